Context: an optimization exercise on an open-source flow, tuned for small area. The choices shown serve that exercise and are no tape-out recipe.
RTL that was checked went through simulation tests only; none was proved equivalent to the original.
Order is by start time. A run may have started before the one above it ended, and the first run may already hold edits.
Not every run is shown, and edits may drop behaviour that the tests do not exercise.
The RTL of runs 2, 5 and 9 was laid out without a check of its function.
No activity file was given, so power comes from the tool's default toggle rates. The clock port is modelled as an ideal driver; clocking choices that lean on that would not hold on a real chip.

[design.v]
`timescale 1ns / 1ps
module FD (output reg Q, input C, input D);
  always @(posedge C) Q <= D;
endmodule
module FDR (output reg Q, input C, input D, input R);
  always @(posedge C) Q <= R ? 1'b0 : D;
endmodule
module FDRE (output reg Q, input C, input CE, input D, input R);
  always @(posedge C)
    if (R) Q <= 1'b0;
    else if (CE) Q <= D;
endmodule
module FDS (output reg Q, input C, input D, input S);
  always @(posedge C) Q <= S ? 1'b1 : D;
endmodule
module LUT6 #(parameter [63:0] INIT = 64'h0)
  (output O, input I0, input I1, input I2, input I3, input I4, input I5);
  assign O = INIT[{I5, I4, I3, I2, I1, I0}];
endmodule
module LUT6_2 #(parameter [63:0] INIT = 64'h0)
  (output O6, output O5, input I0, input I1, input I2, input I3, input I4, input I5);
  assign O6 = INIT[{I5, I4, I3, I2, I1, I0}];
  assign O5 = INIT[{1'b0, I4, I3, I2, I1, I0}];
endmodule
module MUXCY (output O, input CI, input DI, input S);
  assign O = S ? CI : DI;
endmodule
module XORCY (output O, input CI, input LI);
  assign O = CI ^ LI;
endmodule
module RAM32M #(parameter [63:0] INIT_A = 64'h0, parameter [63:0] INIT_B = 64'h0,
                parameter [63:0] INIT_C = 64'h0, parameter [63:0] INIT_D = 64'h0)
  (output [1:0] DOA, output [1:0] DOB, output [1:0] DOC, output [1:0] DOD,
   input [4:0] ADDRA, input [4:0] ADDRB, input [4:0] ADDRC, input [4:0] ADDRD,
   input [1:0] DIA, input [1:0] DIB, input [1:0] DIC, input [1:0] DID,
   input WCLK, input WE);
  reg [1:0] ma [0:31];
  reg [1:0] mb [0:31];
  reg [1:0] mc [0:31];
  reg [1:0] md [0:31];
  always @(posedge WCLK)
    if (WE) begin
      ma[ADDRD] <= DIA;
      mb[ADDRD] <= DIB;
      mc[ADDRD] <= DIC;
      md[ADDRD] <= DID;
    end
  assign DOA = ma[ADDRA];
  assign DOB = mb[ADDRB];
  assign DOC = mc[ADDRC];
  assign DOD = md[ADDRD];
endmodule
module RAM64M #(parameter [63:0] INIT_A = 64'h0, parameter [63:0] INIT_B = 64'h0,
                parameter [63:0] INIT_C = 64'h0, parameter [63:0] INIT_D = 64'h0)
  (output DOA, output DOB, output DOC, output DOD,
   input [5:0] ADDRA, input [5:0] ADDRB, input [5:0] ADDRC, input [5:0] ADDRD,
   input DIA, input DIB, input DIC, input DID,
   input WCLK, input WE);
  reg ma [0:63];
  reg mb [0:63];
  reg mc [0:63];
  reg md [0:63];
  always @(posedge WCLK)
    if (WE) begin
      ma[ADDRD] <= DIA;
      mb[ADDRD] <= DIB;
      mc[ADDRD] <= DIC;
      md[ADDRD] <= DID;
    end
  assign DOA = ma[ADDRA];
  assign DOB = mb[ADDRB];
  assign DOC = mc[ADDRC];
  assign DOD = md[ADDRD];
endmodule
module RAM128X1S #(parameter [127:0] INIT = 128'h0)
  (output O, input A0, input A1, input A2, input A3, input A4, input A5, input A6,
   input D, input WCLK, input WE);
  reg m [0:127];
  wire [6:0] a = {A6, A5, A4, A3, A2, A1, A0};
  always @(posedge WCLK) if (WE) m[a] <= D;
  assign O = m[a];
endmodule
module RAM256X1S #(parameter [255:0] INIT = 256'h0)
  (output O, input [7:0] A, input D, input WCLK, input WE);
  reg m [0:255];
  always @(posedge WCLK) if (WE) m[A] <= D;
  assign O = m[A];
endmodule
`timescale 1ps/1ps
module kcpsm6 (address, instruction, bram_enable, in_port, out_port, port_id, write_strobe, k_write_strobe, read_strobe, interrupt, interrupt_ack, sleep, reset, clk) ;
parameter [7:0] 	hwbuild = 8'h00 ;
parameter [11:0] 	interrupt_vector = 12'h3FF ;
parameter integer scratch_pad_memory_size = 64 ;   
output [11:0]	address ;
input	 [17:0]    	instruction ;
output		bram_enable ;
input	 [7:0]	in_port ;
output [7:0]	out_port ;
output [7:0]	port_id ;
output		write_strobe ;
output		k_write_strobe ;
output		read_strobe ;
input			interrupt ;
output		interrupt_ack ;
input			sleep ;
input			reset ;
input			clk ;
wire	[2:1]		t_state_value ;
wire	[2:1]		t_state ;
wire 			run_value ;
wire              run ;
wire  		internal_reset_value ;
wire 			internal_reset ;
wire 			sync_sleep ;
wire 			int_enable_type ;
wire 			interrupt_enable_value ;
wire			interrupt_enable ;
wire			sync_interrupt ;
wire 			active_interrupt_value ;
wire 			active_interrupt ;
wire	[2:0]		arith_logical_sel ;
wire			arith_carry_in ;
wire			arith_carry_value ;
wire			arith_carry ;
wire 	[7:0]		half_arith_logical ;
wire 	[7:0]		logical_carry_mask ;
wire 	[7:0]		carry_arith_logical ;
wire 	[7:0]		arith_logical_value ;
wire 	[7:0]		arith_logical_result ;
wire 	[7:0]		shift_rotate_value ;
wire 	[7:0]		shift_rotate_result ;
wire			shift_in_bit ;
wire 	[7:0]		alu_result ;
wire 	[1:0]		alu_mux_sel_value ;
wire 	[1:0]		alu_mux_sel ;
wire			strobe_type ;
wire 			write_strobe_value ;
wire 			k_write_strobe_value ;
wire			read_strobe_value ;
wire			flag_enable_type ;
wire			flag_enable_value ;
wire			flag_enable ; 
wire			lower_parity ;
wire			lower_parity_sel ;
wire			carry_lower_parity ;
wire 			upper_parity ;
wire			parity ;
wire			shift_carry_value ;
wire			shift_carry ;
wire			carry_flag_value ;
wire			carry_flag ;
wire 			use_zero_flag_value ;
wire			use_zero_flag ;
wire 			drive_carry_in_zero ;
wire          	carry_in_zero ;
wire             	lower_zero ;
wire         	lower_zero_sel ;
wire       		carry_lower_zero ;
wire           	middle_zero ;
wire        	middle_zero_sel ;
wire      		carry_middle_zero ;
wire         	upper_zero_sel ;
wire        	zero_flag_value ;
wire              zero_flag ;
wire       		spm_enable_value ;
wire             	spm_enable ;
wire 	[7:0]		spm_ram_data ;
wire 	[7:0]		spm_data  ;
wire           	regbank_type ;
wire             	bank_value ;
wire              bank ;
wire          	loadstar_type ;
wire         	sx_addr4_value ;
wire   		register_enable_type ;
wire  		register_enable_value ;
wire        	register_enable ;
wire 	[4:0]		sx_addr ;
wire 	[4:0]		sy_addr ;
wire 	[7:0]		sx ;
wire 	[7:0]		sy ;
wire 	[7:0]		sy_or_kk ;
wire       		pc_move_is_valid ;
wire              move_type ;
wire           	returni_type ;
wire 	[2:0]		pc_mode ;
wire 	[11:0]	register_vector ;
wire 	[11:0]	half_pc ;
wire 	[10:0]	carry_pc ;
wire 	[11:0]	pc_value ;
wire 	[11:0]	pc ;
wire 	[11:0]	pc_vector ;
wire             	push_stack ;
wire              pop_stack ;
wire 	[11:0]	stack_memory ;
wire 	[11:0]	return_vector ;
wire       		stack_carry_flag ;
wire      		shadow_carry_flag ;
wire        	stack_zero_flag ;
wire      		shadow_zero_value ;
wire       		shadow_zero_flag ;
wire             	stack_bank ;
wire            	shadow_bank ;
wire              stack_bit ;
wire            	special_bit ;
wire 	[4:0]		half_pointer_value ;
wire 	[4:0]		feed_pointer_value ;
wire 	[4:0]		stack_pointer_carry ;
wire 	[4:0]		stack_pointer_value ;
wire 	[4:0]		stack_pointer ;
LUT6_2 #(
	.INIT	(64'hFFFFF55500000EEE))
reset_lut( 
	.I0 	(run),
	.I1 	(internal_reset),
	.I2 	(stack_pointer_carry[4]),
	.I3 	(t_state[2]),
	.I4 	(reset),
	.I5 	(1'b1),
	.O5 	(run_value),
	.O6 	(internal_reset_value));
FD run_flop (  
	.D 	(run_value),
	.Q 	(run),
	.C 	(clk));
FD internal_reset_flop(
	.D	(internal_reset_value),
	.Q	(internal_reset),
	.C	(clk));
FD sync_sleep_flop(
	.D 	(sleep),
	.Q 	(sync_sleep),
	.C 	(clk));
LUT6_2 #(
	.INIT    (64'h0083000B00C4004C))
t_state_lut( 
	.I0     (t_state[1]),
	.I1     (t_state[2]),
	.I2     (sync_sleep),
	.I3     (internal_reset),
	.I4     (special_bit),
	.I5     (1'b1),
	.O5     (t_state_value[1]),
	.O6     (t_state_value[2]));
FD t_state1_flop (  
	.D      (t_state_value[1]),
	.Q      (t_state[1]),
	.C      (clk));
FD t_state2_flop (  
	.D      (t_state_value[2]),
	.Q      (t_state[2]),
	.C      (clk));
LUT6_2 #(
	.INIT	(64'h0010000000000800))
int_enable_type_lut( 
	.I0     (instruction[13]),
	.I1     (instruction[14]),
	.I2     (instruction[15]),
	.I3     (instruction[16]),
	.I4     (instruction[17]),
	.I5     (1'b1),
	.O5     (loadstar_type),
	.O6     (int_enable_type)) ;
LUT6 #(
	.INIT    (64'h000000000000CAAA))
interrupt_enable_lut( 
	.I0     (interrupt_enable),
	.I1     (instruction[0]),
	.I2     (int_enable_type),
	.I3     (t_state[1]),
	.I4     (active_interrupt),
	.I5     (internal_reset),
	.O      (interrupt_enable_value));                     
FD interrupt_enable_flop (  
	.D      (interrupt_enable_value),
	.Q      (interrupt_enable),
	.C      (clk));
FD sync_interrupt_flop (  
	.D      (interrupt),
	.Q      (sync_interrupt),
	.C      (clk));
LUT6_2 # (
	.INIT    (64'hCC33FF0080808080))
active_interrupt_lut( 
	.I0     (interrupt_enable),
	.I1     (t_state[2]),
	.I2     (sync_interrupt),
	.I3     (bank),
	.I4     (loadstar_type),
	.I5     (1'b1),
	.O5     (active_interrupt_value), 
	.O6     (sx_addr4_value));
FD active_interrupt_flop (  
	.D      (active_interrupt_value),
	.Q      (active_interrupt),
	.C      (clk));
FD interrupt_ack_flop (  
	.D      (active_interrupt),
	.Q      (interrupt_ack),
	.C      (clk));
LUT6 #(
	.INIT    (64'h5A3CFFFF00000000))
pc_move_is_valid_lut( 
	.I0     (carry_flag),
	.I1     (zero_flag),
	.I2     (instruction[14]),
	.I3     (instruction[15]),
	.I4     (instruction[16]),
	.I5     (instruction[17]),
	.O      (pc_move_is_valid)) ;
LUT6_2 # (
	.INIT    (64'h7777027700000200))
move_type_lut( 
	.I0     (instruction[12]),
	.I1     (instruction[13]),
	.I2     (instruction[14]),
	.I3     (instruction[15]),
	.I4     (instruction[16]),
	.I5     (1'b1),
	.O5     (returni_type),
	.O6     (move_type)) ;
LUT6_2 # (
	.INIT    (64'h0000F000000023FF))
pc_mode1_lut( 
	.I0     (instruction[12]),
	.I1     (returni_type),
	.I2     (move_type),
	.I3     (pc_move_is_valid),
	.I4     (active_interrupt),
	.I5     (1'b1),
	.O5     (pc_mode[0]),
	.O6     (pc_mode[1])) ;
LUT6 # (
	.INIT    (64'hFFFFFFFF00040000))
pc_mode2_lut( 
	.I0     (instruction[12]),
	.I1     (instruction[14]),
	.I2     (instruction[15]),
	.I3     (instruction[16]),
	.I4     (instruction[17]),
	.I5     (active_interrupt),
	.O      (pc_mode[2])) ;
LUT6_2 # (
	.INIT    (64'hFFFF100000002000))
push_pop_lut( 
	.I0     (instruction[12]),
	.I1     (instruction[13]),
	.I2     (move_type),
	.I3     (pc_move_is_valid),
	.I4     (active_interrupt),
	.I5     (1'b1),
	.O5     (pop_stack),
	.O6     (push_stack)) ;
LUT6_2 #(
	.INIT    (64'h03CA000004200000))
alu_decode0_lut( 
	.I0     (instruction[13]),
	.I1     (instruction[14]),
	.I2     (instruction[15]),
	.I3     (instruction[16]),
	.I4     (1'b1),
	.I5     (1'b1),
	.O5     (alu_mux_sel_value[0]),
	.O6     (arith_logical_sel[0])) ;
FD alu_mux_sel0_flop(  
	.D      (alu_mux_sel_value[0]),
	.Q      (alu_mux_sel[0]),
	.C      (clk)) ;
LUT6_2 #(
	.INIT    (64'h7708000000000F00))
alu_decode1_lut( 
	.I0     (carry_flag),
	.I1     (instruction[13]),
	.I2     (instruction[14]),
	.I3     (instruction[15]),
	.I4     (instruction[16]),
	.I5     (1'b1),
	.O5     (alu_mux_sel_value[1]),
	.O6     (arith_carry_in)) ;                     
FD alu_mux_sel1_flop (  
	.D      (alu_mux_sel_value[1]),
	.Q      (alu_mux_sel[1]),
	.C      (clk)) ;
LUT6_2 # (
	.INIT    (64'hD000000002000000))
alu_decode2_lut( 
	.I0     (instruction[14]),
	.I1     (instruction[15]),
	.I2     (instruction[16]),
	.I3     (1'b1),
	.I4     (1'b1),
	.I5     (1'b1),
	.O5     (arith_logical_sel[1]),
	.O6     (arith_logical_sel[2])) ;
LUT6_2 # (
	.INIT    (64'h00013F3F0010F7CE))
register_enable_type_lut( 
	.I0     (instruction[13]),
	.I1     (instruction[14]),
	.I2     (instruction[15]),
	.I3     (instruction[16]),
	.I4     (instruction[17]),
	.I5     (1'b1),
	.O5     (flag_enable_type),
	.O6     (register_enable_type)) ;
LUT6_2 # (
	.INIT    (64'hC0CC0000A0AA0000))
register_enable_lut( 
	.I0     (flag_enable_type),
	.I1     (register_enable_type),
	.I2     (instruction[12]),
	.I3     (instruction[17]),
	.I4     (t_state[1]),
	.I5     (1'b1),
	.O5     (flag_enable_value),
	.O6     (register_enable_value)) ;
FDR flag_enable_flop (  
	.D      (flag_enable_value),
	.Q      (flag_enable),
	.R      (active_interrupt),
	.C      (clk)) ;
FDR register_enable_flop (  
	.D      (register_enable_value),
	.Q      (register_enable),
	.R      (active_interrupt),
	.C      (clk)) ;
LUT6_2 # (
	.INIT    (64'h8000000020000000))
spm_enable_lut( 
	.I0     (instruction[13]),
	.I1     (instruction[14]),
	.I2     (instruction[17]),
	.I3     (strobe_type),
	.I4     (t_state[1]),
	.I5     (1'b1),
	.O5     (k_write_strobe_value),
	.O6     (spm_enable_value)) ;
FDR k_write_strobe_flop (  
	.D      (k_write_strobe_value),
	.Q      (k_write_strobe),
	.R      (active_interrupt),
	.C      (clk)) ;
FDR spm_enable_flop (  
	.D      (spm_enable_value),
	.Q      (spm_enable),
	.R      (active_interrupt),
	.C      (clk)) ;
LUT6_2 # (
	.INIT    (64'h4000000001000000))
read_strobe_lut( 
	.I0     (instruction[13]),
	.I1     (instruction[14]),
	.I2     (instruction[17]),
	.I3     (strobe_type),
	.I4     (t_state[1]),
	.I5     (1'b1),
	.O5     (read_strobe_value),
	.O6     (write_strobe_value)) ;
FDR write_strobe_flop (  
	.D      (write_strobe_value),
	.Q      (write_strobe),
	.R      (active_interrupt),
	.C      (clk)) ;
FDR read_strobe_flop (  
	.D      (read_strobe_value),
	.Q      (read_strobe),
	.R      (active_interrupt),
	.C      (clk)) ;
LUT6 # (
	.INIT    (64'h0080020000000000))
regbank_type_lut( 
	.I0     (instruction[12]),
	.I1     (instruction[13]),
	.I2     (instruction[14]),
	.I3     (instruction[15]),
	.I4     (instruction[16]),
	.I5     (instruction[17]),
	.O      (regbank_type)) ;
LUT6 # (
	.INIT    (64'hACACFF00FF00FF00))
bank_lut( 
	.I0     (instruction[0]),
	.I1     (shadow_bank),
	.I2     (instruction[16]),
	.I3     (bank),
	.I4     (regbank_type),
	.I5     (t_state[1]),
	.O      (bank_value)) ;                     
FDR bank_flop (  
	.D      (bank_value),
	.Q      (bank),
	.R      (internal_reset),
	.C      (clk)) ;
FD sx_addr4_flop (  
	.D      (sx_addr4_value),
	.Q      (sx_addr[4]),
	.C      (clk)) ;
assign sx_addr[3:0] = instruction[11:8] ;
assign sy_addr = {bank, instruction[7:4]} ;
XORCY arith_carry_xorcy ( 
	.LI 	(1'b0),
	.CI 	(carry_arith_logical[7]),
	.O      (arith_carry_value)) ;
FD arith_carry_flop (  
	.D      (arith_carry_value),
	.Q      (arith_carry),
	.C      (clk)) ;
LUT6_2 # (
	.INIT    (64'h0000000087780000))
lower_parity_lut( 
	.I0     (instruction[13]),
	.I1     (carry_flag),
	.I2     (arith_logical_result[0]),
	.I3     (arith_logical_result[1]),
	.I4     (1'b1),
	.I5     (1'b1),
	.O5     (lower_parity),
	.O6     (lower_parity_sel)) ;  
MUXCY parity_muxcy ( 
	.DI	(lower_parity),
	.CI	(1'b0),                     
	.S	(lower_parity_sel),
	.O      (carry_lower_parity)) ;
LUT6 #(
	.INIT    (64'h6996966996696996))
upper_parity_lut( 
	.I0     (arith_logical_result[2]),
	.I1     (arith_logical_result[3]),
	.I2     (arith_logical_result[4]),
	.I3     (arith_logical_result[5]),
	.I4     (arith_logical_result[6]),
	.I5     (arith_logical_result[7]),
	.O      (upper_parity)) ;                     
XORCY parity_xorcy( 
	.LI	(upper_parity),
        .CI	(carry_lower_parity),
	.O      (parity)) ;
LUT6 #(
	.INIT    (64'hFFFFAACCF0F0F0F0))
shift_carry_lut( 
	.I0     (sx[0]),
	.I1     (sx[7]),
	.I2     (shadow_carry_flag),
	.I3     (instruction[3]),
	.I4     (instruction[7]),
	.I5     (instruction[16]),
	.O      (shift_carry_value)) ;                     
FD shift_carry_flop(  
	.D      (shift_carry_value),
	.Q      (shift_carry),
	.C      (clk)) ;
LUT6_2 #(
	.INIT    (64'h3333AACCF0AA0000))
carry_flag_lut( 
	.I0     (shift_carry),
	.I1     (arith_carry),
	.I2     (parity),
	.I3     (instruction[14]),
	.I4     (instruction[15]),
	.I5     (instruction[16]),
	.O5     (drive_carry_in_zero),
	.O6     (carry_flag_value)) ;  
FDRE carry_flag_flop(  
	.D      (carry_flag_value),
	.Q      (carry_flag),
       	.CE     (flag_enable),
	.R      (internal_reset),
	.C      (clk)) ;
MUXCY init_zero_muxcy( 
	.DI	(drive_carry_in_zero),
	.CI	(1'b0),
	.S	(carry_flag_value),
	.O      (carry_in_zero)) ;
LUT6_2 # (
	.INIT    (64'hA280000000F000F0))
use_zero_flag_lut( 
	.I0     (instruction[13]),
	.I1     (instruction[14]),
	.I2     (instruction[15]),
	.I3     (instruction[16]),
	.I4     (1'b1),
	.I5     (1'b1),
	.O5     (strobe_type),
	.O6     (use_zero_flag_value)) ;                     
FD use_zero_flag_flop(  
	.D      (use_zero_flag_value),
	.Q      (use_zero_flag),
	.C      (clk)) ;
LUT6_2 #(
	.INIT    (64'h0000000000000001))
lower_zero_lut( 
	.I0     (alu_result[0]),
	.I1     (alu_result[1]),
	.I2     (alu_result[2]),
	.I3     (alu_result[3]),
	.I4     (alu_result[4]),
	.I5     (1'b1),
	.O5     (lower_zero),
	.O6     (lower_zero_sel)) ;                     
MUXCY lower_zero_muxcy( 
	.DI	(lower_zero),
	.CI	(carry_in_zero),
	.S	(lower_zero_sel),
	.O      (carry_lower_zero)) ;
LUT6_2 # (
	.INIT    (64'h0000000D00000000))
middle_zero_lut( 
	.I0     (use_zero_flag),
	.I1     (zero_flag),
	.I2     (alu_result[5]),
	.I3     (alu_result[6]),
	.I4     (alu_result[7]),
	.I5     (1'b1),
	.O5     (middle_zero),
	.O6     (middle_zero_sel)) ;                     
MUXCY middle_zero_muxcy( 
	.DI	(middle_zero),
	.CI	(carry_lower_zero),                     
	.S 	(middle_zero_sel),
  	.O      (carry_middle_zero)) ;
LUT6 #(
	.INIT    (64'hFBFF000000000000))
upper_zero_lut( 
	.I0     (instruction[14]),
	.I1     (instruction[15]),
	.I2     (instruction[16]),
	.I3     (1'b1),
	.I4     (1'b1),
	.I5     (1'b1),
	.O      (upper_zero_sel)) ;                     
MUXCY upper_zero_muxcy( 
	.DI	(shadow_zero_flag),
	.CI	(carry_middle_zero),                    
	.S	(upper_zero_sel),
	.O      (zero_flag_value)) ;
FDRE zero_flag_flop(  
	.D      (zero_flag_value),
	.Q      (zero_flag),
	.CE     (flag_enable),
	.R      (internal_reset),
	.C      (clk)) ;
assign register_vector = {sx[3:0], sy} ;
genvar i ;
generate
for (i = 0 ; i <= 11 ; i = i+1)
begin : address_loop
parameter [7:0] id4 = 8'h30 + i/4 ;
parameter [7:0] id8 = 8'h30 + i/8 ;
parameter [7:0] ip4d8 = 8'h30 + (i+4)/8 ;	  
FD return_vector_flop(  
	.D      (stack_memory[i]),
	.Q      (return_vector[i]),
	.C      (clk));
if (i % 2 == 0) begin: output_data
LUT6_2 #(
	.INIT   (64'hFF00F0F0CCCCAAAA))
pc_vector_mux_lut( 
	.I0     (instruction[i]),
	.I1     (return_vector[i]),
	.I2     (instruction[i+1]),
	.I3     (return_vector[i+1]),
	.I4     (instruction[12]),
	.I5     (1'b1),
	.O5     (pc_vector[i]),
	.O6     (pc_vector[i+1]));
end  
FDRE pc_flop(  
	.D      (pc_value[i]),
	.Q      (pc[i]),
	.R      (internal_reset),
	.CE     (t_state[1]),
	.C      (clk));
if (i == 0) begin: lsb_pc
if (interrupt_vector[i] == 1'b0) begin: low_int_vector
LUT6 #(
	.INIT    (64'h00AA000033CC0F00))
pc_lut( 
	.I0     (register_vector[i]),
	.I1     (pc_vector[i]),
	.I2     (pc[i]),
	.I3     (pc_mode[0]),
	.I4     (pc_mode[1]),
	.I5     (pc_mode[2]), 
	.O      (half_pc[i]));
end  
if (interrupt_vector[i] == 1'b1) begin: high_int_vector
LUT6 #(
	.INIT    (64'h00AA00FF33CC0F00))
pc_lut( 
	.I0     (register_vector[i]),
	.I1     (pc_vector[i]),
	.I2     (pc[i]),
	.I3     (pc_mode[0]),
	.I4     (pc_mode[1]),
	.I5     (pc_mode[2]), 
	.O      (half_pc[i]));
end  
XORCY pc_xorcy( 
	.LI	(half_pc[i]),
	.CI	(1'b0),
	.O      (pc_value[i]));
MUXCY pc_muxcy( 
	.DI 	(pc_mode[0]),
	.CI 	(1'b0),
	.S	(half_pc[i]),
        .O      (carry_pc[i]));
end  
if (i > 0) begin : upper_pc
if (interrupt_vector[i] == 1'b0) begin: low_int_vector
LUT6 #(
	.INIT    (64'h00AA0000CCCCF000))
pc_lut( 
	.I0     (register_vector[i]),
	.I1     (pc_vector[i]),
	.I2     (pc[i]),
	.I3     (pc_mode[0]),
	.I4     (pc_mode[1]),
	.I5     (pc_mode[2]), 
	.O      (half_pc[i]));
end  
if (interrupt_vector[i] == 1'b1) begin: high_int_vector
LUT6 #(
	.INIT    (64'h00AA00FFCCCCF000))
pc_lut( 
	.I0     (register_vector[i]),
	.I1     (pc_vector[i]),
	.I2     (pc[i]),
	.I3     (pc_mode[0]),
	.I4     (pc_mode[1]),
	.I5     (pc_mode[2]), 
	.O      (half_pc[i]));
end  
XORCY pc_xorcy( 
	.LI	(half_pc[i]),
	.CI	(carry_pc[i-1]),
	.O      (pc_value[i]));
if (i < 11) begin: mid_pc
MUXCY pc_muxcy( 
	.DI 	(1'b0),
	.CI 	(carry_pc[i-1]),
	.S 	(half_pc[i]),
	.O     	(carry_pc[i]));
end  
end  
end  
endgenerate
FD shadow_carry_flag_flop(  
	.D      (stack_carry_flag),
	.Q      (shadow_carry_flag),
	.C      (clk)) ;
FD stack_zero_flop(  
	.D      (stack_zero_flag),
	.Q      (shadow_zero_value),
	.C      (clk)) ;
FD shadow_zero_flag_flop(  
	.D      (shadow_zero_value),
	.Q      (shadow_zero_flag),
	.C      (clk)) ;
FD shadow_bank_flop(  
	.D      (stack_bank),
	.Q      (shadow_bank),
	.C      (clk)) ;
FD stack_bit_flop(  
	.D      (stack_bit),
	.Q      (special_bit),
	.C      (clk)) ;
RAM32M #(
	.INIT_A	(64'h0000000000000000), 
	.INIT_B	(64'h0000000000000000), 
	.INIT_C (64'h0000000000000000), 
	.INIT_D (64'h0000000000000000)) 
stack_ram_low ( 
	.DOA	({stack_zero_flag, stack_carry_flag}), 
	.DOB	({stack_bit, stack_bank}),
	.DOC    (stack_memory[1:0]), 
	.DOD    (stack_memory[3:2]),
	.ADDRA	(stack_pointer[4:0]), 
	.ADDRB	(stack_pointer[4:0]), 
	.ADDRC  (stack_pointer[4:0]), 
	.ADDRD  (stack_pointer[4:0]),
	.DIA	({zero_flag, carry_flag}), 
	.DIB	({run, bank}),
	.DIC    (pc[1:0]),
	.DID    (pc[3:2]),
	.WE 	(t_state[1]), 
	.WCLK	(clk));
RAM32M #(
	.INIT_A	(64'h0000000000000000), 
	.INIT_B	(64'h0000000000000000), 
	.INIT_C	(64'h0000000000000000), 
	.INIT_D	(64'h0000000000000000)) 
stack_ram_high(    
	.DOA	(stack_memory[5:4]), 
	.DOB	(stack_memory[7:6]),
	.DOC   	(stack_memory[9:8]),
	.DOD   	(stack_memory[11:10]),
	.ADDRA 	(stack_pointer[4:0]), 
	.ADDRB 	(stack_pointer[4:0]), 
	.ADDRC  (stack_pointer[4:0]), 
	.ADDRD  (stack_pointer[4:0]),
	.DIA    (pc[5:4]),
	.DIB    (pc[7:6]),
	.DIC    (pc[9:8]),
	.DID    (pc[11:10]),
	.WE 	(t_state[1]),  
	.WCLK 	(clk));
generate
for (i = 0 ; i <= 4 ; i = i+1)
begin : stack_loop
parameter [7:0]	id4 = 8'h30 + i/4 ;
if (i == 0) begin: lsb_stack
FDR pointer_flop(  
	.D      (stack_pointer_value[i]),
	.Q      (stack_pointer[i]),
	.R      (internal_reset),
	.C      (clk)) ;
LUT6_2 #(
	.INIT    (64'h001529AAAAAAAAAA))
stack_pointer_lut( 
	.I0     (stack_pointer[i]),
	.I1     (pop_stack),
	.I2     (push_stack),
	.I3     (t_state[1]),
	.I4     (t_state[2]),
	.I5     (1'b1), 
	.O5     (feed_pointer_value[i]),
	.O6     (half_pointer_value[i]));
XORCY stack_xorcy( 
	.LI 	(half_pointer_value[i]),
	.CI 	(1'b0),
	.O      (stack_pointer_value[i]));
MUXCY stack_muxcy( 
	.DI	(feed_pointer_value[i]),
	.CI	(1'b0),
	.S 	(half_pointer_value[i]),
	.O      (stack_pointer_carry[i]));
end  
if (i > 0) begin: upper_stack
FDR pointer_flop(  
	.D      (stack_pointer_value[i]),
	.Q      (stack_pointer[i]),
	.R      (internal_reset),
	.C      (clk)) ;
LUT6_2 #(
	.INIT    (64'h002A252AAAAAAAAA))
stack_pointer_lut( 
	.I0     (stack_pointer[i]),
	.I1     (pop_stack),
	.I2     (push_stack),
	.I3     (t_state[1]),
	.I4     (t_state[2]),
	.I5     (1'b1), 
	.O5     (feed_pointer_value[i]),
	.O6     (half_pointer_value[i]));
XORCY stack_xorcy( 
	.LI 	(half_pointer_value[i]),
	.CI 	(stack_pointer_carry[i-1]),
	.O      (stack_pointer_value[i]));
MUXCY stack_muxcy( 
	.DI 	(feed_pointer_value[i]),
	.CI 	(stack_pointer_carry[i-1]),
	.S 	(half_pointer_value[i]),
	.O      (stack_pointer_carry[i]));
end  
end  
endgenerate
generate
for (i = 0 ; i <= 7 ; i = i+1)
begin : data_path_loop
parameter [7:0]	id1 = 8'h30 + i ;
parameter [7:0]	id2 = 8'h30 + i/2 ;
parameter [7:0]	id4 = 8'h30 + i/4 ;
if (i % 2 == 0) begin: output_data
LUT6_2 #(
	.INIT    (64'hFF00F0F0CCCCAAAA))
sy_kk_mux_lut( 
	.I0     (sy[i]),
	.I1     (instruction[i]),
	.I2     (sy[i+1]),
	.I3     (instruction[i+1]),
	.I4     (instruction[12]),
	.I5     (1'b1),
	.O5     (sy_or_kk[i]),
	.O6     (sy_or_kk[i+1]));
end  
if (i % 2 == 0) begin: second_operand
LUT6_2 #(
	.INIT    (64'hFF00F0F0CCCCAAAA))
out_port_lut( 
	.I0     (sx[i]),
	.I1     (instruction[i+4]),
	.I2     (sx[i+1]),
	.I3     (instruction[i+5]),
	.I4     (instruction[13]),
	.I5     (1'b1),
	.O5     (out_port[i]),
	.O6     (out_port[i+1]));
end  
LUT6_2 #(
	.INIT    (64'h69696E8ACCCC0000))
arith_logical_lut( 
	.I0     (sy_or_kk[i]),
	.I1     (sx[i]),
	.I2     (arith_logical_sel[0]),
	.I3     (arith_logical_sel[1]),
	.I4     (arith_logical_sel[2]),
	.I5     (1'b1),
	.O5     (logical_carry_mask[i]),
	.O6     (half_arith_logical[i]));
FD arith_logical_flop( 
	.D      (arith_logical_value[i]),
	.Q      (arith_logical_result[i]),
	.C      (clk)) ;
if (i == 0) begin: lsb_arith_logical
MUXCY arith_logical_muxcy( 
	.DI 	(logical_carry_mask[i]),
	.CI 	(arith_carry_in),
	.S 	(half_arith_logical[i]),
	.O      (carry_arith_logical[i]));
XORCY arith_logical_xorcy( 
	.LI 	(half_arith_logical[i]),
	.CI 	(arith_carry_in),
	.O      (arith_logical_value[i]));
end  
if (i > 0) begin: upper_arith_logical
MUXCY arith_logical_muxcy( 
	.DI 	(logical_carry_mask[i]),
	.CI 	(carry_arith_logical[i-1]),
	.S 	(half_arith_logical[i]),
	.O      (carry_arith_logical[i]));
XORCY arith_logical_xorcy( 
	.LI 	(half_arith_logical[i]),
	.CI 	(carry_arith_logical[i-1]),
	.O      (arith_logical_value[i]));
end  
if (hwbuild[i] == 1'b0) begin: low_hwbuild 
FDR shift_rotate_flop( 
	.D      (shift_rotate_value[i]),
	.Q      (shift_rotate_result[i]),
	.R      (instruction[7]),
	.C      (clk)) ;
end  
if (hwbuild[i] == 1'b1) begin: high_hwbuild 
FDS shift_rotate_flop( 
	.D      (shift_rotate_value[i]),
	.Q      (shift_rotate_result[i]),
	.S 	(instruction[7]),
	.C      (clk)) ;
end  
if (i == 0) begin: lsb_shift_rotate
LUT6 #(
	.INIT    (64'hBFBC8F8CB3B08380))
shift_bit_lut( 
	.I0     (instruction[0]),
	.I1     (instruction[1]),
	.I2     (instruction[2]),
	.I3     (carry_flag),
	.I4     (sx[0]),
	.I5     (sx[7]),
	.O      (shift_in_bit));
LUT6_2 #(
	.INIT    (64'hFF00F0F0CCCCAAAA))
shift_rotate_lut( 
	.I0     (shift_in_bit),
	.I1     (sx[i+1]),
	.I2     (sx[i]),
	.I3     (sx[i+2]),
	.I4     (instruction[3]),
	.I5     (1'b1),
	.O5     (shift_rotate_value[i]),
	.O6     (shift_rotate_value[i+1]));
end  
if (i == 2 || i == 4) begin: mid_shift_rotate
LUT6_2 #(
	.INIT    (64'hFF00F0F0CCCCAAAA))
shift_rotate_lut( 
	.I0     (sx[i-1]),
	.I1     (sx[i+1]),
	.I2     (sx[i]),
	.I3     (sx[i+2]),
	.I4     (instruction[3]),
	.I5     (1'b1),
	.O5     (shift_rotate_value[i]),
	.O6     (shift_rotate_value[i+1]));
end  
if (i == 6) begin: msb_shift_rotate
LUT6_2 #(
	.INIT    (64'hFF00F0F0CCCCAAAA))
shift_rotate_lut( 
	.I0     (sx[i-1]),
	.I1     (sx[i+1]),
	.I2     (sx[i]),
	.I3     (shift_in_bit),
	.I4     (instruction[3]),
	.I5     (1'b1),
	.O5     (shift_rotate_value[i]),
	.O6     (shift_rotate_value[i+1]));
end  
LUT6 #(
	.INIT    (64'hFF00F0F0CCCCAAAA))
alu_mux_lut( 
	.I0     (arith_logical_result[i]),
	.I1     (shift_rotate_result[i]),
	.I2     (in_port[i]),
	.I3     (spm_data[i]),
	.I4     (alu_mux_sel[0]),
	.I5     (alu_mux_sel[1]),
	.O      (alu_result[i]));
if (scratch_pad_memory_size == 64) begin : small_spm
FD spm_flop( 
	.D      (spm_ram_data[i]),
	.Q      (spm_data[i]),
	.C      (clk)) ;
if (i == 0 || i == 4) begin: small_spm_ram
RAM64M #( 
	.INIT_A	(64'h0000000000000000),
	.INIT_B	(64'h0000000000000000),
	.INIT_C	(64'h0000000000000000),
	.INIT_D	(64'h0000000000000000)) 
spm_ram(   
	.DOA 	(spm_ram_data[i]),
	.DOB 	(spm_ram_data[i+1]),
	.DOC    (spm_ram_data[i+2]),
	.DOD    (spm_ram_data[i+3]),
	.ADDRA 	(sy_or_kk[5:0]),
	.ADDRB 	(sy_or_kk[5:0]),
	.ADDRC  (sy_or_kk[5:0]),
	.ADDRD  (sy_or_kk[5:0]),
	.DIA 	(sx[i]),
	.DIB 	(sx[i+1]),
	.DIC    (sx[i+2]),
	.DID    (sx[i+3]),
	.WE 	(spm_enable),
	.WCLK 	(clk));
end  
end  
if (scratch_pad_memory_size == 128) begin : medium_spm
RAM128X1S  #(
	.INIT	(128'h00000000000000000000000000000000))
spm_ram(       
	.D      (sx[i]),
	.WE 	(spm_enable),
	.WCLK 	(clk),
	.A0 	(sy_or_kk[0]),
	.A1 	(sy_or_kk[1]),
	.A2 	(sy_or_kk[2]),
	.A3 	(sy_or_kk[3]),
	.A4 	(sy_or_kk[4]),
	.A5 	(sy_or_kk[5]),
	.A6 	(sy_or_kk[6]),
	.O      (spm_ram_data[i]));
FD spm_flop( 
	.D      (spm_ram_data[i]),
	.Q      (spm_data[i]),
	.C      (clk)) ;
end  
if (scratch_pad_memory_size == 256) begin : large_spm
RAM256X1S #(
	.INIT	(256'h0000000000000000000000000000000000000000000000000000000000000000))
spm_ram (       
	.D      (sx[i]),
	.WE 	(spm_enable),
	.WCLK 	(clk),
	.A 	(sy_or_kk),
	.O      (spm_ram_data[i]));
FD spm_flop( 
	.D      (spm_ram_data[i]),
	.Q      (spm_data[i]),
	.C      (clk)) ;
end  
end  
endgenerate
RAM32M #(
	.INIT_A	(64'h0000000000000000), 
	.INIT_B	(64'h0000000000000000), 
	.INIT_C (64'h0000000000000000), 
	.INIT_D (64'h0000000000000000)) 
lower_reg_banks(    
	.DOA 	(sy[1:0]), 
	.DOB 	(sx[1:0]),
	.DOC    (sy[3:2]),
	.DOD    (sx[3:2]),
	.ADDRA 	(sy_addr), 
	.ADDRB 	(sx_addr), 
	.ADDRC  (sy_addr), 
	.ADDRD  (sx_addr), 
	.DIA 	(alu_result[1:0]),
	.DIB 	(alu_result[1:0]),
	.DIC    (alu_result[3:2]),
	.DID    (alu_result[3:2]),
	.WE 	(register_enable), 
	.WCLK	(clk));
RAM32M #(
	.INIT_A	(64'h0000000000000000), 
	.INIT_B	(64'h0000000000000000), 
	.INIT_C (64'h0000000000000000),  
	.INIT_D (64'h0000000000000000)) 
upper_reg_banks(    
	.DOA 	(sy[5:4]), 
	.DOB 	(sx[5:4]),
	.DOC    (sy[7:6]),
	.DOD    (sx[7:6]),
	.ADDRA 	(sy_addr),
	.ADDRB 	(sx_addr),
	.ADDRC  (sy_addr), 
	.ADDRD  (sx_addr), 
	.DIA 	(alu_result[5:4]),
	.DIB 	(alu_result[5:4]),
	.DIC    (alu_result[7:6]),
	.DID    (alu_result[7:6]),
	.WE 	(register_enable), 
	.WCLK	(clk));
assign address = pc;
assign bram_enable = t_state[2];
assign port_id = sy_or_kk;
endmodule
[run.sh]
#!/bin/bash
# synth_recipe.tcl (not shown) runs the flow's synth.tcl, then flattens the netlist and writes it again
# the make line also repeats each setting of config.mk as NAME=value (left out here)
make -C /OpenROAD-flow-scripts/flow DESIGN_CONFIG=/design/flow/config.mk WORK_HOME=/design/flow/orfs CLKGATE_MAP_FILE= SYNTH_SCRIPT=/design/flow/synth_recipe.tcl finish
[config.mk]
export PLATFORM = sky130hd
export DESIGN_NAME = kcpsm6
export DESIGN_NICKNAME = kcpsm6
export VERILOG_FILES = /design/flow/design.v
export SDC_FILE = /design/flow/constraint.sdc
export NUM_CORES = 4
export LEC_CHECK = 0
export CAP_MARGIN = 20
export CORE_MARGIN = 2
export CORE_UTILIZATION = 40
export PLACE_DENSITY = 0.6
export SLEW_MARGIN = 20
[constraint.sdc]
create_clock -name core_clock -period 9.0 [get_ports {clk}]
set_input_delay 1.8000 -clock core_clock [delete_from_list [all_inputs] [get_ports {clk}]]
set_output_delay 1.8000 -clock core_clock [all_outputs]
set_load 0.01 [all_outputs]
==> run summary, run 1 <==
Tightest Hold Check Type=reg2reg; GRT Residual Overflow=0; die footprint=143000 sq um; Crit path required time=7.20 ns; Initial Util=40.2%; DRT Pass-1 Iters=6; Clk Latency, worst-skew pair=0.78 ns; Layout fillers=12000; Hold Fails Final Rpt=0; Post-synth EDFFs=1280; initial antenna violation count=8; Total GRT Usage=21.8%; PD cells=221 nW/um^2; number of core rows=137; area growth from synthesis to layout=12.9%; hold path start=stack_zero_flop.Q; Final Power=14000 uW; CP Launch Type=input port; Mapped Nets=3266; largest net degree at the start of global routing=71; DRC errors left=0; H-tree depth=4; footprint of the multi-input gates=14700 sq um; ratio of cells with drive above 1 in the final layout=18.8%; number of vias per cell=6.00; Netlist cell types=79; Top FF cell, synth=edfxtp_1; Mapped Area=55900 sq um; Max IR drop VDD=0.178 mV; Resize count post-CTS=0; RR Startpoint=lower_reg_banks.mb[19][1]; met2 Resource Use GR=33.1%; worst slew pin tran=1.23 ns; IO Pins=63; Synth Register Bits=1362; max-cap violation count=0; post-route ant nets=0; min Tclk post-route=7.78 ns; Mean Syn Cell Area=17.4 sq um; DR iter-0 viols=3826; total CTS buffers=142; Max Clk Rate=128 MHz; Leakage=0.0206 uW; wirelength, routed=156000 microns; Layout Nets=3337; commonest non-fill, non-tap cell in the layout=edfxtp_1; clock-pin transition on the worst setup and hold timing paths=0.06 ns; CTS sink cnt=1362; Seq/Total Area, Yosys=71.6%; Slew Limit Fails=0; routability cong.=0.918; buffer count from post-CTS setup fixing=0; Worst EP arrival=5.98 ns; crit path max fanout=16; run status=timing/DRC/antenna clean; Layout Skew=0.0403 ns; I/O Buffers=62; post-detail-place hpwl=97200 microns; CP Class=in2out; CP Capture Type=output pin; pre-CTS setup slack=1.16 ns; worst setup margin=1.22 ns; Chip Height=378 microns; commonest non-fill, non-tap cells in the layout=1280 x edfxtp_1, 249 x mux4_2, 228 x a22oi_1; Max clock buf depth=3; Die Width=378 microns; busiest grt layer=met2; grt met3 use=4.78%; setup TNS=0 ns; Root Driver=clkbuf_16; vias=31600; ys async rst share=0%; first-pass GRT wire length=225000 microns; Core ar.=139000 sq um; final period utilization=86.5%; RSZ-0062 raised after global routing=false; WL/cell=29.7 microns; slew margin rel.=17.1%; final setup fails=0; Worst setup startpoint=instruction[6]; Hold Buf Count CTS=0; FF/Latch Area=40100 sq um; number of global-route vias before repair=30500; met1 Use GR=31.7%; CTS tree=done; yosys warns=5; Syn Inst Count=3206
==> synth_stat cells, types with 39 or more instances <==
cell type	number	share of area, %
o21ai_0	42	0.38
a22oi_1	228	3.1
buf_4	39	0.52
mux4_2	249	10
a21oi_1	70	0.63
clkbuf_1	106	0.71
mux2i_1	153	2.7
dfxtp_1	82	2.9
edfxtp_1	1280	69
nor2_1	233	1.6
buf_2	47	0.42
nand2_1	123	0.83
nand4_1	56	0.63
==> per-stage QoR <==
stage	utilization (%)	area, sq um	hold WS [ns]	cells
detailed placement	42.1	58600	0.326	5009
global route	45.4	63200	0.355	5269
global placement	42.1	58600	0.314	5009
floorplan	-	55900	0.310	3206
finish	45.4	63200	0.340	5270
CTS	45.4	63200	0.341	5269
==> critical path, cell delays in order <==
cell,delay (ns)
clkdlybuf4s50_1,0.80
and2_1,0.54
a22oi_1,0.29
a21oi_1,0.11
nor4_1,1.04
mux2_2,0.57
clkdlybuf4s50_1,0.81
==> per-layer routing <==
| metal | wire length (microns) | part of all wire, % |
|---|---|---|
| met1 | 66400 | 42 |
| met2 | 71600 | 46 |
| met3 | 14400 | 9.2 |
| met4 | 3930 | 2.5 |
| met5 | 53 | 0.034 |
==> logic make-up after synthesis <==
logic type	count (synthesis)	share of synthesized area [%]
xor+xnor	25	0.391
compound gates	533	6.89
buf+inv	262	2.38
fa+ha+maj	30	0.671
simple gates	569	4.80
mux	425	13.2
flops	1362	71.6
==> final cells by class <==
type	count	share of cell area [%]
Antenna cell	1	0.00396
Clock buffer	178	5.95
Clock inverter	82	1.30
Inverter	24	0.151
Multi-Input combinational cell	1582	23.2
Sequential cell	1362	63.4
Tap cell	1876	3.72
Timing Repair Buffer	165	2.20
==> state kept, by name (all words and copies together), names as in the netlist, 6 cells and up <==
| name | cells |
|---|---|
| data_path_loop.small_spm.small_spm_ram.spm_ram.ma | 128 |
| data_path_loop.small_spm.small_spm_ram.spm_ram.mb | 128 |
| data_path_loop.small_spm.small_spm_ram.spm_ram.mc | 128 |
| data_path_loop.small_spm.small_spm_ram.spm_ram.md | 128 |
| stack_ram_high.ma | 64 |
| stack_ram_high.mb | 64 |
| stack_ram_high.mc | 64 |
| stack_ram_high.md | 64 |
| stack_ram_low.ma | 64 |
| stack_ram_low.mb | 64 |
| stack_ram_low.mc | 64 |
| stack_ram_low.md | 64 |
| upper_reg_banks.ma | 64 |
| lower_reg_banks.mc | 58 |
| lower_reg_banks.mb | 46 |
| upper_reg_banks.md | 44 |
| upper_reg_banks.mc | 20 |
| lower_reg_banks.ma | 18 |
| address_loop.pc_flop.Q | 12 |
| address_loop.return_vector_flop.Q | 12 |
| data_path_loop.arith_logical_flop.Q | 8 |
| data_path_loop.low_hwbuild.shift_rotate_flop.Q | 8 |
| data_path_loop.small_spm.spm_flop.Q | 8 |
| lower_reg_banks.md | 6 |
==> power breakdown <==
| part | internal, uW | switching (uW) | total (uW) |
|---|---|---|---|
| registers | 7080 | 33.6 | 7120 |
| clock network | 3260 | 2500 | 5760 |
| logic | 326 | 774 | 1100 |
| total | 10700 | 3310 | 14000 |
==> worst paths after layout <==
check | end | slack [ns] | cells after the start
worst max-delay path | port_id[1] | 1.22 | 7
worst min-delay path | shadow_zero_flag_flop.Q | 0.34 | 0
worst max register to register | data_path_loop[7].small_spm.spm_flop.Q | 3.88 | 12
worst min register to register | shadow_zero_flag_flop.Q | 0.34 | 0
==> run 2: changes to the inputs <==
--- a/design.v
+++ b/design.v
@@ -86,6 +86,30 @@
   always @(posedge WCLK) if (WE) m[A] <= D;
   assign O = m[A];
 endmodule
+module ohram #(parameter W = 8, parameter AW = 5, parameter NR = 1)
+  (input clk, input we, input [AW-1:0] wa, input [W-1:0] wd,
+   input [NR*AW-1:0] ra, output [NR*W-1:0] rd);
+  localparam N = 1 << AW;
+  wire [N*W-1:0] q;
+  genvar i, p;
+  generate
+    for (i = 0; i < N; i = i + 1) begin : word
+      reg [W-1:0] r;
+      always @(posedge clk) if (we && wa == i) r <= wd;
+      assign q[i*W +: W] = r;
+    end
+    for (p = 0; p < NR; p = p + 1) begin : port
+      wire [AW-1:0] a = ra[p*AW +: AW];
+      reg [W-1:0] o;
+      integer k;
+      always @* begin
+        o = {W{1'b0}};
+        for (k = 0; k < N; k = k + 1) o = o | ({W{a == k}} & q[k*W +: W]);
+      end
+      assign rd[p*W +: W] = o;
+    end
+  endgenerate
+endmodule
 `timescale 1ps/1ps
 module kcpsm6 (address, instruction, bram_enable, in_port, out_port, port_id, write_strobe, k_write_strobe, read_strobe, interrupt, interrupt_ack, sleep, reset, clk) ;
 parameter [7:0] 	hwbuild = 8'h00 ;
@@ -763,46 +787,11 @@
 	.D      (stack_bit),
 	.Q      (special_bit),
 	.C      (clk)) ;
-RAM32M #(
-	.INIT_A	(64'h0000000000000000), 
-	.INIT_B	(64'h0000000000000000), 
-	.INIT_C (64'h0000000000000000), 
-	.INIT_D (64'h0000000000000000)) 
-stack_ram_low ( 
-	.DOA	({stack_zero_flag, stack_carry_flag}), 
-	.DOB	({stack_bit, stack_bank}),
-	.DOC    (stack_memory[1:0]), 
-	.DOD    (stack_memory[3:2]),
-	.ADDRA	(stack_pointer[4:0]), 
-	.ADDRB	(stack_pointer[4:0]), 
-	.ADDRC  (stack_pointer[4:0]), 
-	.ADDRD  (stack_pointer[4:0]),
-	.DIA	({zero_flag, carry_flag}), 
-	.DIB	({run, bank}),
-	.DIC    (pc[1:0]),
-	.DID    (pc[3:2]),
-	.WE 	(t_state[1]), 
-	.WCLK	(clk));
-RAM32M #(
-	.INIT_A	(64'h0000000000000000), 
-	.INIT_B	(64'h0000000000000000), 
-	.INIT_C	(64'h0000000000000000), 
-	.INIT_D	(64'h0000000000000000)) 
-stack_ram_high(    
-	.DOA	(stack_memory[5:4]), 
-	.DOB	(stack_memory[7:6]),
-	.DOC   	(stack_memory[9:8]),
-	.DOD   	(stack_memory[11:10]),
-	.ADDRA 	(stack_pointer[4:0]), 
-	.ADDRB 	(stack_pointer[4:0]), 
-	.ADDRC  (stack_pointer[4:0]), 
-	.ADDRD  (stack_pointer[4:0]),
-	.DIA    (pc[5:4]),
-	.DIB    (pc[7:6]),
-	.DIC    (pc[9:8]),
-	.DID    (pc[11:10]),
-	.WE 	(t_state[1]),  
-	.WCLK 	(clk));
+ohram #(.W(16), .AW(5), .NR(1)) stack_ram (
+	.clk(clk), .we(t_state[1]), .wa(stack_pointer[4:0]),
+	.wd({zero_flag, carry_flag, run, bank, pc}),
+	.ra(stack_pointer[4:0]),
+	.rd({stack_zero_flag, stack_carry_flag, stack_bit, stack_bank, stack_memory}));
 generate
 for (i = 0 ; i <= 4 ; i = i+1)
 begin : stack_loop
@@ -1010,28 +999,6 @@
 	.D      (spm_ram_data[i]),
 	.Q      (spm_data[i]),
 	.C      (clk)) ;
-if (i == 0 || i == 4) begin: small_spm_ram
-RAM64M #( 
-	.INIT_A	(64'h0000000000000000),
-	.INIT_B	(64'h0000000000000000),
-	.INIT_C	(64'h0000000000000000),
-	.INIT_D	(64'h0000000000000000)) 
-spm_ram(   
-	.DOA 	(spm_ram_data[i]),
-	.DOB 	(spm_ram_data[i+1]),
-	.DOC    (spm_ram_data[i+2]),
-	.DOD    (spm_ram_data[i+3]),
-	.ADDRA 	(sy_or_kk[5:0]),
-	.ADDRB 	(sy_or_kk[5:0]),
-	.ADDRC  (sy_or_kk[5:0]),
-	.ADDRD  (sy_or_kk[5:0]),
-	.DIA 	(sx[i]),
-	.DIB 	(sx[i+1]),
-	.DIC    (sx[i+2]),
-	.DID    (sx[i+3]),
-	.WE 	(spm_enable),
-	.WCLK 	(clk));
-end  
 end  
 if (scratch_pad_memory_size == 128) begin : medium_spm
 RAM128X1S  #(
@@ -1069,46 +1036,12 @@
 end  
 end  
 endgenerate
-RAM32M #(
-	.INIT_A	(64'h0000000000000000), 
-	.INIT_B	(64'h0000000000000000), 
-	.INIT_C (64'h0000000000000000), 
-	.INIT_D (64'h0000000000000000)) 
-lower_reg_banks(    
-	.DOA 	(sy[1:0]), 
-	.DOB 	(sx[1:0]),
-	.DOC    (sy[3:2]),
-	.DOD    (sx[3:2]),
-	.ADDRA 	(sy_addr), 
-	.ADDRB 	(sx_addr), 
-	.ADDRC  (sy_addr), 
-	.ADDRD  (sx_addr), 
-	.DIA 	(alu_result[1:0]),
-	.DIB 	(alu_result[1:0]),
-	.DIC    (alu_result[3:2]),
-	.DID    (alu_result[3:2]),
-	.WE 	(register_enable), 
-	.WCLK	(clk));
-RAM32M #(
-	.INIT_A	(64'h0000000000000000), 
-	.INIT_B	(64'h0000000000000000), 
-	.INIT_C (64'h0000000000000000),  
-	.INIT_D (64'h0000000000000000)) 
-upper_reg_banks(    
-	.DOA 	(sy[5:4]), 
-	.DOB 	(sx[5:4]),
-	.DOC    (sy[7:6]),
-	.DOD    (sx[7:6]),
-	.ADDRA 	(sy_addr),
-	.ADDRB 	(sx_addr),
-	.ADDRC  (sy_addr), 
-	.ADDRD  (sx_addr), 
-	.DIA 	(alu_result[5:4]),
-	.DIB 	(alu_result[5:4]),
-	.DIC    (alu_result[7:6]),
-	.DID    (alu_result[7:6]),
-	.WE 	(register_enable), 
-	.WCLK	(clk));
+ohram #(.W(8), .AW(6), .NR(1)) spm_ram (
+	.clk(clk), .we(spm_enable), .wa(sy_or_kk[5:0]), .wd(sx),
+	.ra(sy_or_kk[5:0]), .rd(spm_ram_data));
+ohram #(.W(8), .AW(5), .NR(2)) reg_banks (
+	.clk(clk), .we(register_enable), .wa(sx_addr), .wd(alu_result),
+	.ra({sy_addr, sx_addr}), .rd({sy, sx}));
 assign address = pc;
 assign bram_enable = t_state[2];
 assign port_id = sy_or_kk;
--- a/config.mk
+++ b/config.mk
@@ -5,8 +5,10 @@
 export SDC_FILE = /design/flow/constraint.sdc
 export NUM_CORES = 4
 export LEC_CHECK = 0
+export ABC_AREA = 1
 export CAP_MARGIN = 20
 export CORE_MARGIN = 2
 export CORE_UTILIZATION = 40
+export CTS_BUF_LIST = sky130_fd_sc_hd__clkbuf_4
 export PLACE_DENSITY = 0.6
 export SLEW_MARGIN = 20
==> run 2 against run 1 <==
Still clean. Sequential share of layout area down 0.26 points. Critical path type unchanged. Largest cell class unchanged. Hold slack better by 0.032 ns. Largest power group unchanged. Flip-flop and latch count unchanged. Wire length up 39%. Utilization up 0.86 points. Cell count up 33%. Synthesized cell count up 40%. Clock power down 8.2%. Sequential power about the same. Via count up 28%.
==> run summary, run 2 <==
FF/Latch Area=40100 sq um (about the same); Sw Share=25.2% (+1.5 points); CP Cell Sequence=clkdlybuf4s50_1 -> nor2_2 -> nand3_1 -> inv_1 -> nand2_1 -> nand4_1 -> a211oi_1 -> nand4_1 -> or2_1 -> o21ai_2 -> inv_1 -> clkdlybuf4s50_1; largest registers=spm_ram.word.r: 512 flops, stack_ram.word.r: 512 flops, reg_banks.word.r: 256 flops; Slew Limit Fails=0 (unchanged); footprint of the multi-input gates=13500 sq um (-7.7%); CP Capture Type=output pin; number of vias per cell=5.78 (-3.6%); Comb pwr share=7.7% (-0.2 points); Max IR drop VDD=0.134 mV (-25%); Seq/Total Area, Yosys=72.7% (+1.1 points); Chip Height=375 microns (-0.73%); Simple-Gate Fraction of Synth Area=16.7% (+12 points); DRC errors left=0 (unchanged); vias=40600 (+28%); WL/cell=30.9 microns (+4.2%); Int Pwr=10100 uW (-5.5%); Seq pwr share=53.0% (+2.1 points); CP Class=in2out; CTS sink cnt=1362 (unchanged); adder-cell share of the synthesized area=0.636% (-0.035 points); setup TNS=0 ns (unchanged); Synth area leaders=edfxtp_1 70%, nand2_1 8.3%, dfxtp_1 3.0%; Post-DP Area=59000 sq um (+0.76%); I/O Buffers=62 (unchanged); Psw=3390 uW (+2.6%); number of global-route vias before repair=38500 (+26%); ys async rst share=0% (unchanged); clock-pin transition on the worst setup and hold timing paths=0.07 ns (about the same); Layout Nets=5044 (+51%); Hold Buf Count CTS=0 (unchanged); Clk Latency, worst-skew pair=1.37 ns (+0.59 ns); Hold Fails Final Rpt=0 (unchanged); Leakage=0.0222 uW (+7.3%); initial antenna violation count=21 (+13); post-synthesis mux area share=0% (-13 points); Finished Layout Cells=7024 (+33%); Post-synth EDFFs=1280 (unchanged); Mean Syn Cell Area=12.3 sq um (-30%); Max Clk Rate=125 MHz (-2.5%); min Tclk post-route=7.98 ns (+0.199 ns); crit path buf inv count=4 (+2); R2R cell count=22 (+10); PD cells=212 nW/um^2 (-4.0%); worst stage delay on the critical path=0.83 ns (-0.21 ns); total CTS buffers=369 (+160%); routability cong.=1.05 (+14%); Mapped Nets=4556 (+39%); crit path max fanout=15 (-1); yosys warns=6 (+1); hold path depth=0 (unchanged); Tightest Hold Check Type=reg2reg; wirelength, routed=217000 microns (+39%); Top FF cell, synth=edfxtp_1; Initial Util=40.2% (about the same); ratio of cells with drive above 1 in the final layout=18.0% (-0.73 points); final setup fails=0 (unchanged); max-cap violation count=0 (unchanged); H-tree depth=5 (+1); post-route ant nets=0 (unchanged); Total GRT Usage=30.4% (+8.6 points); cell depth of the worst setup path=12 (+5); die footprint=141000 sq um (-1.5%); hold_ws=0.372 ns (+0.0319 ns); Root Driver=clkbuf_4; largest family of logic cells by synthesized area=simple AND/OR/NAND/NOR gates; number of core rows=136 (-0.73%); final period utilization=88.7% (+2.2 points); top-area cell type share of the netlist area=69.7% (+1.0 points); Mapped Area=55100 sq um (-1.5%); Worst EP arrival=6.18 ns (+0.20 ns); CTS tree=done; Placed Cells=6409 (+28%); Synth top cells by count=1280 x edfxtp_1, 1218 x nand2_1, 356 x nor2_1, 264 x inv_1, 215 x nand4_1; cell with the most instances after synthesis=edfxtp_1; Layout fillers=12700 (+6.5%); RSZ-0062 raised after global routing=false; Clk network pwr share=39.3% (-1.9 points); Max clock buf depth=4 (+1); DR iter-0 viols=5888 (+54%); GRT Residual Overflow=0 (unchanged); area growth from synthesis to layout=15.1%; slew margin rel.=23.0% (+5.9 points); commonest non-fill, non-tap cell in the layout=edfxtp_1; Core ar.=137000 sq um (-1.5%); commonest non-fill, non-tap cells in the layout=1280 x edfxtp_1, 1212 x nand2_1, 553 x clkbuf_4; largest net degree at the start of global routing=71 (unchanged); buffer count from post-CTS setup fixing=0 (unchanged); Die Width=375 microns (-0.73%); DRT Pass-1 Iters=6 (unchanged); run status=timing/DRC/antenna clean; IO Pins=63 (unchanged); Crit path required time=7.20 ns (about the same); first-pass GRT wire length=298000 microns (+32%); CP Launch Type=input port; Yosys top cell by area=edfxtp_1; Resize count post-CTS=0 (unchanged); Layout Skew=0.155 ns (+0.114 ns); xor and xnor area share after synthesis=0.302% (-0.089 points); Synth Register Bits=1362 (unchanged); Netlist cell types=53 (-33%); worst slew pin tran=1.15 ns (-0.0836 ns); Crit path max-delay family=buffers and inverters; Syn Inst Count=4498 (+40%); Synth Area in Compound Gates=6.43% (-0.46 points); post-detail-place hpwl=152000 microns (+57%); design area=63400 sq um (+0.41%); CP max stage cell=clkdlybuf4s50_1
## run 2: power groups by stage
stage          clock network, uW  registers (uW)  logic [uW]
2_1_floorplan                  0            7260         474
3_3_place_gp                   0            7280        1020
6_report                    5290            7150        1030
3_5_place_dp                   0            7280        1020
4_1_cts                     5370            7150        1020
5_1_grt                     5720            7140        1080
## run 2: layout make-up
cell class / instances / area share, %
Inverter: 303 / 1.79
Antenna cell: 10 / 0.0394
Multi-Input combinational cell: 2699 / 21.3
Clock inverter: 52 / 0.323
Sequential cell: 1362 / 63.2
Timing Repair Buffer: 251 / 3.23
Tap cell: 1794 / 3.54
Clock buffer: 553 / 6.54
## run 2: per-stage QoR
stage	total power (uW)	utilization [%]	setup slack, ns
after floorplan	7740	-	2.96
after global placement	8300	43.0	1.24
after detailed placement	8300	43.0	1.24
after CTS	13500	46.2	1.29
after global routing	13900	46.2	1.06
final	13500	46.3	1.02
## run 2: worst reg2reg max path: cells and delay by family, from the launching register on
kind / cells / cell delay [ns]
AO/OA/AOI/OAI: 4 / 0.98
adder cells (fa/ha/maj): 1 / 0.29
buffers and inverters: 4 / 1.60
flip-flops: 1 / 0.84
AND/OR/NAND/NOR: 13 / 2.26
## run 2: final timing paths
path | slack, ns | startpoint | endpoint
hold / removal | 0.37 | stack_zero_flop.Q | shadow_zero_flag_flop.Q
setup / recovery | 1.02 | instruction[7] | port_id[5]
hold reg to reg | 0.37 | stack_zero_flop.Q | shadow_zero_flag_flop.Q
setup reg to reg | 3.00 | sx_addr4_flop.Q | data_path_loop[7].arith_logical_flop.Q
## run 2: logic make-up after synthesis
| kind of cell | after synthesis |
|---|---|
| adder cells (fa/ha/maj) | 28 |
| AND/OR/NAND/NOR | 2141 |
| flip-flops | 1362 |
| AO/OA/AOI/OAI | 511 |
| XOR/XNOR | 19 |
| buffers and inverters | 437 |
## run 2: per-layer routing
layer  GRT usage (%)  vias up  wire, microns
li1                -    17500              -
met1            45.2    20200          94500
met2            43.2     2604          91800
met3            7.95      370          24100
met4            10.2       10           6790
met5               0        -             68
==> run 3: changes to the inputs <==
==> design.v (replaced) <==
`timescale 1ns / 1ps
module aoi222 (input a0, input b0, input a1, input b1, input a2, input b2, output y);
  assign y = ~((a0 & b0) | (a1 & b1) | (a2 & b2));
endmodule
module aoi22 (input a0, input b0, input a1, input b1, output y);
  assign y = ~((a0 & b0) | (a1 & b1));
endmodule
module rdmux #(parameter N = 32) (input [N-1:0] s, input [N-1:0] d, output y);
  localparam G = N / 3, R = N % 3, P = G + (R != 0);
  wire [P-1:0] p;
  genvar i;
  generate
    for (i = 0; i < G; i = i + 1) begin : g
      aoi222 u (s[3*i], d[3*i], s[3*i+1], d[3*i+1], s[3*i+2], d[3*i+2], p[i]);
    end
    if (R == 2) begin : r2
      aoi22 u (s[3*G], d[3*G], s[3*G+1], d[3*G+1], p[G]);
    end
    if (R == 1) begin : r1
      assign p[G] = ~(s[3*G] & d[3*G]);
    end
  endgenerate
  assign y = ~&p;
endmodule
module nor2g (input a, input b, output y);
  assign y = ~(a | b);
endmodule
module dec #(parameter AW = 5, parameter W = 1)
  (input [AW-1:0] a, input we, output [(1<<AW)-1:0] y, output [(1<<AW)-1:0] w);
  localparam NB = 1 << (AW - 2);
  wire [3:0] pa_n, paw_n;
  wire [NB-1:0] pb_n;
  genvar i;
  generate
    for (i = 0; i < 4; i = i + 1) begin : pa
      assign pa_n[i] = ~(a[1:0] == i);
      assign paw_n[i] = ~(we & (a[1:0] == i));
    end
    for (i = 0; i < NB; i = i + 1) begin : pb
      assign pb_n[i] = ~(a[AW-1:2] == i);
    end
    for (i = 0; i < (1<<AW); i = i + 1) begin : d
      nor2g ur (.a(pa_n[i%4]), .b(pb_n[i/4]), .y(y[i]));
      if (W) begin : wr
        nor2g uw (.a(paw_n[i%4]), .b(pb_n[i/4]), .y(w[i]));
      end else begin : nwr
        assign w[i] = 1'b0;
      end
    end
  endgenerate
endmodule
`timescale 1ps/1ps
module kcpsm6 (address, instruction, bram_enable, in_port, out_port, port_id, write_strobe, k_write_strobe, read_strobe, interrupt, interrupt_ack, sleep, reset, clk) ;
parameter [7:0] 	hwbuild = 8'h00 ;
parameter [11:0] 	interrupt_vector = 12'h3FF ;
parameter integer scratch_pad_memory_size = 64 ;   
output [11:0]	address ;
input	 [17:0]    	instruction ;
output		bram_enable ;
input	 [7:0]	in_port ;
output [7:0]	out_port ;
output [7:0]	port_id ;
output		write_strobe ;
output		k_write_strobe ;
output		read_strobe ;
input			interrupt ;
output		interrupt_ack ;
input			sleep ;
input			reset ;
input			clk ;
function lut_bit(input [63:0] init, input [5:0] idx);
  lut_bit = init[idx];
endfunction
wire	[2:1]		t_state_value ;
wire	[2:1]		t_state ;
wire 			run_value ;
wire              run ;
wire  		internal_reset_value ;
wire 			internal_reset ;
wire 			sync_sleep ;
wire 			int_enable_type ;
wire 			interrupt_enable_value ;
wire			interrupt_enable ;
wire			sync_interrupt ;
wire 			active_interrupt_value ;
wire 			active_interrupt ;
wire	[2:0]		arith_logical_sel ;
wire			arith_carry_in ;
wire			arith_carry_value ;
wire			arith_carry ;
wire 	[7:0]		half_arith_logical ;
wire 	[7:0]		logical_carry_mask ;
wire 	[7:0]		carry_arith_logical ;
wire 	[7:0]		arith_logical_value ;
wire 	[7:0]		arith_logical_result ;
wire 	[7:0]		shift_rotate_value ;
wire 	[7:0]		shift_rotate_result ;
wire			shift_in_bit ;
wire 	[7:0]		alu_result ;
wire 	[1:0]		alu_mux_sel_value ;
wire 	[1:0]		alu_mux_sel ;
wire			strobe_type ;
wire 			write_strobe_value ;
wire 			k_write_strobe_value ;
wire			read_strobe_value ;
wire			flag_enable_type ;
wire			flag_enable_value ;
wire			flag_enable ; 
wire			lower_parity ;
wire			lower_parity_sel ;
wire			carry_lower_parity ;
wire 			upper_parity ;
wire			parity ;
wire			shift_carry_value ;
wire			shift_carry ;
wire			carry_flag_value ;
wire			carry_flag ;
wire 			use_zero_flag_value ;
wire			use_zero_flag ;
wire 			drive_carry_in_zero ;
wire          	carry_in_zero ;
wire             	lower_zero ;
wire         	lower_zero_sel ;
wire       		carry_lower_zero ;
wire           	middle_zero ;
wire        	middle_zero_sel ;
wire      		carry_middle_zero ;
wire         	upper_zero_sel ;
wire        	zero_flag_value ;
wire              zero_flag ;
wire       		spm_enable_value ;
wire             	spm_enable ;
wire 	[7:0]		spm_ram_data ;
wire 	[7:0]		spm_data  ;
wire           	regbank_type ;
wire             	bank_value ;
wire              bank ;
wire          	loadstar_type ;
wire         	sx_addr4_value ;
wire   		register_enable_type ;
wire  		register_enable_value ;
wire        	register_enable ;
wire 	[4:0]		sx_addr ;
wire 	[4:0]		sy_addr ;
wire 	[7:0]		sx ;
wire 	[7:0]		sy ;
wire 	[7:0]		sy_or_kk ;
wire       		pc_move_is_valid ;
wire              move_type ;
wire           	returni_type ;
wire 	[2:0]		pc_mode ;
wire 	[11:0]	register_vector ;
wire 	[11:0]	half_pc ;
wire 	[10:0]	carry_pc ;
wire 	[11:0]	pc_value ;
wire 	[11:0]	pc ;
wire 	[11:0]	pc_vector ;
wire             	push_stack ;
wire              pop_stack ;
wire 	[11:0]	stack_memory ;
wire 	[11:0]	return_vector ;
wire       		stack_carry_flag ;
wire      		shadow_carry_flag ;
wire        	stack_zero_flag ;
wire      		shadow_zero_value ;
wire       		shadow_zero_flag ;
wire             	stack_bank ;
wire            	shadow_bank ;
wire              stack_bit ;
wire            	special_bit ;
wire 	[4:0]		half_pointer_value ;
wire 	[4:0]		feed_pointer_value ;
wire 	[4:0]		stack_pointer_carry ;
wire 	[4:0]		stack_pointer_value ;
wire 	[4:0]		stack_pointer ;
assign internal_reset_value = lut_bit(64'hFFFFF55500000EEE, {1'b1, reset, t_state[2], stack_pointer_carry[4], internal_reset, run});
assign run_value = lut_bit(64'hFFFFF55500000EEE, {1'b0, reset, t_state[2], stack_pointer_carry[4], internal_reset, run});
reg run_flop_q;
always @(posedge clk) run_flop_q <= run_value;
assign run = run_flop_q;
reg internal_reset_flop_q;
always @(posedge clk) internal_reset_flop_q <= internal_reset_value;
assign internal_reset = internal_reset_flop_q;
reg sync_sleep_flop_q;
always @(posedge clk) sync_sleep_flop_q <= sleep;
assign sync_sleep = sync_sleep_flop_q;
assign t_state_value[2] = lut_bit(64'h0083000B00C4004C, {1'b1, special_bit, internal_reset, sync_sleep, t_state[2], t_state[1]});
assign t_state_value[1] = lut_bit(64'h0083000B00C4004C, {1'b0, special_bit, internal_reset, sync_sleep, t_state[2], t_state[1]});
reg t_state1_flop_q;
always @(posedge clk) t_state1_flop_q <= t_state_value[1];
assign t_state[1] = t_state1_flop_q;
reg t_state2_flop_q;
always @(posedge clk) t_state2_flop_q <= t_state_value[2];
assign t_state[2] = t_state2_flop_q;
assign int_enable_type = lut_bit(64'h0010000000000800, {1'b1, instruction[17], instruction[16], instruction[15], instruction[14], instruction[13]});
assign loadstar_type = lut_bit(64'h0010000000000800, {1'b0, instruction[17], instruction[16], instruction[15], instruction[14], instruction[13]});
assign interrupt_enable_value = lut_bit(64'h000000000000CAAA, {internal_reset, active_interrupt, t_state[1], int_enable_type, instruction[0], interrupt_enable});                     
reg interrupt_enable_flop_q;
always @(posedge clk) interrupt_enable_flop_q <= interrupt_enable_value;
assign interrupt_enable = interrupt_enable_flop_q;
reg sync_interrupt_flop_q;
always @(posedge clk) sync_interrupt_flop_q <= interrupt;
assign sync_interrupt = sync_interrupt_flop_q;
assign sx_addr4_value = lut_bit(64'hCC33FF0080808080, {1'b1, loadstar_type, bank, sync_interrupt, t_state[2], interrupt_enable});
assign active_interrupt_value = lut_bit(64'hCC33FF0080808080, {1'b0, loadstar_type, bank, sync_interrupt, t_state[2], interrupt_enable});
reg active_interrupt_flop_q;
always @(posedge clk) active_interrupt_flop_q <= active_interrupt_value;
assign active_interrupt = active_interrupt_flop_q;
reg interrupt_ack_flop_q;
always @(posedge clk) interrupt_ack_flop_q <= active_interrupt;
assign interrupt_ack = interrupt_ack_flop_q;
assign pc_move_is_valid = lut_bit(64'h5A3CFFFF00000000, {instruction[17], instruction[16], instruction[15], instruction[14], zero_flag, carry_flag});
assign move_type = lut_bit(64'h7777027700000200, {1'b1, instruction[16], instruction[15], instruction[14], instruction[13], instruction[12]});
assign returni_type = lut_bit(64'h7777027700000200, {1'b0, instruction[16], instruction[15], instruction[14], instruction[13], instruction[12]});
assign pc_mode[1] = lut_bit(64'h0000F000000023FF, {1'b1, active_interrupt, pc_move_is_valid, move_type, returni_type, instruction[12]});
assign pc_mode[0] = lut_bit(64'h0000F000000023FF, {1'b0, active_interrupt, pc_move_is_valid, move_type, returni_type, instruction[12]});
assign pc_mode[2] = lut_bit(64'hFFFFFFFF00040000, {active_interrupt, instruction[17], instruction[16], instruction[15], instruction[14], instruction[12]});
assign push_stack = lut_bit(64'hFFFF100000002000, {1'b1, active_interrupt, pc_move_is_valid, move_type, instruction[13], instruction[12]});
assign pop_stack = lut_bit(64'hFFFF100000002000, {1'b0, active_interrupt, pc_move_is_valid, move_type, instruction[13], instruction[12]});
assign arith_logical_sel[0] = lut_bit(64'h03CA000004200000, {1'b1, 1'b1, instruction[16], instruction[15], instruction[14], instruction[13]});
assign alu_mux_sel_value[0] = lut_bit(64'h03CA000004200000, {1'b0, 1'b1, instruction[16], instruction[15], instruction[14], instruction[13]});
reg alu_mux_sel0_flop_q;
always @(posedge clk) alu_mux_sel0_flop_q <= alu_mux_sel_value[0];
assign alu_mux_sel[0] = alu_mux_sel0_flop_q;
assign arith_carry_in = lut_bit(64'h7708000000000F00, {1'b1, instruction[16], instruction[15], instruction[14], instruction[13], carry_flag});
assign alu_mux_sel_value[1] = lut_bit(64'h7708000000000F00, {1'b0, instruction[16], instruction[15], instruction[14], instruction[13], carry_flag});                     
reg alu_mux_sel1_flop_q;
always @(posedge clk) alu_mux_sel1_flop_q <= alu_mux_sel_value[1];
assign alu_mux_sel[1] = alu_mux_sel1_flop_q;
assign arith_logical_sel[2] = lut_bit(64'hD000000002000000, {1'b1, 1'b1, 1'b1, instruction[16], instruction[15], instruction[14]});
assign arith_logical_sel[1] = lut_bit(64'hD000000002000000, {1'b0, 1'b1, 1'b1, instruction[16], instruction[15], instruction[14]});
assign register_enable_type = lut_bit(64'h00013F3F0010F7CE, {1'b1, instruction[17], instruction[16], instruction[15], instruction[14], instruction[13]});
assign flag_enable_type = lut_bit(64'h00013F3F0010F7CE, {1'b0, instruction[17], instruction[16], instruction[15], instruction[14], instruction[13]});
assign register_enable_value = lut_bit(64'hC0CC0000A0AA0000, {1'b1, t_state[1], instruction[17], instruction[12], register_enable_type, flag_enable_type});
assign flag_enable_value = lut_bit(64'hC0CC0000A0AA0000, {1'b0, t_state[1], instruction[17], instruction[12], register_enable_type, flag_enable_type});
reg flag_enable_flop_q;
always @(posedge clk) flag_enable_flop_q <= (active_interrupt) ? 1'b0 : (flag_enable_value);
assign flag_enable = flag_enable_flop_q;
reg register_enable_flop_q;
always @(posedge clk) register_enable_flop_q <= (active_interrupt) ? 1'b0 : (register_enable_value);
assign register_enable = register_enable_flop_q;
assign spm_enable_value = lut_bit(64'h8000000020000000, {1'b1, t_state[1], strobe_type, instruction[17], instruction[14], instruction[13]});
assign k_write_strobe_value = lut_bit(64'h8000000020000000, {1'b0, t_state[1], strobe_type, instruction[17], instruction[14], instruction[13]});
reg k_write_strobe_flop_q;
always @(posedge clk) k_write_strobe_flop_q <= (active_interrupt) ? 1'b0 : (k_write_strobe_value);
assign k_write_strobe = k_write_strobe_flop_q;
reg spm_enable_flop_q;
always @(posedge clk) spm_enable_flop_q <= (active_interrupt) ? 1'b0 : (spm_enable_value);
assign spm_enable = spm_enable_flop_q;
assign write_strobe_value = lut_bit(64'h4000000001000000, {1'b1, t_state[1], strobe_type, instruction[17], instruction[14], instruction[13]});
assign read_strobe_value = lut_bit(64'h4000000001000000, {1'b0, t_state[1], strobe_type, instruction[17], instruction[14], instruction[13]});
reg write_strobe_flop_q;
always @(posedge clk) write_strobe_flop_q <= (active_interrupt) ? 1'b0 : (write_strobe_value);
assign write_strobe = write_strobe_flop_q;
reg read_strobe_flop_q;
always @(posedge clk) read_strobe_flop_q <= (active_interrupt) ? 1'b0 : (read_strobe_value);
assign read_strobe = read_strobe_flop_q;
assign regbank_type = lut_bit(64'h0080020000000000, {instruction[17], instruction[16], instruction[15], instruction[14], instruction[13], instruction[12]});
assign bank_value = lut_bit(64'hACACFF00FF00FF00, {t_state[1], regbank_type, bank, instruction[16], shadow_bank, instruction[0]});                     
reg bank_flop_q;
always @(posedge clk) bank_flop_q <= (internal_reset) ? 1'b0 : (bank_value);
assign bank = bank_flop_q;
reg sx_addr4_flop_q;
always @(posedge clk) sx_addr4_flop_q <= sx_addr4_value;
assign sx_addr[4] = sx_addr4_flop_q;
assign sx_addr[3:0] = instruction[11:8] ;
assign sy_addr = {bank, instruction[7:4]} ;
assign arith_carry_value = (carry_arith_logical[7]) ^ (1'b0);
reg arith_carry_flop_q;
always @(posedge clk) arith_carry_flop_q <= arith_carry_value;
assign arith_carry = arith_carry_flop_q;
assign lower_parity_sel = lut_bit(64'h0000000087780000, {1'b1, 1'b1, arith_logical_result[1], arith_logical_result[0], carry_flag, instruction[13]});
assign lower_parity = lut_bit(64'h0000000087780000, {1'b0, 1'b1, arith_logical_result[1], arith_logical_result[0], carry_flag, instruction[13]});  
assign carry_lower_parity = (lower_parity_sel) ? (1'b0) : (lower_parity);
assign upper_parity = lut_bit(64'h6996966996696996, {arith_logical_result[7], arith_logical_result[6], arith_logical_result[5], arith_logical_result[4], arith_logical_result[3], arith_logical_result[2]});                     
assign parity = (carry_lower_parity) ^ (upper_parity);
assign shift_carry_value = lut_bit(64'hFFFFAACCF0F0F0F0, {instruction[16], instruction[7], instruction[3], shadow_carry_flag, sx[7], sx[0]});                     
reg shift_carry_flop_q;
always @(posedge clk) shift_carry_flop_q <= shift_carry_value;
assign shift_carry = shift_carry_flop_q;
assign carry_flag_value = lut_bit(64'h3333AACCF0AA0000, {instruction[16], instruction[15], instruction[14], parity, arith_carry, shift_carry});
assign drive_carry_in_zero = lut_bit(64'h3333AACCF0AA0000, {1'b0, instruction[15], instruction[14], parity, arith_carry, shift_carry});  
reg carry_flag_flop_q;
always @(posedge clk) carry_flag_flop_q <= (internal_reset) ? 1'b0 : (flag_enable) ? (carry_flag_value) : carry_flag_flop_q;
assign carry_flag = carry_flag_flop_q;
assign carry_in_zero = (carry_flag_value) ? (1'b0) : (drive_carry_in_zero);
assign use_zero_flag_value = lut_bit(64'hA280000000F000F0, {1'b1, 1'b1, instruction[16], instruction[15], instruction[14], instruction[13]});
assign strobe_type = lut_bit(64'hA280000000F000F0, {1'b0, 1'b1, instruction[16], instruction[15], instruction[14], instruction[13]});                     
reg use_zero_flag_flop_q;
always @(posedge clk) use_zero_flag_flop_q <= use_zero_flag_value;
assign use_zero_flag = use_zero_flag_flop_q;
assign lower_zero_sel = lut_bit(64'h0000000000000001, {1'b1, alu_result[4], alu_result[3], alu_result[2], alu_result[1], alu_result[0]});
assign lower_zero = lut_bit(64'h0000000000000001, {1'b0, alu_result[4], alu_result[3], alu_result[2], alu_result[1], alu_result[0]});                     
assign carry_lower_zero = (lower_zero_sel) ? (carry_in_zero) : (lower_zero);
assign middle_zero_sel = lut_bit(64'h0000000D00000000, {1'b1, alu_result[7], alu_result[6], alu_result[5], zero_flag, use_zero_flag});
assign middle_zero = lut_bit(64'h0000000D00000000, {1'b0, alu_result[7], alu_result[6], alu_result[5], zero_flag, use_zero_flag});                     
assign carry_middle_zero = (middle_zero_sel) ? (carry_lower_zero) : (middle_zero);
assign upper_zero_sel = lut_bit(64'hFBFF000000000000, {1'b1, 1'b1, 1'b1, instruction[16], instruction[15], instruction[14]});                     
assign zero_flag_value = (upper_zero_sel) ? (carry_middle_zero) : (shadow_zero_flag);
reg zero_flag_flop_q;
always @(posedge clk) zero_flag_flop_q <= (internal_reset) ? 1'b0 : (flag_enable) ? (zero_flag_value) : zero_flag_flop_q;
assign zero_flag = zero_flag_flop_q;
assign register_vector = {sx[3:0], sy} ;
genvar i ;
genvar j ;
generate
for (i = 0 ; i <= 11 ; i = i+1)
begin : address_loop
parameter [7:0] id4 = 8'h30 + i/4 ;
parameter [7:0] id8 = 8'h30 + i/8 ;
parameter [7:0] ip4d8 = 8'h30 + (i+4)/8 ;	  
reg return_vector_flop_q;
always @(posedge clk) return_vector_flop_q <= stack_memory[i];
assign return_vector[i] = return_vector_flop_q;
if (i % 2 == 0) begin: output_data
assign pc_vector[i+1] = lut_bit(64'hFF00F0F0CCCCAAAA, {1'b1, instruction[12], return_vector[i+1], instruction[i+1], return_vector[i], instruction[i]});
assign pc_vector[i] = lut_bit(64'hFF00F0F0CCCCAAAA, {1'b0, instruction[12], return_vector[i+1], instruction[i+1], return_vector[i], instruction[i]});
end 
reg pc_flop_q;
always @(posedge clk) pc_flop_q <= (internal_reset) ? 1'b0 : (t_state[1]) ? (pc_value[i]) : pc_flop_q;
assign pc[i] = pc_flop_q;
if (i == 0) begin: lsb_pc
if (interrupt_vector[i] == 1'b0) begin: low_int_vector
assign half_pc[i] = lut_bit(64'h00AA000033CC0F00, {pc_mode[2], pc_mode[1], pc_mode[0], pc[i], pc_vector[i], register_vector[i]});
end 
if (interrupt_vector[i] == 1'b1) begin: high_int_vector
assign half_pc[i] = lut_bit(64'h00AA00FF33CC0F00, {pc_mode[2], pc_mode[1], pc_mode[0], pc[i], pc_vector[i], register_vector[i]});
end 
assign pc_value[i] = (1'b0) ^ (half_pc[i]);
assign carry_pc[i] = (half_pc[i]) ? (1'b0) : (pc_mode[0]);
end 
if (i > 0) begin : upper_pc
if (interrupt_vector[i] == 1'b0) begin: low_int_vector
assign half_pc[i] = lut_bit(64'h00AA0000CCCCF000, {pc_mode[2], pc_mode[1], pc_mode[0], pc[i], pc_vector[i], register_vector[i]});
end 
if (interrupt_vector[i] == 1'b1) begin: high_int_vector
assign half_pc[i] = lut_bit(64'h00AA00FFCCCCF000, {pc_mode[2], pc_mode[1], pc_mode[0], pc[i], pc_vector[i], register_vector[i]});
end 
assign pc_value[i] = (carry_pc[i-1]) ^ (half_pc[i]);
if (i < 11) begin: mid_pc
assign carry_pc[i] = (half_pc[i]) ? (carry_pc[i-1]) : (1'b0);
end 
end 
end 
endgenerate
reg shadow_carry_flag_flop_q;
always @(posedge clk) shadow_carry_flag_flop_q <= stack_carry_flag;
assign shadow_carry_flag = shadow_carry_flag_flop_q;
reg stack_zero_flop_q;
always @(posedge clk) stack_zero_flop_q <= stack_zero_flag;
assign shadow_zero_value = stack_zero_flop_q;
reg shadow_zero_flag_flop_q;
always @(posedge clk) shadow_zero_flag_flop_q <= shadow_zero_value;
assign shadow_zero_flag = shadow_zero_flag_flop_q;
reg shadow_bank_flop_q;
always @(posedge clk) shadow_bank_flop_q <= stack_bank;
assign shadow_bank = shadow_bank_flop_q;
reg stack_bit_flop_q;
always @(posedge clk) stack_bit_flop_q <= stack_bit;
assign special_bit = stack_bit_flop_q;
wire [31:0] sp_sel ;
wire [15:0] stack_wd = {zero_flag, carry_flag, run, bank, pc} ;
wire [15:0] stack_rd ;
wire [31:0] sp_wr ;
dec #(.AW(5), .W(1)) sp_dec (.a(stack_pointer[4:0]), .we(t_state[1]), .y(sp_sel), .w(sp_wr)) ;
reg [15:0] stack_mem [0:31] ;
generate
for (i = 0 ; i < 32 ; i = i+1) begin : stack_word
  always @(posedge clk) if (sp_wr[i]) stack_mem[i] <= stack_wd ;
end
for (j = 0 ; j < 16 ; j = j+1) begin : stack_bit_rd
  wire [31:0] col ;
  for (i = 0 ; i < 32 ; i = i+1) begin : c
    assign col[i] = stack_mem[i][j] ;
  end
  rdmux #(.N(32)) u (.s(sp_sel), .d(col), .y(stack_rd[j])) ;
end
endgenerate
assign {stack_zero_flag, stack_carry_flag, stack_bit, stack_bank, stack_memory} = stack_rd ;
generate
for (i = 0 ; i <= 4 ; i = i+1)
begin : stack_loop
parameter [7:0]	id4 = 8'h30 + i/4 ;
if (i == 0) begin: lsb_stack
reg pointer_flop_q;
always @(posedge clk) pointer_flop_q <= (internal_reset) ? 1'b0 : (stack_pointer_value[i]);
assign stack_pointer[i] = pointer_flop_q;
assign half_pointer_value[i] = lut_bit(64'h001529AAAAAAAAAA, {1'b1, t_state[2], t_state[1], push_stack, pop_stack, stack_pointer[i]});
assign feed_pointer_value[i] = lut_bit(64'h001529AAAAAAAAAA, {1'b0, t_state[2], t_state[1], push_stack, pop_stack, stack_pointer[i]});
assign stack_pointer_value[i] = (1'b0) ^ (half_pointer_value[i]);
assign stack_pointer_carry[i] = (half_pointer_value[i]) ? (1'b0) : (feed_pointer_value[i]);
end 
if (i > 0) begin: upper_stack
reg pointer_flop_q;
always @(posedge clk) pointer_flop_q <= (internal_reset) ? 1'b0 : (stack_pointer_value[i]);
assign stack_pointer[i] = pointer_flop_q;
assign half_pointer_value[i] = lut_bit(64'h002A252AAAAAAAAA, {1'b1, t_state[2], t_state[1], push_stack, pop_stack, stack_pointer[i]});
assign feed_pointer_value[i] = lut_bit(64'h002A252AAAAAAAAA, {1'b0, t_state[2], t_state[1], push_stack, pop_stack, stack_pointer[i]});
assign stack_pointer_value[i] = (stack_pointer_carry[i-1]) ^ (half_pointer_value[i]);
assign stack_pointer_carry[i] = (half_pointer_value[i]) ? (stack_pointer_carry[i-1]) : (feed_pointer_value[i]);
end 
end 
endgenerate
generate
for (i = 0 ; i <= 7 ; i = i+1)
begin : data_path_loop
parameter [7:0]	id1 = 8'h30 + i ;
parameter [7:0]	id2 = 8'h30 + i/2 ;
parameter [7:0]	id4 = 8'h30 + i/4 ;
if (i % 2 == 0) begin: output_data
assign sy_or_kk[i+1] = lut_bit(64'hFF00F0F0CCCCAAAA, {1'b1, instruction[12], instruction[i+1], sy[i+1], instruction[i], sy[i]});
assign sy_or_kk[i] = lut_bit(64'hFF00F0F0CCCCAAAA, {1'b0, instruction[12], instruction[i+1], sy[i+1], instruction[i], sy[i]});
end 
if (i % 2 == 0) begin: second_operand
assign out_port[i+1] = lut_bit(64'hFF00F0F0CCCCAAAA, {1'b1, instruction[13], instruction[i+5], sx[i+1], instruction[i+4], sx[i]});
assign out_port[i] = lut_bit(64'hFF00F0F0CCCCAAAA, {1'b0, instruction[13], instruction[i+5], sx[i+1], instruction[i+4], sx[i]});
end 
assign half_arith_logical[i] = lut_bit(64'h69696E8ACCCC0000, {1'b1, arith_logical_sel[2], arith_logical_sel[1], arith_logical_sel[0], sx[i], sy_or_kk[i]});
assign logical_carry_mask[i] = lut_bit(64'h69696E8ACCCC0000, {1'b0, arith_logical_sel[2], arith_logical_sel[1], arith_logical_sel[0], sx[i], sy_or_kk[i]});
reg arith_logical_flop_q;
always @(posedge clk) arith_logical_flop_q <= arith_logical_value[i];
assign arith_logical_result[i] = arith_logical_flop_q;
if (i == 0) begin: lsb_arith_logical
assign carry_arith_logical[i] = (half_arith_logical[i]) ? (arith_carry_in) : (logical_carry_mask[i]);
assign arith_logical_value[i] = (arith_carry_in) ^ (half_arith_logical[i]);
end 
if (i > 0) begin: upper_arith_logical
assign carry_arith_logical[i] = (half_arith_logical[i]) ? (carry_arith_logical[i-1]) : (logical_carry_mask[i]);
assign arith_logical_value[i] = (carry_arith_logical[i-1]) ^ (half_arith_logical[i]);
end 
if (hwbuild[i] == 1'b0) begin: low_hwbuild 
reg shift_rotate_flop_q;
always @(posedge clk) shift_rotate_flop_q <= (instruction[7]) ? 1'b0 : (shift_rotate_value[i]);
assign shift_rotate_result[i] = shift_rotate_flop_q;
end 
if (hwbuild[i] == 1'b1) begin: high_hwbuild 
reg shift_rotate_flop_q;
always @(posedge clk) shift_rotate_flop_q <= (instruction[7]) ? 1'b1 : (shift_rotate_value[i]);
assign shift_rotate_result[i] = shift_rotate_flop_q;
end 
if (i == 0) begin: lsb_shift_rotate
assign shift_in_bit = lut_bit(64'hBFBC8F8CB3B08380, {sx[7], sx[0], carry_flag, instruction[2], instruction[1], instruction[0]});
assign shift_rotate_value[i+1] = lut_bit(64'hFF00F0F0CCCCAAAA, {1'b1, instruction[3], sx[i+2], sx[i], sx[i+1], shift_in_bit});
assign shift_rotate_value[i] = lut_bit(64'hFF00F0F0CCCCAAAA, {1'b0, instruction[3], sx[i+2], sx[i], sx[i+1], shift_in_bit});
end 
if (i == 2 || i == 4) begin: mid_shift_rotate
assign shift_rotate_value[i+1] = lut_bit(64'hFF00F0F0CCCCAAAA, {1'b1, instruction[3], sx[i+2], sx[i], sx[i+1], sx[i-1]});
assign shift_rotate_value[i] = lut_bit(64'hFF00F0F0CCCCAAAA, {1'b0, instruction[3], sx[i+2], sx[i], sx[i+1], sx[i-1]});
end 
if (i == 6) begin: msb_shift_rotate
assign shift_rotate_value[i+1] = lut_bit(64'hFF00F0F0CCCCAAAA, {1'b1, instruction[3], shift_in_bit, sx[i], sx[i+1], sx[i-1]});
assign shift_rotate_value[i] = lut_bit(64'hFF00F0F0CCCCAAAA, {1'b0, instruction[3], shift_in_bit, sx[i], sx[i+1], sx[i-1]});
end 
assign alu_result[i] = lut_bit(64'hFF00F0F0CCCCAAAA, {alu_mux_sel[1], alu_mux_sel[0], spm_data[i], in_port[i], shift_rotate_result[i], arith_logical_result[i]});
if (scratch_pad_memory_size == 64) begin : small_spm
reg spm_flop_q;
always @(posedge clk) spm_flop_q <= spm_ram_data[i];
assign spm_data[i] = spm_flop_q;
end 
if (scratch_pad_memory_size == 128) begin : medium_spm
RAM128X1S  #(
	.INIT	(128'h00000000000000000000000000000000))
spm_ram(       
	.D      (sx[i]),
	.WE 	(spm_enable),
	.WCLK 	(clk),
	.A0 	(sy_or_kk[0]),
	.A1 	(sy_or_kk[1]),
	.A2 	(sy_or_kk[2]),
	.A3 	(sy_or_kk[3]),
	.A4 	(sy_or_kk[4]),
	.A5 	(sy_or_kk[5]),
	.A6 	(sy_or_kk[6]),
	.O      (spm_ram_data[i]));
reg spm_flop_q;
always @(posedge clk) spm_flop_q <= spm_ram_data[i];
assign spm_data[i] = spm_flop_q;
end 
if (scratch_pad_memory_size == 256) begin : large_spm
RAM256X1S #(
	.INIT	(256'h0000000000000000000000000000000000000000000000000000000000000000))
spm_ram (       
	.D      (sx[i]),
	.WE 	(spm_enable),
	.WCLK 	(clk),
	.A 	(sy_or_kk),
	.O      (spm_ram_data[i]));
reg spm_flop_q;
always @(posedge clk) spm_flop_q <= spm_ram_data[i];
assign spm_data[i] = spm_flop_q;
end 
end 
endgenerate
wire [63:0] spm_sel ;
wire [63:0] spm_wr ;
dec #(.AW(6), .W(1)) spm_dec (.a(sy_or_kk[5:0]), .we(spm_enable), .y(spm_sel), .w(spm_wr)) ;
reg [7:0] spm_mem [0:63] ;
generate
for (i = 0 ; i < 64 ; i = i+1) begin : spm_word
  always @(posedge clk) if (spm_wr[i]) spm_mem[i] <= sx ;
end
for (j = 0 ; j < 8 ; j = j+1) begin : spm_bit_rd
  wire [63:0] col ;
  for (i = 0 ; i < 64 ; i = i+1) begin : c
    assign col[i] = spm_mem[i][j] ;
  end
  rdmux #(.N(64)) u (.s(spm_sel), .d(col), .y(spm_ram_data[j])) ;
end
endgenerate
wire [31:0] sx_sel ;
wire [31:0] sy_sel ;
wire [31:0] sx_wr ;
dec #(.AW(5), .W(1)) sx_dec (.a(sx_addr), .we(register_enable), .y(sx_sel), .w(sx_wr)) ;
wire [31:0] sy_unused ;
dec #(.AW(5), .W(0)) sy_dec (.a(sy_addr), .we(1'b0), .y(sy_sel), .w(sy_unused)) ;
reg [7:0] reg_mem [0:31] ;
generate
for (i = 0 ; i < 32 ; i = i+1) begin : reg_word
  always @(posedge clk) if (sx_wr[i]) reg_mem[i] <= alu_result ;
end
for (j = 0 ; j < 8 ; j = j+1) begin : reg_bit_rd
  wire [31:0] col ;
  for (i = 0 ; i < 32 ; i = i+1) begin : c
    assign col[i] = reg_mem[i][j] ;
  end
  rdmux #(.N(32)) ux (.s(sx_sel), .d(col), .y(sx[j])) ;
  rdmux #(.N(32)) uy (.s(sy_sel), .d(col), .y(sy[j])) ;
end
endgenerate
assign address = pc;
assign bram_enable = t_state[2];
assign port_id = sy_or_kk;
endmodule
==> config.mk (replaced) <==
export PLATFORM = sky130hd
export DESIGN_NAME = kcpsm6
export DESIGN_NICKNAME = kcpsm6
export VERILOG_FILES = /design/flow/design.v
export SDC_FILE = /design/flow/constraint.sdc
export NUM_CORES = 4
export LEC_CHECK = 0
export CAP_MARGIN = 20
export CORE_MARGIN = 2
export CORE_UTILIZATION = 60
export CTS_BUF_LIST = sky130_fd_sc_hd__clkbuf_8
export CTS_CLUSTER_DIAMETER = 60
export CTS_CLUSTER_SIZE = 20
export PLACE_DENSITY = 0.75
export SLEW_MARGIN = 20
export SYNTH_HIERARCHICAL = 1
export SYNTH_MINIMUM_KEEP_SIZE = 0
==> run 3 against run 2 <==
Critical path depth is 3 lower. Combinational power shrank 16%. Global-route usage rose by 1.5 points. Sequential power about the same. Setup slack worse by 0.17 ns. Largest power group unchanged. Fmax decreased by 2.0%. Non-clock buffer count fell by 110. Final area decreased by 11%. Total power fell by 17%. Wire length fell by 34%. Hold slack improved by 0.031 ns.
==> run summary, run 3 <==
run status=timing/DRC/antenna clean; met1 Use GR=45.6% (+0.47 points); CP Capture Type=output pin; Syn Inst Count=2971 (-34%); GRT Residual Overflow=0 (unchanged); Layout Nets=3199 (-37%); CTS sink cnt=1362 (unchanged); Max IR drop VDD=0.199 mV (+49%); Initial Util=60.7% (+21 points); DRC errors left=0 (unchanged); Total GRT Usage=31.9% (+1.5 points); commonest non-fill, non-tap cell in the layout=edfxtp_1; ratio of cells with drive above 1 in the final layout=10.9% (-7.2 points); final setup fails=0 (unchanged); IO Pins=63 (unchanged); post-route ant nets=0 (unchanged); Layout fillers=5808 (-54%); Hold Buf Count CTS=0 (unchanged); number of core rows=107 (-21%); cell mode on critical path=clkdlybuf4s50_1; Chip Height=298 microns (-21%); Die Width=298 microns (-21%); Max Clk Rate=123 MHz (-2.0%); CP Class=in2out; CP Cell Sequence=clkdlybuf4s50_1 -> or3b_1 -> nor2_1 -> a222oi_1 -> nand4_1 -> or3_1 -> mux2i_1 -> inv_1 -> clkdlybuf4s50_1; design area=56200 sq um (-11%); final period utilization=90.6% (+1.8 points); WL/cell=33.1 microns (+6.9%); worst stage delay on the critical path=1.02 ns (+0.19 ns); Mean Syn Cell Area=17.5 sq um (+42%); DRT Pass-1 Iters=14 (+8); Tightest Hold Check Type=reg2reg; I/O Buffers=62 (unchanged); Slew Limit Fails=0 (unchanged); worst slew pin tran=1.15 ns (+0.000944 ns); crit path max fanout=20 (+5); area growth from synthesis to layout=8.35%; grt met3 use=6.53% (-1.4 points); buffer count from post-CTS setup fixing=0 (unchanged); slew margin rel.=23.1% (+0.11 points); die footprint=88800 sq um (-37%); largest registers=spm_mem: 512 flops, stack_mem: 512 flops, reg_mem: 256 flops; clock-pin transition on the worst setup and hold timing paths=0.12 ns (+0.05 ns); PD cells=200 nW/um^2 (-6.1%); Root Driver=clkbuf_8; CTS tree=done; CP Launch Type=input port; busiest grt layer=met2; Core ar.=85400 sq um (-38%); largest net degree at the start of global routing=70 (-1.4%); Worst EP arrival=6.35 ns (+0.17 ns); Leakage=0.0168 uW (-24%); post-detail-place hpwl=93500 microns (-39%); max-cap violation count=0 (unchanged); total CTS buffers=96 (-74%); Mapped Area=51900 sq um (-5.9%); number of global-route vias before repair=30800 (-20%); DR iter-0 viols=7121 (+21%); wirelength, routed=144000 microns (-34%); Mapped Nets=3030 (-33%); vias=32400 (-20%); Max clock buf depth=3 (-1); Crit path max-delay family=buffers and inverters; Crit path required time=7.20 ns (about the same); Layout Skew=0.0445 ns (-0.110 ns); crit path buf inv count=3 (-1); met2 Resource Use GR=49.4% (+6.2 points); reg2reg setup slack=3.24 ns (+0.24 ns); Clk Latency, worst-skew pair=0.80 ns (-0.57 ns); initial antenna violation count=5 (-76%); min Tclk post-route=8.15 ns (+0.166 ns); CP max stage cell=clkdlybuf4s50_1; Post-DP Area=54100 sq um (-8.3%); commonest non-fill, non-tap cells in the layout=1280 x edfxtp_1, 488 x a222oi_1, 321 x nor2_1; RSZ-0062 raised after global routing=false; first-pass GRT wire length=208000 microns (-30%); routability cong.=0.985 (-5.8%); H-tree depth=3 (-2); Hold Fails Final Rpt=0 (unchanged); number of vias per cell=7.45 (+29%); Resize count post-CTS=0 (unchanged); yosys warns=10 (+4); setup TNS=0 ns (unchanged)
[run 3: cell type report]
| type | count | area, sq um | share of cell area, % |
|---|---|---|---|
| antenna | 4 | 10.0 | 0.0178 |
| clock buffer | 101 | 1390 | 2.47 |
| clock inverter | 64 | 584 | 1.04 |
| inverter | 25 | 93.8 | 0.167 |
| multi-input combinational | 1514 | 11400 | 20.2 |
| sequential | 1362 | 40100 | 71.3 |
| tap | 1144 | 1430 | 2.55 |
| timing repair buffer | 141 | 1230 | 2.18 |
[run 3: per-layer routing]
metal / vias to the layer above / part of all wire (%)
li1: 13400 / -
met3: 329 / 12
met1: 16200 / 38
met2: 2508 / 46
met4: 2 / 4.2
met5: - / 0.0069
[run 3: final timing paths]
check	start	end	depth (start not counted)
max reg2reg	bank_flop_q	data_path_loop[0].small_spm.spm_flop_q	13
min	stack_zero_flop_q	shadow_zero_flag_flop_q	0
max	instruction[7]	port_id[2]	9
min reg2reg	stack_zero_flop_q	shadow_zero_flag_flop_q	0
[run 3: report_power, final]
part | internal (uW) | total [uW] | switching, uW
Sequential | 7080 | 7120 | 36.2
Combinational | 224 | 863 | 639
Clock | 1160 | 3230 | 2060
[run 3: stage by stage]
stage               total power [uW]  setup WS, ns  utilization (%)  cells  hold slack, ns
detailed placement              8120          1.00             63.4   4184           0.385
global route                   11500         0.841             65.8   4352           0.387
finish                         11200         0.850             65.8   4355           0.403
CTS                            11200         0.986             65.7   4349           0.402
floorplan                       7700          2.84                -   2971           0.310
global placement                8090         0.974             63.4   4184           0.376
==> run 4: changes to the inputs <==
--- a/config.mk
+++ b/config.mk
@@ -8,9 +8,9 @@
 export CAP_MARGIN = 20
 export CORE_MARGIN = 2
 export CORE_UTILIZATION = 60
-export CTS_BUF_LIST = sky130_fd_sc_hd__clkbuf_8
-export CTS_CLUSTER_DIAMETER = 60
-export CTS_CLUSTER_SIZE = 20
+export CTS_BUF_LIST = sky130_fd_sc_hd__clkbuf_16
+export CTS_CLUSTER_DIAMETER = 80
+export CTS_CLUSTER_SIZE = 30
 export PLACE_DENSITY = 0.75
 export SLEW_MARGIN = 20
 export SYNTH_HIERARCHICAL = 1
==> run 4 against run 3 <==
Sequential power hardly changed. Setup slack better by 0.0032 ns. Count of clock-buffer cells in the layout is 44 lower. Hold slack better by 0.014 ns. Synthesized cell count stayed put. Register-to-register slack hardly changed. Global-route usage is 0.18 points lower. Via count is 0.72% lower. Clock skew is 0.010 ns lower. Combinational power hardly changed. Wire length hardly changed.
==> run summary, run 4 <==
wirelength, routed=144000 microns (about the same); I/O Buffers=62 (unchanged); post-route ant nets=0 (unchanged); RSZ-0062 raised after global routing=false; DR iter-0 viols=7169 (+0.67%); CP Class=in2out; initial antenna violation count=2 (-3); largest registers=spm_mem: 512 flops, stack_mem: 512 flops, reg_mem: 256 flops; Psw=2550 uW (-6.8%); Initial Util=60.7% (unchanged); Layout Nets=3156 (-1.3%); Worst EP arrival=6.35 ns (about the same); commonest non-fill, non-tap cell in the layout=edfxtp_1; number of global-route vias before repair=30300 (-1.5%); H-tree depth=2 (-1); Chip Height=298 microns (unchanged); die footprint=88800 sq um (unchanged); CTS tree=done; Layout Skew=0.0341 ns (-0.0104 ns); final period utilization=90.5% (about the same); Mean Syn Cell Area=17.5 sq um (unchanged); Hold Buf Count CTS=0 (unchanged); ratio of cells with drive above 1 in the final layout=8.68% (-2.2 points); buffer count from post-CTS setup fixing=0 (unchanged); Max IR drop VDD=0.251 mV (+26%); PD cells=198 nW/um^2 (-0.65%); worst stage delay on the critical path=0.99 ns (-0.03 ns); GRT Residual Overflow=0 (unchanged); CP max stage cell=clkdlybuf4s50_1; Sw Share=23.0% (-1.4 points); yosys warns=10 (unchanged); Mapped Area=51900 sq um (unchanged); total CTS buffers=55 (-43%); worst slew pin tran=1.17 ns (+0.0252 ns); min Tclk post-route=8.15 ns (-0.00318 ns); CTS sink cnt=1362 (unchanged); Die Width=298 microns (unchanged); Clk Latency, worst-skew pair=0.69 ns (-0.11 ns); final setup fails=0 (unchanged); Comb pwr share=7.8% (about the same); CP Cell Sequence=clkdlybuf4s50_1 -> or3b_1 -> nor2_1 -> a222oi_1 -> nand4_1 -> or3_1 -> mux2i_1 -> inv_1 -> clkdlybuf4s50_1; cell mode on critical path=clkdlybuf4s50_1; max-cap violation count=0 (unchanged); RR Startpoint=bank_flop_q; post-detail-place hpwl=93500 microns (unchanged); Worst setup startpoint=instruction[7]; met1 Use GR=45.8% (+0.16 points); WL/cell=33.5 microns (+1.4%); crit path max fanout=20 (unchanged); CP Launch Type=input port; busiest grt layer=met2; DRT Pass-1 Iters=14 (unchanged); met2 Resource Use GR=49.6% (+0.18 points); largest net degree at the start of global routing=70 (unchanged); Root Driver=clkbuf_16; Post-DP Area=54100 sq um (unchanged); Layout fillers=5828 (+0.34%); Core ar.=85400 sq um (unchanged); IO Pins=63 (unchanged); design area=55900 sq um (-0.42%); Clk network pwr share=28.0% (-0.8 points); Leakage=0.0167 uW (-0.54%); Syn Inst Count=2971 (unchanged); Hold Fails Final Rpt=0 (unchanged); hold path start=stack_zero_flop_q; number of core rows=107 (unchanged); clock-pin transition on the worst setup and hold timing paths=0.12 ns (about the same); commonest non-fill, non-tap cells in the layout=1280 x edfxtp_1, 488 x a222oi_1, 320 x nor2_1; setup TNS=0 ns (unchanged); first-pass GRT wire length=208000 microns (-0.35%); Max clock buf depth=3 (unchanged); Total GRT Usage=31.8% (-0.18 points); Max Clk Rate=123 MHz (about the same); area growth from synthesis to layout=7.89%; Mapped Nets=3030 (unchanged); Slew Limit Fails=0 (unchanged); number of vias per cell=7.51 (+0.79%); Crit path required time=7.20 ns (about the same); vias=32200 (-0.72%); Resize count post-CTS=0 (unchanged); Tightest Hold Check Type=reg2reg; CP Capture Type=output pin; run status=timing/DRC/antenna clean; Int Pwr=8540 uW (+0.77%); routability cong.=0.985 (unchanged); slew margin rel.=21.4% (-1.7 points); Seq pwr share=64.2% (+0.7 points); grt met3 use=5.65% (-0.88 points); DRC errors left=0 (unchanged)
[run 4: changes by cell type in the layout (fill, tap and decap cells not counted), sizes merged]
cell	change
clkbuf	-44
clkinvlp	-4
buf	-2
clkinv	-16
diode	-2
inv	+3
[run 4: per-layer routing]
| layer | wire, microns | up-vias | part of all wire (%) |
|---|---|---|---|
| met2 | 66800 | 2507 | 46 |
| met5 | 0 | - | 0 |
| met3 | 17500 | 324 | 12 |
| met1 | 53800 | 16100 | 37 |
| li1 | - | 13300 | - |
| met4 | 5800 | 0 | 4.0 |
[run 4: path summary, 6_finish.rpt]
| kind | end | slack, ns | cells past startpoint |
|---|---|---|---|
| setup / recovery | port_id[2] | 0.85 | 9 |
| hold reg to reg | shadow_zero_flag_flop_q | 0.42 | 0 |
| hold / removal | shadow_zero_flag_flop_q | 0.42 | 0 |
| setup reg to reg | data_path_loop[0].small_spm.spm_flop_q | 3.25 | 13 |
[run 4: power by group through the flow]
stage | Clock (uW) | Combinational, uW | Sequential (uW)
floorplan | 0 | 456 | 7240
global placement | 0 | 829 | 7260
detailed placement | 0 | 851 | 7270
CTS | 3130 | 848 | 7120
global route | 3340 | 906 | 7120
finish | 3110 | 862 | 7120
[run 4: worst max-delay path: cells and delay by family]
family                 cells  cell delay [ns]
buffers and inverters      3             2.18
and+or+nand+nor            4             1.84
AOI/OAI and AO/OA          1             0.31
muxes                      1             0.17
[run 4: stage by stage]
stage	setup slack, ns	util (%)	hold slack [ns]	power, uW	cells
floorplan	2.84	-	0.310	7700	2971
global placement	0.974	63.4	0.376	8090	4184
detailed placement	1.00	63.4	0.385	8120	4184
CTS	0.986	65.4	0.404	11100	4288
global route	0.858	65.5	0.399	11400	4288
finish	0.854	65.5	0.417	11100	4290
[run 4: area by class of cell]
type                       instances  area, sq um  area share (%)
sequential                      1362        40100            71.6
clock inverter                    47          328           0.586
multi-input combinational       1514        11400            20.3
tap                             1144         1430            2.56
antenna                            2         5.00         0.00895
inverter                          25         93.8           0.168
timing repair buffer             139         1210            2.16
clock buffer                      57         1430            2.55
==> run 5: changes to the inputs <==
--- a/design.v
+++ b/design.v
@@ -417,9 +417,6 @@
 end 
 assign half_arith_logical[i] = lut_bit(64'h69696E8ACCCC0000, {1'b1, arith_logical_sel[2], arith_logical_sel[1], arith_logical_sel[0], sx[i], sy_or_kk[i]});
 assign logical_carry_mask[i] = lut_bit(64'h69696E8ACCCC0000, {1'b0, arith_logical_sel[2], arith_logical_sel[1], arith_logical_sel[0], sx[i], sy_or_kk[i]});
-reg arith_logical_flop_q;
-always @(posedge clk) arith_logical_flop_q <= arith_logical_value[i];
-assign arith_logical_result[i] = arith_logical_flop_q;
 if (i == 0) begin: lsb_arith_logical
 assign carry_arith_logical[i] = (half_arith_logical[i]) ? (arith_carry_in) : (logical_carry_mask[i]);
 assign arith_logical_value[i] = (arith_carry_in) ^ (half_arith_logical[i]);
@@ -428,16 +425,6 @@
 assign carry_arith_logical[i] = (half_arith_logical[i]) ? (carry_arith_logical[i-1]) : (logical_carry_mask[i]);
 assign arith_logical_value[i] = (carry_arith_logical[i-1]) ^ (half_arith_logical[i]);
 end 
-if (hwbuild[i] == 1'b0) begin: low_hwbuild 
-reg shift_rotate_flop_q;
-always @(posedge clk) shift_rotate_flop_q <= (instruction[7]) ? 1'b0 : (shift_rotate_value[i]);
-assign shift_rotate_result[i] = shift_rotate_flop_q;
-end 
-if (hwbuild[i] == 1'b1) begin: high_hwbuild 
-reg shift_rotate_flop_q;
-always @(posedge clk) shift_rotate_flop_q <= (instruction[7]) ? 1'b1 : (shift_rotate_value[i]);
-assign shift_rotate_result[i] = shift_rotate_flop_q;
-end 
 if (i == 0) begin: lsb_shift_rotate
 assign shift_in_bit = lut_bit(64'hBFBC8F8CB3B08380, {sx[7], sx[0], carry_flag, instruction[2], instruction[1], instruction[0]});
 assign shift_rotate_value[i+1] = lut_bit(64'hFF00F0F0CCCCAAAA, {1'b1, instruction[3], sx[i+2], sx[i], sx[i+1], shift_in_bit});
@@ -451,46 +438,15 @@
 assign shift_rotate_value[i+1] = lut_bit(64'hFF00F0F0CCCCAAAA, {1'b1, instruction[3], shift_in_bit, sx[i], sx[i+1], sx[i-1]});
 assign shift_rotate_value[i] = lut_bit(64'hFF00F0F0CCCCAAAA, {1'b0, instruction[3], shift_in_bit, sx[i], sx[i+1], sx[i-1]});
 end 
-assign alu_result[i] = lut_bit(64'hFF00F0F0CCCCAAAA, {alu_mux_sel[1], alu_mux_sel[0], spm_data[i], in_port[i], shift_rotate_result[i], arith_logical_result[i]});
-if (scratch_pad_memory_size == 64) begin : small_spm
-reg spm_flop_q;
-always @(posedge clk) spm_flop_q <= spm_ram_data[i];
-assign spm_data[i] = spm_flop_q;
-end 
-if (scratch_pad_memory_size == 128) begin : medium_spm
-RAM128X1S  #(
-	.INIT	(128'h00000000000000000000000000000000))
-spm_ram(       
-	.D      (sx[i]),
-	.WE 	(spm_enable),
-	.WCLK 	(clk),
-	.A0 	(sy_or_kk[0]),
-	.A1 	(sy_or_kk[1]),
-	.A2 	(sy_or_kk[2]),
-	.A3 	(sy_or_kk[3]),
-	.A4 	(sy_or_kk[4]),
-	.A5 	(sy_or_kk[5]),
-	.A6 	(sy_or_kk[6]),
-	.O      (spm_ram_data[i]));
-reg spm_flop_q;
-always @(posedge clk) spm_flop_q <= spm_ram_data[i];
-assign spm_data[i] = spm_flop_q;
-end 
-if (scratch_pad_memory_size == 256) begin : large_spm
-RAM256X1S #(
-	.INIT	(256'h0000000000000000000000000000000000000000000000000000000000000000))
-spm_ram (       
-	.D      (sx[i]),
-	.WE 	(spm_enable),
-	.WCLK 	(clk),
-	.A 	(sy_or_kk),
-	.O      (spm_ram_data[i]));
-reg spm_flop_q;
-always @(posedge clk) spm_flop_q <= spm_ram_data[i];
-assign spm_data[i] = spm_flop_q;
-end 
 end 
 endgenerate
+reg [7:0] result_q ;
+always @(posedge clk)
+  result_q <= alu_mux_sel_value[1] ? spm_ram_data :
+              alu_mux_sel_value[0] ? (instruction[7] ? hwbuild : shift_rotate_value) :
+              arith_logical_value ;
+assign alu_result = (alu_mux_sel[1] & ~alu_mux_sel[0]) ? in_port : result_q ;
+assign arith_logical_result = result_q ;
 wire [63:0] spm_sel ;
 wire [63:0] spm_wr ;
 dec #(.AW(6), .W(1)) spm_dec (.a(sy_or_kk[5:0]), .we(spm_enable), .y(spm_sel), .w(spm_wr)) ;
--- a/config.mk
+++ b/config.mk
@@ -7,11 +7,11 @@
 export LEC_CHECK = 0
 export CAP_MARGIN = 20
 export CORE_MARGIN = 2
-export CORE_UTILIZATION = 60
+export CORE_UTILIZATION = 70
 export CTS_BUF_LIST = sky130_fd_sc_hd__clkbuf_16
 export CTS_CLUSTER_DIAMETER = 80
 export CTS_CLUSTER_SIZE = 30
-export PLACE_DENSITY = 0.75
+export PLACE_DENSITY = 0.85
 export SLEW_MARGIN = 20
 export SYNTH_HIERARCHICAL = 1
 export SYNTH_MINIMUM_KEEP_SIZE = 0
==> run 5 against run 4 <==
Largest power group unchanged. Setup slack got worse by 0.055 ns. Count of clock-buffer cells in the layout decreased by 4. Hold slack got worse by 0.050 ns. Sequential share of layout area increased by 0.45 points. Global-route usage increased by 6.4 points. Still clean on timing, DRC and antenna. Non-clock buffer count increased by 15. Highest routed layer is now met5. Sequential power decreased by 1%. Via count increased by 3.9%. Die area decreased by 15%.
==> run summary, run 5 <==
GRT Residual Overflow=0 (unchanged); Core ar.=72800 sq um (-15%); worst setup margin=0.799 ns (-0.0549 ns); hold path depth=0 (unchanged); post-route ant nets=0 (unchanged); vias=33500 (+3.9%); Layout Skew=0.0385 ns (+0.00436 ns); I/O Buffers=62 (unchanged); Crit path max-delay family=buffers and inverters; DR iter-0 viols=7861 (+9.7%); Die Width=275 microns (-7.7%); Syn Inst Count=2976 (+0.17%); number of core rows=99 (-7.5%); pre-CTS setup slack=0.768 ns (-0.232 ns); RR Startpoint=bank_flop_q; CP Class=in2out; IO Pins=63 (unchanged); PD cells=197 nW/um^2 (-0.37%); die footprint=75700 sq um (-15%); CTS tree=done; CTS sink cnt=1346 (-1.2%); first-pass GRT wire length=208000 microns (+0.26%); Layout Nets=3169 (+0.41%); Initial Util=70.6% (+9.9 points); ratio of cells with drive above 1 in the final layout=7.93% (-0.75 points); buffer count from post-CTS setup fixing=0 (unchanged); setup TNS=0 ns (unchanged); final setup fails=0 (unchanged); DRC errors left=0 (unchanged); Final Power=10900 uW (-1.8%); final period utilization=91.1% (+0.61 points); clock-pin transition on the worst setup and hold timing paths=0.11 ns (about the same); Chip Height=275 microns (-7.7%); Hold Buf Count CTS=0 (unchanged); largest net degree at the start of global routing=72 (+2.9%); hold path start=stack_zero_flop_q; largest registers=spm_mem: 512 flops, stack_mem: 512 flops, reg_mem: 256 flops; max-cap violation count=0 (unchanged); Worst setup startpoint=instruction[10]; Root Driver=clkbuf_16; RSZ-0062 raised after global routing=false; Post-DP Area=53500 sq um (-1.2%); crit path buf inv count=4 (+1); post-detail-place hpwl=93400 microns (about the same); yosys warns=10 (unchanged); DRT Pass-1 Iters=14 (unchanged); crit path max fanout=71 (+250%); Total GRT Usage=38.1% (+6.4 points); routability cong.=0.956 (-2.9%); initial antenna violation count=10 (+8); Max IR drop VDD=0.247 mV (-1.4%); CP Launch Type=input port; Max Clk Rate=122 MHz (-0.67%); Layout Utilization=75.7% (+10 points); run status=timing/DRC/antenna clean; Worst EP arrival=6.40 ns (+0.05 ns); Max clock buf depth=3 (unchanged); Tightest Hold Check Type=reg2reg; Mean Syn Cell Area=17.3 sq um (-0.96%); CP Capture Type=output pin; CP Cell Sequence=clkdlybuf4s50_1 -> or3b_1 -> nor2_1 -> a222oi_1 -> nand3_1 -> or3_2 -> buf_4 -> inv_1 -> o21ai_0 -> clkdlybuf4s50_1; commonest non-fill, non-tap cell in the layout=edfxtp_1; slew margin rel.=20.4% (-1.0 points); Worst Hold End=shadow_zero_flag_flop_q; commonest non-fill, non-tap cells in the layout=1280 x edfxtp_1, 488 x a222oi_1, 329 x nor2_1; cell mode on critical path=clkdlybuf4s50_1; Mapped Area=51400 sq um (-0.79%); worst slew pin tran=1.19 ns (+0.0153 ns); area growth from synthesis to layout=7.20%; CP max stage cell=clkdlybuf4s50_1; min Tclk post-route=8.20 ns (+0.0549 ns); R2R cell count=17 (+4); total CTS buffers=52 (-5.5%); Slew Limit Fails=0 (unchanged); number of vias per cell=8.14 (+8.4%); worst stage delay on the critical path=0.78 ns (-0.21 ns); reg2reg setup slack=2.10 ns (-1.15 ns); WL/cell=35.3 microns (+5.4%); Resize count post-CTS=0 (unchanged); Crit path required time=7.20 ns (about the same); Hold Fails Final Rpt=0 (unchanged); number of global-route vias before repair=30900 (+1.8%); design area=55200 sq um (-1.4%); Clk Latency, worst-skew pair=0.69 ns (about the same); H-tree depth=2 (unchanged); Leakage=0.0177 uW (+6.4%); wirelength, routed=145000 microns (+1.0%); RR Endpoint=result_q[0]; Mapped Nets=3035 (+0.17%)
-- run 5: metrics by stage --
stage / hold slack, ns / instances
CTS: 0.367 / 4106
global placement: 0.349 / 4009
global route: 0.379 / 4112
floorplan: 0.310 / 2976
finish: 0.367 / 4114
detailed placement: 0.348 / 4009
-- run 5: final cells by class --
cell class,count,area [sq um]
Antenna cell,2,5.00
Clock buffer,53,1330
Clock inverter,44,230
Fill cell,3982,17700
Inverter,26,97.6
Multi-Input combinational cell,1530,11200
Sequential cell,1346,39800
Tap cell,959,1200
Timing Repair Buffer,154,1310
-- run 5: how the worst max path moves through the flow --
stage | cells past startpoint | slack, ns | to
2_1_floorplan | 8 | 2.89 | out_port[0]
3_3_place_gp | 17 | 0.86 | result_q[0]
3_5_place_dp | 17 | 0.77 | result_q[4]
4_1_cts | 10 | 0.93 | out_port[0]
5_1_grt | 10 | 0.71 | out_port[0]
6_report | 10 | 0.80 | out_port[0]
-- run 5: report_power, final --
group	leakage (uW)	switching, uW	internal, uW
registers	0.0129	29.6	7020
clock network	0.000880	1800	1100
logic	0.00391	713	227
total	0.0177	2550	8350
-- run 5: layer usage --
metal  track usage [%]  routed length, microns  vias to the layer above
met2              58.1                   65800                     3296
li1                  -                       -                    13300
met1              55.1                   50200                    16400
met5                 0                      82                        -
met4              13.8                    6940                       12
met3              8.80                   22300                      480
==> run 6: changes to the inputs <==
--- a/design.v
+++ b/design.v
@@ -26,25 +26,26 @@
   assign y = ~(a | b);
 endmodule
 module dec #(parameter AW = 5, parameter W = 1)
-  (input [AW-1:0] a, input we, output [(1<<AW)-1:0] y, output [(1<<AW)-1:0] w);
-  localparam NB = 1 << (AW - 2);
-  wire [3:0] pa_n, paw_n;
+  (input [AW-1:0] a, input we, output [(1<<AW)-1:0] y, output [(W ? (1<<AW) : 1)-1:0] w);
+  localparam LA = AW / 2, NA = 1 << LA, NB = 1 << (AW - LA);
+  wire [NA-1:0] pa_n, paw_n;
   wire [NB-1:0] pb_n;
   genvar i;
   generate
-    for (i = 0; i < 4; i = i + 1) begin : pa
-      assign pa_n[i] = ~(a[1:0] == i);
-      assign paw_n[i] = ~(we & (a[1:0] == i));
+    for (i = 0; i < NA; i = i + 1) begin : pa
+      assign pa_n[i] = ~(a[LA-1:0] == i);
+      assign paw_n[i] = ~(we & (a[LA-1:0] == i));
     end
     for (i = 0; i < NB; i = i + 1) begin : pb
-      assign pb_n[i] = ~(a[AW-1:2] == i);
+      assign pb_n[i] = ~(a[AW-1:LA] == i);
+    end
+    if (!W) begin : nw
+      assign w = 1'b0;
     end
     for (i = 0; i < (1<<AW); i = i + 1) begin : d
-      nor2g ur (.a(pa_n[i%4]), .b(pb_n[i/4]), .y(y[i]));
+      nor2g ur (.a(pa_n[i%NA]), .b(pb_n[i/NA]), .y(y[i]));
       if (W) begin : wr
-        nor2g uw (.a(paw_n[i%4]), .b(pb_n[i/4]), .y(w[i]));
-      end else begin : nwr
-        assign w[i] = 1'b0;
+        nor2g uw (.a(paw_n[i%NA]), .b(pb_n[i/NA]), .y(w[i]));
       end
     end
   endgenerate
@@ -467,7 +468,7 @@
 wire [31:0] sy_sel ;
 wire [31:0] sx_wr ;
 dec #(.AW(5), .W(1)) sx_dec (.a(sx_addr), .we(register_enable), .y(sx_sel), .w(sx_wr)) ;
-wire [31:0] sy_unused ;
+wire sy_unused ;
 dec #(.AW(5), .W(0)) sy_dec (.a(sy_addr), .we(1'b0), .y(sy_sel), .w(sy_unused)) ;
 reg [7:0] reg_mem [0:31] ;
 generate
==> run 6 against run 5 <==
Still clean. Clock power about the same. Sequential power about the same. Flip-flop and latch count unchanged. Global-route usage grew 0.22 points. Non-clock buffer count fell by 6. Clock skew about the same. Wire length down 0.20%. Synthesized cell count shrank 0.84%. Critical path type is now in2reg. Critical endpoint is now result_q[4]. Largest cell class unchanged. Largest power group unchanged. Highest routed layer unchanged.
==> run summary, run 6 <==
run status=timing/DRC/antenna clean; DRC errors left=0 (unchanged); slew margin rel.=22.8% (+2.4 points); post-detail-place hpwl=96200 microns (+3.0%); first-pass GRT wire length=208000 microns (about the same); hold path depth=0 (unchanged); final period utilization=90.5% (-0.62 points); WL/cell=35.5 microns (+0.49%); Clk Latency, worst-skew pair=0.67 ns (-0.02 ns); Worst EP arrival=8.68 ns (+2.28 ns); Layout Nets=3144 (-0.79%); Layout fillers=4068 (+2.2%); design area=55100 sq um (-0.12%); Mapped Area=51400 sq um (-0.12%); Hold Fails Final Rpt=0 (unchanged); Final Power=10800 uW (-0.72%); FF/Latch Area=39800 sq um (about the same); Total GRT Usage=38.4% (+0.22 points); clock-pin transition on the worst setup and hold timing paths=0.10 ns (about the same); post-route ant nets=0 (unchanged); min Tclk post-route=8.15 ns (-0.0557 ns); max-cap violation count=0 (unchanged); number of core rows=99 (unchanged); worst stage delay on the critical path=0.78 ns (about the same); Core ar.=72800 sq um (unchanged); wirelength, routed=145000 microns (-0.20%); PD cells=196 nW/um^2 (-0.60%); vias=33000 (-1.6%); Post-DP Area=53400 sq um (-0.11%); CP Capture Type=flip-flop; Initial Util=70.6% (-0.082 points); Crit path required time=9.53 ns (+2.33 ns); commonest non-fill, non-tap cell in the layout=edfxtp_1; CP Cell Sequence=clkdlybuf4s50_1 -> buf_4 -> or3b_1 -> nor2_1 -> a222oi_1 -> nand4_1 -> or3_1 -> mux2i_1 -> inv_1 -> nand3b_1 -> nor2_1 -> a222oi_1 -> nand4_1 -> nor4_1 -> nand2_1 -> a21oi_1 -> o31ai_1; Root Driver=clkbuf_16; pre-CTS setup slack=0.749 ns (-0.0191 ns); Max Clk Rate=123 MHz (+0.68%); CTS sink cnt=1346 (unchanged); Slew Limit Fails=0 (unchanged); yosys warns=10 (unchanged); CTS tree=done; worst setup margin=0.854 ns (+0.0557 ns); Crit path max-delay family=simple AND/OR/NAND/NOR gates; Syn Inst Count=2951 (-0.84%); Mean Syn Cell Area=17.4 sq um (+0.73%); largest net degree at the start of global routing=70 (-2.8%); buffer count from post-CTS setup fixing=0 (unchanged); largest registers=spm_mem: 512 flops, stack_mem: 512 flops, reg_mem: 256 flops; DR iter-0 viols=8361 (+6.4%); worst slew pin tran=1.15 ns (-0.0362 ns); R2R cell count=16 (-1); Die Width=275 microns (about the same); Max clock buf depth=3 (unchanged); crit path buf inv count=3 (-1); initial antenna violation count=14 (+4); total CTS buffers=53 (+1.9%); Mapped Nets=3010 (-0.82%); DRT Pass-1 Iters=13 (-1); number of global-route vias before repair=30700 (-0.43%); crit path max fanout=17 (-76%); ratio of cells with drive above 1 in the final layout=8.13% (+0.20 points); routability cong.=0.973 (+1.8%); Tightest Hold Check Type=reg2reg; I/O Buffers=62 (unchanged); Layout Skew=0.0386 ns (+0.000149 ns); die footprint=75600 sq um (-0.11%); RSZ-0062 raised after global routing=false; IO Pins=63 (unchanged); Hold Buf Count CTS=0 (unchanged); cell depth of the worst setup path=17 (+7); Resize count post-CTS=0 (unchanged); setup TNS=0 ns (unchanged); final setup fails=0 (unchanged); CP Launch Type=input port; number of vias per cell=8.06 (-0.88%); footprint of the multi-input gates=11200 sq um (-0.47%); GRT Residual Overflow=0 (unchanged); Leakage=0.0164 uW (-7.6%); Chip Height=275 microns (about the same); H-tree depth=2 (unchanged); commonest non-fill, non-tap cells in the layout=1280 x edfxtp_1, 489 x a222oi_1, 335 x nor2_1; Max IR drop VDD=0.201 mV (-19%); area growth from synthesis to layout=7.19% (about the same); CP Class=in2reg; CP max stage cell=nor4_1
-- run 6: per-layer routing --
layer	track usage [%]	wire length (microns)	vias up
met5	0	57	-
met4	12.4	5890	10
met3	9.12	22700	434
met2	60.2	67700	3282
met1	54.3	48800	16100
li1	-	-	13200
-- run 6: stage by stage --
step | std cells | hold WS [ns] | utilization (%)
CTS | 4084 | 0.347 | 75.6
global route | 4085 | 0.351 | 75.6
floorplan | 2951 | 0.310 | -
finish | 4086 | 0.352 | 75.6
global placement | 3988 | 0.318 | 73.4
detailed placement | 3988 | 0.322 | 73.4
-- run 6: where the power goes --
group	leakage, uW	switching (uW)	internal (uW)	total, uW
Sequential	0.0114	25.8	7000	7030
Clock	0.000883	1790	1130	2920
Combinational	0.00413	652	219	871
-- run 6: cell type report --
class | instances | area share [%]
clock inverter | 43 | 0.466
multi-input combinational | 1508 | 20.3
tap | 959 | 2.18
clock buffer | 53 | 2.41
sequential | 1346 | 72.2
timing repair buffer | 148 | 2.30
inverter | 28 | 0.191
antenna | 1 | 0.00454
-- run 6: path summary, 6_finish.rpt --
check                         start                 endpoint  slack, ns
setup / recovery     instruction[7]              result_q[4]       0.85
hold / removal    stack_zero_flop_q  shadow_zero_flag_flop_q       0.35
setup reg to reg        bank_flop_q              result_q[4]       1.78
hold reg to reg   stack_zero_flop_q  shadow_zero_flag_flop_q       0.35
==> run 7: changes to the inputs <==
--- a/design.v
+++ b/design.v
@@ -2,9 +2,6 @@
 module aoi222 (input a0, input b0, input a1, input b1, input a2, input b2, output y);
   assign y = ~((a0 & b0) | (a1 & b1) | (a2 & b2));
 endmodule
-module aoi22 (input a0, input b0, input a1, input b1, output y);
-  assign y = ~((a0 & b0) | (a1 & b1));
-endmodule
 module rdmux #(parameter N = 32) (input [N-1:0] s, input [N-1:0] d, output y);
   localparam G = N / 3, R = N % 3, P = G + (R != 0);
   wire [P-1:0] p;
@@ -14,7 +11,7 @@
       aoi222 u (s[3*i], d[3*i], s[3*i+1], d[3*i+1], s[3*i+2], d[3*i+2], p[i]);
     end
     if (R == 2) begin : r2
-      aoi22 u (s[3*G], d[3*G], s[3*G+1], d[3*G+1], p[G]);
+      aoi222 u (s[3*G], d[3*G], s[3*G+1], d[3*G+1], s[0], d[0], p[G]);
     end
     if (R == 1) begin : r1
       assign p[G] = ~(s[3*G] & d[3*G]);
@@ -167,7 +164,6 @@
 wire       		shadow_zero_flag ;
 wire             	stack_bank ;
 wire            	shadow_bank ;
-wire              stack_bit ;
 wire            	special_bit ;
 wire 	[4:0]		half_pointer_value ;
 wire 	[4:0]		feed_pointer_value ;
@@ -356,20 +352,18 @@
 reg shadow_bank_flop_q;
 always @(posedge clk) shadow_bank_flop_q <= stack_bank;
 assign shadow_bank = shadow_bank_flop_q;
-reg stack_bit_flop_q;
-always @(posedge clk) stack_bit_flop_q <= stack_bit;
-assign special_bit = stack_bit_flop_q;
+assign special_bit = 1'b1 ;
 wire [31:0] sp_sel ;
-wire [15:0] stack_wd = {zero_flag, carry_flag, run, bank, pc} ;
-wire [15:0] stack_rd ;
+wire [14:0] stack_wd = {zero_flag, carry_flag, bank, pc} ;
+wire [14:0] stack_rd ;
 wire [31:0] sp_wr ;
 dec #(.AW(5), .W(1)) sp_dec (.a(stack_pointer[4:0]), .we(t_state[1]), .y(sp_sel), .w(sp_wr)) ;
-reg [15:0] stack_mem [0:31] ;
+reg [14:0] stack_mem [0:31] ;
 generate
 for (i = 0 ; i < 32 ; i = i+1) begin : stack_word
   always @(posedge clk) if (sp_wr[i]) stack_mem[i] <= stack_wd ;
 end
-for (j = 0 ; j < 16 ; j = j+1) begin : stack_bit_rd
+for (j = 0 ; j < 15 ; j = j+1) begin : stack_bit_rd
   wire [31:0] col ;
   for (i = 0 ; i < 32 ; i = i+1) begin : c
     assign col[i] = stack_mem[i][j] ;
@@ -377,7 +371,7 @@
   rdmux #(.N(32)) u (.s(sp_sel), .d(col), .y(stack_rd[j])) ;
 end
 endgenerate
-assign {stack_zero_flag, stack_carry_flag, stack_bit, stack_bank, stack_memory} = stack_rd ;
+assign {stack_zero_flag, stack_carry_flag, stack_bank, stack_memory} = stack_rd ;
 generate
 for (i = 0 ; i <= 4 ; i = i+1)
 begin : stack_loop
==> run 7 against run 6 <==
Still clean on timing, DRC and antenna. Flip-flop and latch count is 33 lower. Setup slack improved by 0.20 ns. Sequential power shrank 2%. Cell count down 1.5%. Combinational power rose by 2%. Critical path type is now in2out. Critical endpoint is now port_id[1]. Highest routed layer unchanged.
==> run summary, run 7 <==
run status=timing/DRC/antenna clean; worst slew pin tran=1.17 ns (+0.0181 ns); area growth from synthesis to layout=7.18% (about the same); Slew Limit Fails=0 (unchanged); max layer used=met5; vias=32700 (-0.69%); Die Width=272 microns (-1.1%); CTS tree=done; Crit path required time=7.20 ns (-2.33 ns); CP max stage cell=clkdlybuf4s50_1; Layout Skew=0.0261 ns (-0.0125 ns); Layout Nets=3089 (-1.7%); DRT Pass-1 Iters=13 (unchanged); Mean Syn Cell Area=17.2 sq um (-1.2%); wirelength, routed=139000 microns (-4.5%); final setup fails=0 (unchanged); max-cap violation count=0 (unchanged); Chip Height=272 microns (-1.1%); number of global-route vias before repair=30600 (-0.42%); commonest non-fill, non-tap cell in the layout=edfxtp_1; clock-pin transition on the worst setup and hold timing paths=0.10 ns (about the same); Clk Latency, worst-skew pair=0.66 ns (about the same); PD cells=198 nW/um^2 (+1.1%); Total GRT Usage=37.0% (-1.4 points); pre-CTS setup slack=1.10 ns (+0.347 ns); Max Clk Rate=126 MHz (+2.5%); RSZ-0062 raised after global routing=false; routability cong.=1.00 (+2.8%); met3 WL=20300 microns (-10%); slew margin rel.=21.6% (-1.2 points); number of vias per cell=8.13 (+0.87%); Resize count post-CTS=0 (unchanged); total CTS buffers=52 (-1.9%); I/O Buffers=62 (unchanged); Worst EP arrival=6.15 ns (-2.53 ns); Largest register FFs=512; Leakage=0.0161 uW (-1.8%); DRC errors left=0 (unchanged); largest registers=spm_mem: 512 flops, stack_mem: 480 flops, reg_mem: 256 flops; cell mode on critical path=clkdlybuf4s50_1; die footprint=74000 sq um (-2.1%); CP Capture Type=output pin; final period utilization=88.3% (-2.2 points); largest net degree at the start of global routing=71 (+1.4%); worst stage delay on the critical path=0.69 ns (-0.09 ns); post-route ant nets=0 (unchanged); number of core rows=98 (-1.0%); setup TNS=0 ns (unchanged); commonest non-fill, non-tap cells in the layout=1248 x edfxtp_1, 509 x a222oi_1, 314 x nor2_1; Mapped Area=50300 sq um (-2.2%); IO Pins=63 (unchanged); CP Launch Type=input port; Hold Buf Count CTS=0 (unchanged); Crit path max-delay family=buffers and inverters; Core ar.=71200 sq um (-2.2%); H-tree depth=2 (unchanged); Max IR drop VDD=0.199 mV (-0.91%); Hold Fails Final Rpt=0 (unchanged); DR iter-0 viols=9016 (+7.8%); crit path max fanout=18 (+1); initial antenna violation count=7 (-7); ratio of cells with drive above 1 in the final layout=6.71% (-1.4 points); CTS sink cnt=1313 (-2.5%); crit path buf inv count=3 (unchanged); CP Cell Sequence=clkdlybuf4s50_1 -> nand2b_1 -> nor2_1 -> a222oi_1 -> nand4_1 -> or3_1 -> mux2i_1 -> inv_1 -> clkdlybuf4s50_1; register with the most flip-flops=spm_mem; WL/cell=34.5 microns (-3.0%); GRT Residual Overflow=0 (unchanged); min Tclk post-route=7.95 ns (-0.200 ns); Syn Inst Count=2922 (-0.98%); hold_ws=0.380 ns (+0.0283 ns); DRT met1 WL=46900 microns (-3.9%); CP Class=in2out; worst setup margin=1.05 ns (+0.200 ns); Max clock buf depth=3 (unchanged); Initial Util=70.6% (about the same); met2 wire length=64000 microns (-5.4%); first-pass GRT wire length=201000 microns (-3.4%); Root Driver=clkbuf_16; post-detail-place hpwl=90000 microns (-6.4%); Mapped Nets=2981 (-0.96%); yosys warns=10 (unchanged); Tightest Hold Check Type=reg2reg; buffer count from post-CTS setup fixing=0 (unchanged)
-- run 7: through the flow --
stage | std cells | util (%) | power, uW | cell area (sq um)
floorplan | 2922 | - | 7470 | 50300
global placement | 3925 | 73.2 | 7840 | 52200
detailed placement | 3925 | 73.2 | 7860 | 52200
CTS | 4019 | 75.5 | 10700 | 53800
global route | 4020 | 75.6 | 10900 | 53900
finish | 4023 | 75.6 | 10700 | 53900
-- run 7: area by class of cell --
| type | count | area [sq um] |
|---|---|---|
| antenna | 3 | 7.51 |
| clock buffer | 54 | 1350 |
| clock inverter | 40 | 285 |
| fill | 3923 | 17400 |
| inverter | 28 | 105 |
| multi-input combinational | 1512 | 11100 |
| sequential | 1313 | 38800 |
| tap | 950 | 1190 |
| timing repair buffer | 123 | 1080 |
-- run 7: path summary, 6_finish.rpt --
check                       endpoint  slack, ns  depth (start not counted)               from
max                       port_id[1]       1.05                          9     instruction[5]
min reg2reg  shadow_zero_flag_flop_q       0.38                          0  stack_zero_flop_q
max reg2reg              result_q[1]       2.64                         16        bank_flop_q
min          shadow_zero_flag_flop_q       0.38                          0  stack_zero_flop_q
-- run 7: layer usage --
metal  global-route usage [%]  up-vias
li1                         -    13100
met1                     52.0    15900
met2                     58.9     3257
met3                     6.96      492
met4                     13.9       10
met5                        0        -
-- run 7: worst reg2reg max path, cell delays in order (launching register included) --
cell and delay [ns]:
dfxtp_1 0.44, buf_4 0.34, nand3b_1 0.24, nor2_1 0.22, a222oi_1 0.54, nand4_1 0.19
or3_1 0.47, mux2i_1 0.48, inv_1 0.42, nand3b_1 0.63, nor2_1 0.31, a222oi_1 0.69
nand4_1 0.22, a211oi_1 0.64, nand2_1 0.24, nand2_1 0.11, o21ai_0 0.09
-- run 7: power breakdown --
part	internal [uW]	switching, uW	leakage, uW
clock	1180	1760	0.000891
sequential	6840	30.1	0.0113
combinational	225	660	0.00388
==> run 8: changes to the inputs <==
--- a/design.v
+++ b/design.v
@@ -358,17 +358,17 @@
 wire [14:0] stack_rd ;
 wire [31:0] sp_wr ;
 dec #(.AW(5), .W(1)) sp_dec (.a(stack_pointer[4:0]), .we(t_state[1]), .y(sp_sel), .w(sp_wr)) ;
-reg [14:0] stack_mem [0:31] ;
+reg [14:0] stack_mem [0:30] ;
 generate
-for (i = 0 ; i < 32 ; i = i+1) begin : stack_word
+for (i = 0 ; i < 31 ; i = i+1) begin : stack_word
   always @(posedge clk) if (sp_wr[i]) stack_mem[i] <= stack_wd ;
 end
 for (j = 0 ; j < 15 ; j = j+1) begin : stack_bit_rd
-  wire [31:0] col ;
-  for (i = 0 ; i < 32 ; i = i+1) begin : c
+  wire [30:0] col ;
+  for (i = 0 ; i < 31 ; i = i+1) begin : c
     assign col[i] = stack_mem[i][j] ;
   end
-  rdmux #(.N(32)) u (.s(sp_sel), .d(col), .y(stack_rd[j])) ;
+  rdmux #(.N(31)) u (.s(sp_sel[30:0]), .d(col), .y(stack_rd[j])) ;
 end
 endgenerate
 assign {stack_zero_flag, stack_carry_flag, stack_bank, stack_memory} = stack_rd ;
==> run 8 against run 7 <==
Register-to-register slack better by 0.49 ns. Global-route usage up 0.62 points. Sequential share of layout area down 0.33 points. Flip-flop and latch count down 15. Count of clock-buffer cells in the layout down 1. Final area down 0.70%. Clock skew down 0.0034 ns. Area after synthesis down 0.63%. Combinational power up 2%. Critical path type unchanged. Largest cell class unchanged. Highest routed layer unchanged.
==> run summary, run 8 <==
Crit path required time=7.20 ns (about the same); vias=32700 (-0.23%); clock-pin transition on the worst setup and hold timing paths=0.11 ns (about the same); number of vias per cell=8.16 (+0.29%); die footprint=73500 sq um (-0.62%); final setup fails=0 (unchanged); DR iter-0 viols=8741 (-3.1%); ratio of cells with drive above 1 in the final layout=7.03% (+0.32 points); Max clock buf depth=3 (unchanged); Sw Share=23.1% (+0.22 points); area growth from synthesis to layout=7.10% (about the same); routability cong.=0.994 (-0.68%); Comb pwr share=8.5% (+0.2 points); hold path start=stack_zero_flop_q; Hold Fails Final Rpt=0 (unchanged); total CTS buffers=51 (-1.9%); Initial Util=71.0% (+0.40 points); Mapped Nets=2967 (-0.47%); footprint of the multi-input gates=11100 sq um (+0.41%); hold path depth=0 (unchanged); Mapped Area=50000 sq um (-0.63%); largest registers=spm_mem: 512 flops, stack_mem: 465 flops, reg_mem: 256 flops; Int Pwr=8130 uW (-1.5%); commonest non-fill, non-tap cells in the layout=1233 x edfxtp_1, 494 x a222oi_1, 312 x nor2_1; H-tree depth=2 (unchanged); setup TNS=0 ns (unchanged); Core ar.=70400 sq um (-1.2%); Critical Path End=out_port[7]; number of global-route vias before repair=30300 (-1.0%); Resize count post-CTS=0 (unchanged); Hold Buf Count CTS=0 (unchanged); I/O Buffers=62 (unchanged); Max Clk Rate=127 MHz (+0.85%); final period utilization=87.5% (-0.74 points); R2R cell count=15 (-1); CP Capture Type=output pin; Clk network pwr share=27.2% (-0.3 points); DRC errors left=0 (unchanged); Root Driver=clkbuf_16; Largest register FFs=512 (unchanged); initial antenna violation count=2 (-5); register with the most flip-flops=spm_mem; number of core rows=97 (-1.0%); largest net degree at the start of global routing=71 (unchanged); Psw=2440 uW (-0.21%); yosys warns=10 (unchanged); worst setup margin=1.12 ns (+0.0667 ns); buffer count from post-CTS setup fixing=0 (unchanged); Layout fillers=3836 (-2.2%); WL/cell=35.0 microns (+1.6%); RSZ-0062 raised after global routing=false; Seq pwr share=64.3% (about the same); CP Class=in2out; PD cells=198 nW/um^2 (-0.48%); Chip Height=271 microns (-0.31%); RR Endpoint=result_q[2]; Worst EP arrival=6.08 ns (-0.07 ns); post-detail-place hpwl=91800 microns (+2.0%); Tightest Hold Check Type=reg2reg; GRT Residual Overflow=0 (unchanged); Slew Limit Fails=0 (unchanged); pre-CTS setup slack=1.28 ns (+0.181 ns); Worst setup startpoint=instruction[8]; FF/Latch Area=38300 sq um (-1.2%); CTS sink cnt=1298 (-1.1%); Syn Inst Count=2908 (-0.48%); reg2reg setup slack=3.13 ns (+0.49 ns); crit path max fanout=10 (-8); first-pass GRT wire length=203000 microns (+1.1%); IO Pins=63 (unchanged); RR Startpoint=bank_flop_q; slew margin rel.=22.5% (+0.90 points); wirelength, routed=140000 microns (+1.0%); Clk Latency, worst-skew pair=0.67 ns (about the same); max-cap violation count=0 (unchanged); Mean Syn Cell Area=17.2 sq um (-0.16%); Die Width=271 microns (-0.31%); Layout Nets=3075 (-0.45%); CTS tree=done; post-route ant nets=0 (unchanged); Total GRT Usage=37.6% (+0.62 points); min Tclk post-route=7.88 ns (-0.0667 ns); run status=timing/DRC/antenna clean; commonest non-fill, non-tap cell in the layout=edfxtp_1; worst slew pin tran=1.16 ns (-0.0134 ns); DRT Pass-1 Iters=14 (+1); Leakage=0.0162 uW (+0.95%); CP Launch Type=input port; Layout Skew=0.0227 ns (-0.00340 ns); Max IR drop VDD=0.206 mV (+3.7%)
[run 8: power by group through the flow]
stage	Combinational (uW)	Sequential (uW)	Clock [uW]
floorplan	491	6910	0
global route	943	6790	3060
detailed placement	877	6930	0
finish	903	6790	2870
global placement	851	6920	0
CTS	882	6790	2880
[run 8: metrics by stage]
stage | cells | power, uW | util, % | cell area, sq um | hold slack (ns)
5_1_grt | 3999 | 10800 | 76.0 | 53500 | 0.361
3_3_place_gp | 3902 | 7780 | 73.7 | 51800 | 0.323
3_5_place_dp | 3902 | 7800 | 73.7 | 51800 | 0.314
4_1_cts | 3998 | 10500 | 75.9 | 53400 | 0.353
2_1_floorplan | 2908 | 7400 | - | 50000 | 0.310
6_report | 4002 | 10600 | 76.0 | 53500 | 0.357
[run 8: layer usage]
| layer | GRT usage, % | share of wire, % | vias up |
|---|---|---|---|
| li1 | - | - | 13000 |
| met1 | 55.0 | 35 | 15900 |
| met2 | 57.8 | 46 | 3284 |
| met3 | 7.99 | 15 | 462 |
| met4 | 12.3 | 4.5 | 4 |
| met5 | 0 | 0.021 | - |
[run 8: how the worst min path moves through the flow]
stage	to
floorplan	shadow_zero_flag_flop_q
global placement	shadow_zero_flag_flop_q
detailed placement	shadow_zero_flag_flop_q
CTS	shadow_zero_flag_flop_q
global route	shadow_zero_flag_flop_q
finish	shadow_zero_flag_flop_q
[run 8: area by class of cell]
cell class                      count  area share, %
Clock inverter                     43          0.498
Antenna cell                        3         0.0140
Inverter                           33          0.232
Sequential cell                  1298           71.6
Clock buffer                       53           2.48
Multi-Input combinational cell   1500           20.8
Timing Repair Buffer              132           2.14
Tap cell                          940           2.20
[run 8: worst max-delay path, cell delays in order]
cell             delay, ns
clkdlybuf4s50_1       0.71
nand2_1               0.65
nor2_1                0.31
a222oi_1              0.61
nand4_1               0.35
or3_2                 0.57
inv_1                 0.18
o21ai_0               0.27
clkdlybuf4s50_1       0.61
==> run 9: changes to the inputs <==
--- a/design.v
+++ b/design.v
@@ -23,7 +23,8 @@
   assign y = ~(a | b);
 endmodule
 module dec #(parameter AW = 5, parameter W = 1)
-  (input [AW-1:0] a, input we, output [(1<<AW)-1:0] y, output [(W ? (1<<AW) : 1)-1:0] w);
+  (input [AW-1:0] a, input we, output [(1<<AW)-1:0] y, output [(W ? (1<<AW) : 1)-1:0] w,
+   output [(1<<AW)-1:0] y2, output [(W ? (1<<AW) : 1)-1:0] w2);
   localparam LA = AW / 2, NA = 1 << LA, NB = 1 << (AW - LA);
   wire [NA-1:0] pa_n, paw_n;
   wire [NB-1:0] pb_n;
@@ -38,11 +39,14 @@
     end
     if (!W) begin : nw
       assign w = 1'b0;
+      assign w2 = 1'b0;
     end
     for (i = 0; i < (1<<AW); i = i + 1) begin : d
       nor2g ur (.a(pa_n[i%NA]), .b(pb_n[i/NA]), .y(y[i]));
+      nor2g ur2 (.a(pa_n[i%NA]), .b(pb_n[i/NA]), .y(y2[i]));
       if (W) begin : wr
         nor2g uw (.a(paw_n[i%NA]), .b(pb_n[i/NA]), .y(w[i]));
+        nor2g uw2 (.a(paw_n[i%NA]), .b(pb_n[i/NA]), .y(w2[i]));
       end
     end
   endgenerate
@@ -357,18 +361,21 @@
 wire [14:0] stack_wd = {zero_flag, carry_flag, bank, pc} ;
 wire [14:0] stack_rd ;
 wire [31:0] sp_wr ;
-dec #(.AW(5), .W(1)) sp_dec (.a(stack_pointer[4:0]), .we(t_state[1]), .y(sp_sel), .w(sp_wr)) ;
+wire [31:0] sp_sel2 ;
+wire [31:0] sp_wr2 ;
+dec #(.AW(5), .W(1)) sp_dec (.a(stack_pointer[4:0]), .we(t_state[1]), .y(sp_sel), .w(sp_wr), .y2(sp_sel2), .w2(sp_wr2)) ;
 reg [14:0] stack_mem [0:30] ;
 generate
 for (i = 0 ; i < 31 ; i = i+1) begin : stack_word
-  always @(posedge clk) if (sp_wr[i]) stack_mem[i] <= stack_wd ;
+  always @(posedge clk) if (sp_wr[i]) stack_mem[i][7:0] <= stack_wd[7:0] ;
+  always @(posedge clk) if (sp_wr2[i]) stack_mem[i][14:8] <= stack_wd[14:8] ;
 end
 for (j = 0 ; j < 15 ; j = j+1) begin : stack_bit_rd
   wire [30:0] col ;
   for (i = 0 ; i < 31 ; i = i+1) begin : c
     assign col[i] = stack_mem[i][j] ;
   end
-  rdmux #(.N(31)) u (.s(sp_sel[30:0]), .d(col), .y(stack_rd[j])) ;
+  rdmux #(.N(31)) u (.s(j < 8 ? sp_sel[30:0] : sp_sel2[30:0]), .d(col), .y(stack_rd[j])) ;
 end
 endgenerate
 assign {stack_zero_flag, stack_carry_flag, stack_bank, stack_memory} = stack_rd ;
@@ -444,7 +451,7 @@
 assign arith_logical_result = result_q ;
 wire [63:0] spm_sel ;
 wire [63:0] spm_wr ;
-dec #(.AW(6), .W(1)) spm_dec (.a(sy_or_kk[5:0]), .we(spm_enable), .y(spm_sel), .w(spm_wr)) ;
+dec #(.AW(6), .W(1)) spm_dec (.a(sy_or_kk[5:0]), .we(spm_enable), .y(spm_sel), .w(spm_wr), .y2(), .w2()) ;
 reg [7:0] spm_mem [0:63] ;
 generate
 for (i = 0 ; i < 64 ; i = i+1) begin : spm_word
@@ -461,9 +468,9 @@
 wire [31:0] sx_sel ;
 wire [31:0] sy_sel ;
 wire [31:0] sx_wr ;
-dec #(.AW(5), .W(1)) sx_dec (.a(sx_addr), .we(register_enable), .y(sx_sel), .w(sx_wr)) ;
+dec #(.AW(5), .W(1)) sx_dec (.a(sx_addr), .we(register_enable), .y(sx_sel), .w(sx_wr), .y2(), .w2()) ;
 wire sy_unused ;
-dec #(.AW(5), .W(0)) sy_dec (.a(sy_addr), .we(1'b0), .y(sy_sel), .w(sy_unused)) ;
+dec #(.AW(5), .W(0)) sy_dec (.a(sy_addr), .we(1'b0), .y(sy_sel), .w(sy_unused), .y2(), .w2()) ;
 reg [7:0] reg_mem [0:31] ;
 generate
 for (i = 0 ; i < 32 ; i = i+1) begin : reg_word
==> run 9 against run 8 <==
Combinational power decreased by 5.3%. First-iteration DRC count is 0.70% lower. Die area up 0.20%. Total power fell by 0.56%. Global-route usage shrank 2.1 points. Hold slack better by 0.0067 ns. Sequential power about the same. Sequential share of layout area rose by 0.23 points. Via count shrank 0.48%. Largest power group unchanged. Highest routed layer unchanged.
==> run summary, run 9 <==
Worst Hold End=shadow_zero_flag_flop_q; reg2reg setup slack=2.83 ns (-0.30 ns); post-route ant nets=0 (unchanged); GRT Residual Overflow=0 (unchanged); Max clock buf depth=3 (unchanged); largest net degree at the start of global routing=71 (unchanged); number of vias per cell=8.05 (-1.3%); register with the most flip-flops=spm_mem; Total GRT Usage=35.5% (-2.1 points); CP Capture Type=output pin; DRT Pass-1 Iters=17 (+3); Die Width=271 microns (+0.10%); Post-DP Area=51800 sq um (-0.17%); Max Clk Rate=128 MHz (+0.57%); hold path depth=0 (unchanged); final period utilization=87.0% (-0.50 points); R2R cell count=18 (+3); post-detail-place hpwl=86200 microns (-6.1%); Initial Util=70.4% (-0.58 points); RSZ-0062 raised after global routing=false; Syn Inst Count=2968 (+2.1%); DR iter-0 viols=8680 (-0.70%); Largest register FFs=512 (unchanged); clock-pin transition on the worst setup and hold timing paths=0.10 ns (about the same); first-pass GRT wire length=194000 microns (-4.5%); Hold Fails Final Rpt=0 (unchanged); final setup fails=0 (unchanged); Comb pwr share=8.1% (-0.4 points); Slew Limit Fails=0 (unchanged); die footprint=73700 sq um (+0.20%); Sw Share=22.8% (-0.34 points); Leakage=0.0159 uW (-1.9%); Layout Nets=3111 (+1.2%); Mapped Nets=3027 (+2.0%); Crit path required time=7.20 ns (about the same); number of global-route vias before repair=30200 (-0.26%); Max IR drop VDD=0.205 mV (-0.66%); total CTS buffers=52 (+2.0%); CP Launch Type=input port; H-tree depth=2 (unchanged); area growth from synthesis to layout=6.54%; Core ar.=71100 sq um (+1.0%); IO Pins=63 (unchanged); commonest non-fill, non-tap cell in the layout=edfxtp_1; worst slew pin tran=1.22 ns (+0.0633 ns); Int Pwr=8120 uW (-0.11%); WL/cell=33.1 microns (-5.5%); Clk Latency, worst-skew pair=0.66 ns (about the same); Psw=2390 uW (-2.0%); vias=32500 (-0.48%); RR Startpoint=bank_flop_q; ratio of cells with drive above 1 in the final layout=5.06% (-2.0 points); max-cap violation count=0 (unchanged); slew margin rel.=18.3% (-4.2 points); largest registers=spm_mem: 512 flops, stack_mem: 465 flops, reg_mem: 256 flops; Final Power=10500 uW (-0.56%); CTS sink cnt=1298 (unchanged); wirelength, routed=134000 microns (-4.6%); Worst EP arrival=6.03 ns (-0.05 ns); Seq pwr share=64.5% (+0.2 points); Mapped Area=50100 sq um (+0.21%); Root Driver=clkbuf_16; Mean Syn Cell Area=16.9 sq um (-1.8%); initial antenna violation count=5 (+3); setup TNS=0 ns (unchanged); Hold Buf Count CTS=0 (unchanged); routability cong.=1.06 (+6.3%); Clk network pwr share=27.3% (about the same); Resize count post-CTS=0 (unchanged); run status=timing/DRC/antenna clean; Layout Skew=0.0358 ns (+0.0131 ns); Chip Height=271 microns (+0.10%); Layout Utilization=75.0% (-1.0 points); I/O Buffers=62 (unchanged); design area=53300 sq um (-0.32%); RR Endpoint=result_q[7]; hold path start=stack_zero_flop_q; yosys warns=10 (unchanged); PD cells=197 nW/um^2 (-0.24%); commonest non-fill, non-tap cells in the layout=1233 x edfxtp_1, 496 x a222oi_1, 401 x nor2_1; CTS tree=done; DRC errors left=0 (unchanged); CP Class=in2out; buffer count from post-CTS setup fixing=0 (unchanged); number of core rows=98 (+1.0%); Tightest Hold Check Type=reg2reg; min Tclk post-route=7.83 ns (-0.0448 ns); crit path max fanout=10 (unchanged)
run 9: power groups by stage:
stage          registers, uW  logic [uW]  clock network, uW
5_1_grt                 6790         898               3060
3_3_place_gp            6920         807                  0
4_1_cts                 6780         837               2880
6_report                6780         855               2870
3_5_place_dp            6920         836                  0
2_1_floorplan           6910         475                  0
run 9: metrics by stage:
stage | setup slack [ns] | hold slack (ns) | std cells
3_5_place_dp | 1.23 | 0.320 | 3948
3_3_place_gp | 1.34 | 0.326 | 3947
4_1_cts | 1.48 | 0.365 | 4036
5_1_grt | 1.22 | 0.367 | 4036
2_1_floorplan | 2.56 | 0.310 | 2968
6_report | 1.17 | 0.363 | 4037
run 9: area by class of cell:
type | count | area [sq um]
flip-flops and latches | 1298 | 38300
fillers | 4072 | 17800
multi-input cells | 1573 | 11200
clock buffers | 53 | 1330
well taps | 950 | 1190
repair buffers | 98 | 893
clock inverters | 35 | 244
inverters | 29 | 109
diodes | 1 | 2.50
run 9: worst max-delay path by stage:
stage,slack (ns),to,from,cells past startpoint
finish,1.17,out_port[0],instruction[9],9
global route,1.22,port_id[0],instruction[7],9
CTS,1.48,out_port[7],instruction[11],10
detailed placement,1.23,result_q[7],instruction[7],17
global placement,1.34,result_q[7],instruction[7],18
floorplan,2.56,out_port[0],instruction[10],8
run 9: routing by layer:
layer	share of wire, %	global-route usage (%)	routed length (microns)
met3	14	8.09	19000
met5	0.027	0	36
met1	35	49.8	46700
met2	46	55.2	61200
met4	5.0	13.9	6680
run 9: worst max-delay path, cell delays in order:
cell,delay (ns)
clkdlybuf4s50_1,0.77
nand2b_1,0.65
nor2_1,0.29
a222oi_1,0.60
nand4_1,0.26
or3_2,0.60
inv_1,0.22
o21ai_0,0.27
clkdlybuf4s50_1,0.58
==> run 10: changes to the inputs <==
--- a/design.v
+++ b/design.v
@@ -310,9 +310,7 @@
 parameter [7:0] id4 = 8'h30 + i/4 ;
 parameter [7:0] id8 = 8'h30 + i/8 ;
 parameter [7:0] ip4d8 = 8'h30 + (i+4)/8 ;	  
-reg return_vector_flop_q;
-always @(posedge clk) return_vector_flop_q <= stack_memory[i];
-assign return_vector[i] = return_vector_flop_q;
+assign return_vector[i] = stack_memory[i];
 if (i % 2 == 0) begin: output_data
 assign pc_vector[i+1] = lut_bit(64'hFF00F0F0CCCCAAAA, {1'b1, instruction[12], return_vector[i+1], instruction[i+1], return_vector[i], instruction[i]});
 assign pc_vector[i] = lut_bit(64'hFF00F0F0CCCCAAAA, {1'b0, instruction[12], return_vector[i+1], instruction[i+1], return_vector[i], instruction[i]});
@@ -344,18 +342,12 @@
 end 
 end 
 endgenerate
-reg shadow_carry_flag_flop_q;
-always @(posedge clk) shadow_carry_flag_flop_q <= stack_carry_flag;
-assign shadow_carry_flag = shadow_carry_flag_flop_q;
+assign shadow_carry_flag = stack_carry_flag;
 reg stack_zero_flop_q;
 always @(posedge clk) stack_zero_flop_q <= stack_zero_flag;
 assign shadow_zero_value = stack_zero_flop_q;
-reg shadow_zero_flag_flop_q;
-always @(posedge clk) shadow_zero_flag_flop_q <= shadow_zero_value;
-assign shadow_zero_flag = shadow_zero_flag_flop_q;
-reg shadow_bank_flop_q;
-always @(posedge clk) shadow_bank_flop_q <= stack_bank;
-assign shadow_bank = shadow_bank_flop_q;
+assign shadow_zero_flag = shadow_zero_value;
+assign shadow_bank = stack_bank;
 assign special_bit = 1'b1 ;
 wire [31:0] sp_sel ;
 wire [14:0] stack_wd = {zero_flag, carry_flag, bank, pc} ;
@@ -375,7 +367,7 @@
   for (i = 0 ; i < 31 ; i = i+1) begin : c
     assign col[i] = stack_mem[i][j] ;
   end
-  rdmux #(.N(31)) u (.s(j < 8 ? sp_sel[30:0] : sp_sel2[30:0]), .d(col), .y(stack_rd[j])) ;
+  rdmux #(.N(31)) u (.s(j < 8 ? sp_sel[31:1] : sp_sel2[31:1]), .d(col), .y(stack_rd[j])) ;
 end
 endgenerate
 assign {stack_zero_flag, stack_carry_flag, stack_bank, stack_memory} = stack_rd ;
==> run 10 against run 9 <==
Setup slack worse by 0.16 ns. Cell count fell by 0.50%. Via count fell by 0.83%. First-iteration DRC count down 5.8%. Area after synthesis is 0.75% lower. Non-clock buffer count increased by 10. Largest power group unchanged.
==> run summary, run 10 <==
DRC errors left=0 (unchanged); Die Width=270 microns (-0.37%); number of vias per cell=8.02 (-0.34%); CP Launch Type=input port; slew margin rel.=15.1% (-3.3 points); design area=53000 sq um (-0.63%); Post-DP Area=51500 sq um (-0.58%); Total GRT Usage=36.6% (+1.1 points); area growth from synthesis to layout=6.67%; Layout fillers=4046 (-0.64%); worst setup margin=1.01 ns (-0.159 ns); Layout Skew=0.0350 ns (-0.000776 ns); Initial Util=70.8% (+0.44 points); run status=timing/DRC/antenna clean; Chip Height=270 microns (-0.37%); final period utilization=88.8% (+1.8 points); number of global-route vias before repair=30000 (-0.69%); Sw Share=22.9% (+0.16 points); DR iter-0 viols=8179 (-5.8%); post-detail-place hpwl=89600 microns (+4.0%); Leakage=0.0167 uW (+4.8%); Max clock buf depth=3 (unchanged); clock-pin transition on the worst setup and hold timing paths=0.10 ns (about the same); PD cells=195 nW/um^2 (-1.0%); Core ar.=70100 sq um (-1.4%); first-pass GRT wire length=198000 microns (+1.8%); pre-CTS setup slack=1.06 ns (-0.174 ns); Root Driver=clkbuf_16; CTS sink cnt=1283 (-1.2%); Layout Utilization=75.5% (+0.56 points); Comb pwr share=8.2% (about the same); Psw=2370 uW (-0.94%); post-route ant nets=0 (unchanged); number of core rows=97 (-1.0%); crit path max fanout=10 (unchanged); Layout Nets=3095 (-0.51%); Hold Fails Final Rpt=0 (unchanged); Hold Buf Count CTS=0 (unchanged); min Tclk post-route=7.99 ns (+0.159 ns); Clk network pwr share=26.9% (-0.4 points); yosys warns=10 (unchanged); final setup fails=0 (unchanged); Tightest Hold Check Type=reg2reg; Max Clk Rate=125 MHz (-2.0%); DRT Pass-1 Iters=13 (-4); Int Pwr=7970 uW (-1.8%); FF/Latch Area=38000 sq um (-0.78%); commonest non-fill, non-tap cells in the layout=1233 x edfxtp_1, 494 x a222oi_1, 397 x nor2_1; IO Pins=63 (unchanged); die footprint=73100 sq um (-0.74%); setup TNS=0 ns (unchanged); footprint of the multi-input gates=11200 sq um (-0.41%); Mean Syn Cell Area=16.9 sq um (+0.16%); I/O Buffers=62 (unchanged); Mapped Area=49700 sq um (-0.75%); Largest register FFs=512 (unchanged); Slew Limit Fails=0 (unchanged); max-cap violation count=0 (unchanged); CTS tree=done; buffer count from post-CTS setup fixing=0 (unchanged); routability cong.=1.03 (-2.5%); RSZ-0062 raised after global routing=false; commonest non-fill, non-tap cell in the layout=edfxtp_1; Seq pwr share=64.9% (+0.4 points); Worst EP arrival=6.19 ns (+0.16 ns); largest net degree at the start of global routing=72 (+1.4%); Mapped Nets=3000 (-0.89%); register with the most flip-flops=spm_mem; GRT Residual Overflow=0 (unchanged); Clk Latency, worst-skew pair=0.66 ns (about the same); Syn Inst Count=2941 (-0.91%); Crit path required time=7.20 ns (about the same); WL/cell=33.8 microns (+2.1%); total CTS buffers=51 (-1.9%); initial antenna violation count=5 (unchanged); Max IR drop VDD=0.194 mV (-5.3%); wirelength, routed=136000 microns (+1.6%); vias=32200 (-0.83%); worst slew pin tran=1.27 ns (+0.0524 ns); H-tree depth=2 (unchanged); largest registers=spm_mem: 512 flops, stack_mem: 465 flops, reg_mem: 256 flops; CP Class=in2out; Resize count post-CTS=0 (unchanged); ratio of cells with drive above 1 in the final layout=5.56% (+0.51 points); CP Capture Type=output pin
[run 10: cell types whose count changed in the layout (fill, tap and decap cells not counted), sizes merged, moves of 4 or more]
cell | previous run | this run
nand2 | 80 | 85
o21ai | 55 | 48
o221ai | 1 | 7
mux2i | 40 | 36
nor2 | 401 | 397
a221o | 5 | 1
buf | 37 | 46
xnor2 | 14 | 10
clkinv | 2 | 7
a22o | 0 | 4
dfxtp | 65 | 50
[run 10: layout make-up]
type / count / share of cell area (%)
flip-flops and latches: 1283 / 71.8
diodes: 4 / 0.0189
multi-input cells: 1563 / 21.1
clock buffers: 51 / 2.41
repair buffers: 108 / 1.83
well taps: 940 / 2.22
inverters: 29 / 0.205
clock inverters: 39 / 0.444
[run 10: final timing paths]
check	slack [ns]	cells after the start	endpoint	from
setup / recovery	1.01	9	out_port[7]	instruction[10]
hold / removal	0.41	1	internal_reset_flop_q	run_flop_q
setup reg to reg	2.16	21	address_loop[11].pc_flop_q	stack_loop[0].lsb_stack.pointer_flop_q
hold reg to reg	0.41	1	internal_reset_flop_q	run_flop_q
[run 10: routing by layer]
layer  vias to the layer above  global-route usage [%]  part of all wire, %
met3                       389                    6.69                   13
li1                      13000                       -                    -
met5                         -                       0                0.013
met4                         2                    14.2                  4.7
met1                     15900                    51.6                   35
met2                      2911                    57.9                   47
[run 10: power groups by stage]
| stage | combinational, uW | clock [uW] | sequential [uW] |
|---|---|---|---|
| 2_1_floorplan | 459 | 0 | 6830 |
| 3_3_place_gp | 799 | 0 | 6840 |
| 3_5_place_dp | 820 | 0 | 6840 |
| 4_1_cts | 823 | 2790 | 6710 |
| 5_1_grt | 883 | 2990 | 6710 |
| 6_report | 847 | 2790 | 6710 |
[run 10: critical path, cell delays in order]
cell and delay (ns):
clkdlybuf4s50_1 0.97, nand3_1 0.63, nor2_1 0.70, a222oi_1 0.26, nand4_1 0.29, or3_2 0.21, inv_1 0.09, o21ai_0 0.57
clkdlybuf4s50_1 0.67
[run 10: per-stage QoR]
| stage | instances | hold WS [ns] | total power [uW] |
|---|---|---|---|
| 2_1_floorplan | 2941 | 0.368 | 7290 |
| 3_3_place_gp | 3922 | 0.373 | 7640 |
| 3_5_place_dp | 3922 | 0.387 | 7660 |
| 4_1_cts | 4012 | 0.411 | 10300 |
| 5_1_grt | 4013 | 0.426 | 10600 |
| 6_report | 4017 | 0.411 | 10300 |
==> run 11: changes to the inputs <==
==> flow/run.sh (new file) <==
#!/bin/bash
set -euo pipefail
bash standard.sh \
  "CTS_ARGS=-sink_clustering_enable -repair_clock_nets -sink_clustering_size 30 -sink_clustering_max_diameter 80 -buf_list sky130_fd_sc_hd__clkbuf_16 -dont_use_dummy_load" \
  finish > flow_make.log 2>&1
==> standard.sh (new file) <==
#!/bin/bash
# synth_recipe.tcl (not shown) runs the flow's synth.tcl, then flattens the netlist and writes it again
# the make line also repeats each setting of config.mk as NAME=value (left out here)
make -C /OpenROAD-flow-scripts/flow DESIGN_CONFIG=/design/flow/config.mk WORK_HOME=/design/flow/orfs CLKGATE_MAP_FILE= SYNTH_SCRIPT=/design/flow/synth_recipe.tcl "${@:-finish}"
removed: run.sh
==> run 11 against run 10 <==
Total power down 1.5%. Fmax up 0.42%. Utilization down 0.35 points. Area after synthesis unchanged. Wire length down 0.15%. Sequential share of layout area up 0.33 points. Non-clock buffer count unchanged. Critical path depth unchanged. Hold slack better by 0.0037 ns. Count of clock-buffer cells in the layout unchanged.
==> run summary, run 11 <==
run status=timing/DRC/antenna clean; total CTS buffers=51 (unchanged); Root Driver=clkbuf_16; Hold Buf Count CTS=0 (unchanged); R2R cell count=21 (unchanged); number of global-route vias before repair=30100 (+0.51%); met2 Resource Use GR=57.9% (about the same); max-cap violation count=0 (unchanged); yosys warns=10 (unchanged); Crit path required time=7.20 ns (about the same); CP max stage cell=clkdlybuf4s50_1; Clk Latency, worst-skew pair=0.66 ns (about the same); number of vias per cell=8.12 (+1.2%); wirelength, routed=135000 microns (-0.15%); largest net degree at the start of global routing=72 (unchanged); final period utilization=88.4% (-0.37 points); clock-pin transition on the worst setup and hold timing paths=0.10 ns (about the same); area growth from synthesis to layout=6.18%; initial antenna violation count=4 (-1); Resize count post-CTS=0 (unchanged); RSZ-0062 raised after global routing=false; worst slew pin tran=1.21 ns (-0.0686 ns); GRT Residual Overflow=0 (unchanged); setup TNS=0 ns (unchanged); commonest non-fill, non-tap cell in the layout=edfxtp_1; post-route ant nets=0 (unchanged); Largest register FFs=512 (unchanged); Layout fillers=4080 (+0.84%); min Tclk post-route=7.96 ns (-0.0336 ns); crit path buf inv count=3 (unchanged); Worst setup startpoint=instruction[10]; met1 Use GR=50.9% (-0.74 points); Mean Syn Cell Area=16.9 sq um (unchanged); H-tree depth=2 (unchanged); DR iter-0 viols=7933 (-3.0%); Die Width=270 microns (unchanged); final setup fails=0 (unchanged); busiest grt layer=met2; Initial Util=70.8% (unchanged); ratio of cells with drive above 1 in the final layout=5.24% (-0.32 points); PD cells=193 nW/um^2 (-0.99%); CP Cell Sequence=clkdlybuf4s50_1 -> nand3_1 -> nor2_1 -> a222oi_1 -> nand4_1 -> or3_2 -> inv_1 -> o21ai_0 -> clkdlybuf4s50_1; register with the most flip-flops=spm_mem; Layout Nets=3095 (unchanged); CP Launch Type=input port; buffer count from post-CTS setup fixing=0 (unchanged); Total GRT Usage=36.5% (-0.11 points); grt met3 use=7.09% (+0.40 points); CTS tree=done; I/O Buffers=62 (unchanged); largest registers=spm_mem: 512 flops, stack_mem: 465 flops, reg_mem: 256 flops; Syn Inst Count=2941 (unchanged); worst stage delay on the critical path=0.97 ns (about the same); slew margin rel.=19.0% (+4.0 points); DRT Pass-1 Iters=11 (-2); CP Class=in2out; crit path max fanout=10 (unchanged); Slew Limit Fails=0 (unchanged); Core ar.=70100 sq um (unchanged); RR Startpoint=stack_loop[0].lsb_stack.pointer_flop_q; Tightest Hold Check Type=reg2reg; cell mode on critical path=clkdlybuf4s50_1; Chip Height=270 microns (unchanged); RR Endpoint=address_loop[11].pc_flop_q; Worst EP arrival=6.16 ns (-0.03 ns); Critical Path End=out_port[7]; Mapped Nets=3000 (unchanged); CP Capture Type=output pin; commonest non-fill, non-tap cells in the layout=1233 x edfxtp_1, 494 x a222oi_1, 397 x nor2_1; Mapped Area=49700 sq um (unchanged); CTS sink cnt=1283 (unchanged); Hold Fails Final Rpt=0 (unchanged); post-detail-place hpwl=89600 microns (unchanged); Layout Utilization=75.2% (-0.35 points); WL/cell=34.1 microns (+0.88%); DRC errors left=0 (unchanged); Max clock buf depth=3 (unchanged); Leakage=0.0165 uW (-1.2%); Max Clk Rate=126 MHz (+0.42%); cell depth of the worst setup path=9 (unchanged); Crit path max-delay family=simple AND/OR/NAND/NOR gates; number of core rows=97 (unchanged); first-pass GRT wire length=197000 microns (-0.29%); IO Pins=63 (unchanged); reg2reg setup slack=2.19 ns (+0.03 ns); Layout Skew=0.0631 ns (+0.0281 ns); vias=32300 (+0.16%); routability cong.=1.03 (unchanged); hold path start=run_flop_q; Max IR drop VDD=0.177 mV (-8.5%); die footprint=73100 sq um (unchanged)
==> run 11: worst min-delay path by stage <==
| stage | endpoint | slack (ns) | cells after the start |
|---|---|---|---|
| after floorplan | internal_reset_flop_q | 0.37 | 1 |
| after global placement | internal_reset_flop_q | 0.37 | 1 |
| after detailed placement | internal_reset_flop_q | 0.39 | 1 |
| after CTS | internal_reset_flop_q | 0.41 | 1 |
| after global routing | internal_reset_flop_q | 0.43 | 1 |
| final | internal_reset_flop_q | 0.41 | 1 |
==> run 11: report_power, final <==
part / switching (uW) / total (uW) / internal [uW]
Sequential: 22.0 / 6710 / 6680
Clock: 1610 / 2630 / 1020
Combinational: 632 / 849 / 217
Total: 2270 / 10200 / 7920
==> run 11: layer usage <==
layer | vias to the layer above | wire length, microns
met1 | 15900 | 47100
met2 | 2890 | 63800
met4 | 2 | 6560
li1 | 13000 | -
met5 | - | 16
met3 | 451 | 18000
==> run 11: area by class of cell <==
type / count / area [sq um] / area share (%)
Sequential cell: 1283 / 38000 / 72.1
Antenna cell: 2 / 5.00 / 0.00949
Inverter: 29 / 109 / 0.206
Tap cell: 940 / 1180 / 2.23
Clock buffer: 51 / 1280 / 2.42
Multi-Input combinational cell: 1563 / 11200 / 21.2
Timing Repair Buffer: 108 / 970 / 1.84
==> run 11: worst reg2reg max path, cell delays in order, from the launching register on <==
cell and delay, ns:
dfxtp_1 0.62, nand2b_1 0.98, nor2_1 0.41, a222oi_1 0.62, nand2_1 0.18, a2111o_1 0.52
mux2_2 0.31, o22ai_1 0.21, a22oi_1 0.11, ha_1 0.24, ha_1 0.20, ha_1 0.19
ha_1 0.20, ha_1 0.20, ha_1 0.21, ha_1 0.24, ha_1 0.22, ha_1 0.20
ha_1 0.20, or3_1 0.32, mux2_2 0.27, o221ai_1 0.07
==> run 11: per-stage QoR <==
stage	power (uW)	std cells	cell area (sq um)	hold slack (ns)	setup WS, ns
2_1_floorplan	7290	2941	49700	0.368	2.56
3_3_place_gp	7640	3922	51500	0.373	1.10
3_5_place_dp	7660	3922	51500	0.387	1.06
4_1_cts	10200	3973	52700	0.411	1.32
5_1_grt	10400	3974	52700	0.426	1.07
6_report	10200	3976	52800	0.415	1.04
==> run 12: changes to the inputs <==
--- a/design.v
+++ b/design.v
@@ -266,7 +266,12 @@
 assign sx_addr[4] = sx_addr4_flop_q;
 assign sx_addr[3:0] = instruction[11:8] ;
 assign sy_addr = {bank, instruction[7:4]} ;
-assign arith_carry_value = (carry_arith_logical[7]) ^ (1'b0);
+wire alu_sub = arith_logical_sel[2] & ~arith_logical_sel[0] ;
+wire [8:0] alu_sum = {1'b0, sx} + {1'b0, alu_sub ? ~sy_or_kk : sy_or_kk} + {8'b0, arith_carry_in} ;
+wire [7:0] alu_logic = arith_logical_sel[1] ? (arith_logical_sel[0] ? sx ^ sy_or_kk : sx | sy_or_kk) :
+                                              (arith_logical_sel[0] ? sx & sy_or_kk : sy_or_kk) ;
+assign arith_logical_value = arith_logical_sel[2] ? alu_sum[7:0] : alu_logic ;
+assign arith_carry_value = arith_logical_sel[2] & alu_sum[8] ;
 reg arith_carry_flop_q;
 always @(posedge clk) arith_carry_flop_q <= arith_carry_value;
 assign arith_carry = arith_carry_flop_q;
@@ -371,30 +376,13 @@
 end
 endgenerate
 assign {stack_zero_flag, stack_carry_flag, stack_bank, stack_memory} = stack_rd ;
-generate
-for (i = 0 ; i <= 4 ; i = i+1)
-begin : stack_loop
-parameter [7:0]	id4 = 8'h30 + i/4 ;
-if (i == 0) begin: lsb_stack
-reg pointer_flop_q;
-always @(posedge clk) pointer_flop_q <= (internal_reset) ? 1'b0 : (stack_pointer_value[i]);
-assign stack_pointer[i] = pointer_flop_q;
-assign half_pointer_value[i] = lut_bit(64'h001529AAAAAAAAAA, {1'b1, t_state[2], t_state[1], push_stack, pop_stack, stack_pointer[i]});
-assign feed_pointer_value[i] = lut_bit(64'h001529AAAAAAAAAA, {1'b0, t_state[2], t_state[1], push_stack, pop_stack, stack_pointer[i]});
-assign stack_pointer_value[i] = (1'b0) ^ (half_pointer_value[i]);
-assign stack_pointer_carry[i] = (half_pointer_value[i]) ? (1'b0) : (feed_pointer_value[i]);
-end 
-if (i > 0) begin: upper_stack
-reg pointer_flop_q;
-always @(posedge clk) pointer_flop_q <= (internal_reset) ? 1'b0 : (stack_pointer_value[i]);
-assign stack_pointer[i] = pointer_flop_q;
-assign half_pointer_value[i] = lut_bit(64'h002A252AAAAAAAAA, {1'b1, t_state[2], t_state[1], push_stack, pop_stack, stack_pointer[i]});
-assign feed_pointer_value[i] = lut_bit(64'h002A252AAAAAAAAA, {1'b0, t_state[2], t_state[1], push_stack, pop_stack, stack_pointer[i]});
-assign stack_pointer_value[i] = (stack_pointer_carry[i-1]) ^ (half_pointer_value[i]);
-assign stack_pointer_carry[i] = (half_pointer_value[i]) ? (stack_pointer_carry[i-1]) : (feed_pointer_value[i]);
-end 
-end 
-endgenerate
+wire [4:0] sp_step = t_state[2] ? 5'd1 :
+                     t_state[1] ? (push_stack ? 5'd0 : pop_stack ? 5'd30 : 5'd31) : 5'd0 ;
+assign stack_pointer_value = stack_pointer + sp_step ;
+assign stack_pointer_carry = {&stack_pointer, 4'b0000} ;
+reg [4:0] pointer_q ;
+always @(posedge clk) pointer_q <= internal_reset ? 5'd0 : stack_pointer_value ;
+assign stack_pointer = pointer_q ;
 generate
 for (i = 0 ; i <= 7 ; i = i+1)
 begin : data_path_loop
@@ -409,16 +397,6 @@
 assign out_port[i+1] = lut_bit(64'hFF00F0F0CCCCAAAA, {1'b1, instruction[13], instruction[i+5], sx[i+1], instruction[i+4], sx[i]});
 assign out_port[i] = lut_bit(64'hFF00F0F0CCCCAAAA, {1'b0, instruction[13], instruction[i+5], sx[i+1], instruction[i+4], sx[i]});
 end 
-assign half_arith_logical[i] = lut_bit(64'h69696E8ACCCC0000, {1'b1, arith_logical_sel[2], arith_logical_sel[1], arith_logical_sel[0], sx[i], sy_or_kk[i]});
-assign logical_carry_mask[i] = lut_bit(64'h69696E8ACCCC0000, {1'b0, arith_logical_sel[2], arith_logical_sel[1], arith_logical_sel[0], sx[i], sy_or_kk[i]});
-if (i == 0) begin: lsb_arith_logical
-assign carry_arith_logical[i] = (half_arith_logical[i]) ? (arith_carry_in) : (logical_carry_mask[i]);
-assign arith_logical_value[i] = (arith_carry_in) ^ (half_arith_logical[i]);
-end 
-if (i > 0) begin: upper_arith_logical
-assign carry_arith_logical[i] = (half_arith_logical[i]) ? (carry_arith_logical[i-1]) : (logical_carry_mask[i]);
-assign arith_logical_value[i] = (carry_arith_logical[i-1]) ^ (half_arith_logical[i]);
-end 
 if (i == 0) begin: lsb_shift_rotate
 assign shift_in_bit = lut_bit(64'hBFBC8F8CB3B08380, {sx[7], sx[0], carry_flag, instruction[2], instruction[1], instruction[0]});
 assign shift_rotate_value[i+1] = lut_bit(64'hFF00F0F0CCCCAAAA, {1'b1, instruction[3], sx[i+2], sx[i], sx[i+1], shift_in_bit});
==> run 12 against run 11 <==
Die area shrank 0.61%. Count of clock-buffer cells in the layout shrank 1. Global-route usage grew 0.15 points. Sequential share of layout area grew 0.59 points. Still clean on timing, DRC and antenna. Cell count shrank 2.1%. Flip-flop and latch count is the same. Hold slack lost 0.011 ns. Critical endpoint is now port_id[0]. Wire length shrank 0.26%. Largest power group unchanged. Final area shrank 0.82%.
==> run summary, run 12 <==
DRC errors left=0 (unchanged); Crit path max-delay family=buffers and inverters; first-pass GRT wire length=197000 microns (-0.15%); cell depth of the worst setup path=9 (unchanged); PD cells=194 nW/um^2 (+0.27%); Layout Skew=0.0791 ns (+0.0160 ns); Resize count post-CTS=0 (unchanged); min Tclk post-route=7.90 ns (-0.0607 ns); CP max stage cell=clkdlybuf4s50_1; largest registers=spm_mem: 512 flops, stack_mem: 465 flops, reg_mem: 256 flops; R2R cell count=22 (+4.8%); crit path max fanout=19 (+9); I/O Buffers=62 (unchanged); setup TNS=0 ns (unchanged); Largest register FFs=512 (unchanged); footprint of the multi-input gates=10900 sq um (-2.8%); met2 wire length=62500 microns (-2.1%); Leakage=0.0167 uW (+1.0%); die footprint=72700 sq um (-0.61%); Post-DP Area=51100 sq um (-0.78%); Mapped Nets=2938 (-2.1%); run status=timing/DRC/antenna clean; commonest non-fill, non-tap cell in the layout=edfxtp_1; Total GRT Usage=36.6% (+0.15 points); register with the most flip-flops=spm_mem; DRT met1 WL=47000 microns (-0.24%); DR iter-0 viols=8381 (+5.6%); Max IR drop VDD=0.197 mV (+11%); area growth from synthesis to layout=5.97%; final setup fails=0 (unchanged); Max clock buf depth=3 (unchanged); Worst EP arrival=6.10 ns (-0.06 ns); H-tree depth=2 (unchanged); RSZ-0062 raised after global routing=false; Mapped Area=49400 sq um (-0.62%); Layout Utilization=74.8% (-0.35 points); commonest non-fill, non-tap cells in the layout=1233 x edfxtp_1, 494 x a222oi_1, 404 x nor2_1; Hold Fails Final Rpt=0 (unchanged); CP Capture Type=output pin; yosys warns=10 (unchanged); total CTS buffers=50 (-2.0%); met3 WL=20000 microns (+11%); number of core rows=97 (unchanged); FF/Latch Area=38000 sq um (unchanged); CP Class=in2out; buffer count from post-CTS setup fixing=0 (unchanged); Chip Height=270 microns (-0.31%); CP Cell Sequence=clkdlybuf4s50_1 -> or3b_1 -> nor2_1 -> a222oi_1 -> nand4_1 -> or3_1 -> mux2i_1 -> inv_1 -> clkdlybuf4s50_1; worst stage delay on the critical path=0.87 ns (-0.10 ns); Syn Inst Count=2868 (-2.5%); Mean Syn Cell Area=17.2 sq um (+1.9%); max layer used=met5; design area=52300 sq um (-0.82%); Tightest Hold Check Type=reg2reg; initial antenna violation count=6 (+2); Layout fillers=3973 (-2.6%); DRT Pass-1 Iters=14 (+3); number of global-route vias before repair=29700 (-1.4%); Root Driver=clkbuf_16; IO Pins=63 (unchanged); CP Launch Type=input port; worst slew pin tran=1.14 ns (-0.0684 ns); post-detail-place hpwl=88800 microns (-0.88%); hold_ws=0.404 ns (-0.0111 ns); Layout Nets=3025 (-2.3%); slew margin rel.=24.1% (+5.1 points); max-cap violation count=0 (unchanged); final period utilization=87.8% (-0.67 points); WL/cell=34.7 microns (+1.8%); Hold Buf Count CTS=0 (unchanged); CTS tree=done; routability cong.=1.04 (+0.77%); Slew Limit Fails=0 (unchanged); Crit path required time=7.20 ns (about the same); cell mode on critical path=clkdlybuf4s50_1; clock-pin transition on the worst setup and hold timing paths=0.11 ns (about the same); vias=31700 (-1.9%); crit path buf inv count=3 (unchanged); post-route ant nets=0 (unchanged); GRT Residual Overflow=0 (unchanged); Initial Util=70.6% (-0.20 points); wirelength, routed=135000 microns (-0.26%); Clk Latency, worst-skew pair=0.67 ns (about the same); largest net degree at the start of global routing=70 (-2.8%); Core ar.=69900 sq um (-0.35%); ratio of cells with drive above 1 in the final layout=4.37% (-0.87 points); Max Clk Rate=127 MHz (+0.77%); CTS sink cnt=1283 (unchanged); hold path depth=1 (unchanged); number of vias per cell=8.13 (+0.18%); Die Width=270 microns (-0.31%)
## run 12: stage by stage
step                setup WS, ns  instances  power, uW
detailed placement         0.932       3842       7620
global placement            1.01       3841       7600
global route                1.10       3894      10400
CTS                         1.39       3892      10100
floorplan                   2.53       2868       7260
finish                      1.10       3894      10100
## run 12: layout make-up
cell class | instances | area share [%]
Tap cell | 940 | 2.25
Clock buffer | 50 | 2.39
Sequential cell | 1283 | 72.7
Multi-Input combinational cell | 1494 | 20.8
Antenna cell | 1 | 0.00478
Inverter | 30 | 0.215
Timing Repair Buffer | 96 | 1.68
## run 12: per-layer routing
metal	up-vias	GRT usage (%)
li1	12700	-
met1	15500	52.4
met2	3096	57.0
met3	394	8.44
met4	10	12.0
met5	-	0
## run 12: path summary, 6_finish.rpt
check / from / endpoint / slack [ns]
worst min register to register: run_flop_q / internal_reset_flop_q / 0.40
worst max register to register: pointer_q[1] / address_loop[11].pc_flop_q / 2.31
worst max-delay path: instruction[7] / port_id[0] / 1.10
worst min-delay path: run_flop_q / internal_reset_flop_q / 0.40
## run 12: where the power goes
part / internal, uW / leakage, uW / switching [uW]
combinational: 215 / 0.00387 / 603
clock: 1000 / 0.000616 / 1620
sequential: 6670 / 0.0122 / 21.0
total: 7890 / 0.0167 / 2250
## run 12: worst reg2reg max path, delay by kind of cell (launching register included)
kind,cells,cell delay [ns]
and+or+nand+nor,5,2.17
DFF,1,0.43
muxes,1,0.19
adders and majority gates,10,2.12
AOI/OAI and AO/OA,6,1.70
==> run 13: changes to the inputs <==
==> flow/run.sh (replaced) <==
#!/bin/bash
# The standard layout, with two changes: every input and output port is
# buffered with sky130_fd_sc_hd__buf_1 (the standard flow's buffer_ports picks
# a larger delay buffer), and the clock tree is built without dummy loads
# (CTS's load-balancing cells that drive nothing), with the same CTS settings
# as config.mk otherwise. make's full output goes to flow_make.log; each ORFS
# step keeps its own log under orfs/logs/.
set -euo pipefail
bash standard.sh \
  "BUFFER_PORTS_ARGS=-inputs -outputs -buffer_cell sky130_fd_sc_hd__buf_1" \
  "CTS_ARGS=-sink_clustering_enable -repair_clock_nets -sink_clustering_size 30 -sink_clustering_max_diameter 80 -buf_list sky130_fd_sc_hd__clkbuf_16 -dont_use_dummy_load" \
  finish > flow_make.log 2>&1
==> run 13 against run 12 <==
Die area did not move. First-iteration DRC count rose by 0.21%. Final area fell by 0.73%. Critical endpoint is now out_port[0]. Setup slack improved by 0.18 ns. Fmax rose by 2.3%. Still clean on timing, DRC and antenna. Hold slack improved by 0.0035 ns. Via count rose by 0.46%. Flip-flop and latch count did not move. Sequential power barely moved. Clock skew fell by 0.022 ns. Global-route usage fell by 0.99 points.
==> run summary, run 13 <==
total CTS buffers=50 (unchanged); slew margin rel.=12.4% (-12 points); Layout Utilization=74.3% (-0.55 points); CTS tree=done; worst slew pin tran=1.31 ns (+0.173 ns); initial antenna violation count=6 (unchanged); Core ar.=69900 sq um (unchanged); Mapped Nets=2938 (unchanged); Mean Syn Cell Area=17.2 sq um (unchanged); Seq pwr share=66.3% (+0.3 points); Leakage=0.0165 uW (-0.95%); Hold Buf Count CTS=0 (unchanged); number of global-route vias before repair=29700 (-0.034%); Largest register FFs=512 (unchanged); final period utilization=85.8% (-2.0 points); CP Capture Type=output pin; crit path max fanout=70 (+51); min Tclk post-route=7.72 ns (-0.178 ns); Max Clk Rate=130 MHz (+2.3%); footprint of the multi-input gates=10900 sq um (unchanged); post-route ant nets=0 (unchanged); die footprint=72700 sq um (unchanged); run status=timing/DRC/antenna clean; IO Pins=63 (unchanged); clock-pin transition on the worst setup and hold timing paths=0.11 ns (about the same); Hold Fails Final Rpt=0 (unchanged); routability cong.=1.00 (-3.7%); Initial Util=70.6% (unchanged); Layout fillers=4034 (+1.5%); RSZ-0062 raised after global routing=false; CTS sink cnt=1283 (unchanged); yosys warns=10 (unchanged); Syn Inst Count=2868 (unchanged); post-detail-place hpwl=85500 microns (-3.7%); commonest non-fill, non-tap cells in the layout=1233 x edfxtp_1, 494 x a222oi_1, 404 x nor2_1; Clk Latency, worst-skew pair=0.66 ns (about the same); CP Launch Type=input port; Mapped Area=49400 sq um (unchanged); WL/cell=33.8 microns (-2.5%); Layout Skew=0.0567 ns (-0.0224 ns); Chip Height=270 microns (unchanged); first-pass GRT wire length=192000 microns (-2.2%); setup TNS=0 ns (unchanged); GRT Residual Overflow=0 (unchanged); max-cap violation count=0 (unchanged); Sw Share=22.0% (-0.15 points); DRT Pass-1 Iters=14 (unchanged); Int Pwr=7870 uW (-0.22%); vias=31800 (+0.46%); Comb pwr share=7.9% (-0.2 points); Total GRT Usage=35.6% (-0.99 points); buffer count from post-CTS setup fixing=0 (unchanged); Max clock buf depth=3 (unchanged); Layout Nets=3024 (-0.033%); CP Class=in2out; Worst EP arrival=5.92 ns (-0.18 ns); I/O Buffers=62 (unchanged); Clk network pwr share=25.8% (about the same); DR iter-0 viols=8399 (+0.21%); area growth from synthesis to layout=5.20%; largest net degree at the start of global routing=71 (+1.4%); Die Width=270 microns (unchanged); PD cells=194 nW/um^2 (+0.32%); Resize count post-CTS=0 (unchanged); Crit path required time=7.20 ns (about the same); final setup fails=0 (unchanged); number of core rows=97 (unchanged); largest registers=spm_mem: 512 flops, stack_mem: 465 flops, reg_mem: 256 flops; Max IR drop VDD=0.202 mV (+2.3%); DRC errors left=0 (unchanged); register with the most flip-flops=spm_mem; H-tree depth=2 (unchanged); number of vias per cell=8.17 (+0.44%); FF/Latch Area=38000 sq um (about the same); commonest non-fill, non-tap cell in the layout=edfxtp_1; ratio of cells with drive above 1 in the final layout=4.40% (+0.035 points); Psw=2220 uW (-1.1%); Root Driver=clkbuf_16; wirelength, routed=132000 microns (-2.4%); Tightest Hold Check Type=reg2reg; Slew Limit Fails=0 (unchanged)
[run 13: cell types whose count changed in the layout (fill, tap and decap cells not counted), moves of 2 or more]
cell,change
diode_2,+2
buf_6,-2
clkdlybuf4s50_1,-61
clkbuf_2,+2
buf_1,+60
[run 13: worst paths after layout]
path,from,endpoint,slack [ns],depth (start not counted)
setup / recovery,instruction[11],out_port[0],1.28,10
hold reg to reg,run_flop_q,internal_reset_flop_q,0.41,1
setup reg to reg,pointer_q[0],address_loop[11].pc_flop_q,2.23,22
hold / removal,run_flop_q,internal_reset_flop_q,0.41,1
[run 13: critical path, cell delays in order]
cell and delay (ns):
buf_1 0.55, nand3_1 0.49, nor2_1 0.66, a222oi_1 0.28, nand4_1 0.31, or3_2 0.17, buf_4 0.59, inv_1 0.18
o21ai_0 0.55, buf_1 0.22
[run 13: final cells by class]
type / count / area share, %
diodes: 3 / 0.0145
clock buffers: 50 / 2.41
inverters: 30 / 0.217
multi-input cells: 1494 / 20.9
flip-flops and latches: 1283 / 73.2
well taps: 940 / 2.26
repair buffers: 95 / 0.944
[run 13: metal layers]
metal  global-route usage [%]  up-vias  wire length, microns
li1                         -    12700                     -
met3                     8.11      476                 19900
met2                     54.5     3222                 60100
met1                     51.0    15400                 45400
met5                        0        -                    41
met4                     13.8        6                  6470
[run 13: power by group through the flow]
stage	Combinational, uW	Clock (uW)	Sequential [uW]
finish	796	2610	6690
global route	831	2790	6690
CTS	769	2600	6690
detailed placement	770	0	6820
global placement	740	0	6820
floorplan	445	0	6820
[run 13: metrics by stage]
stage	hold slack (ns)	setup slack (ns)	instances	area (sq um)	total power [uW]
final	0.407	1.28	3895	51900	10100
after global routing	0.424	1.23	3894	51900	10300
after CTS	0.401	1.55	3891	51900	10100
after detailed placement	0.374	1.33	3841	50700	7590
after global placement	0.362	1.34	3841	50700	7560
after floorplan	0.358	2.53	2868	49400	7260
==> run 14: changes to the inputs <==
==> flow/run.sh (replaced) <==
#!/bin/bash
# The standard layout, with three changes: every input and output port is
# buffered with sky130_fd_sc_hd__buf_1 (the standard flow's buffer_ports picks
# a larger delay buffer), and the clock tree is built without dummy loads
# (CTS's load-balancing cells that drive nothing), with the same CTS settings
# as config.mk otherwise; and after global routing the resizer may slow any
# path with positive slack to save power (RECOVER_POWER, which downsizes
# cells). make's full output goes to flow_make.log; each ORFS
# step keeps its own log under orfs/logs/.
set -euo pipefail
bash standard.sh \
  "BUFFER_PORTS_ARGS=-inputs -outputs -buffer_cell sky130_fd_sc_hd__buf_1" \
  "CTS_ARGS=-sink_clustering_enable -repair_clock_nets -sink_clustering_size 30 -sink_clustering_max_diameter 80 -buf_list sky130_fd_sc_hd__clkbuf_16 -dont_use_dummy_load" \
  RECOVER_POWER=100 \
  finish > flow_make.log 2>&1
==> run 14 against run 13 <==
The layout now fails its checks (capacitance limit, slew limit). Sequential power is essentially flat. Fmax fell by 6.0%. Combinational power decreased by 0.9%. Synthesized cell count unchanged. Register-to-register slack worse by 0.67 ns. Die area is the same. Clock power is essentially flat. Critical path type is now in2reg. Largest power group unchanged.
==> run summary, run 14 <==
Root Driver=clkbuf_16; clock-pin transition on the worst setup and hold timing paths=0.10 ns (about the same); Core ar.=69900 sq um (unchanged); CTS tree=done; min Tclk post-route=8.22 ns (+0.496 ns); IO Pins=63 (unchanged); pre-CTS setup slack=1.33 ns (unchanged); CP Launch Type=input port; cell mode on critical path=o21a_1; Psw=2220 uW (-0.12%); Chip Height=270 microns (unchanged); wirelength, routed=132000 microns (about the same); DRC errors left=0 (unchanged); R2R cell count=17 (-23%); RR Endpoint=result_q[2]; Layout Skew=0.0535 ns (-0.00312 ns); Clk Latency, worst-skew pair=0.65 ns (about the same); Worst Hold End=internal_reset_flop_q; number of vias per cell=8.14 (-0.31%); Total GRT Usage=35.6% (unchanged); Clk network pwr share=25.8% (about the same); area growth from synthesis to layout=4.99%; commonest non-fill, non-tap cell in the layout=edfxtp_1; Max Clk Rate=122 MHz (-6.0%); Hold Fails Final Rpt=0 (unchanged); post-detail-place hpwl=85500 microns (unchanged); PD cells=195 nW/um^2 (+0.25%); Worst EP arrival=8.81 ns (+2.89 ns); CP Class=in2reg; CP Cell Sequence=clkbuf_1 -> nand3b_1 -> nor2_1 -> a222oi_1 -> nand4_1 -> or3_2 -> clkbuf_1 -> ha_1 -> o21a_1 -> a21boi_0 -> o21a_1 -> o21a_1 -> or3_1 -> a31oi_1; RSZ-0062 raised after global routing=false; setup TNS=0 ns (unchanged); buffer count from post-CTS setup fixing=0 (unchanged); Comb pwr share=7.8% (about the same); Resize count post-CTS=0 (unchanged); Post-DP Area=50700 sq um (unchanged); Layout fillers=4060 (+0.64%); Finished Layout Cells=3895 (unchanged); worst setup margin=0.784 ns (-0.496 ns); commonest non-fill, non-tap cells in the layout=1233 x edfxtp_1, 494 x a222oi_1, 405 x nor2_1; GRT Residual Overflow=0 (unchanged); worst slew pin tran=3.56 ns (+2.25 ns); Hold Buf Count CTS=0 (unchanged); Crit path required time=9.59 ns (+2.39 ns); Final Power=10100 uW (about the same); hold path start=run_flop_q; total CTS buffers=50 (unchanged); initial antenna violation count=6 (unchanged); FF/Latch Area=38000 sq um (about the same); slew margin rel.=-138% (-150 points); die footprint=72700 sq um (unchanged); post-route ant nets=0 (unchanged); DR iter-0 viols=8351 (-0.57%); Tightest Hold Check Type=reg2reg; Layout Nets=3024 (unchanged); Seq pwr share=66.4% (about the same); run status=complete, but fails checks; largest net degree at the start of global routing=71 (unchanged); number of core rows=97 (unchanged); Max clock buf depth=3 (unchanged); max-cap violation count=20 (+20); vias=31700 (-0.31%); Int Pwr=7880 uW (about the same); Die Width=270 microns (unchanged); Largest register FFs=512 (unchanged); Mapped Area=49400 sq um (unchanged); Sw Share=22.0% (-0.035 points); number of global-route vias before repair=29700 (unchanged); H-tree depth=2 (unchanged); routability cong.=1.00 (unchanged); yosys warns=10 (unchanged); I/O Buffers=62 (unchanged); final setup fails=0 (unchanged); CP max stage cell=clkbuf_1; RR Startpoint=bank_flop_q; CP Capture Type=flip-flop; largest registers=spm_mem: 512 flops, stack_mem: 465 flops, reg_mem: 256 flops; DRT Pass-1 Iters=12 (-2); Initial Util=70.6% (unchanged); ratio of cells with drive above 1 in the final layout=3.12% (-1.3 points); Mapped Nets=2938 (unchanged); final period utilization=91.3% (+5.5 points); WL/cell=33.8 microns (about the same); worst stage delay on the critical path=2.41 ns (+1.75 ns); Mean Syn Cell Area=17.2 sq um (unchanged); register with the most flip-flops=spm_mem; footprint of the multi-input gates=10900 sq um (-0.10%); design area=51800 sq um (-0.20%); Placed Cells=3841 (unchanged); CTS sink cnt=1283 (unchanged); Leakage=0.0164 uW (-0.59%); first-pass GRT wire length=192000 microns (unchanged); reg2reg setup slack=1.56 ns (-0.67 ns); Max IR drop VDD=0.203 mV (+0.59%); Slew Limit Fails=810 (+810); Syn Inst Count=2868 (unchanged); SO Faults=capacitance limit, slew limit; hold path depth=1 (unchanged); crit path max fanout=67 (-4.3%)
==> run 14: worst max path at each step <==
stage	from	end	slack [ns]	depth (start not counted)
CTS	instruction[11]	out_port[1]	1.55	10
floorplan	instruction[10]	out_port[1]	2.53	8
detailed placement	instruction[7]	result_q[2]	1.33	17
global placement	instruction[7]	result_q[2]	1.34	17
global route	instruction[11]	result_q[7]	0.66	13
finish	instruction[11]	result_q[6]	0.78	14
==> run 14: critical path: cells and delay by family <==
family          cells  cell delay, ns
buf+inv             2            2.99
simple gates        5            2.08
compound gates      6            1.29
fa+ha+maj           1            0.61
==> run 14: cell type report <==
type                       count  share of cell area (%)
clock buffer                  50                    2.41
antenna                        3                  0.0145
sequential                  1283                    73.4
timing repair buffer          95                   0.770
inverter                      30                   0.217
tap                          940                    2.27
multi-input combinational   1494                    21.0
==> run 14: routing by layer <==
layer	wire length, microns	part of all wire (%)	track usage [%]	vias to the layer above
li1	-	-	-	12700
met5	41	0.031	0	-
met1	44900	34	51.0	15400
met3	19900	15	8.11	505
met4	6880	5.2	13.8	6
met2	60100	46	54.5	3123
==> run 14: through the flow <==
step / hold slack, ns / util [%]
2_1_floorplan: 0.358 / -
3_3_place_gp: 0.362 / 72.5
3_5_place_dp: 0.374 / 72.5
4_1_cts: 0.401 / 74.3
5_1_grt: 0.424 / 74.1
6_report: 0.402 / 74.1
==> run 14: power groups by stage <==
stage / registers [uW] / clock network, uW / logic [uW]
final: 6700 / 2610 / 789
after global routing: 6710 / 2790 / 825
after CTS: 6690 / 2600 / 769
after detailed placement: 6820 / 0 / 770
after global placement: 6820 / 0 / 740
after floorplan: 6820 / 0 / 445
==> run 15: changes to the inputs <==
--- a/design.v
+++ b/design.v
@@ -220,14 +220,10 @@
 assign pop_stack = lut_bit(64'hFFFF100000002000, {1'b0, active_interrupt, pc_move_is_valid, move_type, instruction[13], instruction[12]});
 assign arith_logical_sel[0] = lut_bit(64'h03CA000004200000, {1'b1, 1'b1, instruction[16], instruction[15], instruction[14], instruction[13]});
 assign alu_mux_sel_value[0] = lut_bit(64'h03CA000004200000, {1'b0, 1'b1, instruction[16], instruction[15], instruction[14], instruction[13]});
-reg alu_mux_sel0_flop_q;
-always @(posedge clk) alu_mux_sel0_flop_q <= alu_mux_sel_value[0];
-assign alu_mux_sel[0] = alu_mux_sel0_flop_q;
+assign alu_mux_sel[0] = alu_mux_sel_value[0];
 assign arith_carry_in = lut_bit(64'h7708000000000F00, {1'b1, instruction[16], instruction[15], instruction[14], instruction[13], carry_flag});
 assign alu_mux_sel_value[1] = lut_bit(64'h7708000000000F00, {1'b0, instruction[16], instruction[15], instruction[14], instruction[13], carry_flag});                     
-reg alu_mux_sel1_flop_q;
-always @(posedge clk) alu_mux_sel1_flop_q <= alu_mux_sel_value[1];
-assign alu_mux_sel[1] = alu_mux_sel1_flop_q;
+assign alu_mux_sel[1] = alu_mux_sel_value[1];
 assign arith_logical_sel[2] = lut_bit(64'hD000000002000000, {1'b1, 1'b1, 1'b1, instruction[16], instruction[15], instruction[14]});
 assign arith_logical_sel[1] = lut_bit(64'hD000000002000000, {1'b0, 1'b1, 1'b1, instruction[16], instruction[15], instruction[14]});
 assign register_enable_type = lut_bit(64'h00013F3F0010F7CE, {1'b1, instruction[17], instruction[16], instruction[15], instruction[14], instruction[13]});
@@ -272,9 +268,7 @@
                                               (arith_logical_sel[0] ? sx & sy_or_kk : sy_or_kk) ;
 assign arith_logical_value = arith_logical_sel[2] ? alu_sum[7:0] : alu_logic ;
 assign arith_carry_value = arith_logical_sel[2] & alu_sum[8] ;
-reg arith_carry_flop_q;
-always @(posedge clk) arith_carry_flop_q <= arith_carry_value;
-assign arith_carry = arith_carry_flop_q;
+assign arith_carry = arith_carry_value;
 assign lower_parity_sel = lut_bit(64'h0000000087780000, {1'b1, 1'b1, arith_logical_result[1], arith_logical_result[0], carry_flag, instruction[13]});
 assign lower_parity = lut_bit(64'h0000000087780000, {1'b0, 1'b1, arith_logical_result[1], arith_logical_result[0], carry_flag, instruction[13]});  
 assign carry_lower_parity = (lower_parity_sel) ? (1'b0) : (lower_parity);
@@ -292,9 +286,7 @@
 assign carry_in_zero = (carry_flag_value) ? (1'b0) : (drive_carry_in_zero);
 assign use_zero_flag_value = lut_bit(64'hA280000000F000F0, {1'b1, 1'b1, instruction[16], instruction[15], instruction[14], instruction[13]});
 assign strobe_type = lut_bit(64'hA280000000F000F0, {1'b0, 1'b1, instruction[16], instruction[15], instruction[14], instruction[13]});                     
-reg use_zero_flag_flop_q;
-always @(posedge clk) use_zero_flag_flop_q <= use_zero_flag_value;
-assign use_zero_flag = use_zero_flag_flop_q;
+assign use_zero_flag = use_zero_flag_value;
 assign lower_zero_sel = lut_bit(64'h0000000000000001, {1'b1, alu_result[4], alu_result[3], alu_result[2], alu_result[1], alu_result[0]});
 assign lower_zero = lut_bit(64'h0000000000000001, {1'b0, alu_result[4], alu_result[3], alu_result[2], alu_result[1], alu_result[0]});                     
 assign carry_lower_zero = (lower_zero_sel) ? (carry_in_zero) : (lower_zero);
==> flow/run.sh (replaced) <==
#!/bin/bash
# The standard layout, with two changes: every input and output port is
# buffered with sky130_fd_sc_hd__buf_1 (the standard flow's buffer_ports picks
# a larger delay buffer), and the clock tree is built without dummy loads
# (CTS's load-balancing cells that drive nothing), with the same CTS settings
# as config.mk otherwise. make's full output goes to flow_make.log; each ORFS
# step keeps its own log under orfs/logs/.
set -euo pipefail
bash standard.sh \
  "BUFFER_PORTS_ARGS=-inputs -outputs -buffer_cell sky130_fd_sc_hd__buf_1" \
  "CTS_ARGS=-sink_clustering_enable -repair_clock_nets -sink_clustering_size 30 -sink_clustering_max_diameter 80 -buf_list sky130_fd_sc_hd__clkbuf_16 -dont_use_dummy_load" \
  finish > flow_make.log 2>&1
==> run 15 against run 14 <==
Highest routed layer unchanged. Clock power about the same. Sequential power about the same. Now clean on timing, DRC and antenna. Total power up 0.37%. Clock skew up 0.026 ns. Critical endpoint is now out_port[0]. Combinational power up 5.8%. Fmax up 2.6%.
==> run summary, run 15 <==
Syn Inst Count=2888 (+0.70%); CP Capture Type=output pin; PD cells=195 nW/um^2 (+0.30%); CP Cell Sequence=buf_1 -> nand3_1 -> nor2_1 -> a222oi_1 -> nand4_1 -> or3_2 -> buf_4 -> inv_1 -> o21ai_0 -> buf_1; Mapped Area=49300 sq um (-0.11%); pre-CTS setup slack=1.00 ns (-0.324 ns); Layout Nets=3039 (+0.50%); Leakage=0.0164 uW (+0.15%); commonest non-fill, non-tap cell in the layout=edfxtp_1; post-detail-place hpwl=87500 microns (+2.3%); number of vias per cell=8.10 (-0.51%); buffer count from post-CTS setup fixing=0 (unchanged); clock-pin transition on the worst setup and hold timing paths=0.11 ns (about the same); slew margin rel.=22.3% (+160 points); hold path depth=1 (unchanged); Crit path max-delay family=buffers and inverters; register with the most flip-flops=spm_mem; crit path buf inv count=4 (+2); Max Clk Rate=125 MHz (+2.6%); Initial Util=70.5% (-0.079 points); Chip Height=269 microns (about the same); number of core rows=97 (unchanged); routability cong.=1.03 (+2.9%); Worst EP arrival=6.20 ns (-2.61 ns); CTS tree=done; commonest non-fill, non-tap cells in the layout=1233 x edfxtp_1, 495 x a222oi_1, 397 x nor2_1; area growth from synthesis to layout=5.18%; yosys warns=10 (unchanged); die footprint=72600 sq um (-0.11%); number of global-route vias before repair=29500 (-0.64%); largest registers=spm_mem: 512 flops, stack_mem: 465 flops, reg_mem: 256 flops; DR iter-0 viols=8205 (-1.7%); DRC errors left=0 (unchanged); Crit path required time=7.20 ns (-2.39 ns); CP max stage cell=buf_1; Tightest Hold Check Type=reg2reg; Mapped Nets=2958 (+0.68%); crit path max fanout=70 (+4.5%); final setup fails=0 (unchanged); Max IR drop VDD=0.204 mV (+0.78%); max-cap violation count=0 (-100%); DRT Pass-1 Iters=15 (+3); R2R cell count=15 (-2); Hold Fails Final Rpt=0 (unchanged); Largest register FFs=512 (unchanged); initial antenna violation count=10 (+4); largest net degree at the start of global routing=71 (unchanged); cell depth of the worst setup path=10 (-4); setup TNS=0 ns (unchanged); worst stage delay on the critical path=0.68 ns (-1.73 ns); worst slew pin tran=1.17 ns (-2.40 ns); GRT Residual Overflow=0 (unchanged); Slew Limit Fails=0 (-100%); I/O Buffers=62 (unchanged); vias=31700 (-0.098%); Layout Skew=0.0796 ns (+0.0261 ns); final period utilization=88.9% (-2.3 points); Mean Syn Cell Area=17.1 sq um (-0.80%); Die Width=269 microns (about the same); H-tree depth=2 (unchanged); Core ar.=69900 sq um (unchanged); Hold Buf Count CTS=0 (unchanged); ratio of cells with drive above 1 in the final layout=4.35% (+1.2 points); cell mode on critical path=buf_1; Clk Latency, worst-skew pair=0.68 ns (+0.03 ns); RSZ-0062 raised after global routing=false; design area=51900 sq um (about the same); Resize count post-CTS=0 (unchanged); total CTS buffers=50 (unchanged); min Tclk post-route=8.00 ns (-0.211 ns); CP Class=in2out; run status=timing/DRC/antenna clean; first-pass GRT wire length=194000 microns (+1.0%); IO Pins=63 (unchanged); CTS sink cnt=1279 (-0.31%); CP Launch Type=input port; worst setup margin=0.996 ns (+0.211 ns); Max clock buf depth=3 (unchanged); Post-DP Area=50600 sq um (-0.14%); Total GRT Usage=36.1% (+0.50 points); WL/cell=34.2 microns (+1.0%); Root Driver=clkbuf_16; post-route ant nets=0 (unchanged); wirelength, routed=134000 microns (+1.4%)
## run 15: power by group
| group | internal [uW] | leakage (uW) | switching, uW |
|---|---|---|---|
| sequential | 6660 | 0.0122 | 21.9 |
| combinational | 194 | 0.00363 | 641 |
| clock | 1000 | 0.000616 | 1610 |
| total | 7860 | 0.0164 | 2280 |
## run 15: layer usage
metal | vias to the layer above | track usage, % | wire [microns]
met5 | - | 0 | 113
met4 | 16 | 11.1 | 5020
met3 | 399 | 9.06 | 20400
met2 | 2982 | 54.5 | 60200
met1 | 15500 | 53.1 | 48000
li1 | 12700 | - | -
## run 15: final timing paths
path | from | slack [ns] | end
max | instruction[10] | 1.0 | out_port[0]
min | run_flop_q | 0.41 | internal_reset_flop_q
max reg2reg | bank_flop_q | 2.42 | result_q[7]
min reg2reg | run_flop_q | 0.41 | internal_reset_flop_q
## run 15: cell type report
| class | instances | area (sq um) |
|---|---|---|
| Inverter | 28 | 105 |
| Antenna cell | 4 | 10.0 |
| Sequential cell | 1279 | 37900 |
| Multi-Input combinational cell | 1516 | 10900 |
| Clock buffer | 50 | 1250 |
| Fill cell | 4063 | 18000 |
| Tap cell | 940 | 1180 |
| Timing Repair Buffer | 94 | 479 |
## run 15: metrics by stage
stage	power (uW)	util (%)	std cells	hold WS (ns)
2_1_floorplan	7260	-	2888	0.358
3_3_place_gp	7600	72.4	3856	0.362
3_5_place_dp	7620	72.4	3856	0.375
4_1_cts	10100	74.2	3906	0.404
5_1_grt	10400	74.2	3908	0.422
6_report	10100	74.2	3911	0.411
==> run 16: changes to the inputs <==
--- a/design.v
+++ b/design.v
@@ -364,7 +364,7 @@
   for (i = 0 ; i < 31 ; i = i+1) begin : c
     assign col[i] = stack_mem[i][j] ;
   end
-  rdmux #(.N(31)) u (.s(j < 8 ? sp_sel[31:1] : sp_sel2[31:1]), .d(col), .y(stack_rd[j])) ;
+  rdmux #(.N(31)) u (.s(sp_sel[31:1]), .d(col), .y(stack_rd[j])) ;
 end
 endgenerate
 assign {stack_zero_flag, stack_carry_flag, stack_bank, stack_memory} = stack_rd ;
==> run 16 against run 15 <==
Critical endpoint is now result_q[3]. Highest routed layer unchanged. Still clean on timing, DRC and antenna. Total power is 0.10% higher. Global-route usage grew 0.28 points. Flip-flop and latch count is the same. Via count down 0.25%. Largest cell class unchanged. Area after synthesis fell by 0.24%. Hold slack about the same. Cell count about the same. Largest power group unchanged. Critical path depth grew 6. Combinational power down 2%. Sequential share of layout area is 0.16 points lower. Non-clock buffer count grew 27.
==> run summary, run 16 <==
Resize count post-CTS=0 (unchanged); Syn Inst Count=2857 (-1.1%); pre-CTS setup slack=1.18 ns (+0.175 ns); die footprint=72400 sq um (-0.23%); number of vias per cell=8.09 (-0.17%); DRC errors left=0 (unchanged); largest registers=spm_mem: 512 flops, stack_mem: 465 flops, reg_mem: 256 flops; CP Launch Type=input port; run status=timing/DRC/antenna clean; Mapped Area=49200 sq um (-0.24%); Clk network pwr share=26.0% (+0.2 points); Hold Fails Final Rpt=0 (unchanged); Initial Util=70.5% (about the same); post-route ant nets=0 (unchanged); largest net degree at the start of global routing=70 (-1.4%); Root Driver=clkbuf_16; Leakage=0.0166 uW (+0.76%); H-tree depth=2 (unchanged); Finished Layout Cells=3908 (-0.077%); DR iter-0 viols=8833 (+7.7%); CTS tree=done; FF/Latch Area=37900 sq um (about the same); Layout Utilization=74.5% (+0.29 points); RSZ-0062 raised after global routing=false; R2R cell count=16 (+1); register with the most flip-flops=spm_mem; min Tclk post-route=7.51 ns (-0.497 ns); busiest grt layer=met2; Mean Syn Cell Area=17.2 sq um (+0.85%); Crit path required time=9.54 ns (+2.34 ns); total CTS buffers=51 (+2.0%); footprint of the multi-input gates=10800 sq um (-1.0%); Largest register FFs=512 (unchanged); first-pass GRT wire length=195000 microns (+0.27%); area growth from synthesis to layout=5.65%; Chip Height=269 microns (-0.12%); post-detail-place hpwl=88300 microns (+0.88%); Slew Limit Fails=0 (unchanged); max-cap violation count=0 (unchanged); grt met3 use=7.67% (-1.4 points); GRT Residual Overflow=0 (unchanged); Sw Share=22.4% (-0.10 points); final period utilization=83.4% (-5.5 points); design area=52000 sq um (+0.21%); initial antenna violation count=7 (-3); Layout Nets=3036 (-0.099%); commonest non-fill, non-tap cell in the layout=edfxtp_1; Hold Buf Count CTS=0 (unchanged); worst slew pin tran=1.15 ns (-0.0128 ns); met2 Resource Use GR=57.7% (+3.2 points); hold path depth=1 (unchanged); I/O Buffers=62 (unchanged); Tightest Hold Check Type=reg2reg; DRT Pass-1 Iters=22 (+7); Comb pwr share=8.1% (about the same); CP Capture Type=flip-flop; yosys warns=10 (unchanged); Int Pwr=7870 uW (+0.23%); vias=31600 (-0.25%); final setup fails=0 (unchanged); PD cells=195 nW/um^2 (-0.11%); routability cong.=1.05 (+1.8%); number of core rows=97 (unchanged); Placed Cells=3853 (-0.078%); Core ar.=69800 sq um (-0.17%); clock-pin transition on the worst setup and hold timing paths=0.11 ns (about the same); Post-DP Area=50700 sq um (+0.19%); Total GRT Usage=36.4% (+0.28 points); Die Width=269 microns (-0.12%); slew margin rel.=22.9% (+0.62 points); Layout fillers=4006 (-1.4%); Worst EP arrival=8.04 ns (+1.84 ns); crit path max fanout=18 (-74%); worst setup margin=1.49 ns (+0.497 ns); ratio of cells with drive above 1 in the final layout=5.30% (+0.95 points); Mapped Nets=2927 (-1.0%); commonest non-fill, non-tap cells in the layout=1233 x edfxtp_1, 495 x a222oi_1, 365 x nor2_1; Layout Skew=0.0983 ns (+0.0187 ns); Clk Latency, worst-skew pair=0.67 ns (about the same); met1 Use GR=51.2% (-2.0 points); number of global-route vias before repair=29600 (+0.33%); Max Clk Rate=133 MHz (+6.6%); wirelength, routed=134000 microns (+0.42%); CP Class=in2reg; Max clock buf depth=3 (unchanged); WL/cell=34.4 microns (+0.50%); buffer count from post-CTS setup fixing=0 (unchanged); Max IR drop VDD=0.267 mV (+31%); setup TNS=0 ns (unchanged); IO Pins=63 (unchanged); CTS sink cnt=1279 (unchanged); Seq pwr share=65.9% (about the same); Psw=2270 uW (-0.34%)
run 16: worst paths after layout:
kind,from,end,slack (ns)
setup / recovery,instruction[7],result_q[3],1.49
hold / removal,run_flop_q,internal_reset_flop_q,0.41
setup reg to reg,bank_flop_q,result_q[3],2.56
hold reg to reg,run_flop_q,internal_reset_flop_q,0.41
run 16: final cells by class:
class,instances,area share (%)
Sequential cell,1279,73.0
Antenna cell,4,0.0193
Tap cell,940,2.26
Multi-Input combinational cell,1485,20.8
Timing Repair Buffer,121,1.30
Clock buffer,51,2.46
Inverter,28,0.202
run 16: per-stage QoR:
step / total power (uW) / hold WS [ns]
final: 10100 / 0.411
after global routing: 10400 / 0.413
after CTS: 10100 / 0.407
after detailed placement: 7610 / 0.382
after global placement: 7580 / 0.361
after floorplan: 7260 / 0.358
run 16: worst max-delay path, cell delays in order:
cell and delay [ns]:
buf_1 0.64, or3b_1 0.33, nor2_1 0.17, a222oi_1 0.51
nand4_1 0.28, or3_1 0.46, mux2i_1 0.43, inv_1 0.35
or3b_1 0.77, nor2_1 0.31, a222oi_1 0.45, nand4_1 0.34
nor4_1 0.57, nand2_1 0.16, a222oi_1 0.33, o21ai_0 0.14
run 16: power by group through the flow:
stage | combinational (uW) | sequential (uW) | clock, uW
finish | 817 | 6680 | 2640
detailed placement | 787 | 6820 | 0
floorplan | 456 | 6810 | 0
CTS | 791 | 6680 | 2640
global route | 853 | 6690 | 2820
global placement | 764 | 6820 | 0
run 16: metal layers:
| metal | part of all wire [%] | vias to the layer above |
|---|---|---|
| met3 | 15 | 472 |
| met2 | 47 | 3016 |
| met1 | 34 | 15400 |
| met5 | 0.075 | - |
| li1 | - | 12700 |
| met4 | 4.6 | 14 |

==> afterwards: timing with drivers on the ports <==
No port has a modelled driver above. Below, the same layouts with a new extraction and two added sets of constraints. Step 1, drivers: a clkbuf_16 drives clk and a buf_2 each remaining input, both assumed. Step 2 adds t to the input delays and takes it off the output delays; t is the mean of the earliest and latest rising clock arrival at the registers after step 1. Input paths then give back, and output paths get back, about the clock's delay inside the block. a / b / c = ideal ports / drivers / drivers and shift; a / b = the first two.
run	shift t [ns]	slack for setup (ns)	hold slack, ns	pins driven straight from the clock port
run 1	0.830	1.215 / 1.189 / 1.165	0.340 / 0.340 / 0.340	1
run 2	1.372	1.016 / 0.983 / 0.880	0.372 / 0.372 / 0.372	1
run 3	0.837	0.850 / 0.820 / 0.781	0.403 / 0.403 / 0.403	1
run 4	0.742	0.854 / 0.823 / 0.799	0.417 / 0.417 / 0.417	1
run 5	0.743	0.799 / 0.776 / 0.187	0.367 / 0.367 / 0.367	1
run 6	0.722	0.854 / 0.885 / 0.163	0.352 / 0.352 / 0.352	1
run 7	0.719	1.055 / 1.021 / 0.441	0.380 / 0.380 / 0.380	1
run 8	0.726	1.121 / 1.098 / 0.960	0.357 / 0.357 / 0.357	1
run 9	0.704	1.166 / 1.141 / 0.734	0.363 / 0.363 / 0.363	1
run 10	0.716	1.008 / 0.986 / 0.694	0.411 / 0.411 / 0.411	1
run 11	0.696	1.041 / 1.020 / 0.728	0.415 / 0.415 / 0.415	1
run 12	0.705	1.102 / 1.073 / 0.522	0.404 / 0.404 / 0.404	1
run 13	0.699	1.280 / 1.222 / 0.929	0.407 / 0.407 / 0.407	1
run 14	0.697	0.784 / 0.798 / 0.101	0.402 / 0.402 / 0.402	1
run 15	0.708	0.996 / 0.954 / 0.709	0.411 / 0.411 / 0.411	1
run 16	0.694	1.492 / 1.504 / 0.812	0.411 / 0.411 / 0.411	1
The setup slack of run 6, which loses most, moves by +0.031 ns with the drivers and by -0.691 ns with both steps.
